From an optimization exercise on the open Yosys and OpenROAD flow, aimed at small area and a short achievable clock period; shortcuts taken in it are not production practice.
Where RTL was checked, it was by simulation tests only, not by an equivalence proof against the original.
The runs stand in the order in which they began. Some may have run side by side, so a run need not build on the results above it, and the first need not be the original design.
Some runs may be left out. An edit can pass the tests and still lose a function that they never use.
The RTL of runs 2 to 5 was laid out without a check of its function.

==> design/flow/design.v <==
module decoder7 (In, Out);
	input [3:0] In;
	output reg[6:0] Out;
	always @(*)	
		case (In)
			4'b0000 : Out = ~7'b0111111; 
			4'b0001 : Out = ~7'b0000110;
			4'b0010 : Out = ~7'b1011011; 
			4'b0011 : Out = ~7'b1001111; 
			4'b0100 : Out = ~7'b1100110; 
			4'b0101 : Out = ~7'b1101101; 
			4'b0110 : Out = ~7'b1111101; 
			4'b0111 : Out = ~7'b0000111; 
			4'b1000 : Out = ~7'b1111111; 
			4'b1001 : Out = ~7'b1101111;
			4'b1010 : Out = ~7'b1110111; 
			4'b1011 : Out = ~7'b1111100; 
			4'b1100 : Out = ~7'b0111001; 
			4'b1101 : Out = ~7'b1011110; 
			4'b1110 : Out = ~7'b1111001; 
			4'b1111 : Out = ~7'b1110001; 
			default : Out = ~7'b0000000;
		endcase
endmodule
module ula(
	input [2:0] Op,
	input [15:0] A,
	input [15:0] B,
	output reg [15:0] S
);
	always@(*) begin
		S = 16'b0;
		if(Op == 3'b000) begin
			S = A+B;
		end
		if(Op == 3'b001) begin
			S = A-B;
		end
		if(Op == 3'b010) begin
			S = A&B;
		end
		if(Op == 3'b011) begin
			S = A|B;
		end
		if(Op == 3'b100) begin
			S = A^B;
		end
		if (Op == 3'b101) begin
			S = 16'b0;
		end
		if (Op == 3'b110) begin
			S = 16'b0;
		end
		if (Op == 3'b111) begin
			S = 16'b0;
		end
	end
endmodule
module comparador (
	input [15:0] A,
	input [15:0] B,
	output reg [3:0] S
);
always @(*)
	begin
	S = 4'b0000;
	if (A[15] == 0 & B[15] == 0)
		begin
		S[3] = (A == B);
		S[2] = (A != B);
		S[1] = (A >= B);
		S[0] = (A < B);
		end
	if (A[15] == 0 & B[15] == 1)
		begin
		S[3] = 1'b0;
		S[2] = 1'b1;
		S[1] = 1'b1;
		S[0] = 1'b0;
		end
	if (A[15] == 1 & B[15] == 0)
		begin
		S[3] = 1'b0;
		S[2] = 1'b1;
		S[1] = 1'b0;
		S[0] = 1'b1;
		end
	if (A[15] == 1 & B[15] == 1)
		begin
		S[3] = (A == B);
		S[2] = (A != B);
		S[1] = (A >= B);
		S[0] = (A < B);
		end
	end
endmodule
module controle(
	input [31:0] Inst,
	output wire [2:0] Op,
	output wire [3:0] Ra,
	output wire [3:0] Rb,
	output wire [3:0] Rd,
	output wire [15:0] Imm,
	output wire WE,
	output wire Jump,
	output wire CJump,
	output wire beq,
	output wire bne,
	output wire bge,
	output wire blt,
	output wire jalr
);
wire [3:0] Opcode;
assign Opcode = Inst % 5'b10000;
assign Op = Opcode[2:0];
assign Rd = ((Inst % 9'b100000000) >> 4);
assign Ra = ((Inst % 13'b1000000000000) >> 8);
assign Rb = ((Inst % 17'b10000000000000000) >> 12);
assign Imm = ((Inst % 33'b100000000000000000000000000000000) >> 16);
assign Jump = (Opcode == 4'b0101|Opcode == 4'b0110|Opcode == 4'b0111|Opcode == 4'b1001|Opcode == 4'b1011|Opcode == 4'b1100) ? 1'b1 : 1'b0;
assign CJump = (Opcode == 4'b0101|Opcode == 4'b0110|Opcode == 4'b0111|Opcode == 4'b1001) ? 1'b1 : 1'b0;
assign WE = (Opcode == 4'b0000|Opcode == 4'b0001|Opcode == 4'b0010|Opcode == 4'b0011|Opcode == 4'b0100|Opcode == 4'b1011|Opcode == 4'b1100) ? 1'b1 : 1'b0;
assign beq = Opcode == 4'b0101 ? 1'b1 : 1'b0;
assign bne = Opcode == 4'b0110 ? 1'b1 : 1'b0;
assign bge = Opcode == 4'b0111 ? 1'b1 : 1'b0;
assign blt = Opcode == 4'b1001 ? 1'b1 : 1'b0;
assign jalr = Opcode == 4'b1100 ? 1'b1 : 1'b0;
endmodule
module pc(
	input [15:0] E,
	input Reset,
	input clk,
	output wire [15:0] Saida
);
reg [15:0] S;
assign Saida = S;
always @(posedge clk) 
	begin
		if (Reset == 1'b1) 
			begin
				S[0] <= 1'b0;
				S[1] <= 1'b0;
				S[2] <= 1'b0;
				S[3] <= 1'b0;
				S[4] <= 1'b0;
				S[5] <= 1'b0;
				S[6] <= 1'b0;
				S[7] <= 1'b0;
				S[8] <= 1'b0;
				S[9] <= 1'b0;
				S[10] <= 1'b0;
				S[11] <= 1'b0;
				S[12] <= 1'b0;
				S[13] <= 1'b0;
				S[14] <= 1'b0;
				S[15] <= 1'b0;
			end
		else 
			begin
				S <= E;
			end
	end
endmodule
module registrador(
	input [3:0] Ra,
	input [3:0] Rb,
	input [3:0] Rd,
	input [15:0] D,
	input WE,
	input Reset,
	input clk,
	output reg [15:0] A,
	output reg [15:0] B
);
reg [15:0] S;
reg [15:0] R0;
reg [15:0] R1;
reg [15:0] R2;
reg [15:0] R3;
reg [15:0] R4;
reg [15:0] R5;
reg [15:0] R6;
reg [15:0] R7;
reg [15:0] R8;
reg [15:0] R9;
reg [15:0] R10;
reg [15:0] R11;
reg [15:0] R12;
reg [15:0] R13;
reg [15:0] R14;
reg [15:0] R15;
assign R0[0] = 1'b0;
assign R0[1] = 1'b0;
assign R0[2] = 1'b0;
assign R0[3] = 1'b0;
assign R0[4] = 1'b0;
assign R0[5] = 1'b0;
assign R0[6] = 1'b0;
assign R0[7] = 1'b0;
assign R0[8] = 1'b0;
assign R0[9] = 1'b0;
assign R0[10] = 1'b0;
assign R0[11] = 1'b0;
assign R0[12] = 1'b0;
assign R0[13] = 1'b0;
assign R0[14] = 1'b0;
assign R0[15] = 1'b0;
always @(*)  
	begin
	A = 16'b0;
	B = 16'b0;
				if (Ra == 4'b0000)
					begin
					A = R0;
					end
				if (Ra == 4'b0001)
					begin
					A = R1;
					end
				if (Ra == 4'b0010)
					begin
					A = R2;
					end
				if (Ra == 4'b0011)
					begin
					A = R3;
					end
				if (Ra == 4'b0100)
					begin
					A = R4;
					end
				if (Ra == 4'b0101)
					begin
					A = R5;
					end
				if (Ra == 4'b0110)
					begin
					A = R6;
					end
				if (Ra == 4'b0111)
					begin
					A = R7;
					end
				if (Ra == 4'b1000)
					begin
					A = R8;
					end
				if (Ra == 4'b1001)
					begin
					A = R9;
					end
				if (Ra == 4'b1010)
					begin
					A = R10;
					end
				if (Ra == 4'b1011)
					begin
					A = R11;
					end
				if (Ra == 4'b1100)
					begin
					A = R12;
					end
				if (Ra == 4'b1101)
					begin
					A = R13;
					end
				if (Ra == 4'b1110)
					begin
					A = R14;
					end
				if (Ra == 4'b1111)
					begin
					A = R15;
					end
				if (Rb == 4'b0000)
					begin
					B = R0;
					end
				if (Rb == 4'b0001)
					begin
					B = R1;
					end
				if (Rb == 4'b0010)
					begin
					B = R2;
					end
				if (Rb == 4'b0011)
					begin
					B = R3;
					end
				if (Rb == 4'b0100)
					begin
					B = R4;
					end
				if (Rb == 4'b0101)
					begin
					B = R5;
					end
				if (Rb == 4'b0110)
					begin
					B = R6;
					end
				if (Rb == 4'b0111)
					begin
					B = R7;
					end
				if (Rb == 4'b1000)
					begin
					B = R8;
					end
				if (Rb == 4'b1001)
					begin
					B = R9;
					end
				if (Rb == 4'b1010)
					begin
					B = R10;
					end
				if (Rb == 4'b1011)
					begin
					B = R11;
					end
				if (Rb == 4'b1100)
					begin
					B = R12;
					end
				if (Rb == 4'b1101)
					begin
					B = R13;
					end
				if (Rb == 4'b1110)
					begin
					B = R14;
					end
				if (Rb == 4'b1111)
					begin
					B = R15;
					end
	end
always @(posedge clk)  
	begin
	if (Reset == 1)  
		begin
		R1 <= R0;
		R2 <= R0;
		R3 <= R0;
		R4 <= R0;
		R5 <= R0;
		R6 <= R0;
		R7 <= R0;
		R8 <= R0;
		R9 <= R0;
		R10 <= R0;
		R11 <= R0;
		R12 <= R0;
		R13 <= R0;
		R14 <= R0;
		R15 <= R0;
		end
	if (Reset == 0)
		begin
		if (WE == 1)  
			begin
			if (Rd == 4'b0001)
				begin
				R1 <= D;
				end
			if (Rd == 4'b0010)
				begin
				R2 <= D;
				end
			if (Rd == 4'b0011)
				begin
				R3 <= D;
				end
			if (Rd == 4'b0100)
				begin
				R4 <= D;
				end
			if (Rd == 4'b0101)
				begin
				R5 <= D;
				end
			if (Rd == 4'b0110)
				begin
				R6 <= D;
				end
			if (Rd == 4'b0111)
				begin
				R7 <= D;
				end
			if (Rd == 4'b1000)
				begin
				R8 <= D;
				end
			if (Rd == 4'b1001)
				begin
				R9 <= D;
				end
			if (Rd == 4'b1010)
				begin
				R10 <= D;
				end
			if (Rd == 4'b1011)
				begin
				R11 <= D;
				end
			if (Rd == 4'b1100)
				begin
				R12 <= D;
				end
			if (Rd == 4'b1101)
				begin
				R13 <= D;
				end
			if (Rd == 4'b1110)
				begin
				R14 <= D;
				end
			if (Rd == 4'b1111)
				begin
				R15 <= D;
				end
			end
		if (WE == 0)
			begin
			end
		end
	end
endmodule
module zepto_cpu(
	input clk,
	input rst_n,  
	input [1:0] disp_sel,  
	input [31:0] inst,  
	output wire [15:0] pc,
	output reg [6:0] HEX0,
	output reg [6:0] HEX1,
	output reg [6:0] HEX2,
	output reg [6:0] HEX3,
	output reg [6:0] HEX4,
	output reg [6:0] HEX5,
	output reg [6:0] HEX6,
	output reg [6:0] HEX7,
	output [15:0] VerRA
);
wire [1:0] SW_sel;
assign SW_sel = disp_sel;
wire [15:0] E;  
wire [15:0] Adds;  
wire [31:0] Inst;  
wire Reset;
assign Reset = ~rst_n;
pc U1(.E(E),.clk(clk),.Saida(Adds),.Reset(Reset));
assign pc = Adds;
assign Inst = inst;
wire [2:0] Op;
wire [3:0] Ra;
wire [3:0] Rb;
wire [3:0] Rd;
wire [15:0] Imm;
wire WE;
wire Jump;
wire CJump;
wire beq;
wire bne;
wire bge;
wire blt;
wire jalr;
controle U3(.Inst(Inst),.Op(Op),.Ra(Ra),.Rb(Rb),.Rd(Rd),.Imm(Imm),.WE(WE),.Jump(Jump),.CJump(CJump),.beq(beq),.bne(bne),.bge(bge),.blt(blt),.jalr(jalr));
reg [15:0] D;
wire [15:0] A;
wire [15:0] B;
registrador U5(.D(D),.Ra(Ra),.Rb(Rb),.Rd(Rd),.WE(WE),.Reset(Reset),.clk(clk),.A(A),.B(B));
assign VerRA = A;
wire [15:0] P;
wire [15:0] S;
wire [3:0] SComp;
comparador U6(.A(A),.B(B),.S(SComp));
ula U7(.Op(Op),.A(A),.B(B),.S(S));  
ula U8(.Op(Op),.A(S),.B(Imm),.S(P));  
reg [15:0] Sadd;  
always @(*)
begin
	D = Adds + 1;
	Sadd = 16'b0000000000000001;
	if (Jump == 1'b0)
		begin
		D = P;
		Sadd = 16'b0000000000000001;
		end
	else
		begin
		if (CJump == 1'b1)
			begin
			if (beq == 1'b1)
				begin
				Sadd = SComp[3] ? Imm : 16'b0000000000000001;
				end
			if (bne == 1'b1)
				begin
				Sadd = SComp[2] ? Imm : 16'b0000000000000001;
				end
			if (bge == 1'b1)
				begin
				Sadd = SComp[1] ? Imm : 16'b0000000000000001;
				end
			if (blt == 1'b1)
				begin
				Sadd = SComp[0] ? Imm : 16'b0000000000000001;
				end
			end
		else
			begin
			if (jalr == 1'b1)
				begin
				D = Adds + 1;
				Sadd = A - Adds + Imm;
				end
			else
				begin
				D = Adds + 1;
				Sadd = Imm;
				end
			end
		end
end
ula U9(.Op(3'b000),.A(Adds),.B(Sadd),.S(E));  
	wire [6:0] PC0;
	wire [6:0] PC1;
	wire [6:0] PC2;
	wire [6:0] PC3;
	decoder7 D0(.In(Adds[3:0]),.Out(PC0));
	decoder7 D1(.In(Adds[7:4]),.Out(PC1));
	decoder7 D2(.In(Adds[11:8]),.Out(PC2));
	decoder7 D3(.In(Adds[15:12]),.Out(PC3));
	wire [6:0] IN0;
	wire [6:0] IN1;
	wire [6:0] IN2;
	wire [6:0] IN3;
	wire [6:0] IN4;
	wire [6:0] IN5;
	wire [6:0] IN6;
	wire [6:0] IN7;
	decoder7 D5(.In(Inst[3:0]),.Out(IN0));
	decoder7 D6(.In(Inst[7:4]),.Out(IN1));
	decoder7 D7(.In(Inst[11:8]),.Out(IN2));
	decoder7 D8(.In(Inst[15:12]),.Out(IN3));
	decoder7 D9(.In(Inst[19:16]),.Out(IN4));
	decoder7 D10(.In(Inst[23:20]),.Out(IN5));
	decoder7 D11(.In(Inst[27:24]),.Out(IN6));
	decoder7 D12(.In(Inst[31:28]),.Out(IN7));
	wire [6:0] RA0;
	wire [6:0] RA1;
	wire [6:0] RA2;
	wire [6:0] RA3;
	decoder7 D13(.In(A[3:0]),.Out(RA0));
	decoder7 D14(.In(A[7:4]),.Out(RA1));
	decoder7 D15(.In(A[11:8]),.Out(RA2));
	decoder7 D16(.In(A[15:12]),.Out(RA3));
	wire [6:0] RB0;
	wire [6:0] RB1;
	wire [6:0] RB2;
	wire [6:0] RB3;
	decoder7 D17(.In(B[3:0]),.Out(RB0));
	decoder7 D18(.In(B[7:4]),.Out(RB1));
	decoder7 D19(.In(B[11:8]),.Out(RB2));
	decoder7 D20(.In(B[15:12]),.Out(RB3));
	always @(*)
		begin
		HEX0 = PC0;
		HEX1 = PC1;
		HEX2 = PC2;
		HEX3 = PC3;
		HEX4 = 7'b0000000;
		HEX5 = 7'b0000000;
		HEX6 = 7'b0000000;
		HEX7 = 7'b0000000;
		if ((SW_sel[0] == 0) & (SW_sel[1] == 0))
			begin
			HEX0 = PC0;
			HEX1 = PC1;
			HEX2 = PC2;
			HEX3 = PC3;
			HEX4 = 7'b0000000;
			HEX5 = 7'b0000000;
			HEX6 = 7'b0000000;
			HEX7 = 7'b0000000;
			end
		if ((SW_sel[0] == 1) & (SW_sel[1] == 0))
			begin
			HEX0 = IN0;
			HEX1 = IN1;
			HEX2 = IN2;
			HEX3 = IN3;
			HEX4 = IN4;
			HEX5 = IN5;
			HEX6 = IN6;
			HEX7 = IN7;
			end
		if ((SW_sel[0] == 1) & (SW_sel[1] == 1))
			begin
			HEX0 = RA0;
			HEX1 = RA1;
			HEX2 = RA2;
			HEX3 = RA3;
			HEX4 = 7'b0000000;
			HEX5 = 7'b0000000;
			HEX6 = 7'b0000000;
			HEX7 = 7'b0000000;
			end
		if ((SW_sel[0] == 0) & (SW_sel[1] == 1))
			begin
			HEX0 = RB0;
			HEX1 = RB1;
			HEX2 = RB2;
			HEX3 = RB3;
			HEX4 = 7'b0000000;
			HEX5 = 7'b0000000;
			HEX6 = 7'b0000000;
			HEX7 = 7'b0000000;
			end
	end
endmodule
==> design/flow/run.sh <==
#!/bin/bash
# synth_recipe.tcl (not shown) runs the flow's synth.tcl, then flattens the netlist and writes it again
# the make line also repeats each setting of config.mk as NAME=value (left out here)
make -C /OpenROAD-flow-scripts/flow DESIGN_CONFIG=/design/flow/config.mk WORK_HOME=/design/flow/orfs CLKGATE_MAP_FILE= SYNTH_SCRIPT=/design/flow/synth_recipe.tcl finish
==> design/flow/config.mk <==
export PLATFORM = sky130hd
export DESIGN_NAME = zepto_cpu
export DESIGN_NICKNAME = zepto_cpu
export VERILOG_FILES = /design/flow/design.v
export SDC_FILE = /design/flow/constraint.sdc
export NUM_CORES = 4
export LEC_CHECK = 0
export CAP_MARGIN = 20
export CORE_MARGIN = 2
export CORE_UTILIZATION = 40
export SLEW_MARGIN = 20
==> design/flow/constraint.sdc <==
create_clock -name core_clock -period 12.0 [get_ports {clk}]
set_input_delay 2.4000 -clock core_clock [delete_from_list [all_inputs] [get_ports {clk}]]
set_output_delay 2.4000 -clock core_clock [all_outputs]
set_load 0.01 [all_outputs]
==> results of run 1 <==
[layer usage]
| layer | part of all wire (%) | wire, um |
|---|---|---|
| met2 | 41 | 44400 |
| met4 | 3.8 | 4140 |
| met1 | 45 | 49200 |
| met5 | 0 | 0 |
| met3 | 11 | 11700 |
[path summary, 6_finish.rpt]
| check | endpoint | cells after the start |
|---|---|---|
| hold reg to reg | U5.R11[3] | 2 |
| hold / removal | U5.R11[3] | 2 |
| setup reg to reg | D3.Out[0] | 27 |
| setup / recovery | D3.Out[0] | 29 |
[cells by family (layout without fill, tap and decap cells)]
kind of cell	after synthesis	count (layout)	share of synthesized area [%]
AOI/OAI and AO/OA	1330	1330	33.5
xor gates and xnor gates	60	60	2.02
adders and majority gates	283	283	14.2
buffers and inverters	446	491	6.76
DFF	284	284	21.9
muxes	107	107	4.90
other	0	2	0
and+or+nand+nor	905	905	16.7
[layout make-up]
class	instances	area [um^2]	area share (%)
inverters	168	632	2.15
flip-flops and latches	284	5690	19.3
repair buffers	261	2260	7.67
clock inverters	16	199	0.676
well taps	855	1070	3.63
multi-input cells	2685	18600	63.2
diodes	2	5.00	0.0170
clock buffers	46	987	3.35
[worst max-delay path, delay by kind of cell]
| kind | cells | cell delay, ns |
|---|---|---|
| mux | 1 | 0.27 |
| compound gates | 11 | 3.15 |
| xor+xnor | 1 | 0.36 |
| simple gates | 10 | 3.08 |
| buf+inv | 3 | 0.94 |
| fa+ha+maj | 3 | 1.36 |
[through the flow]
stage | setup WS (ns) | area [um^2] | cells | hold slack, ns | utilization, %
after floorplan | 1.90 | 26000 | 3415 | 0.482 | -
after global placement | 0.550 | 28200 | 4252 | 0.504 | 43.9
after detailed placement | 0.441 | 28200 | 4252 | 0.503 | 43.9
after CTS | 1.00 | 29400 | 4314 | 0.511 | 45.7
after global routing | 0.316 | 29400 | 4315 | 0.542 | 45.8
final | 0.889 | 29400 | 4317 | 0.514 | 45.8
[layout by cell type, fill, tap and decap left out, types with 35 or more instances in the layout]
cell	Yosys	final
o21ai_0	294	294
buf_4	2	138
clkbuf_16	0	35
clkdlybuf4s50_1	0	119
a31oi_1	95	94
nand3_1	76	76
a21oi_1	306	306
mux2i_1	82	82
a21o_1	37	37
a221oi_1	47	46
inv_1	158	158
nand3b_1	49	49
nor2b_1	38	36
nor3_1	56	53
o22ai_1	69	69
o221ai_1	52	52
nand2_1	226	226
nor2_1	319	306
dfxtp_1	284	284
a211oi_1	116	116
ha_1	263	259
xnor2_1	44	44
==> impl_metrics.py, run 1 <==
metrics = {
    "synthesis": {
        "syn_inst": 3415,
        "yosysMostFrequentCell": "nor2_1",
        "synth_edf_count": 0,
        "async_flop_share_pct": 0,
        "synth_cell_types": 100,
        "synth_area_per_cell_um2": 7.60,
        "ys_seq_elements": 284,
        "yosys-top-cells-area": "dfxtp_1, ha_1, a21oi_1, o21ai_0, nor2_1",
        "syn_nets": 3734,
        "yosys.area.top_type": "dfxtp_1",
        "synth_area_um2": 26000,
        "ys_seq_area_share_pct": 21.9,
        "yosysTopAreaCellShare_pct": 21.9,
        "synth_flop_cell": "dfxtp_1",
        "yosysWarnings": 22,
        "synthTopCellsByCount": "nor2_1, a21oi_1, o21ai_0, dfxtp_1, ha_1",
    },
    "floorplan": {
        "design.core.area_um2": 64300,
        "die_area_um2": 67000,
        "die_height_um": 259,
        "fp.dieW_um": 259,
        "io_pins": 124,
        "rows": 93,
        "initial_core_util_pct": 40.4,
    },
    "clock_tree": {
        "cts_tree": "yes",
        "clk_pin_slew_worst_paths_ns": 0.06,
        "insertion_delay_ns": 0.58,
        "cts-root-buf": "clkbuf_16",
        "post_cts_buffers": 0,
        "cts_buffer_depth": 3,
        "postCtsHoldBufs": 0,
        "htree_levels": 2,
        "cts_resized": 0,
        "cts_buffers": 35,
        "cts.sinks": 284,
    },
    "worst_setup_path": {
        "worstPathMaxFanout": 28,
        "r2r_slack_ns": 4.04,
        "worst_setup_path_end_kind": "flip-flop",
        "cp_slowest_cell": "o31ai_2",
        "crit_path_start": "inst[13]",
        "critPathRequiredTime_ns": 12.45,
        "cp-start-kind": "input port",
        "critPathMaxStageDelay_ns": 0.87,
        "arrival_ns": 11.56,
        "crit_type": "input port to flip-flop",
        "reg2reg_from": "U5.R1[15]",
    },
    "grt": {
        "antenna_found_initial": 1,
        "gr-usage-met3_pct": 6.92,
        "grt_pass1_vias": 25100,
        "grt_use_met1_pct": 46.8,
        "use_met2_pct": 44.8,
        "grt_pass1_wl_mm": 164,
        "grt_overflow_total": 0,
        "top_usage_layer": "met1",
        "grt_max_degree": 121,
        "grt_usage_pct": 31.7,
    },
    "placement": {
        "hpwlAfterDp_mm": 82.5,
        "io_buffers": 123,
        "place.gp.congestion": 1.02,
    },
    "timing": {
        "rsz0062_at_grt": "false",
        "drv_slew": 0,
        "min_period_over_period_pct": 92.6,
        "fin_crit_ns": 11.11,
        "skew_ns": 0.0325,
        "setup_viol": 0,
        "worst_pin_slew_ns": 1.13,
        "finalSetupTns_ns": 0,
        "max_slew_margin_pct": 24.4,
        "fmax_mhz": 90.0,
        "finalHoldViolCount": 0,
    },
    "layout": {
        "nFillCells": 6499,
        "syn2layout_area_growth_pct": 13.4,
        "fin_nets": 3754,
        "drive_gt1_share_pct": 8.55,
    },
    "drt": {
        "vias": 27800,
        "drc": 0,
        "dr.pass1.iters": 6,
        "ant_nets": 0,
        "drtIter0Drc": 3385,
        "vias_per_cell": 6.43,
        "wirelength_mm": 109,
        "wl_per_cell_um": 25.4,
    },
    "hold_path": {
        "hp-class": "flip-flop to flip-flop",
        "hp-start": "U5.R11[3]",
    },
    "outcome": {
        "status": "finished clean",
    },
    "job": {
        "drv_cap": 0,
    },
}
Power of run 1 is not shown: the default activity estimate is doubtful for this run.
==> inputs of run 2 (changes only) <==
==> design/flow/design.v (replaced) <==
module decoder7 (In, Out);
	input [3:0] In;
	output reg [6:0] Out;
	always @(*)
		case (In)
			4'h0 : Out = 7'h40;
			4'h1 : Out = 7'h79;
			4'h2 : Out = 7'h24;
			4'h3 : Out = 7'h30;
			4'h4 : Out = 7'h19;
			4'h5 : Out = 7'h12;
			4'h6 : Out = 7'h02;
			4'h7 : Out = 7'h78;
			4'h8 : Out = 7'h00;
			4'h9 : Out = 7'h10;
			4'hA : Out = 7'h08;
			4'hB : Out = 7'h03;
			4'hC : Out = 7'h46;
			4'hD : Out = 7'h21;
			4'hE : Out = 7'h06;
			default : Out = 7'h0E;
		endcase
endmodule
module ula(
	input [2:0] Op,
	input Sub,
	input Zb,
	input [15:0] A,
	input [15:0] B,
	input [15:0] Imm,
	output wire [15:0] Sum,
	output reg [15:0] S
);
wire [15:0] b = (B & {16{~Zb}}) ^ {16{Sub}};
wire [15:0] i = Imm ^ {16{Sub}};
wire [15:0] s = A ^ b ^ i;
wire [15:0] c = (A & b) | (A & i) | (b & i);
wire [16:0] t = {s, Sub} + {c[14:0], Sub, Sub};
assign Sum = t[16:1];
always @(*)
	case (Op)
		3'd2: S = A & B & Imm;
		3'd3: S = A | B | Imm;
		3'd4: S = A ^ B ^ Imm;
		default: S = Sum;
	endcase
endmodule
module comparador (
	input [15:0] A,
	input [15:0] B,
	output wire eq,
	output wire lt
);
assign eq = (A == B);
assign lt = ($signed(A) < $signed(B));
endmodule
module controle(
	input [3:0] Opcode,
	output wire WE,     
	output wire Link,   
	output wire Sub,    
	output wire jalr,   
	output wire jal,
	output wire beq,
	output wire bne,
	output wire bge,
	output wire blt
);
assign beq  = Opcode == 4'd5;
assign bne  = Opcode == 4'd6;
assign bge  = Opcode == 4'd7;
assign blt  = Opcode == 4'd9;
assign jal  = Opcode == 4'd11;
assign jalr = Opcode == 4'd12;
assign Link = jal | jalr;
assign Sub  = Opcode == 4'd1;
assign WE   = (Opcode <= 4'd4) | Link;
endmodule
module pc(
	input clk,
	input rst_n,
	input [15:0] E,
	output reg [15:0] Saida
);
always @(posedge clk)
	if (!rst_n) Saida <= 16'd0;
	else Saida <= E;
endmodule
module registrador(
	input clk,
	input rst_n,
	input [3:0] Ra,
	input [3:0] Rb,
	input [3:0] Rd,
	input [15:0] D,
	input WE,
	output reg [15:0] A,
	output reg [15:0] B
);
reg [15:0] R [1:15];
integer k;
always @(*) begin
	A = 16'd0;
	B = 16'd0;
	for (k = 1; k < 16; k = k + 1) begin
		A = A | (R[k] & {16{Ra == k}});
		B = B | (R[k] & {16{Rb == k}});
	end
end
genvar g;
generate for (g = 1; g < 16; g = g + 1) begin : w
	always @(posedge clk)
		if (!rst_n) R[g] <= 16'd0;
		else if (WE && Rd == g) R[g] <= D;
end endgenerate
endmodule
module zepto_cpu(
	input clk,
	input rst_n,
	input [1:0] disp_sel,
	input [31:0] inst,
	output wire [15:0] pc,
	output wire [6:0] HEX0,
	output wire [6:0] HEX1,
	output wire [6:0] HEX2,
	output wire [6:0] HEX3,
	output wire [6:0] HEX4,
	output wire [6:0] HEX5,
	output wire [6:0] HEX6,
	output wire [6:0] HEX7,
	output [15:0] VerRA
);
wire [3:0] Rd = inst[7:4];
wire [3:0] Ra = inst[11:8];
wire [3:0] Rb = inst[15:12];
wire [15:0] Imm = inst[31:16];
wire WE, Link, Sub, jalr, jal, beq, bne, bge, blt;
controle U3(.Opcode(inst[3:0]), .WE(WE), .Link(Link), .Sub(Sub), .jalr(jalr),
	.jal(jal), .beq(beq), .bne(bne), .bge(bge), .blt(blt));
wire [15:0] A, B, Sum, S;
wire [15:0] pc_inc = pc + 16'd1;
wire [15:0] D = Link ? pc_inc : S;
registrador U5(.clk(clk), .rst_n(rst_n), .Ra(Ra), .Rb(Rb), .Rd(Rd), .D(D), .WE(WE), .A(A), .B(B));
assign VerRA = A;
wire eq, lt;
comparador U6(.A(A), .B(B), .eq(eq), .lt(lt));
ula U7(.Op(inst[2:0]), .Sub(Sub), .Zb(jalr), .A(A), .B(B), .Imm(Imm), .Sum(Sum), .S(S));
wire take = (beq & eq) | (bne & ~eq) | (bge & ~lt) | (blt & lt) | jal;
wire [15:0] pc_imm = pc + Imm;
wire [15:0] E = jalr ? Sum : (take ? pc_imm : pc_inc);
pc U1(.clk(clk), .rst_n(rst_n), .E(E), .Saida(pc));
reg [15:0] lo;
always @(*)
	case (disp_sel)
		2'b00: lo = pc;
		2'b01: lo = inst[15:0];
		2'b11: lo = A;
		default: lo = B;
	endcase
wire [6:0] d0, d1, d2, d3, d4, d5, d6, d7;
decoder7 D0(.In(lo[3:0]), .Out(d0));
decoder7 D1(.In(lo[7:4]), .Out(d1));
decoder7 D2(.In(lo[11:8]), .Out(d2));
decoder7 D3(.In(lo[15:12]), .Out(d3));
decoder7 D4(.In(inst[19:16]), .Out(d4));
decoder7 D5(.In(inst[23:20]), .Out(d5));
decoder7 D6(.In(inst[27:24]), .Out(d6));
decoder7 D7(.In(inst[31:28]), .Out(d7));
wire hi_on = (disp_sel == 2'b01);
assign HEX0 = d0;
assign HEX1 = d1;
assign HEX2 = d2;
assign HEX3 = d3;
assign HEX4 = d4 & {7{hi_on}};
assign HEX5 = d5 & {7{hi_on}};
assign HEX6 = d6 & {7{hi_on}};
assign HEX7 = d7 & {7{hi_on}};
endmodule
==> impl_metrics.py, run 2 <==
metrics = {
    "worst_setup_path": {
        "r2r.worst_path.cells": 15,
        "cpLargestDelayFamily": "simple AND/OR/NAND/NOR gates",
        "crit_type": "input port to primary output",
        "crit-reg2reg-capture": "U5.R[1][15]",
        "critPathRequiredTime_ns": 9.60,
        "worstPathMaxFanout": 15,
        "critPathMaxStageDelay_ns": 1.08,
        "r2r_slack_ns": 6.03,
        "arrival_ns": 7.22,
        "crit_buf_inv": 3,
        "worst_setup_path_end_kind": "primary output",
        "cp-start-kind": "input port",
        "reg2reg_from": "U5.R[2][3]",
        "cp_slowest_cell": "nor2_2",
        "crit_chain": "clkdlybuf4s50_1 > nand2b_1 > nor2_2 > a222oi_1 > nand3_1 > nor3_1 > mux4_2 > inv_1 > ha_1 > mux4_2 > clkdlybuf4s50_1",
    },
    "drt": {
        "dr.pass1.iters": 10,
        "drc": 0,
        "ant_nets": 0,
        "drtIter0Drc": 2345,
        "wirelength_mm": 75.4,
        "wl_per_cell_um": 25.3,
        "vias": 18600,
        "vias_per_cell": 6.26,
    },
    "synthesis": {
        "syn_nets": 2501,
        "yosys-top-cells-area": "dfxtp_1, ha_1, a22oi_1, a21oi_1, nand2_1",
        "ys_seq_area_share_pct": 28.3,
        "yosys.area.top_type": "dfxtp_1",
        "synthTopCellsByCount": "dfxtp_1, nand2_1, nor2_1, a21oi_1, a22oi_1",
        "yosysWarnings": 6,
        "synth_area_um2": 18100,
        "synth_cell_types": 70,
        "yosysMostFrequentCell": "dfxtp_1",
        "syn_inst": 2318,
        "synth_edf_count": 0,
        "synth_flop_cell": "dfxtp_1",
        "async_flop_share_pct": 0,
        "yosysTopAreaCellShare_pct": 28.3,
        "synth_area_per_cell_um2": 7.81,
        "ys_seq_elements": 256,
    },
    "floorplan": {
        "initial_core_util_pct": 40.8,
        "die_area_um2": 47000,
        "die_height_um": 217,
        "rows": 77,
        "io_pins": 124,
        "fp.dieW_um": 217,
        "design.core.area_um2": 44400,
    },
    "timing": {
        "finalHoldViolCount": 0,
        "min_period_over_period_pct": 80.1,
        "setup_viol": 0,
        "drv_slew": 0,
        "skew_ns": 0.0158,
        "rsz0062_at_grt": "false",
        "fin_crit_ns": 9.62,
        "worst_pin_slew_ns": 1.32,
        "fmax_mhz": 104,
        "finalSetupTns_ns": 0,
        "max_slew_margin_pct": 12.0,
    },
    "clock_tree": {
        "cts-root-buf": "clkbuf_16",
        "cts_tree": "yes",
        "htree_levels": 1,
        "insertion_delay_ns": 0.59,
        "postCtsHoldBufs": 0,
        "cts.sinks": 256,
        "post_cts_buffers": 0,
        "clk_pin_slew_worst_paths_ns": 0.06,
        "cts_buffer_depth": 3,
        "cts_resized": 0,
        "cts_buffers": 29,
    },
    "layout": {
        "layout_common_cells": "dfxtp_1, nand2_1, nor2_1, a21oi_1, a22oi_1",
        "mostFrequentLayoutCell": "dfxtp_1",
        "largest_register_ffs": 240,
        "fin_nets": 2550,
        "nFillCells": 4368,
        "reg.largest.list": "U5.R x240, U1.Saida x16",
        "top_register": "U5.R",
        "syn2layout_area_growth_pct": 15.6,
        "drive_gt1_share_pct": 7.75,
        "multi_input_area_um2": 12000,
        "regArea_um2": 5120,
    },
    "job": {
        "drv_cap": 0,
    },
    "hold_path": {
        "whs_path_depth": 2,
        "worstHoldEndpoint": "U5.R[6][6]",
        "hp-class": "flip-flop to flip-flop",
        "hp-start": "U5.R[6][6]",
    },
    "grt": {
        "grt_usage_pct": 31.1,
        "antenna_found_initial": 0,
        "grt_max_degree": 101,
        "grt_pass1_wl_mm": 111,
        "grt_pass1_vias": 17700,
        "grt_overflow_total": 0,
    },
    "placement": {
        "hpwlAfterDp_mm": 52.8,
        "io_buffers": 123,
        "place.gp.congestion": 0.938,
    },
    "outcome": {
        "status": "finished clean",
    },
}
run 2: cell count changes after synthesis, sizes merged, moves of 53 or more:
cell	before	now
a22oi	35	174
a31oi	95	5
clkbuf	243	107
inv	161	108
o21ai	303	170
ha	263	131
nor2	319	237
a21oi	306	183
run 2: final cells by class:
| class | instances | area share, % |
|---|---|---|
| Antenna cell | 1 | 0.0120 |
| Clock buffer | 39 | 3.84 |
| Clock inverter | 12 | 0.753 |
| Inverter | 109 | 1.97 |
| Multi-Input combinational cell | 1787 | 57.4 |
| Sequential cell | 256 | 24.5 |
| Tap cell | 592 | 3.54 |
| Timing Repair Buffer | 184 | 8.05 |
run 2: routing by layer:
| layer | GRT usage, % | routed length, um | up-vias |
|---|---|---|---|
| met1 | 38.1 | 29500 | 8788 |
| li1 | - | - | 8558 |
| met5 | 0 | 0 | - |
| met2 | 51.8 | 34700 | 1016 |
| met4 | 15.3 | 4250 | 0 |
| met3 | 6.39 | 6900 | 279 |
run 2: kinds of logic after synthesis:
kind of cell	share of synthesized area [%]
AO/OA/AOI/OAI	28.4
XOR/XNOR	3.86
adder cells (fa/ha/maj)	10.8
buffers and inverters	6.19
flip-flops	28.3
multiplexers	4.51
AND/OR/NAND/NOR	17.9
run 2: worst register-to-register path, delay by kind of cell, from the launching register on:
kind                       cells  cell delay (ns)
buffers and inverters          1             0.35
and+or+nand+nor                4             1.69
AOI/OAI and AO/OA              7             2.37
xor gates and xnor gates       1             0.28
DFF                            1             0.35
adders and majority gates      2             0.84
run 2: worst max-delay path by stage:
stage | start | to | depth (start not counted)
floorplan | inst[8] | HEX2[3] | 10
global placement | inst[9] | HEX3[0] | 11
detailed placement | inst[12] | HEX1[3] | 11
CTS | inst[12] | HEX1[3] | 11
global route | inst[9] | HEX3[0] | 11
finish | inst[9] | HEX1[3] | 11
run 2: through the flow:
stage	setup WS (ns)	hold slack, ns	instances	instance area [um^2]	utilization, %
after floorplan	4.72	0.444	2318	18100	-
after global placement	2.66	0.456	2927	19900	44.9
after detailed placement	2.57	0.463	2927	19900	44.9
after CTS	2.57	0.471	2978	20900	47.1
after global routing	2.30	0.490	2979	20900	47.1
final	2.38	0.476	2980	20900	47.1
Power of run 2 is not shown: the default activity estimate is doubtful for this run.
==> inputs of run 3 (changes only) <==
--- a/design/flow/design.v
+++ b/design/flow/design.v
@@ -79,37 +79,63 @@
 module pc(
-	input clk,
-	input rst_n,
-	input [15:0] E,
-	output reg [15:0] Saida
+	input [15:0] Pc,
+	input [15:0] Imm,
+	input [15:0] Sum,
+	input jalr,
+	input take,
+	output wire [15:0] Inc,
+	output wire [15:0] E
 );
-always @(posedge clk)
-	if (!rst_n) Saida <= 16'd0;
-	else Saida <= E;
+assign Inc = Pc + 16'd1;
+wire [15:0] Tgt = Pc + Imm;
+assign E = jalr ? Sum : (take ? Tgt : Inc);
 endmodule
-module registrador(
-	input clk,
-	input rst_n,
-	input [3:0] Ra,
-	input [3:0] Rb,
-	input [3:0] Rd,
-	input [15:0] D,
-	input WE,
-	output reg [15:0] A,
-	output reg [15:0] B
+module aoi222(input a1, input a2, input b1, input b2, input c1, input c2, output y);
+assign y = ~((a1 & a2) | (b1 & b2) | (c1 & c2));
+endmodule
+module nand5(input a, input b, input c, input d, input e, output y);
+assign y = ~(a & b & c & d & e);
+endmodule
+module rdbit(input [14:0] r, input [14:0] s, output y);
+wire [4:0] n;
+genvar i;
+generate for (i = 0; i < 5; i = i + 1) begin : g
+	aoi222 u(.a1(r[3*i]), .a2(s[3*i]), .b1(r[3*i+1]), .b2(s[3*i+1]),
+		.c1(r[3*i+2]), .c2(s[3*i+2]), .y(n[i]));
+end endgenerate
+nand5 u5(.a(n[0]), .b(n[1]), .c(n[2]), .d(n[3]), .e(n[4]), .y(y));
+endmodule
+module registrador(input [239:0] Q, input [14:0] s, output [15:0] A);
+genvar b, k;
+generate for (b = 0; b < 16; b = b + 1) begin : bt
+	wire [14:0] r;
+	for (k = 0; k < 15; k = k + 1) begin : kk
+		assign r[k] = Q[16*k + b];
+	end
+	rdbit u(.r(r), .s(s), .y(A[b]));
+end endgenerate
+endmodule
+module display(
+	input [1:0] sel,
+	input [15:0] pc,
+	input [31:0] inst,
+	input [15:0] A,
+	input [15:0] B,
+	output [55:0] hex
 );
-reg [15:0] R [1:15];
-integer k;
-always @(*) begin
-	A = 16'd0;
-	B = 16'd0;
-	for (k = 1; k < 16; k = k + 1) begin
-		A = A | (R[k] & {16{Ra == k}});
-		B = B | (R[k] & {16{Rb == k}});
-	end
-end
-genvar g;
-generate for (g = 1; g < 16; g = g + 1) begin : w
-	always @(posedge clk)
-		if (!rst_n) R[g] <= 16'd0;
-		else if (WE && Rd == g) R[g] <= D;
+reg [15:0] lo;
+always @(*)
+	case (sel)
+		2'b00: lo = pc;
+		2'b01: lo = inst[15:0];
+		2'b11: lo = A;
+		default: lo = B;
+	endcase
+wire hi_on = (sel == 2'b01);
+genvar k;
+generate for (k = 0; k < 4; k = k + 1) begin : d
+	wire [6:0] l, h;
+	decoder7 dl(.In(lo[4*k+3:4*k]), .Out(l));
+	decoder7 dh(.In(inst[4*k+19:4*k+16]), .Out(h));
+	assign hex[7*k+6:7*k] = l;
+	assign hex[7*k+34:7*k+28] = h & {7{hi_on}};
 end endgenerate
@@ -121,3 +147,3 @@
 	input [31:0] inst,
-	output wire [15:0] pc,
+	output reg [15:0] pc,
 	output wire [6:0] HEX0,
@@ -139,6 +165,8 @@
 	.jal(jal), .beq(beq), .bne(bne), .bge(bge), .blt(blt));
-wire [15:0] A, B, Sum, S;
-wire [15:0] pc_inc = pc + 16'd1;
-wire [15:0] D = Link ? pc_inc : S;
-registrador U5(.clk(clk), .rst_n(rst_n), .Ra(Ra), .Rb(Rb), .Rd(Rd), .D(D), .WE(WE), .A(A), .B(B));
+reg [239:0] rf;
+wire [15:0] sa = 16'd1 << Ra;
+wire [15:0] sb = 16'd1 << Rb;
+wire [15:0] A, B;
+registrador RA(.Q(rf), .s(sa[15:1]), .A(A));
+registrador RB(.Q(rf), .s(sb[15:1]), .A(B));
 assign VerRA = A;
@@ -146,33 +174,22 @@
 comparador U6(.A(A), .B(B), .eq(eq), .lt(lt));
+wire [15:0] Sum, S;
 ula U7(.Op(inst[2:0]), .Sub(Sub), .Zb(jalr), .A(A), .B(B), .Imm(Imm), .Sum(Sum), .S(S));
 wire take = (beq & eq) | (bne & ~eq) | (bge & ~lt) | (blt & lt) | jal;
-wire [15:0] pc_imm = pc + Imm;
-wire [15:0] E = jalr ? Sum : (take ? pc_imm : pc_inc);
-pc U1(.clk(clk), .rst_n(rst_n), .E(E), .Saida(pc));
-reg [15:0] lo;
-always @(*)
-	case (disp_sel)
-		2'b00: lo = pc;
-		2'b01: lo = inst[15:0];
-		2'b11: lo = A;
-		default: lo = B;
-	endcase
-wire [6:0] d0, d1, d2, d3, d4, d5, d6, d7;
-decoder7 D0(.In(lo[3:0]), .Out(d0));
-decoder7 D1(.In(lo[7:4]), .Out(d1));
-decoder7 D2(.In(lo[11:8]), .Out(d2));
-decoder7 D3(.In(lo[15:12]), .Out(d3));
-decoder7 D4(.In(inst[19:16]), .Out(d4));
-decoder7 D5(.In(inst[23:20]), .Out(d5));
-decoder7 D6(.In(inst[27:24]), .Out(d6));
-decoder7 D7(.In(inst[31:28]), .Out(d7));
-wire hi_on = (disp_sel == 2'b01);
-assign HEX0 = d0;
-assign HEX1 = d1;
-assign HEX2 = d2;
-assign HEX3 = d3;
-assign HEX4 = d4 & {7{hi_on}};
-assign HEX5 = d5 & {7{hi_on}};
-assign HEX6 = d6 & {7{hi_on}};
-assign HEX7 = d7 & {7{hi_on}};
+wire [15:0] Inc, E;
+pc U1(.Pc(pc), .Imm(Imm), .Sum(Sum), .jalr(jalr), .take(take), .Inc(Inc), .E(E));
+always @(posedge clk)
+	if (!rst_n) pc <= 16'd0;
+	else pc <= E;
+wire [15:0] D = Link ? Inc : S;
+wire [15:0] Dm = D & {16{rst_n}};
+wire [15:0] wd = 16'd1 << Rd;
+genvar g;
+generate for (g = 1; g < 16; g = g + 1) begin : w
+	wire en = (WE & wd[g]) | ~rst_n;
+	always @(posedge clk)
+		if (en) rf[16*g-1:16*g-16] <= Dm;
+end endgenerate
+wire [55:0] hex;
+display U9(.sel(disp_sel), .pc(pc), .inst(inst), .A(A), .B(B), .hex(hex));
+assign {HEX7, HEX6, HEX5, HEX4, HEX3, HEX2, HEX1, HEX0} = hex;
 endmodule
--- a/design/flow/config.mk
+++ b/design/flow/config.mk
@@ -10,2 +10,4 @@
 export CORE_UTILIZATION = 40
+export SETUP_SLACK_MARGIN = 5
 export SLEW_MARGIN = 20
+export SYNTH_HIERARCHICAL = 1
==> impl_metrics.py, run 3 <==
metrics = {
    "synthesis": {
        "yosysMostFrequentCell": "edfxtp_1",
        "async_flop_share_pct": 0,
        "yosys-top-cells-area": "edfxtp_1, ha_1, a222oi_1, xnor2_1, mux2i_1",
        "ys_seq_area_share_pct": 42.4,
        "synth_edf_count": 240,
        "synthTopCellsByCount": "edfxtp_1, a222oi_1, ha_1, inv_1, nor2_1",
        "syn_inst": 1568,
        "yosysWarnings": 10,
        "synth_area_um2": 17800,
        "ys_seq_elements": 256,
        "yosysTopAreaCellShare_pct": 40.6,
        "synth_cell_types": 87,
        "synth_area_per_cell_um2": 11.3,
        "synth_flop_cell": "edfxtp_1",
        "yosys.area.top_type": "edfxtp_1",
        "syn_nets": 1756,
    },
    "layout": {
        "syn2layout_area_growth_pct": 33.2,
        "largest_register_ffs": 240,
        "nFillCells": 3731,
        "multi_input_area_um2": 10600,
        "fin_nets": 2074,
        "mostFrequentLayoutCell": "edfxtp_1",
        "post-route-util_pct": 53.7,
        "reg.largest.list": "rf x240, pc x16",
        "regArea_um2": 7530,
        "top_register": "rf",
        "drive_gt1_share_pct": 28.2,
        "design_area_um2": 23700,
        "layout_common_cells": "edfxtp_1, a222oi_1, buf_4, ha_1, inv_1",
        "n_antenna_cell": 0,
    },
    "clock_tree": {
        "cts-root-buf": "clkbuf_16",
        "clk_pin_slew_worst_paths_ns": 0.06,
        "htree_levels": 1,
        "cts_tree": "yes",
        "cts_buffer_depth": 3,
        "postCtsHoldBufs": 0,
        "cts_buffers": 29,
        "cts.sinks": 256,
        "insertion_delay_ns": 0.58,
    },
    "worst_setup_path": {
        "critPathRequiredTime_ns": 9.60,
        "crit_type": "input port to primary output",
        "r2r.worst_path.cells": 19,
        "crit_buf_inv": 6,
        "crit_path_start": "inst[9]",
        "worst_setup_path_end_kind": "primary output",
        "arrival_ns": 5.38,
        "reg2reg_from": "rf[8]",
        "cp_slowest_cell": "mux4_2",
        "path_common_cell": "buf_12",
        "worstPathMaxFanout": 6,
        "cpLargestDelayFamily": "simple AND/OR/NAND/NOR gates",
        "r2r_slack_ns": 7.14,
        "cp.depth": 16,
        "crit_chain": "buf_12 > nand2b_4 > nor3_4 > buf_12 > buf_12 > a222oi_1 > and3_4 > nand3_4 > mux4_2 > buf_6 > inv_8 > ha_4 > and2b_2 > or3b_1 > o21ai_2 > buf_2",
        "critPathCapture": "HEX2[0]",
        "critPathMaxStageDelay_ns": 0.53,
        "cp-start-kind": "input port",
        "crit-reg2reg-capture": "rf[207]",
    },
    "grt": {
        "grt_usage_pct": 26.4,
        "grt_max_degree": 48,
        "grt_overflow_total": 0,
        "grt_pass1_vias": 15500,
        "grt_pass1_wl_mm": 93.5,
        "antenna_found_initial": 1,
    },
    "drt": {
        "dr.pass1.iters": 12,
        "vias_per_cell": 6.32,
        "drtIter0Drc": 2102,
        "wl_per_cell_um": 25.7,
        "ant_nets": 0,
        "drc": 0,
        "vias": 15800,
        "wirelength_mm": 64.1,
    },
    "placement": {
        "hpwlAfterDp_mm": 39.4,
        "post_dp_cell_area_um2": 19900,
        "place.gp.congestion": 0.884,
        "io_buffers": 123,
        "dp_slack_ns": 2.60,
    },
    "timing": {
        "setup_viol": 0,
        "rsz0062_at_grt": "true",
        "drv_slew": 0,
        "worst_pin_slew_ns": 1.00,
        "min_period_over_period_pct": 64.8,
        "skew_ns": 0.0140,
        "max_slew_margin_pct": 33.0,
        "setup_slack_ns": 4.22,
        "finalHoldViolCount": 0,
        "finalSetupTns_ns": 0,
        "fin_crit_ns": 7.78,
        "fmax_mhz": 129,
    },
    "floorplan": {
        "io_pins": 124,
        "die_height_um": 215,
        "initial_core_util_pct": 40.3,
        "die_area_um2": 46100,
        "fp.dieW_um": 215,
        "design.core.area_um2": 44000,
        "rows": 77,
    },
    "job": {
        "drv_cap": 0,
    },
    "hold_path": {
        "hp-class": "flip-flop to flip-flop",
    },
    "outcome": {
        "status": "finished clean",
    },
}
## run 3: changes by cell type in the layout (fill, tap and decap cells not counted), sizes merged, moves of 125 or more
cell    change
a21oi     -126
a222oi    +129
a22oi     -171
buf       +186
dfxtp     -240
edfxtp    +240
nand2     -179
nor2      -125
## run 3: final cells by class
cell class	instances	share of cell area [%]
inverter	115	1.94
timing repair buffer	336	14.4
sequential	256	31.8
multi-input combinational	1148	44.9
clock inverter	15	0.730
tap	592	3.13
clock buffer	34	3.15
## run 3: tightest hold or removal path, stage by stage, from the launching register on
cell and delay [ns]:
dfxtp_1 0.40, xnor2_1 0.22, xnor2_1 0.07, a21oi_1 0.13, and2_1 0.12
## run 3: routing by layer
metal | part of all wire (%) | GRT usage, %
met1 | 38 | 31.8
met3 | 8.6 | 4.77
met5 | 0.030 | 0
met2 | 48 | 46.1
met4 | 5.0 | 11.8
## run 3: worst min-delay path by stage
stage                       from     end  slack [ns]  cells after the start
after floorplan            pc[0]   pc[0]        0.80                      3
after global placement     pc[0]   pc[0]        0.90                      3
after detailed placement  pc[15]  pc[15]        0.94                      4
after CTS                 pc[15]  pc[15]        0.95                      4
after global routing      pc[15]  pc[15]         1.0                      4
final                     pc[15]  pc[15]        0.97                      4
## run 3: logic make-up after synthesis
group | after synthesis | share of synthesized area [%]
AND/OR/NAND/NOR | 422 | 13.1
AO/OA/AOI/OAI | 402 | 17.9
flip-flops | 256 | 42.4
buffers and inverters | 171 | 4.36
adder cells (fa/ha/maj) | 152 | 11.4
multiplexers | 86 | 6.90
XOR/XNOR | 79 | 3.94
## run 3: stage by stage
step | hold WS, ns | std cells
floorplan | 0.796 | 1568
global placement | 0.898 | 2251
detailed placement | 0.944 | 2251
CTS | 0.955 | 2468
global route | 0.996 | 2496
finish | 0.965 | 2496
## run 3: timing repair
action,in CTS,in global routing
pin swaps,76,35
resized for setup,366,71
endpoints found under the setup margin,326,218
gates cloned,8,2
hold endpoints to repair,0,0
buffers inserted,160,26
## run 3: per-module statistics from Yosys (local to each module, per instance), a selection
| module | flops+latches | copies in the design | cells | cell area, um^2 |
|---|---|---|---|---|
| decoder7 | 0 | 8 | 32 | 275 |
| aoi222 | 0 | 160 | 1 | 10.0 |
| zepto_cpu | 256 | 1 | 379 | 8270 |
| nand5 | 0 | 32 | 2 | 11.3 |
| controle | 0 | 1 | 16 | 105 |
| display | 0 | 1 | 54 | 722 |
| pc | 0 | 1 | 180 | 1250 |
| ula | 0 | 1 | 399 | 2820 |
| comparador | 0 | 1 | 60 | 420 |
Power of run 3 is not shown: the default activity estimate is doubtful for this run.
==> inputs of run 4 (changes only) <==
--- a/design/flow/design.v
+++ b/design/flow/design.v
@@ -23,6 +23,46 @@
 endmodule
+module bkadd #(parameter N = 16) (
+	input [N-1:0] X,
+	input [N-1:0] Y,
+	input ci,
+	output [N-1:0] S
+);
+wire [N-1:0] p = X ^ Y;
+reg [N-1:0] G, P;
+integer k, d;
+always @(*) begin
+	G = X & Y;
+	G[0] = G[0] | (p[0] & ci);
+	P = p;
+	for (d = 1; d < N; d = d * 2)
+		for (k = 2*d - 1; k < N; k = k + 2*d) begin
+			G[k] = G[k] | (P[k] & G[k-d]);
+			P[k] = P[k] & P[k-d];
+		end
+	for (d = N / 4; d >= 1; d = d / 2)
+		for (k = 3*d - 1; k < N; k = k + 2*d) begin
+			G[k] = G[k] | (P[k] & G[k-d]);
+			P[k] = P[k] & P[k-d];
+		end
+end
+assign S = p ^ {G[N-2:0], ci};
+endmodule
+module csabit(input a, input bb, input ii, input zb, input ib, input br, input sub,
+	output s, output c);
+wire b = (bb & ~zb) ^ ib;
+wire i = (ii & ~br) ^ sub;
+assign s = a ^ b ^ i;
+assign c = (a & b) | (a & i) | (b & i);
+endmodule
+module resbit(input s, input c, input sum, input inc,
+	input kL, input k1, input k2, input kS, input kI, output d);
+assign d = (s & c & kL) | (s & k1) | (c & k2) | (sum & kS) | (inc & kI);
+endmodule
 module ula(
-	input [2:0] Op,
-	input Sub,
-	input Zb,
+	input [3:0] Opcode,
+	input Sub,      
+	input Br,       
+	input Zb,       
+	input Link,     
+	input rst_n,
 	input [15:0] A,
@@ -30,27 +70,39 @@
 	input [15:0] Imm,
+	input [15:0] Inc,
+	output wire [15:0] s,
 	output wire [15:0] Sum,
-	output reg [15:0] S
-);
-wire [15:0] b = (B & {16{~Zb}}) ^ {16{Sub}};
-wire [15:0] i = Imm ^ {16{Sub}};
-wire [15:0] s = A ^ b ^ i;
-wire [15:0] c = (A & b) | (A & i) | (b & i);
-wire [16:0] t = {s, Sub} + {c[14:0], Sub, Sub};
-assign Sum = t[16:1];
-always @(*)
-	case (Op)
-		3'd2: S = A & B & Imm;
-		3'd3: S = A | B | Imm;
-		3'd4: S = A ^ B ^ Imm;
-		default: S = Sum;
-	endcase
+	output wire [15:0] Dm
+);
+wire ib = Sub | Br;
+wire [15:0] c;
+genvar k;
+generate for (k = 0; k < 16; k = k + 1) begin : bt
+	csabit u(.a(A[k]), .bb(B[k]), .ii(Imm[k]), .zb(Zb), .ib(ib), .br(Br), .sub(Sub),
+		.s(s[k]), .c(c[k]));
+end endgenerate
+bkadd #(16) add(.X(s), .Y({c[14:0], ib}), .ci(Sub), .S(Sum));
+wire op2 = Opcode == 4'd2;
+wire op3 = Opcode == 4'd3;
+wire op4 = Opcode == 4'd4;
+wire kL = (op2 | op3 | op4) & rst_n;
+wire k1 = (op3 | op4) & rst_n;
+wire k2 = op3 & rst_n;
+wire kS = (Opcode[3:1] == 3'd0) & rst_n;
+wire kI = Link & rst_n;
+generate for (k = 0; k < 16; k = k + 1) begin : rb
+	resbit u(.s(s[k]), .c(c[k]), .sum(Sum[k]), .inc(Inc[k]),
+		.kL(kL), .k1(k1), .k2(k2), .kS(kS), .kI(kI), .d(Dm[k]));
+end endgenerate
 endmodule
 module comparador (
-	input [15:0] A,
-	input [15:0] B,
-	output wire eq,
-	output wire lt
-);
-assign eq = (A == B);
-assign lt = ($signed(A) < $signed(B));
+	input [15:0] s,
+	input A15,
+	input B15,
+	input D15,
+	input beq, input bne, input bge, input blt, input jal,
+	output take
+);
+wire eq = &s;
+wire lt = (A15 ^ B15) ? A15 : D15;
+assign take = (beq & eq) | (bne & ~eq) | (bge & ~lt) | (blt & lt) | jal;
 endmodule
@@ -61,2 +113,3 @@
 	output wire Sub,    
+	output wire Br,     
 	output wire jalr,   
@@ -72,2 +125,3 @@
 assign blt  = Opcode == 4'd9;
+assign Br   = beq | bne | bge | blt;
 assign jal  = Opcode == 4'd11;
@@ -77,2 +131,14 @@
 assign WE   = (Opcode <= 4'd4) | Link;
+endmodule
+module incr(input [15:0] X, output [15:0] S);
+wire [16:0] c;
+assign c[0] = 1'b1;
+genvar k;
+generate for (k = 0; k < 16; k = k + 1) begin : h
+	assign S[k] = X[k] ^ c[k];
+	assign c[k+1] = X[k] & c[k];
+end endgenerate
+endmodule
+module pcbit(input sum, input tgt, input inc, input kJ, input kT, input kI, output e);
+assign e = (sum & kJ) | (tgt & kT) | (inc & kI);
 endmodule
@@ -84,2 +150,3 @@
 	input take,
+	input rst_n,
 	output wire [15:0] Inc,
@@ -87,5 +154,12 @@
 );
-assign Inc = Pc + 16'd1;
-wire [15:0] Tgt = Pc + Imm;
-assign E = jalr ? Sum : (take ? Tgt : Inc);
+incr inc(.X(Pc), .S(Inc));
+wire [15:0] Tgt;
+bkadd #(16) tgt(.X(Pc), .Y(Imm), .ci(1'b0), .S(Tgt));
+wire kJ = jalr & rst_n;
+wire kT = ~jalr & take & rst_n;
+wire kI = ~jalr & ~take & rst_n;
+genvar k;
+generate for (k = 0; k < 16; k = k + 1) begin : b
+	pcbit u(.sum(Sum[k]), .tgt(Tgt[k]), .inc(Inc[k]), .kJ(kJ), .kT(kT), .kI(kI), .e(E[k]));
+end endgenerate
 endmodule
@@ -162,4 +236,4 @@
 wire [15:0] Imm = inst[31:16];
-wire WE, Link, Sub, jalr, jal, beq, bne, bge, blt;
-controle U3(.Opcode(inst[3:0]), .WE(WE), .Link(Link), .Sub(Sub), .jalr(jalr),
+wire WE, Link, Sub, Br, jalr, jal, beq, bne, bge, blt;
+controle U3(.Opcode(inst[3:0]), .WE(WE), .Link(Link), .Sub(Sub), .Br(Br), .jalr(jalr),
 	.jal(jal), .beq(beq), .bne(bne), .bge(bge), .blt(blt));
@@ -172,14 +246,11 @@
 assign VerRA = A;
-wire eq, lt;
-comparador U6(.A(A), .B(B), .eq(eq), .lt(lt));
-wire [15:0] Sum, S;
-ula U7(.Op(inst[2:0]), .Sub(Sub), .Zb(jalr), .A(A), .B(B), .Imm(Imm), .Sum(Sum), .S(S));
-wire take = (beq & eq) | (bne & ~eq) | (bge & ~lt) | (blt & lt) | jal;
-wire [15:0] Inc, E;
-pc U1(.Pc(pc), .Imm(Imm), .Sum(Sum), .jalr(jalr), .take(take), .Inc(Inc), .E(E));
+wire [15:0] s, Sum, Dm, Inc, E;
+ula U7(.Opcode(inst[3:0]), .Sub(Sub), .Br(Br), .Zb(jalr), .Link(Link), .rst_n(rst_n),
+	.A(A), .B(B), .Imm(Imm), .Inc(Inc), .s(s), .Sum(Sum), .Dm(Dm));
+wire take;
+comparador U6(.s(s), .A15(A[15]), .B15(B[15]), .D15(Sum[15]),
+	.beq(beq), .bne(bne), .bge(bge), .blt(blt), .jal(jal), .take(take));
+pc U1(.Pc(pc), .Imm(Imm), .Sum(Sum), .jalr(jalr), .take(take), .rst_n(rst_n), .Inc(Inc), .E(E));
 always @(posedge clk)
-	if (!rst_n) pc <= 16'd0;
-	else pc <= E;
-wire [15:0] D = Link ? Inc : S;
-wire [15:0] Dm = D & {16{rst_n}};
+	pc <= E;
 wire [15:0] wd = 16'd1 << Rd;
--- a/design/flow/config.mk
+++ b/design/flow/config.mk
@@ -13 +13,2 @@
 export SYNTH_HIERARCHICAL = 1
+export TNS_END_PERCENT = 5
==> impl_metrics.py, run 4 <==
metrics = {
    "layout": {
        "reg.largest.list": "rf x240, pc x16",
        "syn2layout_area_growth_pct": 27.1,
        "fin_nets": 1670,
        "top_register": "rf",
        "n_antenna_cell": 0,
        "drive_gt1_share_pct": 29.2,
        "layout_common_cells": "edfxtp_1, a222oi_1, buf_4, clkdlybuf4s50_1, ha_1",
        "mostFrequentLayoutCell": "edfxtp_1",
        "largest_register_ffs": 240,
    },
    "clock_tree": {
        "cts_buffers": 27,
        "cts_buffer_depth": 3,
        "cts_tree": "yes",
        "htree_levels": 1,
        "insertion_delay_ns": 0.55,
        "clk_pin_slew_worst_paths_ns": 0.06,
        "cts.sinks": 256,
        "cts-root-buf": "clkbuf_16",
    },
    "synthesis": {
        "yosysMostFrequentCell": "edfxtp_1",
        "synth_flop_cell": "edfxtp_1",
        "synthTopCellsByCount": "edfxtp_1, a222oi_1, ha_1, inv_1, nor2_1",
        "ys_seq_area_share_pct": 46.2,
        "syn_nets": 1387,
        "synth_cell_types": 56,
        "yosys-top-cells-area": "edfxtp_1, a222oi_1, ha_1, fa_1, xnor2_2",
        "ys_seq_elements": 256,
        "synth_edf_count": 240,
        "syn_inst": 1223,
        "async_flop_share_pct": 0,
        "synth_area_um2": 16300,
        "synth_area_per_cell_um2": 13.3,
        "yosysWarnings": 10,
        "yosys.area.top_type": "edfxtp_1",
        "yosysTopAreaCellShare_pct": 44.2,
    },
    "worst_setup_path": {
        "crit-reg2reg-capture": "pc[11]",
        "crit_type": "input port to primary output",
        "worstPathMaxFanout": 16,
        "cp-start-kind": "input port",
        "worst_setup_path_end_kind": "primary output",
        "r2r.worst_path.cells": 22,
        "crit_path_start": "inst[8]",
        "reg2reg_from": "rf[0]",
        "arrival_ns": 5.30,
        "critPathRequiredTime_ns": 9.60,
        "r2r_slack_ns": 6.40,
        "critPathCapture": "HEX3[0]",
    },
    "grt": {
        "grt_pass1_vias": 12800,
        "grt_max_degree": 45,
        "grt_usage_pct": 24.6,
        "grt_pass1_wl_mm": 79.0,
        "antenna_found_initial": 1,
        "grt_overflow_total": 0,
    },
    "timing": {
        "worst_pin_slew_ns": 1.03,
        "drv_slew": 0,
        "rsz0062_at_grt": "true",
        "fmax_mhz": 130,
        "finalHoldViolCount": 0,
        "max_slew_margin_pct": 30.8,
        "min_period_over_period_pct": 64.2,
        "fin_crit_ns": 7.70,
        "finalSetupTns_ns": 0,
        "setup_viol": 0,
        "skew_ns": 0.0155,
    },
    "drt": {
        "drc": 0,
        "wirelength_mm": 52.7,
        "wl_per_cell_um": 25.7,
        "vias_per_cell": 6.35,
        "drtIter0Drc": 2330,
        "vias": 13000,
        "ant_nets": 0,
        "dr.pass1.iters": 10,
    },
    "job": {
        "drv_cap": 0,
    },
    "hold_path": {
        "hp-start": "pc[0]",
        "hp-class": "flip-flop to flip-flop",
    },
    "floorplan": {
        "rows": 73,
        "fp.dieW_um": 206,
        "die_area_um2": 42400,
        "design.core.area_um2": 40000,
        "die_height_um": 206,
        "io_pins": 124,
        "initial_core_util_pct": 40.7,
    },
    "placement": {
        "hpwlAfterDp_mm": 34.3,
        "place.gp.congestion": 0.915,
        "io_buffers": 123,
    },
    "outcome": {
        "status": "finished clean",
    },
}
==> run 4: changes by cell type in the layout (fill, tap and decap cells not counted), sizes merged, moves of 19 or more <==
cell    previous run  this run
nor2             112        66
xnor2             67        40
nand2             64        22
o21ai             79        55
ha               136        94
buf              248       178
mux2i             53        34
a222oi           160       192
inv              115        84
a21oi             57        35
nor2b             22         0
nand2b            18        51
==> run 4: stage by stage <==
stage	setup WS [ns]	instance area, um^2	cells	hold slack (ns)	utilization [%]
after global placement	2.73	18400	1895	0.636	46.1
after floorplan	3.82	16300	1223	0.567	-
after CTS	4.39	20600	2047	0.660	51.6
after detailed placement	2.69	18500	1896	0.641	46.1
final	4.30	20700	2050	0.667	51.8
after global routing	4.13	20700	2050	0.686	51.8
==> run 4: area by class of cell <==
| class | count | area, um^2 |
|---|---|---|
| multi-input combinational | 858 | 8810 |
| timing repair buffer | 280 | 2600 |
| clock inverter | 12 | 104 |
| tap | 525 | 657 |
| clock buffer | 36 | 709 |
| fill | 3397 | 19300 |
| sequential | 256 | 7530 |
| inverter | 83 | 312 |
==> run 4: worst min-delay path by stage <==
| stage | end | slack, ns | cells past startpoint |
|---|---|---|---|
| global route | pc[0] | 0.69 | 3 |
| finish | pc[0] | 0.67 | 3 |
| global placement | pc[0] | 0.64 | 3 |
| CTS | pc[0] | 0.66 | 3 |
| floorplan | pc[0] | 0.57 | 3 |
| detailed placement | pc[0] | 0.64 | 3 |
==> run 4: repair_timing <==
item,CTS,global route
gates resized for setup,306,4
buffers inserted,97,2
cloned,6,0
setup endpoints to repair,288,162
hold buffers,0,0
pin swaps,66,4
==> run 4: logic make-up (layout without fill, tap and decap cells) <==
group | Yosys count | in the layout | share of synthesized area [%]
AO/OA/AOI/OAI | 325 | 325 | 16.9
XOR/XNOR | 49 | 49 | 4.11
adder cells (fa/ha/maj) | 129 | 129 | 11.5
other | 1 | 1 | 0.0230
multiplexers | 66 | 66 | 6.28
buffers and inverters | 110 | 411 | 3.14
flip-flops | 256 | 256 | 46.2
AND/OR/NAND/NOR | 287 | 288 | 11.9
==> run 4: worst max-delay path: stages <==
cell and delay (ns):
buf_12 0.12, nand2_1 0.15, nor3_1 0.06, buf_4 0.21
a222oi_1 0.31, and3_1 0.30, nand3_2 0.13, mux4_2 0.53
inv_2 0.11, buf_6 0.11, buf_6 0.10, ha_4 0.11
nor2_1 0.03, or3b_1 0.36, o21ai_1 0.10, buf_2 0.16
==> run 4: per-module statistics from Yosys, one instance, submodules excluded, a selection <==
module | flip-flops and latches | area, um^2 | cells inside
aoi222 | 0 | 10.0 | 1
csabit | 0 | 80.1 | 5
decoder7 | 0 | 275 | 32
incr | 0 | 188 | 16
nand5 | 0 | 11.3 | 2
pc | 0 | 32.5 | 4
ula | 0 | 60.1 | 10
zepto_cpu | 256 | 7870 | 324
==> run 4: routing by layer <==
layer / track usage [%] / up-vias / routed length (um)
met5: 0 / - / 10
met4: 8.39 / 2 / 1890
met3: 3.52 / 134 / 4790
met2: 42.2 / 733 / 25600
met1: 31.9 / 6467 / 20400
li1: - / 5689 / -
Power of run 4 is not shown: the default activity estimate is doubtful for this run.
==> inputs of run 5 (changes only) <==
--- a/design/flow/config.mk
+++ b/design/flow/config.mk
@@ -13,2 +13 @@
 export SYNTH_HIERARCHICAL = 1
-export TNS_END_PERCENT = 5
==> impl_metrics.py, run 5 <==
metrics = {
    "outcome": {
        "status": "finished clean",
    },
    "grt": {
        "grt_usage_pct": 25.4,
        "antenna_found_initial": 0,
        "grt_pass1_wl_mm": 80.9,
        "grt_overflow_total": 0,
        "grt_pass1_vias": 13100,
        "grt_max_degree": 47,
    },
    "timing": {
        "fin_crit_ns": 7.83,
        "rsz0062_at_grt": "true",
        "finalSetupTns_ns": 0,
        "fmax_mhz": 128,
        "worst_pin_slew_ns": 0.844,
        "finalHoldViolCount": 0,
        "setup_slack_ns": 4.17,
        "setup_viol": 0,
        "drv_slew": 0,
        "holdWs_ns": 0.651,
        "max_slew_margin_pct": 43.5,
        "skew_ns": 0.0235,
        "min_period_over_period_pct": 65.2,
    },
    "layout": {
        "instances_no_fill": 2126,
        "top_register": "rf",
        "syn2layout_area_growth_pct": 35.1,
        "fin_nets": 1745,
        "drive_gt1_share_pct": 37.5,
        "largest_register_ffs": 240,
        "mostFrequentLayoutCell": "edfxtp_1",
        "nFillCells": 3234,
        "reg.largest.list": "rf x240, pc x16",
        "layout_common_cells": "edfxtp_1, a222oi_1, buf_4, ha_1, clkdlybuf4s50_1",
        "n_antenna_cell": 0,
    },
    "worst_setup_path": {
        "crit_chain": "buf_16 > nand2b_4 > buf_4 > nor2_2 > buf_6 > a222oi_1 > nand3_4 > mux4_2 > buf_6 > inv_6 > ha_4 > and2b_2 > or3b_1 > o21ai_2 > buf_2",
        "arrival_ns": 5.43,
        "crit_buf_inv": 6,
        "critPathRequiredTime_ns": 9.60,
        "worstPathMaxFanout": 12,
        "cp_slowest_cell": "a222oi_1",
        "cp-start-kind": "input port",
        "path_common_cell": "buf_6",
        "worst_setup_path_end_kind": "primary output",
        "critPathMaxStageDelay_ns": 0.56,
        "cpLargestDelayFamily": "simple AND/OR/NAND/NOR gates",
        "crit_type": "input port to primary output",
    },
    "drt": {
        "vias_per_cell": 6.38,
        "dr_wl_met3_mm": 5.19,
        "wirelength_mm": 56.1,
        "drtIter0Drc": 2496,
        "vias": 13600,
        "ant_nets": 0,
        "wl_met2_mm": 27.4,
        "drc": 0,
        "wl_per_cell_um": 26.4,
        "top_layer": "met4",
        "dr.pass1.iters": 11,
        "met1Wirelength_mm": 21.5,
    },
    "synthesis": {
        "synth_cell_types": 56,
        "synthTopCellsByCount": "edfxtp_1, a222oi_1, ha_1, inv_1, nor2_1",
        "syn_nets": 1387,
        "synth_area_per_cell_um2": 13.3,
        "synth_edf_count": 240,
        "yosysMostFrequentCell": "edfxtp_1",
        "ys_seq_elements": 256,
        "syn_inst": 1223,
        "yosysTopAreaCellShare_pct": 44.2,
        "synth_area_um2": 16300,
        "ys_seq_area_share_pct": 46.2,
        "yosys-top-cells-area": "edfxtp_1, a222oi_1, ha_1, fa_1, xnor2_2",
        "synth_flop_cell": "edfxtp_1",
        "async_flop_share_pct": 0,
        "yosys.area.top_type": "edfxtp_1",
        "yosysWarnings": 10,
    },
    "clock_tree": {
        "cts-root-buf": "clkbuf_16",
        "cts.sinks": 256,
        "insertion_delay_ns": 0.55,
        "htree_levels": 1,
        "cts_buffers": 26,
        "cts_buffer_depth": 3,
        "cts_tree": "yes",
        "clk_pin_slew_worst_paths_ns": 0.06,
        "postCtsHoldBufs": 0,
    },
    "floorplan": {
        "io_pins": 124,
        "initial_core_util_pct": 40.7,
        "die_height_um": 206,
        "fp.dieW_um": 206,
        "rows": 73,
        "die_area_um2": 42400,
        "design.core.area_um2": 40000,
    },
    "placement": {
        "place_inst": 1870,
        "io_buffers": 123,
        "dp_slack_ns": 2.61,
        "place.gp.congestion": 0.970,
        "hpwlAfterDp_mm": 35.1,
    },
    "job": {
        "drv_cap": 0,
    },
    "hold_path": {
        "hp-class": "flip-flop to flip-flop",
    },
}
-- run 5: worst register-to-register path: cells and delay by family, from the launching register on --
kind / cells / cell delay [ns]
compound gates: 6 / 1.63
fa+ha+maj: 5 / 1.74
flops: 1 / 0.39
xor+xnor: 2 / 0.29
buf+inv: 3 / 0.20
simple gates: 5 / 1.07
mux: 1 / 0.17
-- run 5: layout make-up --
type | instances | area, um^2 | area share (%)
Inverter | 83 | 332 | 1.51
Multi-Input combinational cell | 868 | 9320 | 42.3
Sequential cell | 256 | 7530 | 34.2
Tap cell | 525 | 657 | 2.98
Clock inverter | 17 | 193 | 0.875
Clock buffer | 31 | 691 | 3.14
Timing Repair Buffer | 346 | 3290 | 15.0
-- run 5: final timing paths --
kind / start / endpoint / slack (ns) / cells after the start
hold reg to reg: pc[0] / pc[0] / 0.65 / 3
hold / removal: pc[0] / pc[0] / 0.65 / 3
setup / recovery: inst[12] / HEX3[0] / 4.17 / 15
setup reg to reg: rf[48] / pc[1] / 6.42 / 22
-- run 5: layer usage --
layer | GRT usage, % | vias up
met4 | 8.90 | 0
met1 | 32.2 | 6710
met3 | 3.80 | 136
li1 | - | 5877
met5 | 0 | -
met2 | 44.3 | 841
-- run 5: what timing repair did --
| item | 4_1_cts | 5_1_grt |
|---|---|---|
| pin swaps | 63 | 52 |
| hold endpoints to repair | 0 | 0 |
| setup buffers | 138 | 58 |
| resized for setup | 298 | 74 |
| setup endpoints to repair | 306 | 99 |
| gates cloned | 7 | 4 |
-- run 5: logic make-up (layout without fill, tap and decap cells) --
logic type	count (synthesis)	count (layout)	share of synthesized area, %
muxes	66	68	6.28
and+or+nand+nor	287	294	11.9
AOI/OAI and AO/OA	325	327	16.9
xor gates and xnor gates	49	49	4.11
buffers and inverters	110	477	3.14
DFF	256	256	46.2
other	1	1	0.0230
adders and majority gates	129	129	11.5
-- run 5: Yosys stat by module (local to each module, per instance), excerpt --
| module | copies in the design | cells inside | area (um^2) | flops+latches |
|---|---|---|---|---|
| csabit | 16 | 5 | 80.1 | 0 |
| resbit | 16 | 4 | 23.8 | 0 |
| comparador | 1 | 10 | 78.8 | 0 |
| ula | 1 | 10 | 60.1 | 0 |
| nand5 | 32 | 2 | 11.3 | 0 |
| decoder7 | 8 | 32 | 275 | 0 |
| pc | 1 | 4 | 32.5 | 0 |
| controle | 1 | 19 | 110 | 0 |
| incr | 1 | 16 | 188 | 0 |
| aoi222 | 160 | 1 | 10.0 | 0 |
| display | 1 | 54 | 722 | 0 |
| pcbit | 16 | 2 | 13.8 | 0 |
-- run 5: metrics by stage --
step	area (um^2)	utilization, %
after floorplan	16800	-
after global placement	18700	46.7
after detailed placement	18700	46.7
after CTS	21300	53.2
after global routing	22000	55.0
final	22000	55.0
Power of run 5 is not shown: the default activity estimate is doubtful for this run.
==> inputs of run 6 (changes only) <==
--- a/design/flow/design.v
+++ b/design/flow/design.v
@@ -1,23 +1,145 @@
-module decoder7 (In, Out);
-	input [3:0] In;
-	output reg [6:0] Out;
-	always @(*)
-		case (In)
-			4'h0 : Out = 7'h40;
-			4'h1 : Out = 7'h79;
-			4'h2 : Out = 7'h24;
-			4'h3 : Out = 7'h30;
-			4'h4 : Out = 7'h19;
-			4'h5 : Out = 7'h12;
-			4'h6 : Out = 7'h02;
-			4'h7 : Out = 7'h78;
-			4'h8 : Out = 7'h00;
-			4'h9 : Out = 7'h10;
-			4'hA : Out = 7'h08;
-			4'hB : Out = 7'h03;
-			4'hC : Out = 7'h46;
-			4'hD : Out = 7'h21;
-			4'hE : Out = 7'h06;
-			default : Out = 7'h0E;
-		endcase
+module g_inv(input a, output y);
+assign y = ~a;
+endmodule
+module g_nand2(input a, input b, output y);
+assign y = ~(a & b);
+endmodule
+module g_nand3(input a, input b, input c, output y);
+assign y = ~(a & b & c);
+endmodule
+module g_nand4(input a, input b, input c, input d, output y);
+assign y = ~(a & b & c & d);
+endmodule
+module g_and3(input a, input b, input c, output y);
+assign y = a & b & c;
+endmodule
+module g_or2(input a, input b, output y);
+assign y = a | b;
+endmodule
+module g_nor2(input a, input b, output y);
+assign y = ~(a | b);
+endmodule
+module g_nor3(input a, input b, input c, output y);
+assign y = ~(a | b | c);
+endmodule
+module g_a21oi(input a1, input a2, input b1, output y);
+assign y = ~((a1 & a2) | b1);
+endmodule
+module g_o21ai(input a1, input a2, input b1, output y);
+assign y = ~((a1 | a2) & b1);
+endmodule
+module g_o21a(input a1, input a2, input b1, output y);
+assign y = (a1 | a2) & b1;
+endmodule
+module g_o22ai(input a1, input a2, input b1, input b2, output y);
+assign y = ~((a1 | a2) & (b1 | b2));
+endmodule
+module g_a222oi(input a1, input a2, input b1, input b2, input c1, input c2, output y);
+assign y = ~((a1 & a2) | (b1 & b2) | (c1 & c2));
+endmodule
+module g_xnor2(input a, input b, output y);
+assign y = ~(a ^ b);
+endmodule
+module g_xor2(input a, input b, output y);
+assign y = a ^ b;
+endmodule
+module g_a22oi(input a1, input a2, input b1, input b2, output y);
+assign y = ~((a1 & a2) | (b1 & b2));
+endmodule
+module g_fa(input a, input b, input c, output s, output co);
+assign s = a ^ b ^ c;
+assign co = (a & b) | (a & c) | (b & c);
+endmodule
+module seg_fast(input [3:0] x, input [3:0] xn, output [6:0] y);
+wire t0, t1, t2, t3, t4, t5, t6, t7, t8, t9, t10, t11, t12, t13, t14, t15, t16, t17, t18, t19, t20;
+g_nand4 u_t0(xn[3], xn[2], xn[1], x[0], t0);
+g_nand4 u_t1(xn[3], x[2], xn[1], xn[0], t1);
+g_nand4 u_t2(x[3], xn[2], x[1], x[0], t2);
+g_nand4 u_t3(x[3], x[2], xn[1], x[0], t3);
+g_nand3 u_t4(x[2], x[1], xn[0], t4);
+g_nand3 u_t5(x[3], x[1], x[0], t5);
+g_nand3 u_t6(x[3], x[2], xn[0], t6);
+g_nand4 u_t7(xn[3], x[2], xn[1], x[0], t7);
+g_nand3 u_t8(x[3], x[2], x[1], t8);
+g_nand4 u_t9(xn[3], xn[2], x[1], xn[0], t9);
+g_nand3 u_t10(x[2], x[1], x[0], t10);
+g_nand4 u_t11(x[3], xn[2], x[1], xn[0], t11);
+g_nand3 u_t12(xn[2], xn[1], x[0], t12);
+g_nand2 u_t13(xn[3], x[0], t13);
+g_nand3 u_t14(xn[3], x[2], xn[1], t14);
+g_nand3 u_t15(xn[3], x[1], x[0], t15);
+g_nand3 u_t16(xn[3], xn[2], x[0], t16);
+g_nand3 u_t17(xn[3], xn[2], x[1], t17);
+g_nand3 u_t18(xn[3], xn[2], xn[1], t18);
+g_nand4 u_t19(xn[3], x[2], x[1], x[0], t19);
+g_nand4 u_t20(x[3], x[2], xn[1], xn[0], t20);
+g_nand4 u_y0(t0, t1, t2, t3, y[0]);
+g_nand4 u_y1(t4, t5, t6, t7, y[1]);
+g_nand3 u_y2(t6, t8, t9, y[2]);
+g_nand4 u_y3(t10, t0, t1, t11, y[3]);
+g_nand3 u_y4(t12, t13, t14, y[4]);
+g_nand4 u_y5(t15, t16, t17, t3, y[5]);
+g_nand3 u_y6(t18, t19, t20, y[6]);
+endmodule
+module seg_small(input x0, input x0n, input x1n, input x2, input x2n, input x3, input x3n, output [6:0] y);
+wire w36, w39, w40, w41, w43, w44, w45, w46, w47, w48, w49, w50, w51, w52, w53, w54;
+g_a21oi u56(x1n, x2, x3, w36);
+g_nor2 u59(x2n, x3n, w39);
+g_a21oi u60(w39, x1n, w36, w40);
+g_nand2 u61(x0, x2, w41);
+g_nand2 u63(x0n, x2n, w43);
+g_a21oi u64(w43, w41, x1n, w44);
+g_nor2 u65(x0, w44, w45);
+g_nor2 u66(w40, w45, y[5]);
+g_nand2 u67(w43, x3n, w46);
+g_inv u68(w46, w47);
+g_nand2 u69(w41, x1n, w48);
+g_o21ai u70(x0, x3, w44, w49);
+g_a21oi u71(w49, w48, w39, w50);
+g_nor2 u72(w47, w50, w51);
+g_nor2 u73(w48, w46, w52);
+g_nor2 u74(x0, w52, w53);
+g_nor2 u75(w53, w51, y[4]);
+g_o21ai u76(w46, w48, w49, y[3]);
+g_nor2 u77(w44, w53, w54);
+g_nor3 u78(w47, w54, w50, y[2]);
+g_nor2 u79(y[5], w50, y[1]);
+g_o21a u80(w52, w51, w54, y[0]);
+g_a21oi u81(w49, w48, w40, y[6]);
+endmodule
+module display(
+	input [1:0] sel,
+	input [15:0] pc,
+	input [31:0] inst,
+	input [15:0] A,
+	input [15:0] B,
+	output [55:0] hex
+);
+wire sA = sel[1] & sel[0];
+wire sB = sel[1] & ~sel[0];
+wire sP = ~sel[1] & ~sel[0];
+wire sI = ~sel[1] & sel[0];
+wire [15:0] lo, lon, na, nb, np;
+genvar k;
+generate for (k = 0; k < 16; k = k + 1) begin : m
+	g_nand2 u1(.a(A[k]), .b(sA), .y(na[k]));
+	g_nand2 u2(.a(B[k]), .b(sB), .y(nb[k]));
+	g_a22oi u3(.a1(pc[k]), .a2(sP), .b1(inst[k]), .b2(sI), .y(np[k]));
+	g_nand3 u4(.a(na[k]), .b(nb[k]), .c(np[k]), .y(lo[k]));
+	g_and3 u5(.a(na[k]), .b(nb[k]), .c(np[k]), .y(lon[k]));
+end endgenerate
+generate for (k = 0; k < 4; k = k + 1) begin : d
+	seg_fast dl(.x(lo[4*k+3:4*k]), .xn(lon[4*k+3:4*k]), .y(hex[7*k+6:7*k]));
+	wire i0n, i1n, i2n, i3n, x0, x2, x3, x3n;
+	g_nand2 a0(.a(inst[16+4*k]), .b(sI), .y(i0n));
+	g_nand2 a1(.a(inst[17+4*k]), .b(sI), .y(i1n));
+	g_nand2 a2(.a(inst[18+4*k]), .b(sI), .y(i2n));
+	g_inv a3(.a(inst[19+4*k]), .y(i3n));
+	g_nand2 a4(.a(i3n), .b(sI), .y(x3));
+	g_inv b0(.a(i0n), .y(x0));
+	g_inv b2(.a(i2n), .y(x2));
+	g_inv b3(.a(x3), .y(x3n));
+	seg_small dh(.x0(x0), .x0n(i0n), .x1n(i1n), .x2(x2), .x2n(i2n), .x3(x3), .x3n(x3n),
+		.y(hex[7*k+34:7*k+28]));
+end endgenerate
 endmodule
@@ -49,8 +171,8 @@
 endmodule
-module csabit(input a, input bb, input ii, input zb, input ib, input br, input sub,
-	output s, output c);
-wire b = (bb & ~zb) ^ ib;
-wire i = (ii & ~br) ^ sub;
-assign s = a ^ b ^ i;
-assign c = (a & b) | (a & i) | (b & i);
+module csabit(input a, input bb, input ii, input zb, input sub, output s, output c);
+wire bx, b, i;
+g_xnor2 u0(.a(bb), .b(sub), .y(bx));
+g_nor2 u1(.a(bx), .b(zb), .y(b));
+g_xor2 u2(.a(ii), .b(sub), .y(i));
+g_fa u4(.a(a), .b(b), .c(i), .s(s), .co(c));
 endmodule
@@ -63,3 +185,2 @@
 	input Sub,      
-	input Br,       
 	input Zb,       
@@ -71,3 +192,2 @@
 	input [15:0] Inc,
-	output wire [15:0] s,
 	output wire [15:0] Sum,
@@ -75,10 +195,8 @@
 );
-wire ib = Sub | Br;
-wire [15:0] c;
+wire [15:0] s, c;
 genvar k;
 generate for (k = 0; k < 16; k = k + 1) begin : bt
-	csabit u(.a(A[k]), .bb(B[k]), .ii(Imm[k]), .zb(Zb), .ib(ib), .br(Br), .sub(Sub),
-		.s(s[k]), .c(c[k]));
+	csabit u(.a(A[k]), .bb(B[k]), .ii(Imm[k]), .zb(Zb), .sub(Sub), .s(s[k]), .c(c[k]));
 end endgenerate
-bkadd #(16) add(.X(s), .Y({c[14:0], ib}), .ci(Sub), .S(Sum));
+bkadd #(16) add(.X(s), .Y({c[14:0], Sub}), .ci(Sub), .S(Sum));
 wire op2 = Opcode == 4'd2;
@@ -97,6 +215,4 @@
 module comparador (
-	input [15:0] s,
-	input A15,
-	input B15,
-	input D15,
+	input [15:0] A,
+	input [15:0] B,
 	input beq, input bne, input bge, input blt, input jal,
@@ -104,4 +220,16 @@
 );
-wire eq = &s;
-wire lt = (A15 ^ B15) ? A15 : D15;
+reg [15:0] L, E;
+integer k, d;
+always @(*) begin
+	E = ~(A ^ B);
+	L = ~A & B;
+	L[15] = A[15] & ~B[15];
+	for (d = 1; d < 16; d = d * 2)
+		for (k = 2*d - 1; k < 16; k = k + 2*d) begin
+			L[k] = L[k] | (E[k] & L[k-d]);
+			E[k] = E[k] & E[k-d];
+		end
+end
+wire eq = E[15];
+wire lt = L[15];
 assign take = (beq & eq) | (bne & ~eq) | (bge & ~lt) | (blt & lt) | jal;
@@ -113,3 +241,2 @@
 	output wire Sub,    
-	output wire Br,     
 	output wire jalr,   
@@ -125,3 +252,2 @@
 assign blt  = Opcode == 4'd9;
-assign Br   = beq | bne | bge | blt;
 assign jal  = Opcode == 4'd11;
@@ -169,3 +295,6 @@
 module nand5(input a, input b, input c, input d, input e, output y);
-assign y = ~(a & b & c & d & e);
+wire p, q;
+g_nand3 u0(.a(a), .b(b), .c(c), .y(p));
+g_nand2 u1(.a(d), .b(e), .y(q));
+g_or2 u2(.a(p), .b(q), .y(y));
 endmodule
@@ -190,28 +319,2 @@
 endmodule
-module display(
-	input [1:0] sel,
-	input [15:0] pc,
-	input [31:0] inst,
-	input [15:0] A,
-	input [15:0] B,
-	output [55:0] hex
-);
-reg [15:0] lo;
-always @(*)
-	case (sel)
-		2'b00: lo = pc;
-		2'b01: lo = inst[15:0];
-		2'b11: lo = A;
-		default: lo = B;
-	endcase
-wire hi_on = (sel == 2'b01);
-genvar k;
-generate for (k = 0; k < 4; k = k + 1) begin : d
-	wire [6:0] l, h;
-	decoder7 dl(.In(lo[4*k+3:4*k]), .Out(l));
-	decoder7 dh(.In(inst[4*k+19:4*k+16]), .Out(h));
-	assign hex[7*k+6:7*k] = l;
-	assign hex[7*k+34:7*k+28] = h & {7{hi_on}};
-end endgenerate
-endmodule
 module zepto_cpu(
@@ -236,4 +339,4 @@
 wire [15:0] Imm = inst[31:16];
-wire WE, Link, Sub, Br, jalr, jal, beq, bne, bge, blt;
-controle U3(.Opcode(inst[3:0]), .WE(WE), .Link(Link), .Sub(Sub), .Br(Br), .jalr(jalr),
+wire WE, Link, Sub, jalr, jal, beq, bne, bge, blt;
+controle U3(.Opcode(inst[3:0]), .WE(WE), .Link(Link), .Sub(Sub), .jalr(jalr),
 	.jal(jal), .beq(beq), .bne(bne), .bge(bge), .blt(blt));
@@ -246,8 +349,7 @@
 assign VerRA = A;
-wire [15:0] s, Sum, Dm, Inc, E;
-ula U7(.Opcode(inst[3:0]), .Sub(Sub), .Br(Br), .Zb(jalr), .Link(Link), .rst_n(rst_n),
-	.A(A), .B(B), .Imm(Imm), .Inc(Inc), .s(s), .Sum(Sum), .Dm(Dm));
+wire [15:0] Sum, Dm, Inc, E;
+ula U7(.Opcode(inst[3:0]), .Sub(Sub), .Zb(jalr), .Link(Link), .rst_n(rst_n),
+	.A(A), .B(B), .Imm(Imm), .Inc(Inc), .Sum(Sum), .Dm(Dm));
 wire take;
-comparador U6(.s(s), .A15(A[15]), .B15(B[15]), .D15(Sum[15]),
-	.beq(beq), .bne(bne), .bge(bge), .blt(blt), .jal(jal), .take(take));
+comparador U6(.A(A), .B(B), .beq(beq), .bne(bne), .bge(bge), .blt(blt), .jal(jal), .take(take));
 pc U1(.Pc(pc), .Imm(Imm), .Sum(Sum), .jalr(jalr), .take(take), .rst_n(rst_n), .Inc(Inc), .E(E));
==> design/flow/flow/run.sh (new file) <==
#!/bin/bash
# Layout flow: the standard ORFS flow (standard.sh, which runs the
# standard synthesis unchanged), with the input/output port buffers made
# from the smallest buffer cell; timing repair resizes them where needed.
set -euo pipefail
bash standard.sh "BUFFER_PORTS_ARGS=-buffer_cell sky130_fd_sc_hd__buf_1" finish > flow_make.log 2>&1
==> design/flow/standard.sh (new file) <==
#!/bin/bash
# synth_recipe.tcl (not shown) runs the flow's synth.tcl, then flattens the netlist and writes it again
# the make line also repeats each setting of config.mk as NAME=value (left out here)
make -C /OpenROAD-flow-scripts/flow DESIGN_CONFIG=/design/flow/config.mk WORK_HOME=/design/flow/orfs CLKGATE_MAP_FILE= SYNTH_SCRIPT=/design/flow/synth_recipe.tcl "${@:-finish}"
--- a/design/flow/config.mk
+++ b/design/flow/config.mk
@@ -9,3 +9,3 @@
 export CORE_MARGIN = 2
-export CORE_UTILIZATION = 40
+export CORE_UTILIZATION = 50
 export SETUP_SLACK_MARGIN = 5
@@ -13 +13,2 @@
 export SYNTH_HIERARCHICAL = 1
+export TNS_END_PERCENT = 5
removed: design/flow/run.sh
==> impl_metrics.py, run 6 <==
metrics = {
    "outcome": {
        "status": "finished clean",
    },
    "synthesis": {
        "synthTopCellsByCount": "edfxtp_1, a222oi_1, nand2_1, nand3_1, inv_1",
        "synth_area_um2": 15000,
        "synth_cell_types": 50,
        "ys_seq_area_share_pct": 50.2,
        "yosysWarnings": 9,
        "syn_nets": 1422,
        "async_flop_share_pct": 0,
        "yosys-top-cells-area": "edfxtp_1, a222oi_1, fa_1, ha_1, nand3_1",
        "synth_flop_cell": "edfxtp_1",
        "syn_inst": 1298,
        "synth_edf_count": 240,
        "yosys.area.top_type": "edfxtp_1",
        "synth_area_per_cell_um2": 11.6,
        "yosysMostFrequentCell": "edfxtp_1",
        "yosysTopAreaCellShare_pct": 48.1,
        "ys_seq_elements": 256,
    },
    "timing": {
        "finalSetupTns_ns": 0,
        "drv_slew": 0,
        "max_slew_margin_pct": 46.6,
        "fmax_mhz": 139,
        "setup_viol": 0,
        "worst_pin_slew_ns": 0.802,
        "fin_crit_ns": 7.19,
        "min_period_over_period_pct": 59.9,
        "holdWs_ns": 0.662,
        "skew_ns": 0.0474,
        "finalHoldViolCount": 0,
        "rsz0062_at_grt": "true",
    },
    "floorplan": {
        "initial_core_util_pct": 50.7,
        "die_height_um": 177,
        "io_pins": 124,
        "die_area_um2": 31400,
        "design.core.area_um2": 29600,
        "rows": 63,
        "fp.dieW_um": 177,
    },
    "worst_setup_path": {
        "cp-start-kind": "input port",
        "crit_type": "input port to primary output",
        "crit-reg2reg-capture": "rf[63]",
        "r2r_slack_ns": 6.71,
        "crit_path_start": "inst[10]",
        "worst_setup_path_end_kind": "primary output",
        "r2r.worst_path.cells": 19,
        "arrival_ns": 4.79,
        "worstPathMaxFanout": 16,
        "critPathCapture": "HEX0[5]",
        "critPathRequiredTime_ns": 9.60,
        "reg2reg_from": "rf[48]",
    },
    "layout": {
        "n_antenna_cell": 0,
        "nFillCells": 2416,
        "layout_common_cells": "edfxtp_1, a222oi_1, nand2_1, buf_1, nand3_1",
        "design_area_um2": 18200,
        "largest_register_ffs": 240,
        "fin_nets": 1677,
        "drive_gt1_share_pct": 20.4,
        "top_register": "rf",
        "mostFrequentLayoutCell": "edfxtp_1",
        "syn2layout_area_growth_pct": 21.5,
        "reg.largest.list": "rf x240, pc x16",
    },
    "placement": {
        "io_buffers": 123,
        "place.gp.congestion": 0.905,
        "hpwlAfterDp_mm": 33.2,
        "post_dp_cell_area_um2": 16400,
    },
    "clock_tree": {
        "cts-root-buf": "clkbuf_16",
        "postCtsHoldBufs": 0,
        "htree_levels": 1,
        "clk_pin_slew_worst_paths_ns": 0.06,
        "cts_tree": "yes",
        "cts.sinks": 256,
        "insertion_delay_ns": 0.58,
        "cts_buffer_depth": 3,
        "cts_buffers": 28,
    },
    "drt": {
        "drtIter0Drc": 2337,
        "vias_per_cell": 6.78,
        "ant_nets": 0,
        "drc": 0,
        "dr.pass1.iters": 11,
        "wl_per_cell_um": 25.7,
        "wirelength_mm": 50.5,
        "vias": 13300,
    },
    "grt": {
        "grt_pass1_vias": 12300,
        "grt_overflow_total": 0,
        "grt_usage_pct": 30.7,
        "antenna_found_initial": 2,
        "grt_max_degree": 35,
        "grt_pass1_wl_mm": 72.5,
    },
    "hold_path": {
        "hp-start": "pc[0]",
        "hp-class": "flip-flop to flip-flop",
    },
    "job": {
        "drv_cap": 0,
    },
}
==> run 6: cell count changes in the layout (fill, tap and decap cells not counted), sizes merged, moves of 26 or more <==
cell and delta:
nand4 +52, or2 +32, and3b -29, clkdlybuf4s50 -70, ha -40, buf -36
mux2i -32, nand2 +97, nand3 +72, mux4 -26, nand2b -31
==> run 6: timing repair <==
| action | in CTS | in global routing |
|---|---|---|
| resized for setup | 113 | 27 |
| endpoints found under the setup margin | 227 | 164 |
| pin swaps | 32 | 15 |
| gates cloned | 2 | 5 |
| buffers inserted | 7 | 36 |
==> run 6: worst max-delay path, stage by stage <==
cell and delay (ns):
buf_4 0.17, nand2_2 0.14, nor3_2 0.06, buf_4 0.22, a222oi_1 0.35, nand3_1 0.17
or2_1 0.32, nand2_1 0.12, nand3_1 0.31, nand4_1 0.25, nand4_1 0.12, buf_1 0.14
==> run 6: layer usage <==
| layer | share of wire, % | global-route usage, % |
|---|---|---|
| met4 | 3.2 | 10.2 |
| met3 | 9.9 | 4.34 |
| met5 | 0.016 | 0 |
| met1 | 39 | 41.4 |
| met2 | 48 | 51.0 |
==> run 6: layout make-up <==
| cell class | count | area (um^2) | share of cell area (%) |
|---|---|---|---|
| clock inverters | 19 | 149 | 0.817 |
| flip-flops and latches | 256 | 7530 | 41.3 |
| clock buffers | 30 | 708 | 3.89 |
| multi-input cells | 951 | 7660 | 42.0 |
| repair buffers | 222 | 1340 | 7.36 |
| well taps | 390 | 488 | 2.68 |
| inverters | 94 | 353 | 1.94 |
==> run 6: logic make-up (layout without fill, tap and decap cells) <==
family	Yosys count	count (layout)	synth area share, %
mux	2	2	0.134
xor+xnor	49	49	2.86
buf+inv	95	365	2.38
other cells	1	1	0.0250
compound gates	336	338	19.6
fa+ha+maj	88	88	9.04
flops	256	256	50.2
simple gates	471	473	15.8
==> run 6: per-stage QoR <==
stage	utilization, %	std cells	setup WS (ns)
after floorplan	-	1298	4.88
after global placement	55.6	1862	3.95
after detailed placement	55.6	1863	3.87
after CTS	60.0	1921	4.86
after global routing	61.7	1962	4.63
final	61.7	1962	4.81
==> run 6: how the worst min path moves through the flow <==
stage                  to  slack (ns)  depth (start not counted)
global placement    pc[0]        0.62                          3
finish              pc[0]        0.66                          3
CTS                 pc[0]        0.64                          3
global route        pc[0]        0.72                          3
detailed placement  pc[0]        0.62                          3
floorplan           pc[0]        0.59                          3
==> run 6: modules after synthesis (local to each module, per instance), excerpt <==
module,flip-flops and latches,times used,cells inside,area [um^2]
aoi222,0,160,1,10.0
comparador,0,1,63,449
g_a21oi,0,20,1,8.76
g_a22oi,0,16,1,12.5
g_and3,0,16,1,6.26
g_fa,0,16,1,20.0
g_inv,0,20,1,3.75
g_nand2,0,100,1,3.75
g_nand3,0,104,1,5.00
g_nand4,0,52,1,6.26
g_o21a,0,4,1,7.51
g_o21ai,0,8,1,5.00
pcbit,0,16,2,13.8
resbit,0,16,4,23.8
zepto_cpu,256,1,324,7870
Power of run 6 is not shown: the default activity estimate is doubtful for this run.
==> inputs of run 7 (changes only) <==
--- a/design/flow/design.v
+++ b/design/flow/design.v
@@ -18,2 +18,11 @@
 endmodule
+module g_a22o(input a1, input a2, input b1, input b2, output y);
+assign y = (a1 & a2) | (b1 & b2);
+endmodule
+module g_a21o(input a1, input a2, input b1, output y);
+assign y = (a1 & a2) | b1;
+endmodule
+module g_and2(input a, input b, output y);
+assign y = a & b;
+endmodule
 module g_nor2(input a, input b, output y);
@@ -48,2 +57,6 @@
 endmodule
+module g_ha(input a, input b, output s, output co);
+assign s = a ^ b;
+assign co = a & b;
+endmodule
 module g_fa(input a, input b, input c, output s, output co);
@@ -145,33 +158,66 @@
 endmodule
-module bkadd #(parameter N = 16) (
-	input [N-1:0] X,
-	input [N-1:0] Y,
-	input ci,
-	output [N-1:0] S
-);
-wire [N-1:0] p = X ^ Y;
-reg [N-1:0] G, P;
-integer k, d;
-always @(*) begin
-	G = X & Y;
-	G[0] = G[0] | (p[0] & ci);
-	P = p;
-	for (d = 1; d < N; d = d * 2)
-		for (k = 2*d - 1; k < N; k = k + 2*d) begin
-			G[k] = G[k] | (P[k] & G[k-d]);
-			P[k] = P[k] & P[k-d];
+module skadd(input [15:0] X, input [15:0] Y, input ci, output [15:0] S);
+wire [15:0] p, g0;
+genvar k;
+generate for (k = 0; k < 16; k = k + 1) begin : pg
+	g_ha u(.a(X[k]), .b(Y[k]), .s(p[k]), .co(g0[k]));
+end endgenerate
+wire [15:0] G1, P1, G2, P2, G3, P3, G4;
+wire g0c;
+g_a21o uc(.a1(p[0]), .a2(ci), .b1(g0[0]), .y(g0c));
+wire [15:0] Gi = {g0[15:1], g0c};
+generate for (k = 0; k < 16; k = k + 1) begin : l1
+	if (k % 2 == 1) begin : n
+		g_a21o ug(.a1(p[k]), .a2(Gi[k-1]), .b1(Gi[k]), .y(G1[k]));
+		g_and2 up(.a(p[k]), .b(p[k-1]), .y(P1[k]));
+	end else begin : w
+		assign G1[k] = Gi[k];
+		assign P1[k] = p[k];
+	end
+end endgenerate
+generate for (k = 0; k < 16; k = k + 1) begin : l2
+	if (k % 4 >= 2) begin : n
+		g_a21o ug(.a1(P1[k]), .a2(G1[k - k % 4 + 1]), .b1(G1[k]), .y(G2[k]));
+		if (k >= 4) begin : q
+			g_and2 up(.a(P1[k]), .b(P1[k - k % 4 + 1]), .y(P2[k]));
+		end else begin : r
+			assign P2[k] = 1'b0;
 		end
-	for (d = N / 4; d >= 1; d = d / 2)
-		for (k = 3*d - 1; k < N; k = k + 2*d) begin
-			G[k] = G[k] | (P[k] & G[k-d]);
-			P[k] = P[k] & P[k-d];
+	end else begin : w
+		assign G2[k] = G1[k];
+		assign P2[k] = P1[k];
+	end
+end endgenerate
+generate for (k = 0; k < 16; k = k + 1) begin : l3
+	if (k % 8 >= 4) begin : n
+		g_a21o ug(.a1(P2[k]), .a2(G2[k - k % 8 + 3]), .b1(G2[k]), .y(G3[k]));
+		if (k >= 8) begin : q
+			g_and2 up(.a(P2[k]), .b(P2[k - k % 8 + 3]), .y(P3[k]));
+		end else begin : r
+			assign P3[k] = 1'b0;
 		end
-end
-assign S = p ^ {G[N-2:0], ci};
+	end else begin : w
+		assign G3[k] = G2[k];
+		assign P3[k] = P2[k];
+	end
+end endgenerate
+generate for (k = 0; k < 16; k = k + 1) begin : l4
+	if (k >= 8) begin : n
+		g_a21o ug(.a1(P3[k]), .a2(G3[7]), .b1(G3[k]), .y(G4[k]));
+	end else begin : w
+		assign G4[k] = G3[k];
+	end
+end endgenerate
+g_xor2 us0(.a(p[0]), .b(ci), .y(S[0]));
+generate for (k = 1; k < 16; k = k + 1) begin : sm
+	g_xor2 u(.a(p[k]), .b(G4[k-1]), .y(S[k]));
+end endgenerate
 endmodule
-module csabit(input a, input bb, input ii, input zb, input sub, output s, output c);
-wire bx, b, i;
-g_xnor2 u0(.a(bb), .b(sub), .y(bx));
-g_nor2 u1(.a(bx), .b(zb), .y(b));
-g_xor2 u2(.a(ii), .b(sub), .y(i));
+module csabit(input aa, input p, input pcr, input npcr, input bb, input ii, input zb, input sub,
+	output s, output c);
+wire a, bx, b, i;
+g_a22o u0(.a1(aa), .a2(npcr), .b1(p), .b2(pcr), .y(a));
+g_xnor2 u1(.a(bb), .b(sub), .y(bx));
+g_nor2 u2(.a(bx), .b(zb), .y(b));
+g_xor2 u3(.a(ii), .b(sub), .y(i));
 g_fa u4(.a(a), .b(b), .c(i), .s(s), .co(c));
@@ -180,3 +226,7 @@
 	input kL, input k1, input k2, input kS, input kI, output d);
-assign d = (s & c & kL) | (s & k1) | (c & k2) | (sum & kS) | (inc & kI);
+wire x, r, ns;
+g_a21o u0(.a1(c), .a2(kL), .b1(k1), .y(x));
+g_a222oi u1(.a1(s), .a2(x), .b1(c), .b2(k2), .c1(inc), .c2(kI), .y(r));
+g_nand2 u2(.a(sum), .b(kS), .y(ns));
+g_nand2 u3(.a(ns), .b(r), .y(d));
 endmodule
@@ -186,2 +236,4 @@
 	input Zb,       
+	input Pcr,      
+	input nPcr,
 	input Link,     
@@ -190,2 +242,3 @@
 	input [15:0] B,
+	input [15:0] Pc,
 	input [15:0] Imm,
@@ -198,5 +251,6 @@
 generate for (k = 0; k < 16; k = k + 1) begin : bt
-	csabit u(.a(A[k]), .bb(B[k]), .ii(Imm[k]), .zb(Zb), .sub(Sub), .s(s[k]), .c(c[k]));
+	csabit u(.aa(A[k]), .p(Pc[k]), .pcr(Pcr), .npcr(nPcr), .bb(B[k]), .ii(Imm[k]), .zb(Zb),
+		.sub(Sub), .s(s[k]), .c(c[k]));
 end endgenerate
-bkadd #(16) add(.X(s), .Y({c[14:0], Sub}), .ci(Sub), .S(Sum));
+skadd add(.X(s), .Y({c[14:0], Sub}), .ci(Sub), .S(Sum));
 wire op2 = Opcode == 4'd2;
@@ -217,3 +271,3 @@
 	input [15:0] B,
-	input beq, input bne, input bge, input blt, input jal,
+	input beq, input bne, input bge, input blt, input jal, input jalr,
 	output take
@@ -234,3 +288,3 @@
 wire lt = L[15];
-assign take = (beq & eq) | (bne & ~eq) | (bge & ~lt) | (blt & lt) | jal;
+assign take = (beq & eq) | (bne & ~eq) | (bge & ~lt) | (blt & lt) | jal | jalr;
 endmodule
@@ -243,2 +297,5 @@
 	output wire jal,
+	output wire Pcr,    
+	output wire nPcr,
+	output wire Zb,     
 	output wire beq,
@@ -255,2 +312,5 @@
 assign Link = jal | jalr;
+assign Pcr  = (Opcode == 4'd5) | (Opcode == 4'd6) | (Opcode == 4'd7) | (Opcode == 4'd9) | (Opcode == 4'd11);
+assign nPcr = ~((Opcode == 4'd5) | (Opcode == 4'd6) | (Opcode == 4'd7) | (Opcode == 4'd9) | (Opcode == 4'd11));
+assign Zb   = (Opcode == 4'd5) | (Opcode == 4'd6) | (Opcode == 4'd7) | (Opcode == 4'd9) | (Opcode == 4'd11) | (Opcode == 4'd12);
 assign Sub  = Opcode == 4'd1;
@@ -267,11 +327,6 @@
 endmodule
-module pcbit(input sum, input tgt, input inc, input kJ, input kT, input kI, output e);
-assign e = (sum & kJ) | (tgt & kT) | (inc & kI);
-endmodule
 module pc(
 	input [15:0] Pc,
-	input [15:0] Imm,
 	input [15:0] Sum,
-	input jalr,
-	input take,
+	input jump,
 	input rst_n,
@@ -281,10 +336,7 @@
 incr inc(.X(Pc), .S(Inc));
-wire [15:0] Tgt;
-bkadd #(16) tgt(.X(Pc), .Y(Imm), .ci(1'b0), .S(Tgt));
-wire kJ = jalr & rst_n;
-wire kT = ~jalr & take & rst_n;
-wire kI = ~jalr & ~take & rst_n;
+wire kS = jump & rst_n;
+wire kI = ~jump & rst_n;
 genvar k;
 generate for (k = 0; k < 16; k = k + 1) begin : b
-	pcbit u(.sum(Sum[k]), .tgt(Tgt[k]), .inc(Inc[k]), .kJ(kJ), .kT(kT), .kI(kI), .e(E[k]));
+	g_a22o u(.a1(Sum[k]), .a2(kS), .b1(Inc[k]), .b2(kI), .y(E[k]));
 end endgenerate
@@ -339,5 +391,5 @@
 wire [15:0] Imm = inst[31:16];
-wire WE, Link, Sub, jalr, jal, beq, bne, bge, blt;
+wire WE, Link, Sub, Pcr, nPcr, Zb, jalr, jal, beq, bne, bge, blt;
 controle U3(.Opcode(inst[3:0]), .WE(WE), .Link(Link), .Sub(Sub), .jalr(jalr),
-	.jal(jal), .beq(beq), .bne(bne), .bge(bge), .blt(blt));
+	.jal(jal), .Pcr(Pcr), .nPcr(nPcr), .Zb(Zb), .beq(beq), .bne(bne), .bge(bge), .blt(blt));
 reg [239:0] rf;
@@ -350,7 +402,7 @@
 wire [15:0] Sum, Dm, Inc, E;
-ula U7(.Opcode(inst[3:0]), .Sub(Sub), .Zb(jalr), .Link(Link), .rst_n(rst_n),
-	.A(A), .B(B), .Imm(Imm), .Inc(Inc), .Sum(Sum), .Dm(Dm));
+ula U7(.Opcode(inst[3:0]), .Sub(Sub), .Zb(Zb), .Pcr(Pcr), .nPcr(nPcr), .Link(Link), .rst_n(rst_n),
+	.A(A), .B(B), .Pc(pc), .Imm(Imm), .Inc(Inc), .Sum(Sum), .Dm(Dm));
 wire take;
-comparador U6(.A(A), .B(B), .beq(beq), .bne(bne), .bge(bge), .blt(blt), .jal(jal), .take(take));
-pc U1(.Pc(pc), .Imm(Imm), .Sum(Sum), .jalr(jalr), .take(take), .rst_n(rst_n), .Inc(Inc), .E(E));
+comparador U6(.A(A), .B(B), .beq(beq), .bne(bne), .bge(bge), .blt(blt), .jal(jal), .jalr(jalr), .take(take));
+pc U1(.Pc(pc), .Sum(Sum), .jump(take), .rst_n(rst_n), .Inc(Inc), .E(E));
 always @(posedge clk)
--- a/design/flow/config.mk
+++ b/design/flow/config.mk
@@ -13,2 +13,2 @@
 export SYNTH_HIERARCHICAL = 1
-export TNS_END_PERCENT = 5
+export TNS_END_PERCENT = 20
==> impl_metrics.py, run 7 <==
metrics = {
    "synthesis": {
        "async_flop_share_pct": 0,
        "syn_nets": 1347,
        "syn_inst": 1249,
        "synth_area_per_cell_um2": 11.6,
        "ys_seq_elements": 256,
        "ys_seq_area_share_pct": 51.8,
        "synth_flop_cell": "edfxtp_1",
        "synth_area_um2": 14500,
        "yosysTopAreaCellShare_pct": 49.6,
        "yosys-top-cells-area": "edfxtp_1, a222oi_1, ha_1, nand2_1, nand3_1",
        "yosys.area.top_type": "edfxtp_1",
        "synthTopCellsByCount": "edfxtp_1, a222oi_1, nand2_1, nand3_1, nor2_1",
        "yosysMostFrequentCell": "edfxtp_1",
        "synth_cell_types": 43,
        "synth_edf_count": 240,
        "yosysWarnings": 8,
    },
    "clock_tree": {
        "cts.sinks": 256,
        "cts_buffers": 28,
        "cts-root-buf": "clkbuf_16",
        "insertion_delay_ns": 0.56,
        "htree_levels": 1,
        "cts_buffer_depth": 3,
        "clk_pin_slew_worst_paths_ns": 0.06,
        "cts_tree": "yes",
    },
    "floorplan": {
        "die_area_um2": 30500,
        "fp.dieW_um": 175,
        "initial_core_util_pct": 50.7,
        "die_height_um": 175,
        "rows": 62,
        "design.core.area_um2": 28700,
        "io_pins": 124,
    },
    "worst_setup_path": {
        "crit_type": "input port to primary output",
        "cp-start-kind": "input port",
        "r2r.worst_path.cells": 16,
        "critPathRequiredTime_ns": 9.60,
        "worstPathMaxFanout": 8,
        "arrival_ns": 4.65,
        "worst_setup_path_end_kind": "primary output",
    },
    "placement": {
        "hpwlAfterDp_mm": 33.1,
        "place.gp.congestion": 0.884,
        "io_buffers": 123,
    },
    "drt": {
        "wirelength_mm": 50.8,
        "drc": 0,
        "dr.pass1.iters": 13,
        "vias": 13300,
        "drtIter0Drc": 2199,
        "wl_per_cell_um": 26.8,
        "vias_per_cell": 6.98,
        "ant_nets": 0,
    },
    "layout": {
        "top_register": "rf",
        "nFillCells": 2267,
        "drive_gt1_share_pct": 22.3,
        "syn2layout_area_growth_pct": 23.8,
        "layout_common_cells": "edfxtp_1, a222oi_1, nand2_1, buf_1, nand3_1",
        "largest_register_ffs": 240,
        "fin_nets": 1595,
        "n_antenna_cell": 0,
        "reg.largest.list": "rf x240, pc x16",
        "mostFrequentLayoutCell": "edfxtp_1",
    },
    "grt": {
        "grt_max_degree": 23,
        "grt_pass1_vias": 12500,
        "antenna_found_initial": 0,
        "grt_usage_pct": 31.8,
        "grt_overflow_total": 0,
        "grt_pass1_wl_mm": 74.0,
    },
    "hold_path": {
        "hp-class": "flip-flop to flip-flop",
        "whs_path_depth": 2,
    },
    "timing": {
        "drv_slew": 0,
        "skew_ns": 0.0329,
        "fin_crit_ns": 7.05,
        "setup_viol": 0,
        "fmax_mhz": 142,
        "finalHoldViolCount": 0,
        "finalSetupTns_ns": 0,
        "min_period_over_period_pct": 58.7,
        "max_slew_margin_pct": 22.5,
        "rsz0062_at_grt": "true",
        "worst_pin_slew_ns": 1.16,
    },
    "job": {
        "drv_cap": 0,
    },
    "outcome": {
        "status": "finished clean",
    },
}
[run 7: cell count changes after synthesis, moves of 14 or more]
| cell | previous run | this run |
|---|---|---|
| fa_1 | 34 | 16 |
| a222oi_1 | 192 | 176 |
| nand2_1 | 119 | 142 |
| and2_1 | 1 | 15 |
| a22o_1 | 0 | 33 |
| a21oi_1 | 32 | 11 |
| o21ai_1 | 30 | 12 |
| inv_1 | 94 | 41 |
| a21o_1 | 2 | 45 |
[run 7: modules after synthesis (local to each module, per instance), a selection]
module / area [um^2] / cells inside / flops+latches / copies in the design
display: 26.3 / 4 / 0 / 1
g_a21o: 7.51 / 1 / 0 / 45
g_a22oi: 12.5 / 1 / 0 / 16
g_fa: 20.0 / 1 / 0 / 16
g_ha: 12.5 / 1 / 0 / 16
g_nand4: 6.26 / 1 / 0 / 52
g_nor2: 3.75 / 1 / 0 / 52
g_xnor2: 8.76 / 1 / 0 / 16
zepto_cpu: 7870 / 324 / 256 / 1
[run 7: logic make-up after synthesis]
family                     Yosys count  share of synthesized area [%]
adders and majority gates           62                           6.16
xor gates and xnor gates            50                           3.01
and+or+nand+nor                    498                           17.0
DFF                                256                           51.8
buffers and inverters               43                           1.14
AOI/OAI and AO/OA                  340                           21.0
[run 7: worst paths after layout]
kind	from	to	slack (ns)
setup / recovery	inst[9]	HEX0[0]	4.95
setup reg to reg	rf[5]	rf[125]	7.34
hold reg to reg	pc[0]	pc[0]	0.65
hold / removal	pc[0]	pc[0]	0.65
[run 7: worst max-delay path: stages]
cell and delay [ns]:
buf_12 0.11, nand2b_4 0.16, nor3_2 0.06, buf_2 0.23, a222oi_1 0.41, nand3_1 0.21, or2_4 0.34, nand2_4 0.09
and3_4 0.24, nand4_1 0.12, nand4_1 0.11, buf_2 0.14
[run 7: per-stage QoR]
stage          area (um^2)  hold slack, ns  cells  worst slack, ns  utilization [%]
2_1_floorplan        14600           0.575   1249             5.01                -
3_3_place_gp         15900           0.653   1793             4.30             55.4
3_5_place_dp         16000           0.637   1794             4.24             55.6
4_1_cts              17500           0.658   1863             4.95             60.8
5_1_grt              18000           0.688   1898             4.88             62.7
6_report             18000           0.651   1898             4.95             62.7
[run 7: timing repair]
item                                    4_1_cts  5_1_grt
pin swaps                                    40       93
cloned                                        5        6
hold buffers                                  0        0
hold endpoints to repair                      0        0
buffers inserted                             17       29
resized for setup                           137       87
endpoints found under the setup margin      146      111
[run 7: cell type report]
type | count | area, um^2 | area share [%]
Clock buffer | 33 | 719 | 4.00
Clock inverter | 14 | 141 | 0.786
Inverter | 41 | 154 | 0.855
Multi-Input combinational cell | 956 | 7600 | 42.2
Sequential cell | 256 | 7530 | 41.8
Tap cell | 384 | 480 | 2.67
Timing Repair Buffer | 214 | 1380 | 7.67
[run 7: routing by layer]
metal  routed length [um]  GRT usage (%)
met4                 1190           9.55
met1                20200           43.4
met5                    0              0
met3                 5480           5.75
met2                24000           52.1
Power of run 7 is not shown: the default activity estimate is doubtful for this run.
==> inputs of run 8 (changes only) <==
--- a/design/flow/config.mk
+++ b/design/flow/config.mk
@@ -9,3 +9,3 @@
 export CORE_MARGIN = 2
-export CORE_UTILIZATION = 50
+export CORE_UTILIZATION = 60
 export SETUP_SLACK_MARGIN = 5
==> impl_metrics.py, run 8 <==
metrics = {
    "floorplan": {
        "design.core.area_um2": 23600,
        "rows": 56,
        "die_area_um2": 25500,
        "die_height_um": 160,
        "io_pins": 124,
        "fp.dieW_um": 160,
        "initial_core_util_pct": 61.6,
    },
    "worst_setup_path": {
        "arrival_ns": 4.73,
        "r2r_slack_ns": 7.31,
        "path_common_cell": "nand3_1",
        "critPathRequiredTime_ns": 9.60,
        "cp_slowest_cell": "a222oi_1",
        "critPathMaxStageDelay_ns": 0.35,
        "crit_chain": "buf_4 > nand2b_4 > nor2_1 > buf_6 > a222oi_1 > nand3_1 > or2_4 > nand2_1 > nand3_2 > nand3_1 > nand4_1 > buf_2",
        "worst_setup_path_end_kind": "primary output",
        "crit_type": "input port to primary output",
        "cp-start-kind": "input port",
        "worstPathMaxFanout": 16,
    },
    "timing": {
        "worst_pin_slew_ns": 1.12,
        "setup_viol": 0,
        "max_slew_margin_pct": 25.3,
        "fin_crit_ns": 7.13,
        "finalSetupTns_ns": 0,
        "drv_slew": 0,
        "rsz0062_at_grt": "true",
        "finalHoldViolCount": 0,
        "min_period_over_period_pct": 59.4,
        "fmax_mhz": 140,
        "skew_ns": 0.0260,
    },
    "clock_tree": {
        "cts-root-buf": "clkbuf_16",
        "clk_pin_slew_worst_paths_ns": 0.06,
        "cts_buffer_depth": 3,
        "cts_buffers": 26,
        "cts_tree": "yes",
        "htree_levels": 1,
        "insertion_delay_ns": 0.55,
        "cts.sinks": 256,
    },
    "synthesis": {
        "yosysWarnings": 8,
        "async_flop_share_pct": 0,
        "ys_seq_elements": 256,
        "yosys-top-cells-area": "edfxtp_1, a222oi_1, ha_1, nand2_1, nand3_1",
        "synthTopCellsByCount": "edfxtp_1, a222oi_1, nand2_1, nand3_1, nor2_1",
        "synth_edf_count": 240,
        "synth_flop_cell": "edfxtp_1",
        "ys_seq_area_share_pct": 51.8,
        "yosys.area.top_type": "edfxtp_1",
        "syn_nets": 1347,
        "synth_area_um2": 14500,
        "synth_area_per_cell_um2": 11.6,
        "yosysTopAreaCellShare_pct": 49.6,
        "synth_cell_types": 43,
        "syn_inst": 1249,
        "yosysMostFrequentCell": "edfxtp_1",
    },
    "layout": {
        "post-route-util_pct": 73.5,
        "n_antenna_cell": 0,
        "layout_common_cells": "edfxtp_1, a222oi_1, nand2_1, buf_1, nand3_1",
        "top_register": "rf",
        "drive_gt1_share_pct": 16.7,
        "syn2layout_area_growth_pct": 19.3,
        "mostFrequentLayoutCell": "edfxtp_1",
        "largest_register_ffs": 240,
        "reg.largest.list": "rf x240, pc x16",
        "fin_nets": 1548,
        "nFillCells": 1661,
    },
    "grt": {
        "antenna_found_initial": 0,
        "grt_usage_pct": 35.9,
        "grt_overflow_total": 0,
        "grt_pass1_vias": 12300,
        "grt_max_degree": 21,
        "grt_pass1_wl_mm": 70.8,
    },
    "drt": {
        "vias": 13100,
        "drc": 0,
        "vias_per_cell": 7.32,
        "dr.pass1.iters": 11,
        "wl_per_cell_um": 26.5,
        "ant_nets": 0,
        "wirelength_mm": 47.4,
        "drtIter0Drc": 2730,
    },
    "job": {
        "drv_cap": 0,
    },
    "hold_path": {
        "hp-class": "flip-flop to flip-flop",
    },
    "outcome": {
        "status": "finished clean",
    },
    "placement": {
        "hpwlAfterDp_mm": 32.0,
        "place.gp.congestion": 0.916,
        "io_buffers": 123,
    },
}
==> run 8: changes by cell type in the layout (fill, tap and decap cells not counted), sizes merged <==
| cell | delta |
|---|---|
| buf | -36 |
| clkbuf | -10 |
| bufinv | +5 |
| clkinv | -3 |
| and3 | -2 |
| inv | +2 |
| nor2 | -1 |
==> run 8: final timing paths <==
kind              startpoint       to  cells past startpoint
hold reg to reg        pc[0]    pc[0]                      2
setup reg to reg       rf[0]  rf[123]                     14
hold / removal         pc[0]    pc[0]                      2
setup / recovery     inst[8]  HEX1[1]                     12
==> run 8: worst max-delay path, delay by kind of cell <==
family / cells / cell delay [ns]
compound gates: 1 / 0.35
buf+inv: 3 / 0.53
simple gates: 8 / 1.45
==> run 8: per-module statistics from Yosys (local to each module, per instance), excerpt <==
| module | cells inside | copies in the design | flops+latches | cell area, um^2 |
|---|---|---|---|---|
| display | 4 | 1 | 0 | 26.3 |
| g_a22o | 1 | 32 | 0 | 8.76 |
| g_xor2 | 1 | 32 | 0 | 8.76 |
| g_and3 | 1 | 16 | 0 | 6.26 |
| incr | 16 | 1 | 0 | 188 |
| controle | 25 | 1 | 0 | 151 |
| pc | 2 | 1 | 0 | 16.3 |
| g_and2 | 1 | 14 | 0 | 6.26 |
| g_xnor2 | 1 | 16 | 0 | 8.76 |
| comparador | 62 | 1 | 0 | 433 |
| aoi222 | 1 | 160 | 0 | 10.0 |
| g_nand2 | 1 | 132 | 0 | 3.75 |
==> run 8: final cells by class <==
class	count	area, um^2	share of cell area [%]
clock buffers	29	683	3.94
inverters	41	154	0.887
flip-flops and latches	256	7530	43.4
well taps	319	399	2.30
multi-input cells	953	7360	42.4
repair buffers	172	947	5.46
clock inverters	18	280	1.62
==> run 8: what timing repair did <==
action,in CTS,in global routing
resized for setup,127,0
hold buffers,0,0
endpoints found under the setup margin,105,149
gates cloned,4,0
setup buffers,10,2
pin swaps,23,1
==> run 8: cell families after synthesis <==
kind of cell	after synthesis	share of synthesized area, %
and+or+nand+nor	498	17.0
AOI/OAI and AO/OA	340	21.0
DFF	256	51.8
adders and majority gates	62	6.16
xor gates and xnor gates	50	3.01
buffers and inverters	43	1.14
==> run 8: through the flow <==
step | worst slack [ns] | instances | hold slack, ns | area [um^2]
2_1_floorplan | 5.01 | 1249 | 0.575 | 14600
3_3_place_gp | 4.44 | 1722 | 0.612 | 15800
3_5_place_dp | 4.36 | 1724 | 0.598 | 15800
4_1_cts | 4.93 | 1785 | 0.614 | 17300
5_1_grt | 4.76 | 1788 | 0.672 | 17400
6_report | 4.87 | 1788 | 0.620 | 17400
==> run 8: routing by layer <==
layer / routed length [um] / track usage (%) / vias to the layer above
li1: - / - / 5668
met4: 1510 / 13.4 / 0
met2: 21200 / 55.3 / 1107
met5: 0 / 0 / -
met3: 6790 / 8.23 / 128
met1: 17800 / 50.0 / 6184
Power of run 8 is not shown: the default activity estimate is doubtful for this run.
==> inputs of run 9 (changes only) <==
--- a/design/flow/config.mk
+++ b/design/flow/config.mk
@@ -9,3 +9,5 @@
 export CORE_MARGIN = 2
-export CORE_UTILIZATION = 60
+export CORE_UTILIZATION = 50
+export CTS_CLUSTER_DIAMETER = 100
+export CTS_CLUSTER_SIZE = 25
 export SETUP_SLACK_MARGIN = 5
==> impl_metrics.py, run 9 <==
metrics = {
    "outcome": {
        "status": "finished clean",
    },
    "layout": {
        "layout_common_cells": "edfxtp_1, a222oi_1, nand2_1, buf_1, nand3_1",
        "syn2layout_area_growth_pct": 20.5,
        "mostFrequentLayoutCell": "edfxtp_1",
        "top_register": "rf",
        "fin_nets": 1580,
        "n_antenna_cell": 0,
        "drive_gt1_share_pct": 20.7,
        "nFillCells": 2301,
        "reg.largest.list": "rf x240, pc x16",
        "largest_register_ffs": 240,
    },
    "synthesis": {
        "ys_seq_elements": 256,
        "synth_edf_count": 240,
        "yosysWarnings": 8,
        "syn_inst": 1249,
        "async_flop_share_pct": 0,
        "synth_flop_cell": "edfxtp_1",
        "yosysMostFrequentCell": "edfxtp_1",
        "yosys.area.top_type": "edfxtp_1",
        "yosysTopAreaCellShare_pct": 49.6,
        "syn_nets": 1347,
        "synth_area_per_cell_um2": 11.6,
        "synthTopCellsByCount": "edfxtp_1, a222oi_1, nand2_1, nand3_1, nor2_1",
        "synth_cell_types": 43,
        "yosys-top-cells-area": "edfxtp_1, a222oi_1, ha_1, nand2_1, nand3_1",
        "synth_area_um2": 14500,
        "ys_seq_area_share_pct": 51.8,
    },
    "clock_tree": {
        "cts_tree": "yes",
        "cts-root-buf": "clkbuf_16",
        "cts_buffers": 15,
        "cts_buffer_depth": 3,
        "htree_levels": 1,
        "insertion_delay_ns": 0.53,
        "cts.sinks": 256,
        "clk_pin_slew_worst_paths_ns": 0.09,
    },
    "timing": {
        "finalHoldViolCount": 0,
        "setup_viol": 0,
        "min_period_over_period_pct": 59.2,
        "worst_pin_slew_ns": 1.15,
        "fin_crit_ns": 7.11,
        "skew_ns": 0.0320,
        "fmax_mhz": 141,
        "max_slew_margin_pct": 23.1,
        "rsz0062_at_grt": "true",
        "finalSetupTns_ns": 0,
        "drv_slew": 0,
    },
    "worst_setup_path": {
        "arrival_ns": 4.71,
        "r2r.worst_path.cells": 14,
        "critPathMaxStageDelay_ns": 0.52,
        "path_common_cell": "nand4_1",
        "crit-reg2reg-capture": "rf[125]",
        "cp_slowest_cell": "a222oi_1",
        "crit_buf_inv": 3,
        "crit_chain": "buf_8 > nand2b_4 > nor2_2 > buf_6 > a222oi_1 > nand3_1 > or2_4 > nand2_4 > and3_4 > nand4_1 > nand4_1 > clkbuf_2",
        "cp-start-kind": "input port",
        "r2r_slack_ns": 7.35,
        "worst_setup_path_end_kind": "primary output",
        "reg2reg_from": "rf[107]",
        "worstPathMaxFanout": 8,
        "critPathRequiredTime_ns": 9.60,
        "crit_type": "input port to primary output",
        "cpLargestDelayFamily": "simple AND/OR/NAND/NOR gates",
    },
    "floorplan": {
        "rows": 62,
        "design.core.area_um2": 28700,
        "initial_core_util_pct": 50.7,
        "die_area_um2": 30500,
        "io_pins": 124,
        "die_height_um": 175,
        "fp.dieW_um": 175,
    },
    "grt": {
        "grt_pass1_vias": 12500,
        "grt_overflow_total": 0,
        "grt_max_degree": 26,
        "grt_pass1_wl_mm": 74.3,
        "grt_usage_pct": 31.8,
        "antenna_found_initial": 0,
    },
    "drt": {
        "dr.pass1.iters": 13,
        "wirelength_mm": 50.3,
        "ant_nets": 0,
        "vias_per_cell": 7.00,
        "vias": 13100,
        "wl_per_cell_um": 26.9,
        "drc": 0,
        "drtIter0Drc": 2165,
    },
    "hold_path": {
        "whs_path_depth": 2,
        "worstHoldEndpoint": "pc[0]",
        "hp-class": "flip-flop to flip-flop",
        "hp-start": "pc[0]",
    },
    "placement": {
        "io_buffers": 123,
        "place.gp.congestion": 0.884,
        "hpwlAfterDp_mm": 33.1,
    },
    "job": {
        "drv_cap": 0,
    },
}
## run 9: cell counts after synthesis
No cell type changed its count.
## run 9: cell families after synthesis
logic type	synth area share (%)
xor gates and xnor gates	3.01
adders and majority gates	6.16
and+or+nand+nor	17.0
DFF	51.8
AOI/OAI and AO/OA	21.0
buffers and inverters	1.14
## run 9: what timing repair did
| action | 4_1_cts | 5_1_grt |
|---|---|---|
| hold buffers | 0 | 0 |
| pin swaps | 46 | 50 |
| endpoints found under the hold margin | 0 | 0 |
| gates cloned | 7 | 3 |
| buffers inserted | 27 | 18 |
| gates resized for setup | 158 | 55 |
| endpoints found under the setup margin | 155 | 111 |
## run 9: through the flow
| step | util [%] | instance area, um^2 | instances | setup slack (ns) | hold WS (ns) |
|---|---|---|---|---|---|
| finish | 61.1 | 17500 | 1869 | 4.89 | 0.670 |
| global route | 61.1 | 17500 | 1869 | 4.82 | 0.693 |
| CTS | 59.9 | 17200 | 1848 | 4.94 | 0.663 |
| detailed placement | 55.6 | 16000 | 1794 | 4.24 | 0.637 |
| global placement | 55.4 | 15900 | 1793 | 4.30 | 0.653 |
| floorplan | - | 14600 | 1249 | 5.01 | 0.575 |
## run 9: layout make-up
cell class	instances	area (um^2)	share of cell area (%)
tap	384	480	2.74
clock inverter	4	57.6	0.328
sequential	256	7530	42.9
inverter	41	154	0.878
clock buffer	16	379	2.16
timing repair buffer	213	1370	7.81
multi-input combinational	955	7560	43.1
## run 9: worst reg2reg max path, cell delays in order, from the launching register on
cell	delay, ns
edfxtp_1	0.39
a222oi_1	0.55
nand3_1	0.25
or2_4	0.34
buf_4	0.15
a22o_1	0.24
fa_1	0.52
ha_1	0.36
and2_1	0.18
a21o_1	0.22
a21o_1	0.17
a21o_1	0.16
xor2_1	0.19
nand2_1	0.08
nand2_1	0.56
## run 9: worst max-delay path by stage
stage          startpoint      end  depth (start not counted)
3_3_place_gp     inst[11]  HEX2[0]                         12
3_5_place_dp     inst[10]  HEX2[5]                         11
4_1_cts          inst[15]  HEX2[3]                         13
6_report         inst[10]  HEX2[3]                         12
2_1_floorplan     inst[9]  HEX0[0]                          9
5_1_grt          inst[11]  HEX2[0]                         14
## run 9: per-module statistics from Yosys (local to each module, per instance), excerpt
module	flip-flops and latches	area (um^2)	copies in the design
ula	0	53.8	1
g_and3	0	6.26	16
g_inv	0	3.75	20
g_o21ai	0	5.00	8
display	0	26.3	1
g_or2	0	6.26	32
zepto_cpu	256	7870	1
g_xor2	0	8.76	32
g_nor3	0	10.0	4
g_a222oi	0	10.0	16
g_nand2	0	3.75	132
g_a22oi	0	12.5	16
g_a21oi	0	8.76	20
controle	0	151	1
## run 9: metal layers
layer | share of wire [%] | track usage [%] | routed length, um | vias up
li1 | - | - | - | 5716
met1 | 39 | 43.5 | 19800 | 6407
met2 | 47 | 52.8 | 23900 | 867
met3 | 11 | 5.38 | 5440 | 88
met4 | 2.3 | 8.61 | 1170 | 0
met5 | 0 | 0 | 0 | -
Power of run 9 is not shown: the default activity estimate is doubtful for this run.
==> inputs of run 10 (changes only) <==
--- a/design/flow/config.mk
+++ b/design/flow/config.mk
@@ -9,3 +9,3 @@
 export CORE_MARGIN = 2
-export CORE_UTILIZATION = 50
+export CORE_UTILIZATION = 60
 export CTS_CLUSTER_DIAMETER = 100
==> impl_metrics.py, run 10 <==
metrics = {
    "outcome": {
        "status": "finished clean",
    },
    "clock_tree": {
        "cts_tree": "yes",
        "postCtsHoldBufs": 0,
        "clk_pin_slew_worst_paths_ns": 0.09,
        "cts-root-buf": "clkbuf_16",
        "htree_levels": 1,
        "cts_buffers": 15,
        "cts_buffer_depth": 3,
        "insertion_delay_ns": 0.50,
        "cts.sinks": 256,
    },
    "timing": {
        "fmax_mhz": 140,
        "drv_slew": 0,
        "setup_viol": 0,
        "holdWs_ns": 0.628,
        "skew_ns": 0.0150,
        "max_slew_margin_pct": 23.4,
        "rsz0062_at_grt": "true",
        "fin_crit_ns": 7.16,
        "worst_pin_slew_ns": 1.15,
        "finalSetupTns_ns": 0,
        "min_period_over_period_pct": 59.7,
        "finalHoldViolCount": 0,
    },
    "synthesis": {
        "ys_seq_area_share_pct": 51.8,
        "synth_cell_types": 43,
        "syn_nets": 1347,
        "yosysWarnings": 8,
        "async_flop_share_pct": 0,
        "synth_edf_count": 240,
        "ys_seq_elements": 256,
        "yosys.area.top_type": "edfxtp_1",
        "synth_area_um2": 14500,
        "synthTopCellsByCount": "edfxtp_1, a222oi_1, nand2_1, nand3_1, nor2_1",
        "synth_area_per_cell_um2": 11.6,
        "syn_inst": 1249,
        "yosys-top-cells-area": "edfxtp_1, a222oi_1, ha_1, nand2_1, nand3_1",
        "synth_flop_cell": "edfxtp_1",
        "yosysTopAreaCellShare_pct": 49.6,
        "yosysMostFrequentCell": "edfxtp_1",
    },
    "layout": {
        "nFillCells": 1736,
        "layout_common_cells": "edfxtp_1, a222oi_1, nand2_1, buf_1, nand3_1",
        "reg.largest.list": "rf x240, pc x16",
        "n_antenna_cell": 0,
        "instances_no_fill": 1759,
        "largest_register_ffs": 240,
        "syn2layout_area_growth_pct": 15.7,
        "top_register": "rf",
        "mostFrequentLayoutCell": "edfxtp_1",
        "fin_nets": 1536,
        "drive_gt1_share_pct": 15.7,
    },
    "drt": {
        "dr.pass1.iters": 15,
        "wl_per_cell_um": 26.9,
        "vias": 13000,
        "dr_wl_met3_mm": 6.62,
        "top_layer": "met4",
        "ant_nets": 0,
        "drc": 0,
        "wl_met2_mm": 21.4,
        "met1Wirelength_mm": 17.6,
        "wirelength_mm": 47.3,
        "vias_per_cell": 7.40,
        "drtIter0Drc": 2773,
    },
    "placement": {
        "hpwlAfterDp_mm": 32.0,
        "io_buffers": 123,
        "place.gp.congestion": 0.916,
        "place_inst": 1724,
    },
    "floorplan": {
        "rows": 56,
        "initial_core_util_pct": 61.6,
        "design.core.area_um2": 23600,
        "die_height_um": 160,
        "die_area_um2": 25500,
        "fp.dieW_um": 160,
        "io_pins": 124,
    },
    "grt": {
        "grt_pass1_wl_mm": 70.1,
        "grt_overflow_total": 0,
        "antenna_found_initial": 0,
        "grt_usage_pct": 35.7,
        "grt_max_degree": 26,
        "grt_pass1_vias": 12100,
    },
    "worst_setup_path": {
        "critPathRequiredTime_ns": 9.60,
        "cp-start-kind": "input port",
        "r2r_slack_ns": 7.21,
        "crit_type": "input port to primary output",
        "worst_setup_path_end_kind": "primary output",
        "arrival_ns": 4.76,
        "worstPathMaxFanout": 11,
    },
    "job": {
        "drv_cap": 0,
    },
    "hold_path": {
        "hp-class": "flip-flop to flip-flop",
    },
}
run 10: cells by family (layout without fill, tap and decap cells):
| family | Yosys count | after routing | synth area share [%] |
|---|---|---|---|
| adders and majority gates | 62 | 62 | 6.16 |
| AOI/OAI and AO/OA | 340 | 340 | 21.0 |
| buffers and inverters | 43 | 231 | 1.14 |
| xor gates and xnor gates | 50 | 50 | 3.01 |
| DFF | 256 | 256 | 51.8 |
| and+or+nand+nor | 498 | 501 | 17.0 |
run 10: metal layers:
| layer | global-route usage [%] | vias up |
|---|---|---|
| li1 | - | 5632 |
| met3 | 8.88 | 145 |
| met5 | 0 | - |
| met4 | 12.4 | 0 |
| met1 | 48.9 | 6170 |
| met2 | 55.8 | 1071 |
run 10: path summary, 6_finish.rpt:
check        startpoint  cells past startpoint  endpoint
max            inst[15]                     12   HEX0[0]
min               pc[0]                      2     pc[0]
max reg2reg       rf[0]                     14   rf[142]
min reg2reg       pc[0]                      2     pc[0]
run 10: per-module statistics from Yosys (local to each module, per instance), excerpt:
module | flops+latches | times used | cell area, um^2
pc | 0 | 1 | 16.3
g_a22oi | 0 | 16 | 12.5
g_nor2 | 0 | 52 | 3.75
g_and3 | 0 | 16 | 6.26
g_nand4 | 0 | 52 | 6.26
g_nand3 | 0 | 104 | 5.00
zepto_cpu | 256 | 1 | 7870
display | 0 | 1 | 26.3
g_xor2 | 0 | 32 | 8.76
g_xnor2 | 0 | 16 | 8.76
controle | 0 | 1 | 151
g_a21oi | 0 | 20 | 8.76
aoi222 | 0 | 160 | 10.0
g_ha | 0 | 16 | 12.5
run 10: area by class of cell:
type | count | area (um^2) | area share [%]
clock inverter | 4 | 52.6 | 0.312
inverter | 41 | 154 | 0.915
sequential | 256 | 7530 | 44.7
tap | 319 | 399 | 2.37
multi-input combinational | 953 | 7380 | 43.8
timing repair buffer | 171 | 941 | 5.59
clock buffer | 15 | 375 | 2.23
run 10: repair_timing:
item,CTS,global route
buffers inserted,9,2
pin swaps,27,1
endpoints found under the setup margin,135,150
hold endpoints to repair,0,0
gates resized for setup,133,0
cloned,5,0
run 10: per-stage QoR:
stage / setup slack [ns] / utilization, % / area, um^2
floorplan: 5.01 / - / 14600
global placement: 4.44 / 66.9 / 15800
detailed placement: 4.36 / 67.0 / 15800
CTS: 4.87 / 71.1 / 16800
global route: 4.76 / 71.3 / 16800
finish: 4.84 / 71.3 / 16800
run 10: critical path: stages:
cell	delay [ns]
buf_6	0.13
nand2_2	0.14
nor3_2	0.43
buf_4	0.34
a222oi_1	0.13
nand2_1	0.10
or2_1	0.25
nand2_1	0.10
nand3_1	0.28
nand4_1	0.18
nand4_1	0.13
buf_2	0.13
Power of run 10 is not shown: the default activity estimate is doubtful for this run.
==> inputs of run 11 (changes only) <==
--- a/design/flow/config.mk
+++ b/design/flow/config.mk
@@ -9,3 +9,3 @@
 export CORE_MARGIN = 2
-export CORE_UTILIZATION = 60
+export CORE_UTILIZATION = 70
 export CTS_CLUSTER_DIAMETER = 100
==> impl_metrics.py, run 11 <==
metrics = {
    "timing": {
        "drv_slew": 0,
        "worst_pin_slew_ns": 1.12,
        "fmax_mhz": 140,
        "skew_ns": 0.0256,
        "fin_crit_ns": 7.16,
        "rsz0062_at_grt": "true",
        "setup_viol": 0,
        "finalSetupTns_ns": 0,
        "max_slew_margin_pct": 25.6,
        "min_period_over_period_pct": 59.6,
        "finalHoldViolCount": 0,
    },
    "worst_setup_path": {
        "crit_buf_inv": 3,
        "arrival_ns": 4.76,
        "worst_setup_path_end_kind": "primary output",
        "cp-start-kind": "input port",
        "r2r.worst_path.cells": 15,
        "cp_slowest_cell": "a222oi_1",
        "path_common_cell": "nand4_1",
        "cpLargestDelayFamily": "simple AND/OR/NAND/NOR gates",
        "cp.depth": 12,
        "worstPathMaxFanout": 16,
        "crit_type": "input port to primary output",
        "critPathRequiredTime_ns": 9.60,
        "critPathMaxStageDelay_ns": 0.47,
        "crit_chain": "buf_12 > nand2b_4 > nor2_1 > buf_6 > a222oi_1 > nand3_1 > or2_4 > nand2_1 > and3_4 > nand4_1 > nand4_1 > buf_2",
    },
    "synthesis": {
        "yosys-top-cells-area": "edfxtp_1, a222oi_1, ha_1, nand2_1, nand3_1",
        "async_flop_share_pct": 0,
        "ys_seq_elements": 256,
        "synth_flop_cell": "edfxtp_1",
        "yosys.area.top_type": "edfxtp_1",
        "syn_nets": 1347,
        "yosysTopAreaCellShare_pct": 49.6,
        "ys_seq_area_share_pct": 51.8,
        "syn_inst": 1249,
        "synth_area_um2": 14500,
        "yosysWarnings": 8,
        "synthTopCellsByCount": "edfxtp_1, a222oi_1, nand2_1, nand3_1, nor2_1",
        "synth_cell_types": 43,
        "synth_area_per_cell_um2": 11.6,
        "synth_edf_count": 240,
        "yosysMostFrequentCell": "edfxtp_1",
    },
    "layout": {
        "top_register": "rf",
        "syn2layout_area_growth_pct": 18.8,
        "largest_register_ffs": 240,
        "reg.largest.list": "rf x240, pc x16",
        "drive_gt1_share_pct": 20.3,
        "fin_nets": 1580,
        "n_antenna_cell": 0,
        "mostFrequentLayoutCell": "edfxtp_1",
        "layout_common_cells": "edfxtp_1, a222oi_1, nand2_1, buf_1, nand3_1",
        "instances_no_fill": 1754,
    },
    "drt": {
        "drc": 0,
        "vias": 13900,
        "dr.pass1.iters": 15,
        "ant_nets": 0,
        "wirelength_mm": 49.2,
        "drtIter0Drc": 3208,
        "vias_per_cell": 7.94,
        "wl_per_cell_um": 28.1,
    },
    "grt": {
        "grt_usage_pct": 41.4,
        "antenna_found_initial": 2,
        "grt_pass1_wl_mm": 70.0,
        "grt_overflow_total": 0,
        "grt_pass1_vias": 12600,
        "grt_max_degree": 36,
    },
    "hold_path": {
        "whs_path_depth": 2,
        "hp-class": "flip-flop to flip-flop",
    },
    "clock_tree": {
        "cts_buffer_depth": 3,
        "insertion_delay_ns": 0.50,
        "cts.sinks": 256,
        "cts_tree": "yes",
        "postCtsHoldBufs": 0,
        "clk_pin_slew_worst_paths_ns": 0.10,
        "cts-root-buf": "clkbuf_16",
        "cts_buffers": 15,
        "htree_levels": 1,
    },
    "placement": {
        "place_inst": 1690,
        "place.gp.congestion": 0.917,
        "io_buffers": 123,
        "hpwlAfterDp_mm": 30.4,
    },
    "floorplan": {
        "io_pins": 124,
        "initial_core_util_pct": 71.6,
        "design.core.area_um2": 20300,
        "fp.dieW_um": 148,
        "die_height_um": 148,
        "rows": 52,
        "die_area_um2": 21900,
    },
    "job": {
        "drv_cap": 0,
    },
    "outcome": {
        "status": "finished clean",
    },
}
## run 11: changes by cell type in the layout (fill, tap and decap cells not counted), moves of 7 or more
cell	previous run	this run
buf_1	103	90
clkbuf_2	1	11
nor2_4	10	3
buf_2	13	21
buf_4	34	65
nand2_2	3	11
or2_4	9	28
or2_1	23	4
nand2_1	136	125
## run 11: final cells by class
type	count	area, um^2
Clock buffer	15	375
Clock inverter	4	78.8
Fill cell	1029	3020
Inverter	41	154
Multi-Input combinational cell	954	7460
Sequential cell	256	7530
Tap cell	270	338
Timing Repair Buffer	214	1350
## run 11: per-stage QoR
step                      util, %  cell area (um^2)  hold WS (ns)  worst slack [ns]
final                        85.1             17300         0.625              4.84
after CTS                    82.6             16800         0.618              4.99
after detailed placement     77.8             15800         0.596              4.26
after global placement       77.8             15800         0.584              4.39
after floorplan                 -             14600         0.575              5.01
after global routing         85.1             17300         0.655              4.82
## run 11: logic make-up (layout without fill, tap and decap cells)
group / count (synthesis) / count (layout) / share of synthesized area (%)
AND/OR/NAND/NOR: 498 / 502 / 17.0
buffers and inverters: 43 / 274 / 1.14
flip-flops: 256 / 256 / 51.8
adder cells (fa/ha/maj): 62 / 62 / 6.16
AO/OA/AOI/OAI: 340 / 340 / 21.0
XOR/XNOR: 50 / 50 / 3.01
## run 11: path summary, 6_finish.rpt
kind / start / endpoint / slack, ns
max: inst[15] / HEX2[0] / 4.84
min: pc[0] / pc[0] / 0.63
max reg2reg: rf[96] / rf[15] / 7.11
min reg2reg: pc[0] / pc[0] / 0.63
## run 11: metal layers
metal | vias up | track usage, % | routed length, um | share of wire [%]
met5 | - | 0 | 17 | 0.035
met4 | 2 | 18.3 | 3410 | 6.9
met3 | 317 | 9.17 | 8110 | 16
met2 | 1528 | 65.5 | 21700 | 44
met1 | 6362 | 55.6 | 16000 | 33
li1 | 5717 | - | - | -
## run 11: what timing repair did
item	CTS	global route
gates cloned	5	7
resized for setup	128	89
setup buffers	9	24
endpoints found under the setup margin	155	128
pin swaps	37	70
## run 11: tightest hold or removal path, cell delays in order, from the launching register on
cell and delay, ns:
dfxtp_1 0.39, inv_1 0.10, a22o_1 0.12
## run 11: Yosys stat by module (local to each module, per instance), excerpt
| module | cells | flops+latches |
|---|---|---|
| g_a21oi | 1 | 0 |
| g_xnor2 | 1 | 0 |
| g_inv | 1 | 0 |
| g_xor2 | 1 | 0 |
| g_a222oi | 1 | 0 |
| g_o21ai | 1 | 0 |
| g_and2 | 1 | 0 |
Power of run 11 is not shown: the default activity estimate is doubtful for this run.
==> inputs of run 12 (changes only) <==
--- a/design/flow/design.v
+++ b/design/flow/design.v
@@ -27,2 +27,8 @@
 endmodule
+module g_o221ai(input a1, input a2, input b1, input b2, input c1, output y);
+assign y = ~((a1 | a2) & (b1 | b2) & c1);
+endmodule
+module g_o221a(input a1, input a2, input b1, input b2, input c1, output y);
+assign y = (a1 | a2) & (b1 | b2) & c1;
+endmodule
 module g_nor2(input a, input b, output y);
@@ -126,4 +132,4 @@
 	input [31:0] inst,
-	input [15:0] A,
-	input [15:0] B,
+	input [15:0] An,    
+	input [15:0] Bn,    
 	output [55:0] hex
@@ -134,10 +140,10 @@
 wire sI = ~sel[1] & sel[0];
-wire [15:0] lo, lon, na, nb, np;
+wire nsA = ~sA;
+wire nsB = ~sB;
+wire [15:0] lo, lon, np;
 genvar k;
 generate for (k = 0; k < 16; k = k + 1) begin : m
-	g_nand2 u1(.a(A[k]), .b(sA), .y(na[k]));
-	g_nand2 u2(.a(B[k]), .b(sB), .y(nb[k]));
 	g_a22oi u3(.a1(pc[k]), .a2(sP), .b1(inst[k]), .b2(sI), .y(np[k]));
-	g_nand3 u4(.a(na[k]), .b(nb[k]), .c(np[k]), .y(lo[k]));
-	g_and3 u5(.a(na[k]), .b(nb[k]), .c(np[k]), .y(lon[k]));
+	g_o221ai u4(.a1(An[k]), .a2(nsA), .b1(Bn[k]), .b2(nsB), .c1(np[k]), .y(lo[k]));
+	g_o221a u5(.a1(An[k]), .a2(nsA), .b1(Bn[k]), .b2(nsB), .c1(np[k]), .y(lon[k]));
 end endgenerate
@@ -215,7 +221,7 @@
 endmodule
-module csabit(input aa, input p, input pcr, input npcr, input bb, input ii, input zb, input sub,
+module csabit(input an, input pn, input pcr, input npcr, input bn, input ii, input zb, input sub,
 	output s, output c);
 wire a, bx, b, i;
-g_a22o u0(.a1(aa), .a2(npcr), .b1(p), .b2(pcr), .y(a));
-g_xnor2 u1(.a(bb), .b(sub), .y(bx));
+g_o22ai u0(.a1(an), .a2(pcr), .b1(pn), .b2(npcr), .y(a));
+g_xor2 u1(.a(bn), .b(sub), .y(bx));
 g_nor2 u2(.a(bx), .b(zb), .y(b));
@@ -240,4 +246,4 @@
 	input rst_n,
-	input [15:0] A,
-	input [15:0] B,
+	input [15:0] An,    
+	input [15:0] Bn,    
 	input [15:0] Pc,
@@ -249,5 +255,6 @@
 wire [15:0] s, c;
+wire [15:0] Pn = ~Pc;
 genvar k;
 generate for (k = 0; k < 16; k = k + 1) begin : bt
-	csabit u(.aa(A[k]), .p(Pc[k]), .pcr(Pcr), .npcr(nPcr), .bb(B[k]), .ii(Imm[k]), .zb(Zb),
+	csabit u(.an(An[k]), .pn(Pn[k]), .pcr(Pcr), .npcr(nPcr), .bn(Bn[k]), .ii(Imm[k]), .zb(Zb),
 		.sub(Sub), .s(s[k]), .c(c[k]));
@@ -269,4 +276,4 @@
 module comparador (
-	input [15:0] A,
-	input [15:0] B,
+	input [15:0] An,    
+	input [15:0] Bn,    
 	input beq, input bne, input bge, input blt, input jal, input jalr,
@@ -277,5 +284,5 @@
 always @(*) begin
-	E = ~(A ^ B);
-	L = ~A & B;
-	L[15] = A[15] & ~B[15];
+	E = ~(An ^ Bn);
+	L = An & ~Bn;
+	L[15] = ~An[15] & Bn[15];
 	for (d = 1; d < 16; d = d * 2)
@@ -346,3 +353,3 @@
 endmodule
-module nand5(input a, input b, input c, input d, input e, output y);
+module and5(input a, input b, input c, input d, input e, output y);
 wire p, q;
@@ -350,5 +357,5 @@
 g_nand2 u1(.a(d), .b(e), .y(q));
-g_or2 u2(.a(p), .b(q), .y(y));
+g_nor2 u2(.a(p), .b(q), .y(y));
 endmodule
-module rdbit(input [14:0] r, input [14:0] s, output y);
+module rdbit(input [14:0] r, input [14:0] s, output yn);
 wire [4:0] n;
@@ -359,5 +366,5 @@
 end endgenerate
-nand5 u5(.a(n[0]), .b(n[1]), .c(n[2]), .d(n[3]), .e(n[4]), .y(y));
+and5 u5(.a(n[0]), .b(n[1]), .c(n[2]), .d(n[3]), .e(n[4]), .y(yn));
 endmodule
-module registrador(input [239:0] Q, input [14:0] s, output [15:0] A);
+module registrador(input [239:0] Q, input [14:0] s, output [15:0] An);
 genvar b, k;
@@ -368,3 +375,3 @@
 	end
-	rdbit u(.r(r), .s(s), .y(A[b]));
+	rdbit u(.r(r), .s(s), .yn(An[b]));
 end endgenerate
@@ -397,11 +404,11 @@
 wire [15:0] sb = 16'd1 << Rb;
-wire [15:0] A, B;
-registrador RA(.Q(rf), .s(sa[15:1]), .A(A));
-registrador RB(.Q(rf), .s(sb[15:1]), .A(B));
-assign VerRA = A;
+wire [15:0] An, Bn;    
+registrador RA(.Q(rf), .s(sa[15:1]), .An(An));
+registrador RB(.Q(rf), .s(sb[15:1]), .An(Bn));
+assign VerRA = ~An;
 wire [15:0] Sum, Dm, Inc, E;
 ula U7(.Opcode(inst[3:0]), .Sub(Sub), .Zb(Zb), .Pcr(Pcr), .nPcr(nPcr), .Link(Link), .rst_n(rst_n),
-	.A(A), .B(B), .Pc(pc), .Imm(Imm), .Inc(Inc), .Sum(Sum), .Dm(Dm));
+	.An(An), .Bn(Bn), .Pc(pc), .Imm(Imm), .Inc(Inc), .Sum(Sum), .Dm(Dm));
 wire take;
-comparador U6(.A(A), .B(B), .beq(beq), .bne(bne), .bge(bge), .blt(blt), .jal(jal), .jalr(jalr), .take(take));
+comparador U6(.An(An), .Bn(Bn), .beq(beq), .bne(bne), .bge(bge), .blt(blt), .jal(jal), .jalr(jalr), .take(take));
 pc U1(.Pc(pc), .Sum(Sum), .jump(take), .rst_n(rst_n), .Inc(Inc), .E(E));
@@ -417,3 +424,3 @@
 wire [55:0] hex;
-display U9(.sel(disp_sel), .pc(pc), .inst(inst), .A(A), .B(B), .hex(hex));
+display U9(.sel(disp_sel), .pc(pc), .inst(inst), .An(An), .Bn(Bn), .hex(hex));
 assign {HEX7, HEX6, HEX5, HEX4, HEX3, HEX2, HEX1, HEX0} = hex;
--- a/design/flow/config.mk
+++ b/design/flow/config.mk
@@ -9,3 +9,3 @@
 export CORE_MARGIN = 2
-export CORE_UTILIZATION = 70
+export CORE_UTILIZATION = 60
 export CTS_CLUSTER_DIAMETER = 100
==> impl_metrics.py, run 12 <==
metrics = {
    "drt": {
        "vias": 13200,
        "vias_per_cell": 7.32,
        "dr.pass1.iters": 15,
        "top_layer": "met4",
        "wl_met2_mm": 22.2,
        "met1Wirelength_mm": 18.1,
        "drtIter0Drc": 2308,
        "dr_wl_met3_mm": 5.87,
        "wl_per_cell_um": 26.7,
        "ant_nets": 0,
        "wirelength_mm": 48.2,
        "drc": 0,
    },
    "synthesis": {
        "yosysTopAreaCellShare_pct": 49.2,
        "synth_flop_cell": "edfxtp_1",
        "synthMuxAreaShare_pct": 0,
        "synthAdderAreaFrac_pct": 6.11,
        "synthSimpleGateAreaFrac_pct": 14.2,
        "synth_top_family_by_area": "compound AO/OA/AOI/OAI gates",
        "synth_edf_count": 240,
        "yosys.area.top_type": "edfxtp_1",
        "yosysWarnings": 8,
        "synth_area_um2": 14700,
        "synth_compound_area_share_pct": 23.4,
        "syn_nets": 1347,
        "async_flop_share_pct": 0,
        "synth_area_per_cell_um2": 11.7,
        "ys_seq_area_share_pct": 51.4,
        "syn_inst": 1249,
        "synthTopCellsByCount": "edfxtp_1, a222oi_1, nand2_1, nor2_1, nand3_1",
        "yosys.area_share.xor_xnor_pct": 2.99,
        "yosys-top-cells-area": "edfxtp_1, a222oi_1, ha_1, nand3_1, xor2_1",
        "ys_seq_elements": 256,
        "synth_cell_types": 44,
        "yosysMostFrequentCell": "edfxtp_1",
    },
    "worst_setup_path": {
        "reg2reg_from": "rf[48]",
        "r2r.worst_path.cells": 15,
        "critPathRequiredTime_ns": 9.60,
        "crit-reg2reg-capture": "rf[125]",
        "worst_setup_path_end_kind": "primary output",
        "crit_type": "input port to primary output",
        "r2r_slack_ns": 7.39,
        "crit_path_start": "inst[15]",
        "worstPathMaxFanout": 16,
        "cp-start-kind": "input port",
        "arrival_ns": 4.58,
    },
    "hold_path": {
        "hp-class": "flip-flop to flip-flop",
        "hp-start": "pc[0]",
        "whs_path_depth": 2,
        "worstHoldEndpoint": "pc[0]",
    },
    "grt": {
        "grt_pass1_wl_mm": 69.8,
        "grt_max_degree": 34,
        "grt_pass1_vias": 12300,
        "antenna_found_initial": 0,
        "grt_usage_pct": 35.1,
        "grt_overflow_total": 0,
    },
    "timing": {
        "setup_viol": 0,
        "worst_pin_slew_ns": 1.20,
        "fmax_mhz": 143,
        "finalSetupTns_ns": 0,
        "min_period_over_period_pct": 58.2,
        "max_slew_margin_pct": 20.1,
        "fin_crit_ns": 6.98,
        "skew_ns": 0.0166,
        "drv_slew": 0,
        "finalHoldViolCount": 0,
        "rsz0062_at_grt": "true",
    },
    "clock_tree": {
        "cts_buffers": 14,
        "cts.sinks": 256,
        "cts-root-buf": "clkbuf_16",
        "cts_buffer_depth": 3,
        "cts_tree": "yes",
        "clk_pin_slew_worst_paths_ns": 0.10,
        "insertion_delay_ns": 0.50,
        "postCtsHoldBufs": 0,
        "htree_levels": 1,
    },
    "floorplan": {
        "design.core.area_um2": 24200,
        "rows": 57,
        "die_area_um2": 25700,
        "die_height_um": 160,
        "fp.dieW_um": 160,
        "initial_core_util_pct": 60.6,
        "io_pins": 124,
    },
    "layout": {
        "top_register": "rf",
        "drive_gt1_share_pct": 18.3,
        "reg.largest.list": "rf x240, pc x16",
        "layout_common_cells": "edfxtp_1, a222oi_1, nand2_1, buf_1, nand3_1",
        "fin_nets": 1575,
        "largest_register_ffs": 240,
        "instances_no_fill": 1807,
        "syn2layout_area_growth_pct": 20.4,
        "mostFrequentLayoutCell": "edfxtp_1",
        "n_antenna_cell": 0,
    },
    "outcome": {
        "status": "finished clean",
    },
    "placement": {
        "place.gp.congestion": 0.908,
        "io_buffers": 123,
        "hpwlAfterDp_mm": 30.5,
        "place_inst": 1739,
    },
    "job": {
        "drv_cap": 0,
    },
}
run 12: cell count changes after synthesis, moves of 31 or more:
cell | before | now
inv_1 | 41 | 73
nand2_1 | 142 | 111
nor2_1 | 79 | 111
or2_1 | 32 | 0
run 12: routing by layer:
layer | global-route usage [%] | vias up
li1 | - | 5748
met2 | 56.3 | 969
met3 | 5.94 | 131
met1 | 48.6 | 6379
met4 | 13.3 | 0
met5 | 0 | -
run 12: cells by family (layout without fill, tap and decap cells):
logic type	count (synthesis)	count (layout)
buffers and inverters	75	305
XOR/XNOR	50	50
AND/OR/NAND/NOR	434	434
adder cells (fa/ha/maj)	62	62
AO/OA/AOI/OAI	372	376
flip-flops	256	256
run 12: worst max path at each step:
stage,endpoint,slack [ns],cells after the start
global route,HEX2[3],4.94,11
finish,HEX2[5],5.02,11
floorplan,HEX0[0],5.07,8
CTS,HEX1[0],4.99,11
detailed placement,HEX0[3],4.20,11
global placement,HEX0[5],4.30,11
run 12: layout make-up:
| class | count | area [um^2] |
|---|---|---|
| sequential | 256 | 7530 |
| inverter | 73 | 274 |
| multi-input combinational | 922 | 7710 |
| clock buffer | 19 | 390 |
| clock inverter | 3 | 50.0 |
| tap | 324 | 405 |
| timing repair buffer | 210 | 1290 |
| fill | 1698 | 6530 |
run 12: worst max-delay path, stage by stage:
cell and delay [ns]:
buf_6 0.13, nand2b_4 0.18, nor3_2 0.05, buf_6 0.17
a222oi_1 0.36, nand3_1 0.29, nor2_4 0.25, o221a_4 0.28
nand4_1 0.15, nand4_1 0.15, buf_1 0.15
run 12: what timing repair did:
action / CTS / global route
cloned: 0 / 8
endpoints found under the setup margin: 83 / 40
setup buffers: 14 / 24
gates resized for setup: 114 / 70
pin swaps: 22 / 56
run 12: modules after synthesis (local to each module, per instance), excerpt:
module | area [um^2] | cells inside | flops+latches | copies in the design
ula | 114 | 25 | 0 | 1
g_nand4 | 6.26 | 1 | 0 | 52
g_o221a | 11.3 | 1 | 0 | 16
g_o21ai | 5.00 | 1 | 0 | 8
g_nor3 | 10.0 | 1 | 0 | 4
g_nor2 | 3.75 | 1 | 0 | 84
controle | 151 | 25 | 0 | 1
g_o21a | 7.51 | 1 | 0 | 4
g_ha | 12.5 | 1 | 0 | 16
run 12: metrics by stage:
stage               utilization [%]  setup slack [ns]  hold slack, ns  instance area [um^2]
global route                   73.0              4.94           0.672                 17600
CTS                            70.2              4.99           0.653                 17000
global placement               66.1              4.30           0.614                 16000
detailed placement             66.1              4.20           0.626                 16000
finish                         73.0              5.02           0.669                 17600
floorplan                         -              5.07           0.575                 14700
Power of run 12 is not shown: the default activity estimate is doubtful for this run.

[re-timing with driven ports]
Ports are ideal in the flow. The routed layouts listed here were re-timed in OpenROAD.
Step 1 assumes that a clkbuf_16 drives the clock port and a buf_2 every other input.
Step 2 also shifts input and output timing later by t, the mid clock arrival at the registers, as if the neighbouring blocks saw the same clock.
Three values: ideal ports, drivers, drivers and shift; two values: the first two.
run	shift t [ns]	setup WS [ns]	worst setup path after step 2	clock arrival spread, ns	pins driven straight from the clock port
run 1	0.624	0.889 / 0.925 / 0.301	input to register	0.032 / 0.032	1
run 2	0.637	2.383 / 2.358 / 2.358	input to output	0.016 / 0.015	1
run 3	0.631	4.222 / 4.131 / 4.131	input to output	0.013 / 0.014	1
run 4	0.597	4.301 / 4.247 / 3.753	input to register	0.015 / 0.016	1
run 5	0.585	4.175 / 4.086 / 3.770	input to register	0.024 / 0.024	1
run 6	0.613	4.812 / 4.781 / 4.222	input to register	0.048 / 0.048	1
run 7	0.597	4.954 / 4.856 / 4.665	input to register	0.033 / 0.033	1
run 8	0.579	4.866 / 4.806 / 4.703	input to register	0.026 / 0.026	1
run 9	0.561	4.892 / 4.819 / 4.676	input to register	0.032 / 0.032	1
run 10	0.538	4.841 / 4.775 / 4.614	input to register	0.015 / 0.015	1
run 11	0.538	4.844 / 4.771 / 4.560	input to register	0.026 / 0.025	1
run 12	0.542	5.016 / 4.947 / 4.743	input to register	0.016 / 0.016	1
After both steps every run listed still meets setup and hold. The setup slack of run 6, which loses most, moves by -0.031 ns with the drivers and by -0.590 ns with both steps.
